Source: an optimization exercise on an open RTL-to-GDS flow (aim: small area, a short achievable clock period and few clock cycles). Production flows keep margins and buffers that such runs may drop. RTL that was checked went through simulation tests only; none was proved equivalent to the original. Runs are listed by start time; runs that overlapped did not see each other's results, and the first one shown may already differ from the original design. Some runs may be left out. An edit can pass the tests and still lose a function that they never use. Only the layout flow was run in run 2; the RTL was not checked for function there. No activity file was given, so power comes from the tool's default toggle rates.

[flow/design.v]
module Decoder(
input [31:0] instrc,
output add_instrc,
output addu_instrc,
output sub_instrc,
output subu_instrc,
output and_instrc,
output or_instrc,
output xor_instrc,
output nor_instrc,
output slt_instrc,
output sltu_instrc,
output sll_instrc,
output srl_instrc,
output sra_instrc,
output sllv_instrc,
output srlv_instrc,
output srav_instrc,
output jr_instrc,
output addi_instrc,
output addiu_instrc,
output andi_instrc,
output ori_instrc,
output xori_instrc,
output lui_instrc,
output lw_instrc,
output sw_instrc,
output beq_instrc,
output bne_instrc,
output slti_instrc,
output sltiu_instrc,
output j_instrc,
output jal_instrc,
output mult_instrc,
output multu_instrc,
output div_instrc,
output divu_instrc,
output mflo_instrc,
output mfhi_instrc,
output mthi_instrc,
output mtlo_instrc,
output lb_instrc,
output lbu_instrc,
output lh_instrc,
output lhu_instrc,
output sb_instrc,
output sh_instrc,
output bgez_instrc,
output jalr_instrc,
output break_instrc,                                     
output syscall_instrc,
output teq_instrc,
output eret_instrc,
output mfc0_instrc,
output mtc0_instrc,
output clz_instrc,
output [15:0] imm,
output [4:0] shamt,
output [4:0] Rsc,
output [4:0] Rtc,
output [4:0] Rdc,
output [25:0] addr,
output [4:0] Rdc_CP0
);
assign imm = instrc[15:0];
assign shamt = instrc[10:6];
assign addr = instrc[25:0];
assign Rsc = instrc[25:21];
assign Rtc = (bgez_instrc)?5'b00000:instrc[20:16];
assign Rdc = (add_instrc|| addu_instrc ||sub_instrc||subu_instrc||and_instrc||or_instrc||xor_instrc
            ||nor_instrc||slt_instrc||sltu_instrc||sll_instrc|| srl_instrc ||sra_instrc||sllv_instrc||srlv_instrc
            ||srav_instrc||jr_instrc|| mflo_instrc||mfhi_instrc||clz_instrc || jalr_instrc )?instrc[15:11]:(jal_instrc)?5'b11111:instrc[20:16];
assign Rdc_CP0 = instrc[15:11];
assign add_instrc = (instrc[31:26]==6'b0 && instrc[10:6]==5'b00000 && instrc[5:0]==6'b100000)?1:0;
assign addu_instrc = (instrc[31:26]==6'b0 && instrc[10:6]==5'b00000 && instrc[5:0]==6'b100001)?1:0;
assign sub_instrc = (instrc[31:26]==6'b0 && instrc[10:6]==5'b00000 && instrc[5:0]==6'b100010)?1:0;
assign subu_instrc = (instrc[31:26]==6'b0 && instrc[10:6]==5'b00000 && instrc[5:0]==6'b100011)?1:0;
assign and_instrc = (instrc[31:26]==6'b0 && instrc[10:6]==5'b00000 && instrc[5:0]==6'b100100)?1:0;
assign or_instrc = (instrc[31:26]==6'b0 && instrc[10:6]==5'b00000 && instrc[5:0]==6'b100101)?1:0;
assign xor_instrc = (instrc[31:26]==6'b0 && instrc[10:6]==5'b00000 && instrc[5:0]==6'b100110)?1:0;
assign nor_instrc = (instrc[31:26]==6'b0 && instrc[10:6]==5'b00000 && instrc[5:0]==6'b100111)?1:0;
assign slt_instrc = (instrc[31:26]==6'b0 && instrc[10:6]==5'b00000 && instrc[5:0]==6'b101010)?1:0;
assign sltu_instrc = (instrc[31:26]==6'b0 && instrc[10:6]==5'b00000 && instrc[5:0]==6'b101011)?1:0;
assign sll_instrc = (instrc[31:26]==6'b0 && instrc[25:21]==5'b00000 && instrc[5:0]==6'b000000)?1:0;
assign srl_instrc = (instrc[31:26]==6'b0 && instrc[25:21]==5'b00000 && instrc[5:0]==6'b000010)?1:0;
assign sra_instrc = (instrc[31:26]==6'b0 && instrc[25:21]==5'b00000 && instrc[5:0]==6'b000011)?1:0;
assign sllv_instrc = (instrc[31:26]==6'b0 && instrc[10:6]==5'b00000 && instrc[5:0]==6'b000100)?1:0;
assign srlv_instrc = (instrc[31:26]==6'b0 && instrc[10:6]==5'b00000 && instrc[5:0]==6'b000110)?1:0;
assign srav_instrc = (instrc[31:26]==6'b0 && instrc[10:6]==5'b00000 && instrc[5:0]==6'b000111)?1:0;
assign jr_instrc = (instrc[31:26]==6'b0 && instrc[20:16]==5'b00000 && instrc[15:11]==5'b00000 && instrc[10:6]==5'b00000 && instrc[5:0]==6'b001000)?1:0;
assign addi_instrc = (instrc[31:26]==6'b001000)?1:0;
assign addiu_instrc = (instrc[31:26]==6'b001001)?1:0;
assign andi_instrc = (instrc[31:26]==6'b001100)?1:0;
assign ori_instrc = (instrc[31:26]==6'b001101)?1:0;
assign xori_instrc = (instrc[31:26]==6'b001110)?1:0;
assign lui_instrc = (instrc[31:26]==6'b001111 && instrc[25:21]==5'b00000)?1:0;
assign lw_instrc = (instrc[31:26]==6'b100011)?1:0;
assign sw_instrc = (instrc[31:26]==6'b101011)?1:0;
assign beq_instrc = (instrc[31:26]==6'b000100)?1:0;
assign bne_instrc = (instrc[31:26]==6'b000101)?1:0;
assign slti_instrc = (instrc[31:26]==6'b001010)?1:0;
assign sltiu_instrc = (instrc[31:26]==6'b001011)?1:0;
assign j_instrc = (instrc[31:26]==6'b000010)?1:0;
assign jal_instrc = (instrc[31:26]==6'b000011)?1:0;
assign mult_instrc = (instrc[31:26]==6'b000000 && instrc[15:11]==5'b00000 && instrc[5:0]==6'b011000)?1:0;
assign multu_instrc = (instrc[31:26]==6'b000000 && instrc[15:11]==5'b00000 && instrc[5:0]==6'b011001)?1:0;
assign div_instrc = (instrc[31:26]==6'b000000 && instrc[15:11]==5'b00000 && instrc[10:6]==5'b00000 && instrc[5:0]==6'b011010)?1:0;
assign divu_instrc = (instrc[31:26]==6'b000000 && instrc[15:11]==5'b00000 && instrc[5:0]==6'b011011)?1:0;
assign mflo_instrc = (instrc[31:26]==6'b000000 && instrc[25:21]==5'b00000 && instrc[20:16]==5'b00000 && instrc[10:6]==5'b00000 && instrc[5:0]==6'b010010)?1:0;
assign mfhi_instrc = (instrc[31:26]==6'b000000 && instrc[25:21]==5'b00000 && instrc[20:16]==5'b00000 && instrc[10:6]==5'b00000 && instrc[5:0]==6'b010000)?1:0;
assign mtlo_instrc = (instrc[31:26]==6'b000000 && instrc[20:16]==5'b00000 && instrc[15:11]==5'b00000 && instrc[10:6]==5'b00000 && instrc[5:0]==6'b010011)?1:0;
assign mthi_instrc = (instrc[31:26]==6'b000000 && instrc[20:16]==5'b00000 && instrc[15:11]==5'b00000 && instrc[10:6]==5'b00000 && instrc[5:0]==6'b010001)?1:0;
assign lb_instrc = (instrc[31:26]==6'b100000)?1:0;
assign lbu_instrc = (instrc[31:26]==6'b100100)?1:0;
assign lh_instrc = (instrc[31:26]==6'b100001)?1:0;
assign lhu_instrc = (instrc[31:26]==6'b100101)?1:0;
assign sb_instrc = (instrc[31:26]==6'b101000)?1:0;
assign sh_instrc = (instrc[31:26]==6'b101001)?1:0;
assign bgez_instrc = (instrc[31:26]==6'b000001 && instrc[20:16]==5'b00001)?1:0;
assign jalr_instrc = (instrc[31:26]==6'b000000 && instrc[20:16]==5'b00000 && instrc[5:0]==6'b001001)?1:0;
assign break_instrc = (instrc[31:26]==6'b000000 && instrc[5:0]==6'b001101)?1:0;
assign syscall_instrc = (instrc[31:26]==6'b000000 && instrc[5:0]==6'b001100)?1:0;
assign teq_instrc = (instrc[31:26]==6'b000000 && instrc[5:0]==6'b110100)?1:0;
assign eret_instrc = (instrc[31:26]==6'b010000 && instrc[25:21]==5'b10000 && instrc[20:16]==5'b00000 && instrc[15:11]==5'b00000 && instrc[10:6]==5'b00000 && instrc[5:0]==6'b011000)?1:0;
assign mfc0_instrc = (instrc[31:26]==6'b010000 && instrc[25:21]==5'b00000 && instrc[10:6]==5'b00000 && instrc[5:0]==6'b000000)?1:0;
assign mtc0_instrc = (instrc[31:26]==6'b010000 && instrc[25:21]==5'b00100 && instrc[10:6]==5'b00000 && instrc[5:0]==6'b000000)?1:0;
assign clz_instrc = (instrc[31:26]==6'b011100 && instrc[10:6]==5'b00000 && instrc[5:0]==6'b100000)?1:0;
endmodule
module Controller(
input add_instrc,
input addu_instrc,
input sub_instrc,
input subu_instrc,
input and_instrc,
input or_instrc,
input xor_instrc,
input nor_instrc,
input slt_instrc,
input sltu_instrc,
input sll_instrc,
input srl_instrc,
input sra_instrc,
input sllv_instrc,
input srlv_instrc,
input srav_instrc,
input jr_instrc,
input addi_instrc,
input addiu_instrc,
input andi_instrc,
input ori_instrc,
input xori_instrc,
input lui_instrc,
input lw_instrc,
input sw_instrc,
input beq_instrc,
input bne_instrc,
input slti_instrc,
input sltiu_instrc,
input j_instrc,
input jal_instrc,
input mult_instrc,
input multu_instrc,
input div_instrc,
input divu_instrc,
input mflo_instrc,
input mfhi_instrc,
input mthi_instrc,
input mtlo_instrc,
input lb_instrc,
input lbu_instrc,
input lh_instrc,
input lhu_instrc,
input sb_instrc,
input sh_instrc,
input bgez_instrc,
input jalr_instrc,
input break_instrc,                                  
input syscall_instrc,
input teq_instrc,
input eret_instrc,
input mfc0_instrc,
input mtc0_instrc,
input clz_instrc,
output M1,
output M2,
output M3,
output M4,
output M5,
output M6,
output M7,
output M8,
output M9,
output [1:0] M10,
output M11,
output M12,
output M13,
output M14,
output M15,
output M16,
output M17,
output M18,
output M19,
output M20,
output [1:0] cs,
output ready,
output [1:0] w,
output IM_R,
output wena1,
output wena2,
output [3:0] aluc,
output ena,
output WR
);
assign M1 = (sll_instrc || srl_instrc || sra_instrc)?0:1;
assign M2 = (addi_instrc || addiu_instrc || andi_instrc || ori_instrc || xori_instrc || lw_instrc || sw_instrc || slti_instrc || sltiu_instrc
             || lb_instrc || lbu_instrc || lh_instrc || lhu_instrc || sb_instrc || sh_instrc)?0:1;
assign M3 = (addi_instrc || lw_instrc || sw_instrc || slti_instrc || sltiu_instrc || addiu_instrc
             || lb_instrc || lbu_instrc || lh_instrc || lhu_instrc || sb_instrc || sh_instrc)?1:0;
assign M4 = (lui_instrc || jal_instrc || jalr_instrc || mfc0_instrc)?1:0;
assign M5 = (lw_instrc || lb_instrc || lbu_instrc || lh_instrc || lhu_instrc)?0:1;
assign M6 = (beq_instrc || bne_instrc || bgez_instrc)?0:1;
assign M7 = (j_instrc || jal_instrc || eret_instrc)?1:0;
assign M8 = (jal_instrc || jalr_instrc)?0:1;
assign M9 = (jr_instrc || jalr_instrc)?0:1;
assign M10 = (mult_instrc)?2'b00:(
              multu_instrc?2'b01:(
              div_instrc?2'b10:2'b11));
assign M11 =  (mflo_instrc || mfhi_instrc)?1:0;
assign M12 = mthi_instrc?1:0;
assign M13 = mtlo_instrc?1:0;
assign M14 = lb_instrc?1:0;
assign M15 = lh_instrc?1:0;
assign M16 = (lh_instrc || lhu_instrc)?1:0;
assign M17 = lw_instrc?0:1;
assign M18 = eret_instrc?1:0;
assign M19 = mfc0_instrc?1:0;
assign M20 = clz_instrc?1:0;
assign cs = (mfhi_instrc || mthi_instrc)? 2'b11:(
            (mtlo_instrc || mflo_instrc)? 2'b00:2'b01);
assign ready = (mthi_instrc || mtlo_instrc)?1:0;
assign w = sw_instrc?2'b00:(
           sb_instrc?2'b10:2'b01);
assign wena2 = (mult_instrc || multu_instrc || div_instrc || divu_instrc || mthi_instrc || mtlo_instrc)?1:0;                   
assign IM_R = 1;
assign wena1 = (jr_instrc || sw_instrc || beq_instrc || bne_instrc || j_instrc || mult_instrc || multu_instrc || div_instrc || divu_instrc || mthi_instrc || mtlo_instrc
                || sb_instrc || sh_instrc || bgez_instrc || break_instrc || syscall_instrc || teq_instrc || eret_instrc || mtc0_instrc )?0:1;
assign ena = (lw_instrc || sw_instrc || lb_instrc || lbu_instrc || lh_instrc || lhu_instrc || sb_instrc || sh_instrc )?1:0;
assign WR = (sw_instrc || sb_instrc || sh_instrc)?1:0;
assign aluc[0] = (sub_instrc || subu_instrc || or_instrc || nor_instrc || slt_instrc || srl_instrc || srlv_instrc || ori_instrc || beq_instrc || bne_instrc || slti_instrc || bgez_instrc || teq_instrc )?1:0;
assign aluc[1] = (addu_instrc || subu_instrc || and_instrc || or_instrc || srl_instrc || sra_instrc || srlv_instrc || srav_instrc || addiu_instrc || andi_instrc || ori_instrc)?0:1;
assign aluc[2] = (and_instrc || or_instrc || xor_instrc || nor_instrc || sll_instrc || srl_instrc || sra_instrc || sllv_instrc || srlv_instrc || srav_instrc || andi_instrc || ori_instrc || xori_instrc )?1:0;
assign aluc[3] = (slt_instrc || sltu_instrc || sll_instrc || srl_instrc || sra_instrc || sllv_instrc || srlv_instrc || srav_instrc || slti_instrc || sltiu_instrc)?1:0;
endmodule
module ALU(
    input [31:0] a,      
    input [31:0] b,      
    input [3:0] aluc,    
    output reg [31:0] r, 
    output reg zero,     
    output reg carry,   
    output reg negative,
    output reg overflow 
    );
    integer a0,b0;
    always@(*)
    begin
        carry = 0;
        overflow = 0;
        zero = 0;
        negative = 0;
        a0 = 0;
        b0 = 0;
        casex(aluc)
            4'b0000:  
            begin
                {carry, r} = a + b;
            end
            4'b0001: 
            begin
                {carry,r} = a - b;
            end
            4'b0010:  
            begin
                r = a + b;
                overflow = ((a[31] == b[31]) & (r[31]^a[31])) ? 1 : 0;
            end
            4'b0011: 
            begin
                r = a - b;
                overflow=(a[31]^b[31])&(r[31]^a[31]) ? 1 : 0;
            end
            4'b0100: r = a & b; 
            4'b0101: r = a | b; 
            4'b0110: r = a ^ b; 
            4'b0111: r = ~(a | b); 
            4'b100x: r = {b[15:0],16'b0}; 
            4'b1010: 
            begin
                r = (a < b) ? 1 : 0;
                carry = r;
                zero = (a == b) ? 1 : 0;
                negative = (r[31] == 1) ? 1 : 0;
            end
            4'b1011: 
            begin
                a0 = a;
                b0 = b;
                r = (a0 < b0) ? 1 : 0;
                zero = (a0 == b0) ? 1 : 0;
                negative = (a0 < b0) ? 1 : 0;
            end
            4'b1100: 
            begin
                b0 = b;
                r = b0 >>> a;
                carry = (a == 0) ? 0 : b0[a-1];
            end
            4'b1101: begin 
                r = b >> a;
                carry = (a == 0) ? 0 : b[a-1];
            end
            4'b111x: {carry,r} = b << a; 
            default: r = 32'b0;
        endcase
        if(aluc != 4'b1011 && aluc != 4'b1010)
        begin
            zero = (r == 32'b0);
            negative=(r[31]==1)?1:0;
        end
    end
endmodule
module CLZ(
input [31:0] datain,
output [31:0] dataout
);
assign dataout = datain[31] ? 0:(
                 datain[30] ? 1:(
                 datain[29] ? 2:(
                 datain[28] ? 3:(
                 datain[27] ? 4:(
                 datain[26] ? 5:(
                 datain[25] ? 6:(
                 datain[24] ? 7:(
                 datain[23] ? 8:(
                 datain[22] ? 9:(
                 datain[21] ? 10:(
                 datain[20] ? 11:(
                 datain[19] ? 12:(
                 datain[18] ? 13:(
                 datain[17] ? 14:(
                 datain[16] ? 15:(
                 datain[15] ? 16:(
                 datain[14] ? 17:(
                 datain[13] ? 18:(
                 datain[12] ? 19:(
                 datain[11] ? 20:(
                 datain[10] ? 21:(
                 datain[9] ? 22:(
                 datain[8] ? 23:(
                 datain[7] ? 24:(
                 datain[6] ? 25:(
                 datain[5] ? 26:(
                 datain[4] ? 27:(
                 datain[3] ? 28:(
                 datain[2] ? 29:(
                 datain[1] ? 30:(
                 datain[0] ? 31:32
                 )))))))))))))))))))))))))))))));
endmodule
module MULT(
input clk,
input reset,
input mult_instrc,
input [31:0] a,
input [31:0] b,
output ready,
output busy,
output [63:0] z
);
wire signed [63:0] signed_A;         
wire signed [63:0] signed_B;         
wire signed [63:0] signed_result;   
assign signed_A = { {32{a[31]}} , a };
assign signed_B = { {32{b[31]}} , b };
assign signed_result = signed_A * signed_B;
assign z = signed_result;
assign busy = 0;
assign ready = 1;
endmodule
module MULTU(
input clk,
input reset,
input multu_instrc,
input [31:0] a,
input [31:0] b,
output ready,
output busy,
output [63:0] z
);
wire [63:0] unsigned_A;              
wire [63:0] unsigned_B;              
wire [63:0] unsigned_result;        
assign unsigned_A = { 32'd0, a };
assign unsigned_B = { 32'd0, b };
assign unsigned_result = unsigned_A * unsigned_B;
assign z = unsigned_result;
assign busy = 0;
assign ready = 1;
endmodule
module DIV(
input [31:0] dividend,
input [31:0] divisor,
input start,
input clock,
input reset,
output [63:0] z,
output reg busy,
output reg ready
);
wire [31:0] q;
wire [31:0] r;
reg judge;
reg [4:0] count;
reg [31:0] reg_q;
reg [31:0] reg_r;
reg [31:0] reg_b;
reg r_sign;
wire [32:0] sub_add = r_sign?{reg_r,reg_q[31]}+{1'b0,reg_b}:{reg_r,reg_q[31]}-{1'b0,reg_b};
assign r = dividend[31]?~reg_r+1:reg_r;
assign q = (dividend[31] == divisor[31])?reg_q:(~reg_q+1);
assign z = {r,q};
always @(posedge clock,posedge reset)
begin
    if (reset==1)
    begin
        ready<=0;
        count<=5'b0;
        judge<=1;
        busy<=0;
    end
    else if (~start)
    begin
        ready<=0;
        count<=5'b0;
        judge<=1;
        busy<=0;
    end
    else
    begin
        if (start)
        begin
            if (count==5'b00000 && ~busy)
            begin
            reg_r<=32'b0;
            r_sign<=0;
            reg_q<=((dividend[31]==1)?(~dividend+1):dividend);
            reg_b<=((divisor[31]==1)?(~divisor+1):divisor);
            judge<=1;
            ready<=0;
            busy<=1'b1;
            end
            else if(busy && judge)
            begin
                reg_r<=sub_add[31:0];
                r_sign<=sub_add[32];
                reg_q<={reg_q[30:0],~sub_add[32]};
                count<=count+1;
                    if (count==5'b11111)
                    begin
                        judge<=0;
                    end
            end
            else if (busy && !judge)
            begin
                if (~ready)
                begin
                    reg_r <= r_sign ? reg_r + reg_b:reg_r;
                    ready<=1;
                end
                else
                begin
                    busy<=0;
                    ready<=0;
                end      
            end
        end
    end
end
endmodule
module DIVU(
input [31:0] dividend,
input [31:0] divisor,
input start,
input clock,
input reset,
output [63:0] z,
output reg busy,
output reg ready
);
wire [31:0] q;
wire [31:0] r;
reg [4:0] count;
reg [31:0] reg_q;
reg [31:0] reg_r;
reg [31:0] reg_b;
reg r_sign;
wire [32:0] sub_add = r_sign?{reg_r,q[31]}+{1'b0,reg_b}:{reg_r,q[31]}-{1'b0,reg_b};
assign r = r_sign ? reg_r+reg_b :reg_r;
assign q = reg_q;
assign z = {r,q};
always @(posedge clock,posedge reset)
begin
    if (reset==1)
    begin
        count<=5'b0;
        busy<=0;
        ready<=0;
    end
    else if (~start)
    begin
        count<=5'b0;
        busy<=0;
        ready<=0;
    end
    else
    begin
        if (start)
        begin
            if (count==5'b00000 && ~busy)
            begin
                reg_r<=32'b0;
                r_sign<=0;
                reg_q<=dividend;
                reg_b<=divisor;
                count<=5'b0;
                busy<=1'b1;
            end
            else if(busy && ~ready)
            begin
                reg_r<=sub_add[31:0];
                r_sign<=sub_add[32];
                reg_q<={reg_q[30:0],~sub_add[32]};
                count<=count+1;
                if (count==5'b11111)
                    ready<=1;
            end
            else if (busy && ready)
            begin
                busy<=0;
                ready<=0;
            end
        end
    end
end
endmodule
module HILO(
input clk,
input ena,
input rst,
input [31:0] hi_datain,
input [31:0] lo_datain,
input [1:0] cs,
input wena,
input ready,
output [31:0] dataout
);
reg [31:0] HI_reg;
reg [31:0] LO_reg;
assign dataout = (cs==2'b00) ? LO_reg:HI_reg;
always@(posedge clk,posedge rst)
begin
    if (rst)
    begin
        HI_reg <= 32'h0;
        LO_reg <= 32'h0;
    end
    else if (ena && wena && ready)
    begin
        if (cs==2'b00)
            LO_reg <= lo_datain;
        else if (cs==2'b11)
            HI_reg <= hi_datain;
        else if (cs==2'b01)
        begin
            LO_reg <= lo_datain;
            HI_reg <= hi_datain;
        end
    end
end
endmodule
module PC(
input clk,
input rst,
input ena,
input busy,
input [31:0] addr_in,
output [31:0] addr_out
);
reg [31:0] pc_reg;
assign addr_out = pc_reg;
always@(posedge clk,posedge rst)
begin
if (rst)
    pc_reg<=32'h00400000;
else if (ena && !busy)
    pc_reg<=addr_in;
end
endmodule
module regfile(
input clk,
input ena,
input rst,
input [31:0] datain,
input [4:0] Rsc,
input [4:0] Rtc,
input [4:0] Rdc,
input wena,
output [31:0] Rs,
output [31:0] Rt
);
reg [31:0] array_reg[31:0];
assign Rs = array_reg[Rsc];
assign Rt = array_reg[Rtc];
always @(posedge clk,posedge rst)
begin
if (rst)
begin
       array_reg[0] <= 32'h0;
       array_reg[1] <= 32'h0;
       array_reg[2] <= 32'h0;
       array_reg[3] <= 32'h0;
       array_reg[4] <= 32'h0;
       array_reg[5] <= 32'h0;
       array_reg[6] <= 32'h0;
       array_reg[7] <= 32'h0;
       array_reg[8] <= 32'h0;
       array_reg[9] <= 32'h0;
       array_reg[10] <= 32'h0;
       array_reg[11] <= 32'h0;
       array_reg[12] <= 32'h0;
       array_reg[13] <= 32'h0;
       array_reg[14] <= 32'h0;
       array_reg[15] <= 32'h0;
       array_reg[16] <= 32'h0;
       array_reg[17] <= 32'h0;
       array_reg[18] <= 32'h0;
       array_reg[19] <= 32'h0;
       array_reg[20] <= 32'h0;
       array_reg[21] <= 32'h0;
       array_reg[22] <= 32'h0;
       array_reg[23] <= 32'h0;
       array_reg[24] <= 32'h0;
       array_reg[25] <= 32'h0;
       array_reg[26] <= 32'h0;
       array_reg[27] <= 32'h0;
       array_reg[28] <= 32'h0;
       array_reg[29] <= 32'h0;
       array_reg[30] <= 32'h0;
       array_reg[31] <= 32'h0;
end
else if (ena && wena)
begin
    if (Rdc!=0)
    array_reg[Rdc] <= datain;
end
end
endmodule
module CP0( 
input clk, 
input rst, 
input mfc0,    
input mtc0,    
input [31:0]pc, 
input [4:0] Rd,   
input [31:0] wdata,    
input exception, 
input eret,      
input [4:0]cause, 
input intr,    
output [31:0] rdata,  
output [31:0] status, 
output reg timer_int,  
output [31:0]exc_addr   
);
parameter STATUS = 12,
            CAUSE = 13,
            EPC= 14;
reg [31:0] CP0_reg [31:0];
assign status = CP0_reg[STATUS];
assign rdata = (mfc0)? CP0_reg[Rd] : 32'b0;
assign exc_addr = (eret)? CP0_reg[EPC] : 32'b0;
always@(posedge clk,posedge rst)
begin
    if (rst)
    begin
        CP0_reg[0] <= 32'b0;
        CP0_reg[1] <= 32'b0;
        CP0_reg[2] <= 32'b0;
        CP0_reg[3] <= 32'b0;
        CP0_reg[4] <= 32'b0;
        CP0_reg[5] <= 32'b0;
        CP0_reg[6] <= 32'b0;
        CP0_reg[7] <= 32'b0;
        CP0_reg[8] <= 32'b0;
        CP0_reg[9] <= 32'b0;
        CP0_reg[10] <= 32'b0;
        CP0_reg[11] <= 32'b0;
        CP0_reg[12] <= 32'b0;
        CP0_reg[13] <= 32'b0;
        CP0_reg[14] <= 32'b0;
        CP0_reg[15] <= 32'b0;
        CP0_reg[16] <= 32'b0;
        CP0_reg[17] <= 32'b0;
        CP0_reg[18] <= 32'b0;
        CP0_reg[19] <= 32'b0;
        CP0_reg[20] <= 32'b0;
        CP0_reg[21] <= 32'b0;
        CP0_reg[22] <= 32'b0;
        CP0_reg[23] <= 32'b0;
        CP0_reg[24] <= 32'b0;
        CP0_reg[25] <= 32'b0;
        CP0_reg[26] <= 32'b0;
        CP0_reg[27] <= 32'b0;
        CP0_reg[28] <= 32'b0;
        CP0_reg[29] <= 32'b0;
        CP0_reg[30] <= 32'b0;
        CP0_reg[31] <= 32'b0;    
    end
    else
    begin
        if (mtc0)
        begin
            CP0_reg[Rd]<= wdata;
        end
        else if (exception)
        begin
            CP0_reg[STATUS] <= (CP0_reg[STATUS] << 5);
            CP0_reg[CAUSE] <= {24'b0,cause,2'b0};
            CP0_reg[EPC] <= pc;      
        end
        else if (eret)
        begin
            CP0_reg[STATUS] <= (CP0_reg[STATUS] >> 5);
        end
    end
end
endmodule
module cpu(
input [31:0] inst,
input clk,
input [31:0] datain_32,
input [15:0] datain_16,
input [7:0] datain_8,
input pc_ena,
input pc_rst,
input reg_ena,
input reg_rst,
input mult_div_rst,
input hilo_ena,
input hilo_rst,
output [31:0] dataout_32,
output [15:0] dataout_16,
output [7:0] dataout_8,
output [31:0] addr_out,
output [31:0] ALUdataout,
output ena,
output WR,
output [1:0] w,
output IM_R,
input [31:0] exc_addr,
input [31:0] CP0_datain,
output eret_instrc,
output mfc0_instrc,
output mtc0_instrc,
output [31:0] NPC_out,
output [31:0] Rt,
output [4:0] Rdc_CP0,
output [5:0] cause,
output exception
);
wire add_instrc;
wire addu_instrc;
wire sub_instrc;
wire subu_instrc;
wire and_instrc;
wire or_instrc;
wire xor_instrc;
wire nor_instrc;
wire slt_instrc;
wire sltu_instrc;
wire sll_instrc;
wire srl_instrc;
wire sra_instrc;
wire sllv_instrc;
wire srlv_instrc;
wire srav_instrc;
wire jr_instrc;
wire addi_instrc;
wire addiu_instrc;
wire andi_instrc;
wire ori_instrc;
wire xori_instrc;
wire lui_instrc;
wire lw_instrc;
wire sw_instrc;
wire beq_instrc;
wire bne_instrc;
wire slti_instrc;
wire sltiu_instrc;
wire j_instrc;
wire jal_instrc;
wire mult_instrc;
wire multu_instrc;
wire div_instrc;
wire divu_instrc;
wire mflo_instrc;
wire mfhi_instrc;
wire mthi_instrc;
wire mtlo_instrc;
wire lb_instrc;
wire lbu_instrc;
wire lh_instrc;
wire lhu_instrc;
wire sb_instrc;
wire sh_instrc;
wire bgez_instrc;
wire jalr_instrc;
wire break_instrc;
wire syscall_instrc;
wire teq_instrc;
wire clz_instrc;
wire [15:0] imm;
wire [4:0] shamt;
wire [4:0] Rsc;
wire [4:0] Rtc;
wire [4:0] Rdc;
wire [25:0] addr;
Decoder decoder(
.instrc(inst),
.add_instrc(add_instrc),
.addu_instrc(addu_instrc),
.sub_instrc(sub_instrc),
.subu_instrc(subu_instrc),
.and_instrc(and_instrc),
.or_instrc(or_instrc),
.xor_instrc(xor_instrc),
.nor_instrc(nor_instrc),
.slt_instrc(slt_instrc),
.sltu_instrc(sltu_instrc),
.sll_instrc(sll_instrc),
.srl_instrc(srl_instrc),
.sra_instrc(sra_instrc),
.sllv_instrc(sllv_instrc),
.srlv_instrc(srlv_instrc),
.srav_instrc(srav_instrc),
.jr_instrc(jr_instrc),
.addi_instrc(addi_instrc),
.addiu_instrc(addiu_instrc),
.andi_instrc( andi_instrc),
.ori_instrc(ori_instrc),
.xori_instrc(xori_instrc),
.lui_instrc(lui_instrc),
.lw_instrc(lw_instrc),
.sw_instrc(sw_instrc),
.beq_instrc(beq_instrc),
.bne_instrc(bne_instrc),
.slti_instrc(slti_instrc),
.sltiu_instrc(sltiu_instrc),
.j_instrc(j_instrc),
.jal_instrc(jal_instrc),
.mult_instrc(mult_instrc),
.multu_instrc(multu_instrc),
.div_instrc(div_instrc),
.divu_instrc(divu_instrc),
.mflo_instrc(mflo_instrc),
.mfhi_instrc(mfhi_instrc),
.mthi_instrc(mthi_instrc),
.mtlo_instrc(mtlo_instrc),
.lb_instrc(lb_instrc),
.lbu_instrc(lbu_instrc),
.lh_instrc(lh_instrc),
.lhu_instrc(lhu_instrc),
.sb_instrc(sb_instrc),
.sh_instrc(sh_instrc),
.bgez_instrc(bgez_instrc),
.jalr_instrc(jalr_instrc),
.break_instrc(break_instrc),
.syscall_instrc(syscall_instrc),
.teq_instrc(teq_instrc),
.eret_instrc(eret_instrc),
.mfc0_instrc(mfc0_instrc),
.mtc0_instrc(mtc0_instrc),
.clz_instrc(clz_instrc),
.imm(imm),
.shamt(shamt),
.Rsc(Rsc),
.Rtc(Rtc),
.Rdc(Rdc),
.addr(addr),
.Rdc_CP0(Rdc_CP0)
);
wire M1;
wire M2;
wire M3;
wire M4;
wire M5;
wire M6;
wire M7;
wire M8;
wire M9;
wire [1:0] M10;
wire M11;
wire M12;
wire M13;
wire M14;
wire M15;
wire M16;
wire M17;
wire M18;
wire M19;
wire M20;
wire [1:0] cs;
wire ready;
wire ready1;
wire ready2;
wire ready2_1;
wire ready2_2;
wire ready2_3;
wire ready2_4;
wire wena2;
wire wena1;
wire [3:0] aluc;
Controller controller(
.add_instrc(add_instrc),
.addu_instrc(addu_instrc),
.sub_instrc(sub_instrc),
.subu_instrc(subu_instrc),
.and_instrc(and_instrc),
.or_instrc(or_instrc),
.xor_instrc(xor_instrc),
.nor_instrc(nor_instrc),
.slt_instrc(slt_instrc),
.sltu_instrc(sltu_instrc),
.sll_instrc(sll_instrc),
.srl_instrc(srl_instrc),
.sra_instrc(sra_instrc),
.sllv_instrc(sllv_instrc),
.srlv_instrc(srlv_instrc),
.srav_instrc(srav_instrc),
.jr_instrc(jr_instrc),
.addi_instrc(addi_instrc),
.addiu_instrc(addiu_instrc),
.andi_instrc( andi_instrc),
.ori_instrc(ori_instrc),
.xori_instrc(xori_instrc),
.lui_instrc(lui_instrc),
.lw_instrc(lw_instrc),
.sw_instrc(sw_instrc),
.beq_instrc(beq_instrc),
.bne_instrc(bne_instrc),
.slti_instrc(slti_instrc),
.sltiu_instrc(sltiu_instrc),
.j_instrc(j_instrc),
.jal_instrc(jal_instrc),
.mult_instrc(mult_instrc),
.multu_instrc(multu_instrc),
.div_instrc(div_instrc),
.divu_instrc(divu_instrc),
.mflo_instrc(mflo_instrc),
.mfhi_instrc(mfhi_instrc),
.mthi_instrc(mthi_instrc),
.mtlo_instrc(mtlo_instrc),
.lb_instrc(lb_instrc),
.lbu_instrc(lbu_instrc),
.lh_instrc(lh_instrc),
.lhu_instrc(lhu_instrc),
.sb_instrc(sb_instrc),
.sh_instrc(sh_instrc),
.bgez_instrc(bgez_instrc),
.jalr_instrc(jalr_instrc),
.break_instrc(break_instrc),
.syscall_instrc(syscall_instrc),
.teq_instrc(teq_instrc),
.eret_instrc(eret_instrc),
.mfc0_instrc(mfc0_instrc),
.mtc0_instrc(mtc0_instrc),
.clz_instrc(clz_instrc),
.M1(M1),
.M2(M2),
.M3(M3),
.M4(M4),
.M5(M5),
.M6(M6),
.M7(M7),
.M8(M8),
.M9(M9),
.M10(M10),
.M11(M11),
.M12(M12),
.M13(M13),
.M14(M14),
.M15(M15),
.M16(M16),
.M17(M17),
.M18(M18),
.M19(M19),
.M20(M20),
.cs(cs),
.ready(ready1),
.w(w),
.wena2(wena2),
.IM_R(IM_R),
.wena1(wena1),
.aluc(aluc),
.ena(ena),
.WR(WR)
);
wire [31:0] M1_out;
wire [31:0] M2_out;
wire [31:0] M3_out;
wire [31:0] M4_out;
wire [31:0] M5_out;
wire [31:0] M6_out;
wire [31:0] M7_out;
wire [31:0] M8_out;
wire [31:0] M9_out;
wire [31:0] M10_hi_out;
wire [31:0] M10_lo_out;
wire [31:0] M11_out;
wire [31:0] M12_out;
wire [31:0] M13_out;
wire [31:0] M14_out;
wire [31:0] M15_out;
wire [31:0] M16_out;
wire [31:0] M17_out;
wire [31:0] M18_out;
wire [31:0] M19_out;
wire [31:0] M20_out;
wire [31:0] M21_out;
wire [31:0] add_out;
wire [31:0] cat_out;
wire [31:0] shift16_out;
wire [31:0] unExt5_out;
wire [31:0] unExt16_1_out;
wire [31:0] Ext16_1_out;
wire [31:0] Ext18_out;
wire [31:0] clz_out;
wire [15:0] least_significant_16_out;
wire [7:0] least_significant_8_out;
wire [31:0] Ext8_out;
wire [31:0] unExt8_out;
wire [31:0] Ext16_2_out;
wire [31:0] unExt16_2_out;
wire [63:0] mult_out;
wire [63:0] multu_out;
wire [63:0] div_out;
wire [63:0] divu_out;
wire zero;
wire carry;
wire negative;
wire overflow;
wire busy;
wire busy_1;
wire busy_2;
wire busy_3;
wire busy_4;
wire [31:0] Rs;
wire [31:0] hilo_dataout;
wire [31:0] exception_addr;
assign exception_addr = 32'h00400004;
assign M1_out = M1 ? Rs:unExt5_out;
assign M2_out = M2 ? Rt:M3_out;
assign M3_out = M3 ? Ext16_1_out:unExt16_1_out;
assign M4_out = M4 ? M19_out:M20_out;
assign M5_out = M5 ? ALUdataout:M17_out;
assign M6_out = M6 ? NPC_out :((beq_instrc && zero || bne_instrc && !zero || bgez_instrc && !negative) ? add_out:NPC_out);
assign M7_out = M7 ? M18_out:M6_out;
assign M8_out = M8 ? shift16_out:NPC_out;
assign M9_out = M9 ? M7_out:Rs;
assign M10_hi_out = (M10==2'b00)?mult_out[63:32]:(
                    (M10==2'b01)?multu_out[63:32]:(
                    (M10==2'b10)?div_out[63:32]:divu_out[63:32]));
assign M10_lo_out = (M10==2'b00)?mult_out[31:0]:(
                    (M10==2'b01)?multu_out[31:0]:(
                    (M10==2'b10)?div_out[31:0]:divu_out[31:0]));
assign M11_out = M11 ? hilo_dataout:M5_out;
assign M12_out = M12 ? Rs:M10_hi_out;
assign M13_out = M13 ? Rs:M10_lo_out;
assign M14_out = M14 ? Ext8_out:unExt8_out;
assign M15_out = M15 ? Ext16_2_out:unExt16_2_out;
assign M16_out = M16 ? M15_out:M14_out;
assign M17_out = M17 ? M16_out:datain_32;
assign M18_out = M18 ? exc_addr:cat_out;
assign M19_out = M19 ? CP0_datain:M8_out;
assign M20_out = M20 ? clz_out:M11_out;
assign M21_out = exception ? exception_addr : M9_out;
assign NPC_out = addr_out+4;
assign add_out = Ext18_out + NPC_out;
assign cat_out = {{NPC_out[31:28]},addr,2'b00};
assign shift16_out = {imm,16'b0};
assign unExt5_out = {27'b0,shamt};
assign unExt16_1_out = {16'b0,imm};
assign Ext16_1_out = {{16{imm[15]}},imm};
assign Ext18_out = {{14{imm[15]}},imm,2'b0};
assign Ext8_out = {{24{datain_8[7]}},datain_8};
assign unExt8_out = {24'b0,datain_8};
assign Ext16_2_out = {{16{datain_16[15]}},datain_16};
assign unExt16_2_out = {16'b0,datain_16};
assign dataout_32 = Rt;
assign dataout_16 = Rt[15:0];
assign dataout_8 = Rt[7:0];
assign exception = (break_instrc || syscall_instrc || (teq_instrc && zero))?1:0;
assign cause = break_instrc?5'b01001:(
               syscall_instrc?5'b01000:(
               (teq_instrc && zero) ?5'b01101:5'b00000));
assign busy = (div_instrc && !ready2_3) || (divu_instrc && !ready2_4);
assign ready2 = div_instrc ? ready2_3 : (divu_instrc ? ready2_4 : (ready2_1 || ready2_2));
assign ready = (mult_instrc || multu_instrc || div_instrc || divu_instrc) ? ready2:ready1;
ALU alu(
.a(M1_out),
.b(M2_out),
.aluc(aluc),
.r(ALUdataout),
.zero(zero),
.carry(carry),
.negative(negative),
.overflow(overflow)
);
PC pc(
.clk(clk),
.rst(pc_rst),
.ena(pc_ena),
.busy(busy),
.addr_in(M21_out),
.addr_out(addr_out)
);
regfile cpu_ref(
.clk(clk),
.ena(reg_ena),
.rst(reg_rst),
.wena(wena1),
.datain(M4_out),
.Rsc(Rsc),
.Rtc(Rtc),
.Rdc(Rdc),
.Rs(Rs),
.Rt(Rt)
);
CLZ clz(
.datain(Rs),
.dataout(clz_out)
);
MULT mult(
.clk(clk),
.reset(mult_div_rst),
.mult_instrc(mult_instrc),
.a(Rs),
.b(Rt),
.ready(ready2_1),
.busy(busy_1),
.z(mult_out)
);
MULTU multu(
.clk(clk),
.reset(mult_div_rst),
.multu_instrc(multu_instrc),
.a(Rs),
.b(Rt),
.ready(ready2_2),
.busy(busy_2),
.z(multu_out)
);
DIV div(
.dividend(Rs),
.divisor(Rt),
.start(div_instrc),
.clock(clk),
.reset(mult_div_rst),
.busy(busy_3),
.z(div_out),
.ready(ready2_3)
);
DIVU divu(
.dividend(Rs),
.divisor(Rt),
.start(divu_instrc),
.clock(clk),
.reset(mult_div_rst),
.z(divu_out),
.busy(busy_4),
.ready(ready2_4)
);
HILO hilo(
.clk(clk),
.ena(hilo_ena),
.rst(hilo_rst),
.hi_datain(M12_out),
.lo_datain(M13_out),
.cs(cs),
.wena(wena2),
.ready(ready),
.dataout(hilo_dataout)
);
endmodule
module mips54(
input clk,
input rst,
output [31:0] pc,
input [31:0] inst,
output [31:0] dmem_addr,
output dmem_we,
output [3:0] dmem_wstrb,
output [31:0] dmem_wdata,
input [31:0] dmem_rdata
);
wire WR;
wire mem_ena;
wire [1:0] w;
wire [31:0] cpu_dataout_32;
wire [15:0] cpu_dataout_16;
wire [7:0] cpu_dataout_8;
wire [31:0] cpu_datain_32;
wire [15:0] cpu_datain_16;
wire [7:0] cpu_datain_8;
wire IM_R;
wire [31:0] exc_addr;
wire [31:0] rdata;
wire eret_instrc;
wire mfc0_instrc;
wire mtc0_instrc;
wire [31:0] CP0_pc;
wire [31:0] wdata;
wire [4:0] Rdc_CP0;
wire [5:0] cause;
wire exception;
cpu sccpu(
.clk(clk),
.pc_ena(1'b1),
.pc_rst(rst),
.reg_ena(1'b1),
.reg_rst(rst),
.mult_div_rst(rst),
.hilo_ena(1'b1),
.hilo_rst(rst),
.inst(inst),
.dataout_32(cpu_dataout_32),
.dataout_16(cpu_dataout_16),
.dataout_8(cpu_dataout_8),
.datain_32(cpu_datain_32),
.datain_8(cpu_datain_8),
.datain_16(cpu_datain_16),
.addr_out(pc),
.ena(mem_ena),
.WR(WR),
.w(w),
.ALUdataout(dmem_addr),
.IM_R(IM_R),
.exc_addr(exc_addr),
.CP0_datain(rdata),
.eret_instrc(eret_instrc),
.mfc0_instrc(mfc0_instrc),
.mtc0_instrc(mtc0_instrc),
.NPC_out(CP0_pc),
.Rt(wdata),
.Rdc_CP0(Rdc_CP0),
.cause(cause),
.exception(exception)
);
assign cpu_datain_32 = dmem_rdata;
assign cpu_datain_16 = dmem_addr[1] ? dmem_rdata[31:16] : dmem_rdata[15:0];
assign cpu_datain_8 = (dmem_addr[1:0] == 2'b00) ? dmem_rdata[7:0] :
                      (dmem_addr[1:0] == 2'b01) ? dmem_rdata[15:8] :
                      (dmem_addr[1:0] == 2'b10) ? dmem_rdata[23:16] : dmem_rdata[31:24];
assign dmem_we = mem_ena && WR;
assign dmem_wstrb = (w == 2'b00) ? 4'b1111 :
                    (w == 2'b01) ? (dmem_addr[1] ? 4'b1100 : 4'b0011) :
                    (w == 2'b10) ? (4'b0001 << dmem_addr[1:0]) : 4'b0000;
assign dmem_wdata = (w == 2'b00) ? cpu_dataout_32 :
                    (w == 2'b01) ? {cpu_dataout_16, cpu_dataout_16} :
                    {cpu_dataout_8, cpu_dataout_8, cpu_dataout_8, cpu_dataout_8};
CP0 cp0(
.clk(clk),
.rst(rst),
.mfc0(mfc0_instrc),
.mtc0(mtc0_instrc),
.eret(eret_instrc),
.pc(CP0_pc),
.Rd(Rdc_CP0),
.wdata(wdata),
.exception(exception),
.cause(cause[4:0]),
.intr(1'b0),
.rdata(rdata),
.status(),
.timer_int(),
.exc_addr(exc_addr)
);
endmodule
[flow/run.sh]
#!/bin/bash
# synth_recipe.tcl (not shown) runs the flow's synth.tcl, then flattens the netlist and writes it again
# the make line also repeats each setting of config.mk as NAME=value (left out here)
make -C /OpenROAD-flow-scripts/flow DESIGN_CONFIG=/design/flow/config.mk WORK_HOME=/design/flow/orfs CLKGATE_MAP_FILE= SYNTH_SCRIPT=/design/flow/synth_recipe.tcl finish
[flow/config.mk]
export PLATFORM = sky130hd
export DESIGN_NAME = mips54
export DESIGN_NICKNAME = mips54
export VERILOG_FILES = /design/flow/design.v
export SDC_FILE = /design/flow/constraint.sdc
export NUM_CORES = 8
export LEC_CHECK = 0
export CAP_MARGIN = 20
export CORE_MARGIN = 2
export CORE_UTILIZATION = 40
export SLEW_MARGIN = 20
[flow/constraint.sdc]
create_clock -name core_clock -period 20.0 [get_ports {clk}]
set_input_delay 4.0000 -clock core_clock [delete_from_list [all_inputs] [get_ports {clk}]]
set_output_delay 4.0000 -clock core_clock [all_outputs]
set_load 0.01 [all_outputs]
==> flow_summary.toml, run 1 <==
[grt]
overflow = 0
grt_pass1_vias = 169000
gr-usage-all-layers_pct = 42.1
grt_first_pass_wirelength_mm = 1370
grt_max_degree = 180
antenna_found_initial = 142

[cts]
numCtsBuffers = 275
cts_setup_buffers = 0
cts_tree = "done"
path_clk_slew_ns = 0.06
cts_max_level = 5
cts_resized = 0
cts_root_buffer = "clkbuf_16"
clock_latency_ns = 1.01
clock_sinks = 2321
clock_path_buffers = 4
holdBufCountCts = 0

[routing]
avgRoutedWirePerCell_um = 37.1
dr_wl_met3_mm = 134
wl_met1_mm = 363
viasPerCell = 6.62
drt_iter0_markers = 27900
first_pass_iters = 10
dr_wl_met2_mm = 397
top_layer_used = "met5"
ant_nets = 0
drt-total-wl_mm = 996
num_vias = 178000
drc = 0

[sta]
timing_worst_slew_pin_value_ns = 1.42
drv_slew = 0
post-route-period-util_pct = 92.2
max_slew_margin_pct = 5.57
rsz0062_at_grt = "false"
finalSetupViolCount = 0
fin_skew_ns = 0.0953
finalHoldViolations = 0
fin_tns_setup_ns = 0
period_minus_slack_ns = 18.44
max_freq_ghz = 0.0542

[placed_design]
place_congestion = 1.05
io_buffers = 166
hpwlAfterDp_mm = 705

[layout]
area_delta_synth_final_pct = 10.7
final_cell_mix = "2,393 x nand2_1, 2,125 x dfrtp_1, 1,976 x nor2_1"
drive_gt1_share_pct = 8.22
final_common_cell = "nand2_1"
largest_reg_flops = 1024
fin_util_pct = 44.5
nNetsFinal = 22700

[logic_synthesis]
synth.distinct_cells = 123
async_reset_ff_share_pct = 91.6
synthTopCellsByArea = "dfrtp_1 29%, fa_1 16%, nand2_1 5.0%, o21ai_0 4.8%, ha_1 4.5%"
netlist_area_um2 = 183000
synth.avg_cell_area_um2 = 8.72
synth_largest_area_cell = "dfrtp_1"
ys_warn_count = 9
synth_nets = 23200
syn_inst = 21000
ys_seq_area_share_pct = 32.2
ys_seq_elements = 2321
yosys_most_used_dff = "dfrtp_1"
synth_edf_count = 194
synth_top_area_share_pct = 29.0

[worst_setup_path]
r2r.worst_path.cells = 40
required_ns = 16.00
setup.worst_path.end = "dmem_wstrb[2]"
cpMostUsedCell = "buf_4"
rrSetupSlack_ns = 7.04
cp.arrival_ns = 14.44
worst_setup_path_end_kind = "primary output"
criticalPathCategory = "input pin to primary output"
cpMaxStageDelayCell = "or3b_1"
slowest_delay_ns = 0.85
r2r-end = "sccpu.hilo.HI_reg[31]"
crit_fanout = 33
critPathLaunchType = "input pin"
crit_start = "inst[17]"
r2r-start = "sccpu.cpu_ref.array_reg[12][1]"

[floorplanning]
core_um2 = 456000
io_pins = 167
die_w_um = 681
die_area_um2 = 464000
die_h_um = 681
std_cell_rows = 248
initial_core_util_pct = 40.2

[hold_path]
min_path_type = "flop to flop"

[status]
status = "no timing/DRC/antenna violations"

[run]
drv_cap = 0
critical path: cells and delay by family:
kind | cells | cell delay [ns]
simple gates | 9 | 3.73
compound gates | 9 | 3.16
buf+inv | 7 | 2.94
fa+ha+maj | 1 | 0.37
cell usage after synthesis (all sizes together), types with 205 or more instances:
library cell / instances
a22o: 220
a22oi: 564
o21ai: 1911
nand2: 2432
clkbuf: 1274
nand4: 205
inv: 1840
nor2: 2098
xnor2: 291
dfrtp: 2125
and3: 542
fa: 1479
buf: 346
nand3: 491
nor3: 288
ha: 656
a221oi: 277
a21oi: 1302
metal layers:
layer  track usage, %  up-vias
met1             52.8    88100
met4             33.5       68
met2             58.6    13900
met3             14.5     4080
met5            0.729        -
li1                 -    71400
through the flow:
step	instance area, um^2	std cells	setup WS, ns	hold WS, ns
5_1_grt	203000	26800	1.80	0.487
2_1_floorplan	183000	21000	-13.54	0.441
3_3_place_gp	193000	26200	2.09	0.454
4_1_cts	202000	26700	2.25	0.477
3_5_place_dp	193000	26300	2.10	0.464
6_report	203000	26800	1.56	0.477
area by class of cell:
class	instances	area, um^2
flip-flops and latches	2321	59100
diodes	91	228
well taps	6000	7510
clock inverters	91	1210
repair buffers	875	7320
inverters	1861	6990
multi-input cells	15200	112000
fillers	45300	253000
clock buffers	393	7970
worst min-delay path by stage:
stage,endpoint,cells after the start,from
2_1_floorplan,cp0.CP0_reg[16][10],2,cp0.CP0_reg[16][10]
3_3_place_gp,cp0.CP0_reg[16][11],2,cp0.CP0_reg[16][11]
3_5_place_dp,cp0.CP0_reg[16][11],2,cp0.CP0_reg[16][11]
4_1_cts,cp0.CP0_reg[0][23],2,cp0.CP0_reg[0][23]
5_1_grt,sccpu.hilo.HI_reg[3],1,sccpu.hilo.HI_reg[3]
6_report,cp0.CP0_reg[17][15],2,cp0.CP0_reg[17][15]
kinds of logic (layout without fill, tap and decap cells):
kind of cell / Yosys count / in the layout / synth area share, %
xor gates and xnor gates: 473 / 473 / 2.26
buffers and inverters: 3481 / 3220 / 7.37
and+or+nand+nor: 6760 / 6760 / 16.8
DFF: 2321 / 2321 / 32.2
adders and majority gates: 2135 / 2135 / 20.6
muxes: 254 / 254 / 1.47
other: 0 / 91 / 0
AOI/OAI and AO/OA: 5581 / 5581 / 19.2
Testbench counts, summed over its fixed seeds: cycles 124,256.
Power of run 1 is not shown: default switching activity piles up to over one toggle a cycle in this logic, so the estimate is an artifact.
==> run 2: changes to the inputs <==
==> flow/design.v (replaced) <==
module mips54(
input clk,
input rst,
output [31:0] pc,
input [31:0] inst,
output [31:0] dmem_addr,
output dmem_we,
output [3:0] dmem_wstrb,
output [31:0] dmem_wdata,
input [31:0] dmem_rdata
);
reg [31:0] pc_f;     
reg [31:0] ir;       
reg        m_we;
reg [31:0] m_addr;
reg [3:0]  m_strb;
reg [31:0] m_wdata;
reg        m_rwe;    
reg [4:0]  m_rd;
reg [31:0] m_res;
reg        m_ld;
reg [1:0]  m_lsz;    
reg        m_lsg;    
assign pc = pc_f;
assign dmem_addr = m_addr;
assign dmem_we = m_we;
assign dmem_wstrb = m_strb;
assign dmem_wdata = m_wdata;
wire [15:0] ld_h = m_addr[1] ? dmem_rdata[31:16] : dmem_rdata[15:0];
wire [7:0]  ld_b = m_addr[0] ? ld_h[15:8] : ld_h[7:0];
wire [31:0] ld_val = m_lsz[1] ? {{24{m_lsg & ld_b[7]}}, ld_b} :
                     m_lsz[0] ? {{16{m_lsg & ld_h[15]}}, ld_h} : dmem_rdata;
wire [31:0] wb_data = m_ld ? ld_val : m_res;
reg  [31:1]   gv;
wire [1023:0] gq;
assign gq[31:0] = 32'b0;
genvar gi;
generate for (gi = 1; gi < 32; gi = gi + 1) begin : GPR
  reg [31:0] r;
  always @(posedge clk)
    if (m_rwe && m_rd == gi) r <= wb_data;
  assign gq[gi*32 +: 32] = r;
end endgenerate
integer k;
always @(posedge clk or posedge rst)
  if (rst) gv <= 31'b0;
  else for (k = 1; k < 32; k = k + 1)
    if (m_rwe && m_rd == k) gv[k] <= 1'b1;
function [31:0] onehot32(input [4:0] i);
  onehot32 = 32'b1 << i;
endfunction
function [31:0] rdport(input [1023:0] q, input [31:0] sel);
  integer j;
  begin
    rdport = 32'b0;
    for (j = 0; j < 32; j = j + 1)
      rdport = rdport | (q[j*32 +: 32] & {32{sel[j]}});
  end
endfunction
wire [5:0]  op  = ir[31:26];
wire [4:0]  rs  = ir[25:21];
wire [4:0]  rt  = ir[20:16];
wire [4:0]  rd  = ir[15:11];
wire [4:0]  sa  = ir[10:6];
wire [5:0]  fn  = ir[5:0];
wire [15:0] imm = ir[15:0];
wire rtype  = (op == 6'h00);
wire d_sll  = rtype & (fn == 6'h00);
wire d_srl  = rtype & (fn == 6'h02);
wire d_sra  = rtype & (fn == 6'h03);
wire d_sllv = rtype & (fn == 6'h04);
wire d_srlv = rtype & (fn == 6'h06);
wire d_srav = rtype & (fn == 6'h07);
wire d_jr   = rtype & (fn == 6'h08);
wire d_jalr = rtype & (fn == 6'h09);
wire d_sysc = rtype & (fn == 6'h0c);
wire d_brk  = rtype & (fn == 6'h0d);
wire d_mfhi = rtype & (fn == 6'h10);
wire d_mthi = rtype & (fn == 6'h11);
wire d_mflo = rtype & (fn == 6'h12);
wire d_mtlo = rtype & (fn == 6'h13);
wire d_mult = rtype & (fn == 6'h18);
wire d_multu= rtype & (fn == 6'h19);
wire d_div  = rtype & (fn == 6'h1a);
wire d_divu = rtype & (fn == 6'h1b);
wire d_add  = rtype & (fn == 6'h20);
wire d_addu = rtype & (fn == 6'h21);
wire d_sub  = rtype & (fn == 6'h22);
wire d_subu = rtype & (fn == 6'h23);
wire d_and  = rtype & (fn == 6'h24);
wire d_or   = rtype & (fn == 6'h25);
wire d_xor  = rtype & (fn == 6'h26);
wire d_nor  = rtype & (fn == 6'h27);
wire d_slt  = rtype & (fn == 6'h2a);
wire d_sltu = rtype & (fn == 6'h2b);
wire d_teq  = rtype & (fn == 6'h34);
wire d_bgez = (op == 6'h01);
wire d_j    = (op == 6'h02);
wire d_jal  = (op == 6'h03);
wire d_beq  = (op == 6'h04);
wire d_bne  = (op == 6'h05);
wire d_addi = (op == 6'h08);
wire d_addiu= (op == 6'h09);
wire d_slti = (op == 6'h0a);
wire d_sltiu= (op == 6'h0b);
wire d_andi = (op == 6'h0c);
wire d_ori  = (op == 6'h0d);
wire d_xori = (op == 6'h0e);
wire d_lui  = (op == 6'h0f);
wire cop0   = (op == 6'h10);
wire d_mfc0 = cop0 & (rs == 5'b00000);
wire d_mtc0 = cop0 & (rs == 5'b00100);
wire d_eret = cop0 & (rs == 5'b10000);
wire d_clz  = (op == 6'h1c);
wire d_lb   = (op == 6'h20);
wire d_lh   = (op == 6'h21);
wire d_lw   = (op == 6'h23);
wire d_lbu  = (op == 6'h24);
wire d_lhu  = (op == 6'h25);
wire d_sb   = (op == 6'h28);
wire d_sh   = (op == 6'h29);
wire d_sw   = (op == 6'h2b);
wire is_load  = d_lb | d_lh | d_lw | d_lbu | d_lhu;
wire is_store = d_sb | d_sh | d_sw;
wire touch_hl = d_mfhi | d_mflo | d_mthi | d_mtlo | d_mult | d_multu | d_div | d_divu;
wire uses_rs = ~(d_j | d_jal | cop0);
wire uses_rt = rtype | d_beq | d_bne | is_store | d_mtc0;
reg md_busy;
wire lu_stall = m_ld & m_rwe & ((uses_rs & (m_rd == rs)) | (uses_rt & (m_rd == rt)));
wire md_stall = md_busy & touch_hl;
wire stall = lu_stall | md_stall;
wire [31:0] rf_s = rdport(gq, onehot32(rs) & {gv, 1'b0});
wire [31:0] rf_t = rdport(gq, onehot32(rt) & {gv, 1'b0});
wire fw_s = m_rwe & (m_rd == rs);
wire fw_t = m_rwe & (m_rd == rt);
wire [31:0] va = fw_s ? m_res : rf_s;
wire [31:0] vb = fw_t ? m_res : rf_t;
wire use_imm = d_addi | d_addiu | d_slti | d_sltiu | d_andi | d_ori | d_xori | is_load | is_store;
wire zimm    = d_andi | d_ori | d_xori;
wire [31:0] immx = {{16{imm[15] & ~zimm}}, imm};
wire [31:0] opb = use_imm ? immx : vb;
wire do_sub = d_sub | d_subu | d_slt | d_sltu | d_slti | d_sltiu;
wire [32:0] sum = {1'b0, va} + {1'b0, opb ^ {32{do_sub}}} + {32'b0, do_sub};
wire lt_u = ~sum[32];
wire lt_s = (va[31] ^ opb[31]) ? va[31] : sum[31];
function [31:0] rev32(input [31:0] x);
  integer j;
  for (j = 0; j < 32; j = j + 1) rev32[j] = x[31-j];
endfunction
wire sh_var = d_sllv | d_srlv | d_srav;
wire sh_l   = d_sll | d_sllv;
wire sh_a   = d_sra | d_srav;
wire [4:0]  sh_n = sh_var ? va[4:0] : sa;
wire sh_big = sh_var & (|va[31:5]);
wire sh_fill = sh_a & vb[31];
wire [31:0] sh_in = sh_l ? rev32(vb) : vb;
wire [63:0] sh_x = {{32{sh_fill}}, sh_in} >> sh_n;
wire [31:0] sh_r = sh_big ? {32{sh_fill}} : sh_x[31:0];
wire [31:0] sh_out = sh_l ? rev32(sh_r) : sh_r;
function [5:0] clz32(input [31:0] x);
  integer j;
  reg found;
  begin
    clz32 = 6'd32;
    found = 1'b0;
    for (j = 31; j >= 0; j = j - 1)
      if (!found && x[j]) begin clz32 = 31 - j; found = 1'b1; end
  end
endfunction
reg [31:0] c0_status, c0_cause, c0_epc;
reg [31:0] cv;               
wire [1023:0] cq;
generate for (gi = 0; gi < 32; gi = gi + 1) begin : CP0R
  if (gi == 12) begin : ST
    assign cq[gi*32 +: 32] = c0_status;
  end else if (gi == 13) begin : CA
    assign cq[gi*32 +: 32] = c0_cause;
  end else if (gi == 14) begin : EP
    assign cq[gi*32 +: 32] = c0_epc;
  end else begin : R
    reg [31:0] r;
    always @(posedge clk)
      if (!stall && d_mtc0 && rd == gi) r <= vb;
    assign cq[gi*32 +: 32] = r;
  end
end endgenerate
always @(posedge clk or posedge rst)
  if (rst) cv <= 32'b0;
  else for (k = 0; k < 32; k = k + 1)
    if (!stall && d_mtc0 && rd == k) cv[k] <= 1'b1;
wire [31:0] c0_rd = rdport(cq, onehot32(rd) & (cv | 32'h00007000));
reg [31:0] hi, lo;
wire eq = (va == vb);
wire br_taken = (d_beq & eq) | (d_bne & ~eq) | (d_bgez & ~va[31]);
wire exc = d_sysc | d_brk | (d_teq & eq);
wire [4:0] exc_code = d_sysc ? 5'd8 : d_brk ? 5'd9 : 5'd13;
wire jmp = d_j | d_jal;
wire jreg = d_jr | d_jalr;
wire redirect = ~stall & (br_taken | jmp | jreg | d_eret | exc);
wire [31:0] br_target = pc_f + {{14{imm[15]}}, imm, 2'b00};
wire [31:0] target = exc ? 32'h00400004 :
                     d_eret ? c0_epc :
                     jreg ? va :
                     jmp ? {pc_f[31:28], ir[25:0], 2'b00} : br_target;
wire r_add = d_add | d_addu | d_sub | d_subu | d_addi | d_addiu;
wire r_slt = d_slt | d_slti;
wire r_sltu = d_sltu | d_sltiu;
wire r_and = d_and | d_andi;
wire r_or  = d_or | d_ori;
wire r_xor = d_xor | d_xori;
wire r_sh  = d_sll | d_srl | d_sra | d_sllv | d_srlv | d_srav;
wire r_link = d_jal | d_jalr;
wire [31:0] res =
    ({32{r_add}}  & sum[31:0]) |
    ({32{r_slt}}  & {31'b0, lt_s}) |
    ({32{r_sltu}} & {31'b0, lt_u}) |
    ({32{r_and}}  & (va & opb)) |
    ({32{r_or}}   & (va | opb)) |
    ({32{r_xor}}  & (va ^ opb)) |
    ({32{d_nor}}  & ~(va | opb)) |
    ({32{d_lui}}  & {imm, 16'b0}) |
    ({32{r_sh}}   & sh_out) |
    ({32{d_clz}}  & {26'b0, clz32(va)}) |
    ({32{r_link}} & pc_f) |
    ({32{d_mfhi}} & hi) |
    ({32{d_mflo}} & lo) |
    ({32{d_mfc0}} & c0_rd);
wire wr_rd = d_add | d_addu | d_sub | d_subu | d_and | d_or | d_xor | d_nor |
             d_slt | d_sltu | r_sh | d_jalr | d_mfhi | d_mflo | d_clz;
wire wr_rt = d_addi | d_addiu | d_slti | d_sltiu | d_andi | d_ori | d_xori |
             d_lui | is_load | d_mfc0;
wire [4:0] dest = d_jal ? 5'd31 : wr_rd ? rd : rt;
wire rwe_x = (wr_rd | wr_rt | d_jal) & (dest != 5'd0);
always @(posedge clk or posedge rst)
  if (rst) begin
    pc_f <= 32'h00400000;
    ir <= 32'b0;
  end else if (redirect) begin
    pc_f <= target;
    ir <= 32'b0;
  end else if (!stall) begin
    pc_f <= pc_f + 32'd4;
    ir <= inst;
  end
always @(posedge clk or posedge rst)
  if (rst) begin
    m_we <= 1'b0;
    m_rwe <= 1'b0;
  end else begin
    m_we <= ~stall & is_store;
    m_rwe <= ~stall & rwe_x;
  end
always @(posedge clk) begin
  m_addr <= sum[31:0];
  m_strb <= d_sw ? 4'b1111 : d_sh ? (sum[1] ? 4'b1100 : 4'b0011) : (4'b0001 << sum[1:0]);
  m_wdata <= d_sw ? vb : d_sh ? {2{vb[15:0]}} : {4{vb[7:0]}};
  m_rd <= dest;
  m_res <= res;
  m_ld <= is_load;
  m_lsz <= {d_lb | d_lbu, d_lh | d_lhu};
  m_lsg <= d_lb | d_lh;
end
always @(posedge clk or posedge rst)
  if (rst) begin
    c0_status <= 32'b0;
    c0_cause <= 32'b0;
    c0_epc <= 32'b0;
  end else if (!stall) begin
    if (d_mtc0) begin
      if (rd == 5'd12) c0_status <= vb;
      if (rd == 5'd13) c0_cause <= vb;
      if (rd == 5'd14) c0_epc <= vb;
    end else if (exc) begin
      c0_status <= c0_status << 5;
      c0_cause <= {25'b0, exc_code, 2'b00};
      c0_epc <= pc_f;
    end else if (d_eret) begin
      c0_status <= c0_status >> 5;
    end
  end
reg        md_div;
reg [4:0]  md_cnt;
reg [32:0] md_a;
reg        md_sg, md_nq, md_nr;
wire [8:0]  mul_c = {md_sg & (md_cnt[1:0] == 2'd3) & lo[7], lo[7:0]};
wire [41:0] mul_t = $signed({md_sg & hi[31], hi}) + $signed(md_a) * $signed(mul_c);
wire [32:0] dv_r1 = {hi, lo[31]};
wire [33:0] dv_d1 = {1'b0, dv_r1} - {2'b0, md_a[31:0]};
wire        dv_q1 = ~dv_d1[33];
wire [31:0] dv_s1 = dv_q1 ? dv_d1[31:0] : dv_r1[31:0];
wire [32:0] dv_r2 = {dv_s1, lo[30]};
wire [33:0] dv_d2 = {1'b0, dv_r2} - {2'b0, md_a[31:0]};
wire        dv_q2 = ~dv_d2[33];
wire [31:0] dv_s2 = dv_q2 ? dv_d2[31:0] : dv_r2[31:0];
wire [31:0] abs_a = (d_div & va[31]) ? -va : va;
wire [31:0] abs_b = (d_div & vb[31]) ? -vb : vb;
always @(posedge clk or posedge rst)
  if (rst) begin
    hi <= 32'b0;
    lo <= 32'b0;
    md_busy <= 1'b0;
  end else if (md_busy) begin
    if (!md_div) begin
      hi <= mul_t[39:8];
      lo <= {mul_t[7:0], lo[31:8]};
      if (md_cnt[1:0] == 2'd3) md_busy <= 1'b0;
    end else if (md_cnt[4]) begin
      if (md_nr) hi <= -hi;
      if (md_nq) lo <= -lo;
      md_busy <= 1'b0;
    end else begin
      hi <= dv_s2;
      lo <= {lo[29:0], dv_q1, dv_q2};
    end
  end else if (!stall) begin
    if (d_mthi) hi <= va;
    if (d_mtlo) lo <= va;
    if (d_mult | d_multu) begin
      hi <= 32'b0;
      lo <= vb;
      md_busy <= 1'b1;
    end
    if (d_div | d_divu) begin
      hi <= 32'b0;
      lo <= abs_a;
      md_busy <= 1'b1;
    end
  end
always @(posedge clk)
  if (md_busy) md_cnt <= md_cnt + 5'd1;
  else if (!stall) begin
    md_cnt <= 5'd0;
    md_div <= d_div | d_divu;
    md_sg <= d_mult;
    md_a <= (d_div | d_divu) ? {1'b0, abs_b} : {d_mult & va[31], va};
    md_nq <= d_div & (va[31] ^ vb[31]);
    md_nr <= d_div & va[31];
  end
endmodule
==> run 2 against run 1 <==
Still clean; wire length shrank 22%; synthesized area shrank 30%; clock skew fell by 0.032 ns; critical endpoint is now hi[22].
==> flow_summary.toml, run 2 <==
[status]
status = "no timing/DRC/antenna violations"

[routing]
first_pass_iters = 13
drt-total-wl_mm = 773
avgRoutedWirePerCell_um = 47.3
viasPerCell = 7.53
ant_nets = 0
drc = 0
num_vias = 123000
drt_iter0_markers = 25500

[layout]
largest_reg_flops = 992
final_cell_mix = "1,962 x edfxtp_1, 1,089 x nand2_1, 714 x nand3_1"
final_common_cell = "edfxtp_1"
area_delta_synth_final_pct = 14.1
nNetsFinal = 12300
drive_gt1_share_pct = 12.6
fin_area_um2 = 147000
final_cell_count_no_fill = 16300

[sta]
holdWs_ns = 0.457
finalSetupViolCount = 0
drv_slew = 0
fin_tns_setup_ns = 0
post-route-period-util_pct = 50.8
max_freq_ghz = 0.0983
period_minus_slack_ns = 10.17
timing_worst_slew_pin_value_ns = 1.32
max_slew_margin_pct = 11.5
finalHoldViolations = 0
rsz0062_at_grt = "false"
fin_skew_ns = 0.0630

[logic_synthesis]
synth_nets = 12300
synth_largest_area_cell = "edfxtp_1"
synth_edf_count = 1962
synth.distinct_cells = 122
synthTopCellsByArea = "edfxtp_1 46%, dfrtp_1 5.6%, fa_1 4.2%, nand2_1 3.2%, nand4_1 3.2%"
synth_top_area_share_pct = 45.7
async_reset_ff_share_pct = 12.2
netlist_area_um2 = 129000
yosys_most_used_dff = "edfxtp_1"
synth.avg_cell_area_um2 = 11.1
synth_common_cells = "1,962 x edfxtp_1, 1,099 x nand2_1, 716 x nand3_1"
syn_inst = 11600
ys_seq_elements = 2358
ys_warn_count = 1
synth.most_common_cell = "edfxtp_1"
ys_seq_area_share_pct = 53.0

[power_and_ir_drop]
ir_drop_uv = 130
p_clk_share_pct = 25.0
power_density_nw_per_um2 = 141
p_seq_share_pct = 30.9
p_leak_uw = 0.0514
p_int_uw = 11500
power.switching_uw = 9140
sw_frac_of_total_pct = 44.2
p_comb_share_pct = 44.1

[cts]
numCtsBuffers = 271
clock_sinks = 2358
cts_max_level = 5
holdBufCountCts = 0
cts_resized = 0
cts_setup_buffers = 0
cts_root_buffer = "clkbuf_16"
path_clk_slew_ns = 0.07
cts_tree = "done"
clock_path_buffers = 4
clock_latency_ns = 0.97

[grt]
overflow = 0
grt_max_degree = 102
grt_first_pass_wirelength_mm = 1020
antenna_found_initial = 112
grt_pass1_vias = 112000
gr-usage-all-layers_pct = 46.1

[worst_setup_path]
slowest_delay_ns = 0.98
crit_fanout = 38
required_ns = 20.80
critPathLaunchType = "flop"
cpMostUsedCell = "o21ai_0"
cpMaxStageDelayCell = "a2111oi_0"
rrSetupSlack_ns = 9.83
cp.arrival_ns = 10.97
criticalPathCategory = "flop to flop"
worst_setup_path_end_kind = "flop"

[placed_design]
place_congestion = 1.07
dp.cells = 15700
dpl_cell_area_um2 = 138000
hpwlAfterDp_mm = 491
io_buffers = 166

[hold_path]
min_path_type = "flop to flop"

[floorplanning]
die_area_um2 = 327000
core_um2 = 321000
io_pins = 167
std_cell_rows = 208
die_w_um = 572
die_h_um = 572
initial_core_util_pct = 40.2

[run]
drv_cap = 0
==> run 2: cell types whose count changed in the layout (fill, tap and decap cells not counted), sizes merged, moves of 446 or more <==
cell,change
inv,-1427
nor2,-1507
nand2,-1329
fa,-1209
edfxtp,+1768
a21oi,-901
o21ai,-1479
nand4,+446
dfrtp,-1839
==> run 2: power by group through the flow <==
stage	Clock, uW	Sequential (uW)	Combinational [uW]
after floorplan	0	6140	5060
after global placement	0	6430	8590
after detailed placement	0	6450	8610
after CTS	5140	6350	8660
after global routing	5320	6380	9410
final	5180	6390	9110
==> run 2: cell families (layout without fill, tap and decap cells) <==
family | count (synthesis) | after routing | share of synthesized area (%)
AOI/OAI and AO/OA | 2606 | 2606 | 14.9
xor gates and xnor gates | 284 | 284 | 1.93
adders and majority gates | 555 | 555 | 6.96
buffers and inverters | 1382 | 1643 | 4.42
DFF | 2358 | 2358 | 53.0
muxes | 266 | 266 | 2.30
other | 0 | 129 | 0
and+or+nand+nor | 4190 | 4190 | 16.5
==> run 2: path summary, 6_finish.rpt <==
kind	start	endpoint	cells past startpoint
max	md_a[1]	hi[22]	32
min	cv[26]	cv[26]	1
max reg2reg	md_a[1]	hi[22]	32
min reg2reg	cv[26]	cv[26]	1
max in group asynchronous	rst	gv[16]	4
min in group asynchronous	rst	ir[2]	2
==> run 2: layout make-up <==
class | instances | area, um^2
antenna | 129 | 323
clock buffer | 340 | 7280
clock inverter | 152 | 1660
fill | 29500 | 174000
inverter | 420 | 1580
multi-input combinational | 7901 | 56300
sequential | 2358 | 68300
tap | 4305 | 5390
timing repair buffer | 731 | 6130
==> run 2: per-stage QoR <==
step	setup slack [ns]	power (uW)	utilization, %
floorplan	8.08	11200	-
global placement	9.58	15000	42.9
detailed placement	9.89	15100	42.9
CTS	9.81	20100	45.7
global route	9.20	21100	45.7
finish	9.83	20700	45.8
==> run 2: worst max-delay path: cells and delay by family, from the launching register on <==
kind / cells / cell delay [ns]
AO/OA/AOI/OAI: 17 / 5.59
adder cells (fa/ha/maj): 2 / 0.61
buffers and inverters: 5 / 1.25
flip-flops: 1 / 0.52
multiplexers: 1 / 0.40
AND/OR/NAND/NOR: 7 / 1.55
==> run 2: layer usage <==
layer / global-route usage (%) / share of wire [%]
met5: 0.250 / 0.074
met4: 32.8 / 9.5
met3: 21.2 / 16
met2: 62.9 / 39
met1: 57.1 / 35
==> run 3: changes to the inputs <==
==> flow/design.v (replaced) <==
module mips54(
input clk,
input rst,
output [31:0] pc,
input [31:0] inst,
output [31:0] dmem_addr,
output dmem_we,
output [3:0] dmem_wstrb,
output [31:0] dmem_wdata,
input [31:0] dmem_rdata
);
localparam C_ADD = 0, C_SUB = 1, C_SLT = 2, C_SLTU = 3, C_AND = 4, C_OR = 5,
           C_XOR = 6, C_NOR = 7, C_LUI = 8, C_SLL = 9, C_SRL = 10, C_SRA = 11,
           C_VAR = 12, C_CLZ = 13, C_LINK = 14, C_MFHI = 15, C_MFLO = 16,
           C_MFC0 = 17, C_MTHI = 18, C_MTLO = 19, C_MULT = 20, C_MULTU = 21,
           C_DIV = 22, C_DIVU = 23, C_BEQ = 24, C_BNE = 25, C_BGEZ = 26,
           C_J = 27, C_JR = 28, C_SYSC = 29, C_BRK = 30, C_TEQ = 31,
           C_ERET = 32, C_MTC0 = 33, C_LD = 34, C_ST = 35, C_IMM = 36,
           C_ZIMM = 37, C_RWE = 38, C_SZH = 39, C_SZB = 40, C_LSG = 41,
           C_HL = 42, C_BR = 43, C_AR = 44, C_C0R = 45, NC = 46;
function [NC+4:0] decode(input [31:0] i);    
  reg [5:0] op, fn;
  reg [4:0] rs, rt, rd, dest;
  reg [NC-1:0] c;
  reg rtype, wr_rd, wr_rt;
  begin
    op = i[31:26]; fn = i[5:0]; rs = i[25:21]; rt = i[20:16]; rd = i[15:11];
    rtype = (op == 6'h00);
    c = {NC{1'b0}};
    c[C_ADD]  = (rtype & (fn == 6'h20 | fn == 6'h21)) | op == 6'h08 | op == 6'h09;
    c[C_SUB]  = rtype & (fn == 6'h22 | fn == 6'h23);
    c[C_SLT]  = (rtype & fn == 6'h2a) | op == 6'h0a;
    c[C_SLTU] = (rtype & fn == 6'h2b) | op == 6'h0b;
    c[C_AND]  = (rtype & fn == 6'h24) | op == 6'h0c;
    c[C_OR]   = (rtype & fn == 6'h25) | op == 6'h0d;
    c[C_XOR]  = (rtype & fn == 6'h26) | op == 6'h0e;
    c[C_NOR]  = rtype & fn == 6'h27;
    c[C_LUI]  = op == 6'h0f;
    c[C_SLL]  = rtype & (fn == 6'h00 | fn == 6'h04);
    c[C_SRL]  = rtype & (fn == 6'h02 | fn == 6'h06);
    c[C_SRA]  = rtype & (fn == 6'h03 | fn == 6'h07);
    c[C_VAR]  = rtype & (fn == 6'h04 | fn == 6'h06 | fn == 6'h07);
    c[C_CLZ]  = op == 6'h1c;
    c[C_LINK] = op == 6'h03 | (rtype & fn == 6'h09);
    c[C_MFHI] = rtype & fn == 6'h10;
    c[C_MFLO] = rtype & fn == 6'h12;
    c[C_MFC0] = op == 6'h10 & rs == 5'b00000;
    c[C_MTHI] = rtype & fn == 6'h11;
    c[C_MTLO] = rtype & fn == 6'h13;
    c[C_MULT] = rtype & fn == 6'h18;
    c[C_MULTU]= rtype & fn == 6'h19;
    c[C_DIV]  = rtype & fn == 6'h1a;
    c[C_DIVU] = rtype & fn == 6'h1b;
    c[C_BEQ]  = op == 6'h04;
    c[C_BNE]  = op == 6'h05;
    c[C_BGEZ] = op == 6'h01;
    c[C_J]    = op == 6'h02 | op == 6'h03;
    c[C_JR]   = rtype & (fn == 6'h08 | fn == 6'h09);
    c[C_SYSC] = rtype & fn == 6'h0c;
    c[C_BRK]  = rtype & fn == 6'h0d;
    c[C_TEQ]  = rtype & fn == 6'h34;
    c[C_ERET] = op == 6'h10 & rs == 5'b10000;
    c[C_MTC0] = op == 6'h10 & rs == 5'b00100;
    c[C_LD]   = op == 6'h20 | op == 6'h21 | op == 6'h23 | op == 6'h24 | op == 6'h25;
    c[C_ST]   = op == 6'h28 | op == 6'h29 | op == 6'h2b;
    c[C_IMM]  = op == 6'h08 | op == 6'h09 | op == 6'h0a | op == 6'h0b |
                op == 6'h0c | op == 6'h0d | op == 6'h0e | c[C_LD] | c[C_ST];
    c[C_ZIMM] = op == 6'h0c | op == 6'h0d | op == 6'h0e;
    c[C_SZH]  = op == 6'h21 | op == 6'h25 | op == 6'h29;
    c[C_SZB]  = op == 6'h20 | op == 6'h24 | op == 6'h28;
    c[C_LSG]  = op == 6'h20 | op == 6'h21;
    c[C_BR]   = op == 6'h04 | op == 6'h05 | op == 6'h01;
    c[C_AR]   = c[C_ADD] | c[C_SUB] | c[C_SLT] | c[C_SLTU];
    c[C_C0R]  = c[C_MFC0] | c[C_ERET] | c[C_SYSC] | c[C_BRK] | c[C_TEQ];
    c[C_HL]   = c[C_MFHI] | c[C_MFLO] | c[C_MTHI] | c[C_MTLO];
    wr_rd = rtype & (fn == 6'h20 | fn == 6'h21 | fn == 6'h22 | fn == 6'h23 |
                     fn == 6'h24 | fn == 6'h25 | fn == 6'h26 | fn == 6'h27 |
                     fn == 6'h2a | fn == 6'h2b | fn == 6'h00 | fn == 6'h02 |
                     fn == 6'h03 | fn == 6'h04 | fn == 6'h06 | fn == 6'h07 |
                     fn == 6'h09 | fn == 6'h10 | fn == 6'h12) | c[C_CLZ];
    wr_rt = op == 6'h08 | op == 6'h09 | op == 6'h0a | op == 6'h0b | op == 6'h0c |
            op == 6'h0d | op == 6'h0e | op == 6'h0f | c[C_LD] | c[C_MFC0];
    dest = (rtype | op == 6'h1c | c[C_MTC0]) ? rd : (op == 6'h03) ? 5'd31 : rt;
    c[C_RWE]  = (wr_rd & (rd != 5'd0)) | (wr_rt & (rt != 5'd0)) | op == 6'h03;
    decode = {dest, c};
  end
endfunction
function [31:0] onehot32(input [4:0] i);
  onehot32 = 32'b1 << i;
endfunction
function [31:0] rdport(input [1023:0] q, input [31:0] sel);
  integer j;
  begin
    rdport = 32'b0;
    for (j = 0; j < 32; j = j + 1)
      rdport = rdport | (q[j*32 +: 32] & {32{sel[j]}});
  end
endfunction
reg [31:0] pc_r;         
wire [31:0] pc_f = pc_r ^ 32'h00400000;    
reg [31:0] npc_x;        
reg        x_erx;        
reg [31:0] ir;           
reg [NC-1:0] xc;         
reg [4:0]  x_dest;
reg [31:0] xs, xt;       
reg        xfsa, xfta;   
reg        xfsr, xftr;   
reg        x_c0st;       
reg        x_lu;         
reg        m_we;
reg [31:0] m_addr;
reg [3:0]  m_strb;
reg [31:0] m_wdata;
reg        m_rwe;        
reg [4:0]  m_rd;
reg [31:0] m_res;        
reg [31:0] m_ar;         
reg        m_sar;        
reg        m_c0w;        
reg        m_ld;
reg        m_szh, m_szb, m_lsg;
reg [31:1] gv;           
reg [31:0] cv;           
reg        hv, lv;       
reg [31:0] hi, lo;
reg        md_busy;
assign pc = pc_f;
assign dmem_addr = m_addr;
assign dmem_we = m_we;
assign dmem_wstrb = m_strb;
assign dmem_wdata = m_wdata;
wire [15:0] ld_h = m_addr[1] ? dmem_rdata[31:16] : dmem_rdata[15:0];
wire [7:0]  ld_b = m_addr[0] ? ld_h[15:8] : ld_h[7:0];
wire [31:0] ld_val = m_szb ? {{24{m_lsg & ld_b[7]}}, ld_b} :
                     m_szh ? {{16{m_lsg & ld_h[15]}}, ld_h} : dmem_rdata;
wire [31:0] wb_data = m_ld ? ld_val : m_sar ? m_ar : m_res;
wire [31:0] wb_sel = m_rwe ? onehot32(m_rd) : 32'b0;
wire [1023:0] gq;
assign gq[31:0] = 32'b0;
genvar gi;
generate for (gi = 1; gi < 32; gi = gi + 1) begin : GPR
  reg [31:0] r;
  always @(posedge clk)
    if (wb_sel[gi]) r <= wb_data;
  assign gq[gi*32 +: 32] = r;
end endgenerate
wire [31:0] gv_next = {gv, 1'b0} | {wb_sel[31:1], 1'b0};
always @(posedge clk or posedge rst)
  if (rst) gv <= 31'b0;
  else gv <= gv_next[31:1];
wire x_add = xc[C_ADD], x_sub = xc[C_SUB], x_slt = xc[C_SLT], x_sltu = xc[C_SLTU];
wire x_and = xc[C_AND], x_or = xc[C_OR], x_xor = xc[C_XOR], x_nor = xc[C_NOR];
wire x_lui = xc[C_LUI], x_sll = xc[C_SLL], x_srl = xc[C_SRL], x_sra = xc[C_SRA];
wire x_var = xc[C_VAR], x_clz = xc[C_CLZ], x_link = xc[C_LINK];
wire x_mfhi = xc[C_MFHI], x_mflo = xc[C_MFLO], x_mfc0 = xc[C_MFC0];
wire x_mthi = xc[C_MTHI], x_mtlo = xc[C_MTLO];
wire x_mult = xc[C_MULT], x_multu = xc[C_MULTU], x_div = xc[C_DIV], x_divu = xc[C_DIVU];
wire x_beq = xc[C_BEQ], x_bne = xc[C_BNE], x_bgez = xc[C_BGEZ];
wire x_j = xc[C_J], x_jr = xc[C_JR];
wire x_sysc = xc[C_SYSC], x_brk = xc[C_BRK], x_teq = xc[C_TEQ];
wire x_eret = xc[C_ERET], x_mtc0 = xc[C_MTC0];
wire x_ld = xc[C_LD], x_st = xc[C_ST], x_imm = xc[C_IMM], x_zimm = xc[C_ZIMM];
wire x_rwe = xc[C_RWE], x_szh = xc[C_SZH], x_szb = xc[C_SZB], x_lsg = xc[C_LSG];
wire x_hl = xc[C_HL], x_br = xc[C_BR], x_ar = xc[C_AR], x_c0r = xc[C_C0R];
wire md_stall = md_busy & x_hl & ~(md_lok & x_mflo);
wire stall = x_lu | md_stall | x_c0st;
wire [31:0] va = rdport(gq, xs) | ({32{xfsa}} & m_ar) | ({32{xfsr}} & m_res);
wire [31:0] vb = rdport(gq, xt) | ({32{xfta}} & m_ar) | ({32{xftr}} & m_res);
wire [15:0] imm = ir[15:0];
wire [31:0] immx = {{16{imm[15] & ~x_zimm}}, imm};
wire [31:0] opb = x_imm ? immx : vb;
function [32:0] ksadd(input [31:0] a, input [31:0] b, input ci);
  reg [31:0] g, p, gn, pn;
  integer lv, j;
  begin
    g = a & b;
    p = a ^ b;
    g[0] = g[0] | (p[0] & ci);
    for (lv = 1; lv < 32; lv = lv * 2) begin
      gn = g; pn = p;
      for (j = lv; j < 32; j = j + 1) begin
        gn[j] = g[j] | (p[j] & g[j-lv]);
        pn[j] = p[j] & p[j-lv];
      end
      g = gn; p = pn;
    end
    ksadd = {g[31], (a ^ b) ^ {g[30:0], ci}};
  end
endfunction
wire [32:0] sum_c = ksadd(va, opb, 1'b0);
wire [31:0] sum = sum_c[31:0];
wire [32:0] dif_c = ksadd(va, ~opb, 1'b1);
wire [32:0] dif = {~dif_c[32], dif_c[31:0]};
wire lt_u = dif[32];
wire lt_s = (va[31] ^ opb[31]) ? va[31] : dif[31];
wire [4:0]  sh_n = x_var ? va[4:0] : ir[10:6];
wire sh_big = x_var & (|va[31:5]);
wire [31:0] shl = sh_big ? 32'b0 : (vb << sh_n);
wire [63:0] shr_x = {{32{x_sra & vb[31]}}, vb} >> sh_n;
wire [31:0] shr = sh_big ? {32{x_sra & vb[31]}} : shr_x[31:0];
function [5:0] clz32(input [31:0] x);
  integer j;
  reg found;
  begin
    clz32 = 6'd32;
    found = 1'b0;
    for (j = 31; j >= 0; j = j - 1)
      if (!found && x[j]) begin clz32 = 31 - j; found = 1'b1; end
  end
endfunction
wire [31:0] c0_wsel;
wire        c0_exc, c0_eret;
wire [4:0]  exc_code;
wire [31:0] status, epc;
wire [1023:0] cq;
generate for (gi = 0; gi < 32; gi = gi + 1) begin : CP0R
  reg [31:0] r;
  assign cq[gi*32 +: 32] = r;
  if (gi == 12) begin : ST
    always @(posedge clk)
      if (c0_exc) r <= status << 5;
      else if (c0_eret) r <= status >> 5;
      else if (c0_wsel[gi]) r <= m_wdata;
  end else if (gi == 13) begin : CA
    always @(posedge clk)
      if (c0_exc) r <= {25'b0, exc_code, 2'b00};
      else if (c0_wsel[gi]) r <= m_wdata;
  end else if (gi == 14) begin : EP
    always @(posedge clk)
      if (c0_exc) r <= npc_x;
      else if (c0_wsel[gi]) r <= m_wdata;
  end else begin : R
    always @(posedge clk)
      if (c0_wsel[gi]) r <= m_wdata;
  end
end endgenerate
wire [31:0] c0_rd = rdport(cq, onehot32(ir[15:11]) & cv);
assign status = cv[12] ? cq[12*32 +: 32] : 32'b0;
assign epc    = cv[14] ? cq[14*32 +: 32] : 32'b0;
always @(posedge clk or posedge rst)
  if (rst) cv <= 32'b0;
  else cv <= cv | c0_wsel | {17'b0, {3{c0_exc}}, 12'b0} | {19'b0, c0_eret, 12'b0};
wire eq = (va == vb);
wire br_taken = (x_beq & eq) | (x_bne & ~eq) | (x_bgez & ~va[31]);
wire exc = x_sysc | x_brk | (x_teq & eq);
assign exc_code = x_sysc ? 5'd8 : x_brk ? 5'd9 : 5'd13;
wire teq_exc = x_teq & eq;
wire redirect = ~stall & ((x_br & ~br_taken) | x_jr | teq_exc | x_erx);
wire [31:0] target = teq_exc ? 32'h00400004 :
                     x_erx ? epc :
                     x_jr ? va : npc_x;
wire [31:0] hi_v = hv ? hi : 32'b0;
wire [31:0] lo_v = lv ? lo : 32'b0;
wire [31:0] ar = x_sub ? dif[31:0] : x_add ? sum : {31'b0, (x_slt & lt_s) | (x_sltu & lt_u)};
wire [31:0] res =
    ({32{x_and}}  & (va & opb)) |
    ({32{x_or}}   & (va | opb)) |
    ({32{x_xor}}  & (va ^ opb)) |
    ({32{x_nor}}  & ~(va | opb)) |
    ({32{x_lui}}  & {imm, 16'b0}) |
    ({32{x_sll}}  & shl) |
    ({32{x_srl | x_sra}} & shr) |
    ({32{x_clz}}  & {26'b0, clz32(va)}) |
    ({32{x_link}} & npc_x) |
    ({32{x_mfhi}} & hi_v) |
    ({32{x_mflo}} & lo_v) |
    ({32{x_mfc0}} & c0_rd);
wire [NC+4:0] f_dec = decode(inst);
wire [NC-1:0] f_c = f_dec[NC-1:0];
wire [4:0] f_rs = stall ? ir[25:21] : inst[25:21];
wire [4:0] f_rt = stall ? ir[20:16] : inst[20:16];
wire nfs = ~stall & x_rwe & (x_dest == inst[25:21]);
wire nft = ~stall & x_rwe & (x_dest == inst[20:16]);
wire nc0 = ~stall & x_mtc0 & f_c[C_C0R];
wire nlu = ~stall & x_ld & x_rwe & ((x_dest == inst[25:21]) | (x_dest == inst[20:16]));
wire [31:0] pc4 = pc_f + 32'd4;
wire f_br = f_c[C_BR];
wire f_j  = f_c[C_J];
wire f_sc = f_c[C_SYSC] | f_c[C_BRK];
wire f_er = f_c[C_ERET] & ~(x_mtc0 | x_sysc | x_brk | x_teq | m_c0w);
wire fr = f_br | f_j | f_sc | f_er;
wire [31:0] f_bt = pc4 + {{14{inst[15]}}, inst[15:0], 2'b00};
wire [31:0] f_target = f_br ? f_bt :
                       f_j ? {pc4[31:28], inst[25:0], 2'b00} :
                       f_sc ? 32'h00400004 : epc;
always @(posedge clk or posedge rst)
  if (rst) begin
    pc_r <= 32'b0;
    xc <= {NC{1'b0}};
    x_lu <= 1'b0;
    x_c0st <= 1'b0;
    x_erx <= 1'b0;
  end else if (redirect) begin
    pc_r <= target ^ 32'h00400000;
    xc <= {NC{1'b0}};
    x_lu <= 1'b0;
    x_c0st <= 1'b0;
    x_erx <= 1'b0;
  end else if (!stall) begin
    pc_r <= (fr ? f_target : pc4) ^ 32'h00400000;
    xc <= f_c;
    x_lu <= nlu;
    x_c0st <= nc0;
    x_erx <= f_c[C_ERET] & ~f_er;
  end else begin
    x_lu <= 1'b0;
    x_c0st <= 1'b0;
  end
always @(posedge clk) begin
  if (!stall) begin
    ir <= inst;
    npc_x <= pc4;
    x_dest <= f_dec[NC+4:NC];
  end
  xs <= onehot32(f_rs) & gv_next & {32{~nfs}};
  xt <= onehot32(f_rt) & gv_next & {32{~nft}};
  xfsa <= nfs & x_ar;
  xfta <= nft & x_ar;
  xfsr <= nfs & ~x_ar;
  xftr <= nft & ~x_ar;
end
always @(posedge clk or posedge rst)
  if (rst) begin
    m_we <= 1'b0;
    m_rwe <= 1'b0;
    m_c0w <= 1'b0;
  end else begin
    m_we <= ~stall & x_st;
    m_rwe <= ~stall & x_rwe;
    m_c0w <= ~stall & x_mtc0;
  end
always @(posedge clk) begin
  m_addr <= sum;
  m_strb <= x_szb ? (4'b0001 << sum[1:0]) : x_szh ? (sum[1] ? 4'b1100 : 4'b0011) : 4'b1111;
  m_wdata <= x_szb ? {4{vb[7:0]}} : x_szh ? {2{vb[15:0]}} : vb;
  m_rd <= x_dest;
  m_res <= res;
  m_ar <= ar;
  m_sar <= x_ar;
  m_ld <= x_ld;
  m_szh <= x_szh;
  m_szb <= x_szb;
  m_lsg <= x_lsg;
end
assign c0_wsel = m_c0w ? onehot32(m_rd) : 32'b0;
assign c0_exc  = ~stall & exc;
assign c0_eret = ~stall & x_eret;
reg        md_div;
reg [4:0]  md_cnt;
reg [32:0] md_a;         
reg [33:0] md_a3;        
reg        md_sg, md_nq, md_nr, md_lok;
reg [34:0] md_s, md_c;
reg        md_ci;
reg [11:0] md_be;        
function [2:0] benc(input [2:0] b);
  benc = {b[2], (b[2] & ~b[1] & ~b[0]) | (~b[2] & b[1] & b[0]), b[1] ^ b[0]};
endfunction
function [11:0] benc4(input [7:0] b, input bp);
  benc4 = {benc(b[7:5]), benc(b[5:3]), benc(b[3:1]), benc({b[1:0], bp})};
endfunction
function [34:0] brow(input [32:0] a, input [2:0] e);
  reg [34:0] t;
  begin
    t = e[0] ? {{2{a[32]}}, a} : e[1] ? {a[32], a, 1'b0} : 35'b0;
    t = t ^ {35{e[2]}};
    brow = {~t[34], t[33:0]};
  end
endfunction
function [87:0] csa(input [43:0] x, input [43:0] y, input [43:0] z);
  csa = {(x & y) | (x & z) | (y & z), x ^ y ^ z};
endfunction
wire mlast = (md_cnt[1:0] == 2'd3);
wire [43:0] mr0 = {9'b0, md_s};
wire [43:0] mr1 = {9'b0, md_c};
wire [43:0] mr2 = {9'b0, brow(md_a, md_be[2:0])};
wire [43:0] mr3 = {7'b0, brow(md_a, md_be[5:3]), 2'b0};
wire [43:0] mr4 = {5'b0, brow(md_a, md_be[8:6]), 4'b0};
wire [43:0] mr5 = {3'b0, brow(md_a, md_be[11:9]), 6'b0};
wire [43:0] mr6 = {3'b0, (~md_sg & mlast & lo[7]) ? md_a : 33'b0, 7'b0, md_ci};
wire [43:0] mr7 = {37'b0, md_be[11], 1'b0, md_be[8], 1'b0, md_be[5], 1'b0, md_be[2]};
wire [87:0] ml1a = csa(mr0, mr1, mr2);
wire [87:0] ml1b = csa(mr3, mr4, mr5);
wire [87:0] ml2a = csa(ml1a[43:0], {ml1a[86:44], 1'b0}, ml1b[43:0]);
wire [87:0] ml2b = csa({ml1b[86:44], 1'b0}, mr6, mr7);
wire [87:0] ml3  = csa(ml2a[43:0], {ml2a[86:44], 1'b0}, ml2b[43:0]);
wire [87:0] ml4  = csa(ml3[43:0], {ml3[86:44], 1'b0}, {ml2b[86:44], 1'b0});
wire [43:0] ms = ml4[43:0];
wire [43:0] mc = {ml4[86:44], 1'b0};
wire [8:0]  mlow = {1'b0, ms[7:0]} + {1'b0, mc[7:0]};
wire [31:0] mhi = md_s[31:0] + md_c[31:0] + {31'b0, md_ci} + 32'haaaaaaac;
wire        dv_first = (md_cnt == 5'd0);
wire [33:0] dv_x  = {hi, lo[31:30]};
wire [35:0] dv_t1 = {2'b00, dv_x} - {3'b000, md_a[31:0]};
wire [35:0] dv_t2 = {2'b00, dv_x} - {2'b00, md_a[31:0], 1'b0};
wire [35:0] dv_t3 = {2'b00, dv_x} - {2'b00, md_a3};
wire        dv_d0 = (md_a[31:0] == 32'd0);
wire        dv_d1 = (md_a[31:0] == 32'd1);
wire        dv_g3 = dv_first ? (dv_d0 | (dv_d1 & dv_x[1:0] == 2'd3)) : ~dv_t3[35];
wire [31:0] dv_r3 = dv_first ? (dv_d0 ? dv_x[31:0] : 32'b0) : dv_t3[31:0];
wire [1:0]  dv_q  = dv_g3 ? 2'd3 : ~dv_t2[35] ? 2'd2 : ~dv_t1[35] ? 2'd1 : 2'd0;
wire [31:0] dv_r  = dv_g3 ? dv_r3 : ~dv_t2[35] ? dv_t2[31:0] :
                    ~dv_t1[35] ? dv_t1[31:0] : dv_x[31:0];
wire [31:0] abs_a = (x_div & va[31]) ? -va : va;
wire [31:0] abs_b = (x_div & vb[31]) ? -vb : vb;
wire md_go = ~stall & (x_mult | x_multu | x_div | x_divu);
wire md_end = md_busy & (md_div ? md_cnt[4] : md_cnt[2]);
always @(posedge clk or posedge rst)
  if (rst) begin
    md_busy <= 1'b0;
    md_lok <= 1'b0;
    hv <= 1'b0;
    lv <= 1'b0;
  end else begin
    if (md_go) md_busy <= 1'b1;
    else if (md_end) md_busy <= 1'b0;
    md_lok <= ~md_go & md_busy & ~md_div & mlast;
    if (md_go | (~stall & x_mthi)) hv <= 1'b1;
    if (md_go | (~stall & x_mtlo)) lv <= 1'b1;
  end
always @(posedge clk)
  if (md_go) begin
    if (x_mult | x_multu) begin
      lo <= vb;
      md_s <= 35'b0;
      md_c <= 35'b0;
      md_ci <= 1'b0;
      md_be <= benc4(vb[7:0], 1'b0);
    end else begin
      hi <= 32'b0;
      lo <= abs_a;
    end
  end else if (md_busy) begin
    if (!md_div) begin
      if (md_cnt[2]) hi <= mhi;
      else begin
        md_s <= ms[42:8];
        md_c <= mc[42:8];
        md_ci <= mlow[8];
        lo <= {mlow[7:0], lo[31:8]};
        md_be <= benc4(lo[15:8], lo[7]);
      end
    end else if (md_cnt[4]) begin
      if (md_nr) hi <= -hi;
      if (md_nq) lo <= -lo;
    end else begin
      hi <= dv_r;
      lo <= {lo[29:0], dv_q};
      if (dv_first) md_a3 <= {1'b0, md_a[31:0], 1'b0} + {2'b0, md_a[31:0]};
    end
  end else if (!stall) begin
    if (x_mthi) hi <= va;
    if (x_mtlo) lo <= va;
  end
always @(posedge clk)
  if (md_go) begin
    md_cnt <= 5'd0;
    md_div <= x_div | x_divu;
    md_sg <= x_mult;
    md_a <= (x_div | x_divu) ? {1'b0, abs_b} : {x_mult & va[31], va};
    md_nq <= x_div & (va[31] ^ vb[31]);
    md_nr <= x_div & va[31];
  end else if (md_busy) md_cnt <= md_cnt + 5'd1;
endmodule
==> flow/flow/run.sh (new file) <==
#!/bin/bash
# Standard ORFS layout (standard.sh), with repair_timing aiming at a
# setup slack margin (shorter achieved period) and faster port buffers.
set -euo pipefail
bash standard.sh SETUP_SLACK_MARGIN=14.5 "BUFFER_PORTS_ARGS=-buffer_cell sky130_fd_sc_hd__buf_4" finish > flow_make.log 2>&1
==> flow/standard.sh (new file) <==
#!/bin/bash
# synth_recipe.tcl (not shown) runs the flow's synth.tcl, then flattens the netlist and writes it again
# the make line also repeats each setting of config.mk as NAME=value (left out here)
make -C /OpenROAD-flow-scripts/flow DESIGN_CONFIG=/design/flow/config.mk WORK_HOME=/design/flow/orfs CLKGATE_MAP_FILE= SYNTH_SCRIPT=/design/flow/synth_recipe.tcl "${@:-finish}"
removed: flow/run.sh
==> run 3 against run 2 <==
Clock power grew 8.5%; sequential share of layout area grew 0.75 points; synthesized cell count up 0.41%; sequential power is 3% higher; via count decreased by 0.36%; clock-buffer cell count grew 40; worst hold slack got worse by 0.016 ns; critical path type is now input pin to flop; critical path depth shrank 18; synthesized area grew 6.3%; largest power group is now registers; clock skew increased by 0.075 ns; final area grew 11%.
==> flow_summary.toml, run 3 <==
[logic_synthesis]
ys_seq_area_share_pct = 55.9
ys_seq_elements = 2657
synth_top_area_share_pct = 49.6
synth_nets = 12300
synth.distinct_cells = 96
syn_inst = 11700
netlist_area_um2 = 137000
synth_edf_count = 2263
synth_largest_area_cell = "edfxtp_1"
async_reset_ff_share_pct = 5.61
ys_warn_count = 1
yosys_most_used_dff = "edfxtp_1"
synth.avg_cell_area_um2 = 11.7
synth.most_common_cell = "edfxtp_1"
synth_common_cells = "2,263 x edfxtp_1, 1,310 x a22oi_1, 714 x nand2_1"
synthTopCellsByArea = "edfxtp_1 50%, a22oi_1 7.2%, ha_1 3.7%, dfxtp_1 3.6%, dfrtp_1 2.7%"

[placed_design]
hpwlAfterDp_mm = 454
io_buffers = 166
place_congestion = 1.04

[routing]
viasPerCell = 7.21
num_vias = 123000
ant_nets = 0
drt-total-wl_mm = 748
drt_iter0_markers = 24200
avgRoutedWirePerCell_um = 44.0
drc = 0
first_pass_iters = 14

[worst_setup_path]
critPathLaunchType = "input pin"
cp.arrival_ns = 6.79
criticalPathCategory = "input pin to flop"
r2r.worst_path.cells = 11
worst_setup_path_end_kind = "flop"
slowest_delay_ns = 0.40
required_ns = 20.88
crit_fanout = 3
cpMostUsedCell = "a21o_1"
cpMaxStageDelayCell = "o41a_1"
cp_cell_sequence = "buf_12 -> ha_4 -> fa_2 -> a21o_1 -> a21oi_2 -> o21ai_2 -> a21oi_4 -> a311oi_4 -> o41a_1 -> a21o_1 -> nor4b_2 -> o21ai_1 -> a211o_1 -> o311ai_2"

[floorplanning]
initial_core_util_pct = 40.2
die_h_um = 589
std_cell_rows = 214
die_w_um = 589
io_pins = 167
core_um2 = 340000
die_area_um2 = 347000

[layout]
final_common_cell = "edfxtp_1"
fillers = 30100
regArea_um2 = 77000
multi_input_area_um2 = 57500
final_cell_mix = "2,263 x edfxtp_1, 1,282 x a22oi_1, 703 x nand2_1"
drive_gt1_share_pct = 17.5
nNetsFinal = 12800
area_delta_synth_final_pct = 19.0
largest_reg_flops = 1024

[sta]
finalSetupViolCount = 0
timing_worst_slew_pin_value_ns = 1.34
fin_tns_setup_ns = 0
post-route-period-util_pct = 29.5
rsz0062_at_grt = "true"
max_freq_ghz = 0.169
drv_slew = 0
fin_skew_ns = 0.138
period_minus_slack_ns = 5.91
max_slew_margin_pct = 9.78
finalHoldViolations = 0

[grt]
grt.busiest_layer = "met2"
met2_usage_pct = 57.2
use_met3_pct = 17.7
globalRouteMet1Util_pct = 50.8
antenna_found_initial = 82
overflow = 0
grt_max_degree = 137
gr-usage-all-layers_pct = 41.3
grt_pass1_vias = 112000
grt_first_pass_wirelength_mm = 982

[cts]
clock_sinks = 2657
cts_tree = "done"
path_clk_slew_ns = 0.06
cts_max_level = 5
holdBufCountCts = 0
numCtsBuffers = 298
clock_path_buffers = 4
clock_latency_ns = 1.01
cts_root_buffer = "clkbuf_16"

[hold_path]
min_path_type = "flop to flop"
hold_path_depth = 0

[run]
drv_cap = 0

[status]
status = "no timing/DRC/antenna violations"

[power_and_ir_drop]
p_leak_uw = 0.0589
p_total_uw = 15400
ir_drop_uv = 113
power_density_nw_per_um2 = 94.4
## run 3: cell count changes in the layout (fill, tap and decap cells not counted), sizes merged, moves of 166 or more
| cell | before | now |
|---|---|---|
| edfxtp | 1962 | 2263 |
| a22oi | 232 | 1310 |
| nand2 | 1103 | 714 |
| o2111ai | 224 | 18 |
| nand3 | 718 | 289 |
| nand4 | 651 | 269 |
| clkdlybuf4s50 | 166 | 0 |
| buf | 565 | 935 |
## run 3: per-layer routing
metal	part of all wire (%)	vias up
li1	-	46400
met1	35	60400
met2	39	12300
met3	16	3475
met4	9.8	72
met5	0.097	-
## run 3: worst paths after layout
kind                            startpoint  slack, ns         to
worst max-delay path               inst[0]      14.09   pc_r[30]
worst min register to register      xc[34]       0.44       m_ld
max in group asynchronous              rst      15.27    md_busy
worst max register to register      ir[12]      14.12  m_res[20]
min in group asynchronous              rst       3.19     gv[23]
worst min-delay path                xc[34]       0.44       m_ld
## run 3: worst max-delay path, delay by kind of cell
family	cells	cell delay (ns)
AOI/OAI and AO/OA	10	1.93
adders and majority gates	2	0.53
and+or+nand+nor	1	0.22
buffers and inverters	1	0.10
## run 3: what timing repair did
item                       4_1_cts  5_1_grt
hold endpoints to repair         0        0
cloned                          49       12
setup endpoints to repair      349      418
resized for setup              625      201
buffers inserted               225      137
pin swaps                       74      110
## run 3: cell type report
class | instances | share of cell area (%)
Sequential cell | 2657 | 47.2
Multi-Input combinational cell | 7665 | 35.3
Timing Repair Buffer | 994 | 6.69
Clock buffer | 380 | 5.00
Tap cell | 4536 | 3.48
Inverter | 532 | 1.24
Clock inverter | 165 | 0.977
Antenna cell | 67 | 0.103
## run 3: cells by family after synthesis
group / Yosys count / share of synthesized area (%)
AOI/OAI and AO/OA: 3515 / 18.4
xor gates and xnor gates: 509 / 3.26
adders and majority gates: 581 / 6.27
buffers and inverters: 1370 / 3.97
DFF: 2657 / 55.9
muxes: 290 / 2.27
and+or+nand+nor: 2767 / 9.88
## run 3: metrics by stage
| stage | instances | util, % | area [um^2] | hold WS (ns) | setup WS, ns |
|---|---|---|---|---|---|
| 2_1_floorplan | 11700 | - | 138000 | 0.348 | 13.51 |
| 3_3_place_gp | 15900 | 42.5 | 145000 | 0.406 | 12.66 |
| 3_5_place_dp | 16000 | 42.6 | 145000 | 0.422 | 12.83 |
| 4_1_cts | 16800 | 47.1 | 160000 | 0.434 | 14.14 |
| 5_1_grt | 16900 | 47.8 | 163000 | 0.445 | 14.03 |
| 6_report | 17000 | 47.9 | 163000 | 0.441 | 14.09 |
## run 3: report_power, final
part	switching [uW]	internal, uW
logic	2040	1170
clock network	2470	3150
registers	276	6290
Testbench counts for the RTL of run 3, summed over its fixed seeds: cycles 115,418.
==> run 4: changes to the inputs <==
--- a/flow/design.v
+++ b/flow/design.v
@@ -101,4 +101,5 @@
 reg [31:0] npc_x;        
 reg        x_erx;        
+reg [31:0] x_c0s;        
 reg [31:0] ir;           
 reg [NC-1:0] xc;         
@@ -118,4 +119,5 @@
 reg [31:0] m_ar;         
 reg        m_sar;        
+reg        m_slt, m_sltu, m_cy, m_sx, m_sa;   
 reg        m_c0w;        
 reg        m_ld;
@@ -126,4 +128,6 @@
 reg [31:0] hi, lo;
 reg        md_busy;
+reg        md_hcs;       
+wire [31:0] mhi;
 assign pc = pc_f;
 assign dmem_addr = m_addr;
@@ -135,5 +139,7 @@
 wire [31:0] ld_val = m_szb ? {{24{m_lsg & ld_b[7]}}, ld_b} :
                      m_szh ? {{16{m_lsg & ld_h[15]}}, ld_h} : dmem_rdata;
-wire [31:0] wb_data = m_ld ? ld_val : m_sar ? m_ar : m_res;
+wire        m_lt  = m_sltu ? m_cy : m_sx ? m_sa : m_ar[31];
+wire [31:0] m_arv = (m_slt | m_sltu) ? {31'b0, m_lt} : m_ar;
+wire [31:0] wb_data = m_ld ? ld_val : m_sar ? m_arv : m_res;
 wire [31:0] wb_sel = m_rwe ? onehot32(m_rd) : 32'b0;
 wire [1023:0] gq;
@@ -164,8 +170,8 @@
 wire x_rwe = xc[C_RWE], x_szh = xc[C_SZH], x_szb = xc[C_SZB], x_lsg = xc[C_LSG];
 wire x_hl = xc[C_HL], x_br = xc[C_BR], x_ar = xc[C_AR], x_c0r = xc[C_C0R];
-wire md_stall = md_busy & x_hl & ~(md_lok & x_mflo);
+wire md_stall = md_busy & x_hl;
 wire stall = x_lu | md_stall | x_c0st;
-wire [31:0] va = rdport(gq, xs) | ({32{xfsa}} & m_ar) | ({32{xfsr}} & m_res);
-wire [31:0] vb = rdport(gq, xt) | ({32{xfta}} & m_ar) | ({32{xftr}} & m_res);
+wire [31:0] va = rdport(gq, xs) | ({32{xfsa}} & m_arv) | ({32{xfsr}} & m_res);
+wire [31:0] vb = rdport(gq, xt) | ({32{xfta}} & m_arv) | ({32{xftr}} & m_res);
 wire [15:0] imm = ir[15:0];
 wire [31:0] immx = {{16{imm[15] & ~x_zimm}}, imm};
@@ -193,6 +199,4 @@
 wire [32:0] dif_c = ksadd(va, ~opb, 1'b1);
 wire [32:0] dif = {~dif_c[32], dif_c[31:0]};
-wire lt_u = dif[32];
-wire lt_s = (va[31] ^ opb[31]) ? va[31] : dif[31];
 wire [4:0]  sh_n = x_var ? va[4:0] : ir[10:6];
 wire sh_big = x_var & (|va[31:5]);
@@ -236,5 +240,5 @@
   end
 end endgenerate
-wire [31:0] c0_rd = rdport(cq, onehot32(ir[15:11]) & cv);
+wire [31:0] c0_rd = rdport(cq, x_c0s & cv);
 assign status = cv[12] ? cq[12*32 +: 32] : 32'b0;
 assign epc    = cv[14] ? cq[14*32 +: 32] : 32'b0;
@@ -247,11 +251,12 @@
 assign exc_code = x_sysc ? 5'd8 : x_brk ? 5'd9 : 5'd13;
 wire teq_exc = x_teq & eq;
-wire redirect = ~stall & ((x_br & ~br_taken) | x_jr | teq_exc | x_erx);
+wire [31:0] br_target = npc_x + {{14{imm[15]}}, imm, 2'b00};
+wire redirect = ~stall & (br_taken | x_jr | teq_exc | x_erx);
 wire [31:0] target = teq_exc ? 32'h00400004 :
                      x_erx ? epc :
-                     x_jr ? va : npc_x;
-wire [31:0] hi_v = hv ? hi : 32'b0;
+                     x_jr ? va : br_target;
+wire [31:0] hi_v = ~hv ? 32'b0 : md_hcs ? mhi : hi;
 wire [31:0] lo_v = lv ? lo : 32'b0;
-wire [31:0] ar = x_sub ? dif[31:0] : x_add ? sum : {31'b0, (x_slt & lt_s) | (x_sltu & lt_u)};
+wire [31:0] ar = x_add ? sum : dif[31:0];
 wire [31:0] res =
     ({32{x_and}}  & (va & opb)) |
@@ -276,16 +281,18 @@
 wire nlu = ~stall & x_ld & x_rwe & ((x_dest == inst[25:21]) | (x_dest == inst[20:16]));
 wire [31:0] pc4 = pc_f + 32'd4;
-wire f_br = f_c[C_BR];
 wire f_j  = f_c[C_J];
 wire f_sc = f_c[C_SYSC] | f_c[C_BRK];
 wire f_er = f_c[C_ERET] & ~(x_mtc0 | x_sysc | x_brk | x_teq | m_c0w);
-wire fr = f_br | f_j | f_sc | f_er;
-wire [31:0] f_bt = pc4 + {{14{inst[15]}}, inst[15:0], 2'b00};
-wire [31:0] f_target = f_br ? f_bt :
-                       f_j ? {pc4[31:28], inst[25:0], 2'b00} :
-                       f_sc ? 32'h00400004 : epc;
+wire fr = f_j | f_sc | f_er;
+wire [31:0] f_other = f_j ? {pc4[31:28], inst[25:0], 2'b00} :
+                      f_sc ? 32'h00400004 : epc;
+wire [31:0] pc_base = redirect ? target : stall ? pc_f :
+                      (f_j | f_sc | f_er) ? f_other : pc4;
+wire [31:0] pc_next = pc_base;
+always @(posedge clk or posedge rst)
+  if (rst) pc_r <= 32'b0;
+  else pc_r <= pc_next ^ 32'h00400000;
 always @(posedge clk or posedge rst)
   if (rst) begin
-    pc_r <= 32'b0;
     xc <= {NC{1'b0}};
     x_lu <= 1'b0;
@@ -293,5 +300,4 @@
     x_erx <= 1'b0;
   end else if (redirect) begin
-    pc_r <= target ^ 32'h00400000;
     xc <= {NC{1'b0}};
     x_lu <= 1'b0;
@@ -299,5 +305,4 @@
     x_erx <= 1'b0;
   end else if (!stall) begin
-    pc_r <= (fr ? f_target : pc4) ^ 32'h00400000;
     xc <= f_c;
     x_lu <= nlu;
@@ -311,4 +316,5 @@
   if (!stall) begin
     ir <= inst;
+    x_c0s <= onehot32(inst[15:11]);
     npc_x <= pc4;
     x_dest <= f_dec[NC+4:NC];
@@ -339,4 +345,9 @@
   m_ar <= ar;
   m_sar <= x_ar;
+  m_slt <= x_slt;
+  m_sltu <= x_sltu;
+  m_cy <= dif[32];
+  m_sx <= va[31] ^ opb[31];
+  m_sa <= va[31];
   m_ld <= x_ld;
   m_szh <= x_szh;
@@ -350,6 +361,6 @@
 reg [4:0]  md_cnt;
 reg [32:0] md_a;         
-reg [33:0] md_a3;        
-reg        md_sg, md_nq, md_nr, md_lok;
+reg        md_nrm;       
+reg        md_sg, md_nq, md_nr, md_nb;    
 reg [34:0] md_s, md_c;
 reg        md_ci;
@@ -390,25 +401,24 @@
 wire [43:0] mc = {ml4[86:44], 1'b0};
 wire [8:0]  mlow = {1'b0, ms[7:0]} + {1'b0, mc[7:0]};
-wire [31:0] mhi = md_s[31:0] + md_c[31:0] + {31'b0, md_ci} + 32'haaaaaaac;
-wire        dv_first = (md_cnt == 5'd0);
+assign mhi = md_s[31:0] + md_c[31:0] + {31'b0, md_ci} + 32'haaaaaaac;
+wire [33:0] md_a3 = md_s[33:0];    
+wire [5:0]  dv_lz0 = clz32(lo ^ {32{md_nr}});
+wire [5:0]  dv_lz = (md_a[31:0] == 32'd0) ? 6'd0 : dv_lz0 - {5'b0, md_nr};
+wire [31:0] dv_na = md_nr ? -lo : lo;
+wire [31:0] dv_nb = md_nb ? -md_a[31:0] : md_a[31:0];
 wire [33:0] dv_x  = {hi, lo[31:30]};
 wire [35:0] dv_t1 = {2'b00, dv_x} - {3'b000, md_a[31:0]};
 wire [35:0] dv_t2 = {2'b00, dv_x} - {2'b00, md_a[31:0], 1'b0};
 wire [35:0] dv_t3 = {2'b00, dv_x} - {2'b00, md_a3};
-wire        dv_d0 = (md_a[31:0] == 32'd0);
-wire        dv_d1 = (md_a[31:0] == 32'd1);
-wire        dv_g3 = dv_first ? (dv_d0 | (dv_d1 & dv_x[1:0] == 2'd3)) : ~dv_t3[35];
-wire [31:0] dv_r3 = dv_first ? (dv_d0 ? dv_x[31:0] : 32'b0) : dv_t3[31:0];
+wire        dv_g3 = ~dv_t3[35];
 wire [1:0]  dv_q  = dv_g3 ? 2'd3 : ~dv_t2[35] ? 2'd2 : ~dv_t1[35] ? 2'd1 : 2'd0;
-wire [31:0] dv_r  = dv_g3 ? dv_r3 : ~dv_t2[35] ? dv_t2[31:0] :
+wire [31:0] dv_r  = dv_g3 ? dv_t3[31:0] : ~dv_t2[35] ? dv_t2[31:0] :
                     ~dv_t1[35] ? dv_t1[31:0] : dv_x[31:0];
-wire [31:0] abs_a = (x_div & va[31]) ? -va : va;
-wire [31:0] abs_b = (x_div & vb[31]) ? -vb : vb;
 wire md_go = ~stall & (x_mult | x_multu | x_div | x_divu);
-wire md_end = md_busy & (md_div ? md_cnt[4] : md_cnt[2]);
+wire md_end = md_busy & (md_div ? md_cnt[4] : mlast);
 always @(posedge clk or posedge rst)
   if (rst) begin
     md_busy <= 1'b0;
-    md_lok <= 1'b0;
+    md_hcs <= 1'b0;
     hv <= 1'b0;
     lv <= 1'b0;
@@ -416,5 +426,6 @@
     if (md_go) md_busy <= 1'b1;
     else if (md_end) md_busy <= 1'b0;
-    md_lok <= ~md_go & md_busy & ~md_div & mlast;
+    if (md_go | (~stall & x_mthi)) md_hcs <= 1'b0;
+    else if (md_end & ~md_div) md_hcs <= 1'b1;
     if (md_go | (~stall & x_mthi)) hv <= 1'b1;
     if (md_go | (~stall & x_mtlo)) lv <= 1'b1;
@@ -430,23 +441,22 @@
     end else begin
       hi <= 32'b0;
-      lo <= abs_a;
+      lo <= va;
     end
   end else if (md_busy) begin
     if (!md_div) begin
-      if (md_cnt[2]) hi <= mhi;
-      else begin
-        md_s <= ms[42:8];
-        md_c <= mc[42:8];
-        md_ci <= mlow[8];
-        lo <= {mlow[7:0], lo[31:8]};
-        md_be <= benc4(lo[15:8], lo[7]);
-      end
+      md_s <= ms[42:8];
+      md_c <= mc[42:8];
+      md_ci <= mlow[8];
+      lo <= {mlow[7:0], lo[31:8]};
+      md_be <= benc4(lo[15:8], lo[7]);
     end else if (md_cnt[4]) begin
       if (md_nr) hi <= -hi;
       if (md_nq) lo <= -lo;
+    end else if (md_nrm) begin
+      lo <= dv_na << {dv_lz[5:1], 1'b0};
+      md_s <= {1'b0, dv_nb, 1'b0} + {2'b0, dv_nb};
     end else begin
       hi <= dv_r;
       lo <= {lo[29:0], dv_q};
-      if (dv_first) md_a3 <= {1'b0, md_a[31:0], 1'b0} + {2'b0, md_a[31:0]};
     end
   end else if (!stall) begin
@@ -457,9 +467,15 @@
   if (md_go) begin
     md_cnt <= 5'd0;
+    md_nrm <= x_div | x_divu;
     md_div <= x_div | x_divu;
     md_sg <= x_mult;
-    md_a <= (x_div | x_divu) ? {1'b0, abs_b} : {x_mult & va[31], va};
+    md_a <= (x_div | x_divu) ? {1'b0, vb} : {x_mult & va[31], va};
+    md_nb <= x_div & vb[31];
     md_nq <= x_div & (va[31] ^ vb[31]);
     md_nr <= x_div & va[31];
-  end else if (md_busy) md_cnt <= md_cnt + 5'd1;
+  end else if (md_busy) begin
+    md_nrm <= 1'b0;
+    if (md_nrm) md_a <= {1'b0, dv_nb};
+    md_cnt <= md_nrm ? dv_lz[5:1] : md_cnt + 5'd1;
+  end
 endmodule
==> flow/flow/run.sh (replaced) <==
#!/bin/bash
# Standard ORFS layout (standard.sh) with: repair_timing aiming at a
# setup slack margin (shorter achieved period), faster port buffers, denser
# placement and somewhat larger clock-tree sink clusters.
set -euo pipefail
bash standard.sh SETUP_SLACK_MARGIN=14.5 "BUFFER_PORTS_ARGS=-buffer_cell sky130_fd_sc_hd__buf_4" \
  CORE_UTILIZATION=60 PLACE_DENSITY=0.75 CTS_CLUSTER_SIZE=25 CTS_CLUSTER_DIAMETER=60 \
  finish > flow_make.log 2>&1
==> run 4 against run 3 <==
The flow now stops in 5_1_grt; synthesized cell count is 3.7% higher; synthesized area increased by 1.9%.
==> flow_summary.toml, run 4 <==
[cts]
cts_max_level = 4
cts_root_buffer = "clkbuf_16"
clock_sinks = 2659
clock_path_buffers = 3
numCtsBuffers = 179

[logic_synthesis]
ys_seq_area_share_pct = 54.9
yosys_most_used_dff = "edfxtp_1"
synth.most_common_cell = "edfxtp_1"
ys_seq_elements = 2659
synth.distinct_cells = 110
netlist_area_um2 = 140000
synth_edf_count = 2263
synth_top_area_share_pct = 48.7
synth_common_cells = "2,263 x edfxtp_1, 1,365 x a22oi_1, 766 x nand2_1"
synth.avg_cell_area_um2 = 11.5
ys_warn_count = 1
synthTopCellsByArea = "edfxtp_1 49%, a22oi_1 7.3%, dfxtp_1 3.6%, ha_1 3.4%, dfrtp_1 2.6%"
synth_largest_area_cell = "edfxtp_1"
synth_nets = 12700
async_reset_ff_share_pct = 5.53
syn_inst = 12100

[floorplanning]
std_cell_rows = 177
die_w_um = 486
io_pins = 167
initial_core_util_pct = 60.2
die_h_um = 486

[grt]
overflow = 112
gr-usage-all-layers_pct = 72.0
grt_max_degree = 125
antenna_found_initial = 107

[placed_design]
hpwlAfterDp_mm = 459
io_buffers = 166
place_congestion = 1.13

[status]
lastStage = "5_1_grt"
firstError = "[ERROR GRT-0232] Routing congestion too high. Check the congestion heatmap in the GUI."
status = "stopped before the end"

[sta]
timing.grt.repair.worst_endpoint = "pc[22]"
worstEndpointType = "top-level output"
## run 4: cell families after synthesis
family / Yosys count / synth area share (%)
flip-flops: 2659 / 54.9
adder cells (fa/ha/maj): 558 / 5.94
buffers and inverters: 1394 / 4.20
AO/OA/AOI/OAI: 3736 / 19.1
AND/OR/NAND/NOR: 3011 / 10.6
XOR/XNOR: 509 / 3.20
multiplexers: 258 / 1.97
## run 4: how the worst min path moves through the flow
stage            from  endpoint  cells after the start
3_5_place_dp    xc[2]     m_slt                      0
2_1_floorplan  xc[40]     m_szb                      0
3_3_place_gp    xc[2]     m_slt                      0
4_1_cts         xc[3]    m_sltu                      0
## run 4: timing repair
action	in CTS
setup endpoints to repair	446
pin swaps	24
setup buffers	149
hold buffers	0
gates resized for setup	492
cloned	34
endpoints found under the hold margin	0
## run 4: stage by stage
step           worst slack, ns  hold slack [ns]  area, um^2  util (%)  instances
2_1_floorplan            14.15            0.345      140000         -      12100
3_3_place_gp             12.92            0.355      145000      62.6      14900
3_5_place_dp             12.65            0.370      145000      62.6      14900
4_1_cts                  14.40            0.392      156000      67.1      15400
## run 4: metal layers
metal | GRT overflow | track usage, %
met1 | 14 | 77.4
met2 | 26 | 84.8
met3 | 12 | 57.8
met4 | 60 | 63.4
met5 | 0 | 31.8
Testbench counts for the RTL of run 4, summed over its fixed seeds: cycles 118,561.
==> run 5: changes to the inputs <==
--- a/flow/design.v
+++ b/flow/design.v
@@ -129,4 +129,6 @@
 reg        md_busy;
 reg        md_hcs;       
+reg        md_dvh, md_dvl;   
+reg        md_nr, md_nq;
 wire [31:0] mhi;
 assign pc = pc_f;
@@ -251,11 +253,10 @@
 assign exc_code = x_sysc ? 5'd8 : x_brk ? 5'd9 : 5'd13;
 wire teq_exc = x_teq & eq;
-wire [31:0] br_target = npc_x + {{14{imm[15]}}, imm, 2'b00};
-wire redirect = ~stall & (br_taken | x_jr | teq_exc | x_erx);
+wire redirect = ~stall & ((x_br & ~br_taken) | x_jr | teq_exc | x_erx);
 wire [31:0] target = teq_exc ? 32'h00400004 :
                      x_erx ? epc :
-                     x_jr ? va : br_target;
-wire [31:0] hi_v = ~hv ? 32'b0 : md_hcs ? mhi : hi;
-wire [31:0] lo_v = lv ? lo : 32'b0;
+                     x_jr ? va : npc_x;
+wire [31:0] hi_v = ~hv ? 32'b0 : md_hcs ? mhi : (md_dvh & md_nr) ? -hi : hi;
+wire [31:0] lo_v = ~lv ? 32'b0 : (md_dvl & md_nq) ? -lo : lo;
 wire [31:0] ar = x_add ? sum : dif[31:0];
 wire [31:0] res =
@@ -284,4 +285,5 @@
 wire f_sc = f_c[C_SYSC] | f_c[C_BRK];
 wire f_er = f_c[C_ERET] & ~(x_mtc0 | x_sysc | x_brk | x_teq | m_c0w);
+wire f_br = f_c[C_BR];
 wire fr = f_j | f_sc | f_er;
 wire [31:0] f_other = f_j ? {pc4[31:28], inst[25:0], 2'b00} :
@@ -289,5 +291,26 @@
 wire [31:0] pc_base = redirect ? target : stall ? pc_f :
                       (f_j | f_sc | f_er) ? f_other : pc4;
-wire [31:0] pc_next = pc_base;
+wire sel_bt = ~redirect & ~stall & f_br;
+wire [16:0] f_bl;
+add16c u_badd(.a(pc4[17:2]), .b(inst[15:0]), .s(f_bl));
+wire [13:0] f_ph = pc4[31:18];
+function [13:0] incdec14(input [13:0] x, input dn);    
+  integer j;
+  reg t;
+  begin
+    t = 1'b1;
+    for (j = 0; j < 14; j = j + 1) begin
+      incdec14[j] = x[j] ^ t;
+      t = t & (x[j] ^ dn);
+    end
+  end
+endfunction
+wire [13:0] f_pi = incdec14(f_ph, 1'b0);
+wire [13:0] f_pd = incdec14(f_ph, 1'b1);
+wire [13:0] f_x1 = sel_bt ? (inst[15] ? f_ph : f_pi) : pc_base[31:18];
+wire [13:0] f_x0 = sel_bt ? (inst[15] ? f_pd : f_ph) : pc_base[31:18];
+wire [31:0] pc_next;
+pcpick u_pick(.sb(sel_bt), .c(f_bl[16]), .bl(f_bl[15:0]), .x1(f_x1), .x0(f_x0),
+              .base(pc_base[17:0]), .pn(pc_next));
 always @(posedge clk or posedge rst)
   if (rst) pc_r <= 32'b0;
@@ -362,5 +385,5 @@
 reg [32:0] md_a;         
 reg        md_nrm;       
-reg        md_sg, md_nq, md_nr, md_nb;    
+reg        md_sg, md_nb;    
 reg [34:0] md_s, md_c;
 reg        md_ci;
@@ -416,9 +439,11 @@
                     ~dv_t1[35] ? dv_t1[31:0] : dv_x[31:0];
 wire md_go = ~stall & (x_mult | x_multu | x_div | x_divu);
-wire md_end = md_busy & (md_div ? md_cnt[4] : mlast);
+wire md_end = md_busy & (~md_div ? mlast : md_nrm ? dv_lz[5] : (md_cnt == 5'd15));
 always @(posedge clk or posedge rst)
   if (rst) begin
     md_busy <= 1'b0;
     md_hcs <= 1'b0;
+    md_dvh <= 1'b0;
+    md_dvl <= 1'b0;
     hv <= 1'b0;
     lv <= 1'b0;
@@ -428,4 +453,8 @@
     if (md_go | (~stall & x_mthi)) md_hcs <= 1'b0;
     else if (md_end & ~md_div) md_hcs <= 1'b1;
+    if (md_go | (~stall & x_mthi)) md_dvh <= 1'b0;
+    else if (md_end & md_div) md_dvh <= 1'b1;
+    if (md_go | (~stall & x_mtlo)) md_dvl <= 1'b0;
+    else if (md_end & md_div) md_dvl <= 1'b1;
     if (md_go | (~stall & x_mthi)) hv <= 1'b1;
     if (md_go | (~stall & x_mtlo)) lv <= 1'b1;
@@ -450,7 +479,4 @@
       lo <= {mlow[7:0], lo[31:8]};
       md_be <= benc4(lo[15:8], lo[7]);
-    end else if (md_cnt[4]) begin
-      if (md_nr) hi <= -hi;
-      if (md_nq) lo <= -lo;
     end else if (md_nrm) begin
       lo <= dv_na << {dv_lz[5:1], 1'b0};
@@ -480,2 +506,22 @@
   end
 endmodule
+module add16c(
+input [15:0] a,
+input [15:0] b,
+output [16:0] s
+);
+assign s = {1'b0, a} + {1'b0, b};
+endmodule
+module pcpick(
+input sb,
+input c,
+input [15:0] bl,
+input [13:0] x1,
+input [13:0] x0,
+input [17:0] base,
+output [31:0] pn
+);
+assign pn[1:0] = base[1:0];
+assign pn[17:2] = sb ? bl : base[17:2];
+assign pn[31:18] = c ? x1 : x0;
+endmodule
==> flow/flow/run.sh (replaced) <==
#!/bin/bash
set -euo pipefail
bash standard.sh SETUP_SLACK_MARGIN=14.5 "BUFFER_PORTS_ARGS=-buffer_cell sky130_fd_sc_hd__buf_4" \
  CORE_UTILIZATION=45 PLACE_DENSITY=0.62 CTS_CLUSTER_SIZE=25 CTS_CLUSTER_DIAMETER=60 \
  finish > flow_make.log 2>&1
--- a/flow/config.mk
+++ b/flow/config.mk
@@ -10,2 +10,3 @@
 export CORE_UTILIZATION = 40
 export SLEW_MARGIN = 20
+export SYNTH_HIERARCHICAL = 1
==> run 5 against run 4 <==
Synthesized cell count about the same; now clean on timing, DRC and antenna; synthesized area up 0.23%.
==> flow_summary.toml, run 5 <==
[worst_setup_path]
crit_buf_inv = 3
cpMaxStageDelayCell = "dfxtp_4"
critPathLaunchType = "flop"
cp_cell_sequence = "buf_4 -> a22oi_1 -> nand4_1 -> nor4_4 -> nand2_2 -> buf_4 -> clkinvlp_4 -> fa_1 -> o21bai_1 -> a21oi_2 -> o21ai_1 -> a21o_1 -> a211o_1 -> a221oi_4 -> a31oi_2 -> a21oi_2 -> o41ai_2 -> o21ai_0 -> xor2_1"
required_ns = 20.84
criticalPathCategory = "flop to flop"
cpLargestDelayFamily = "compound AO/OA/AOI/OAI gates"
slowest_delay_ns = 0.65
crit_fanout = 19
worst_setup_path_end_kind = "flop"
cp.arrival_ns = 6.49

[logic_synthesis]
netlist_area_um2 = 140000
synth_common_cells = "2,263 x edfxtp_1, 1,452 x a22oi_1, 837 x nand2_1"
ys_warn_count = 7
syn_inst = 12100
ys_seq_elements = 2662
yosys_most_used_dff = "edfxtp_1"
yosys.area_share.simple_pct = 10.4
synth-adder-area-share_pct = 6.04
synth_nets = 12800
synth_edf_count = 2263
synth.distinct_cells = 117
synth_top_area_share_pct = 48.6
synth.most_common_cell = "edfxtp_1"
synth_top_family_by_area = "compound AO/OA/AOI/OAI gates"
ys_seq_area_share_pct = 54.8
synth_compound_area_share_pct = 18.8
async_reset_ff_share_pct = 5.63
synth_largest_area_cell = "edfxtp_1"
synth_xor_area_share_pct = 3.20
synthTopCellsByArea = "edfxtp_1 49%, a22oi_1 7.8%, dfxtp_1 3.6%, ha_1 3.6%, dfrtp_1 2.7%"
muxShareOfSynthArea_pct = 2.71
synth.avg_cell_area_um2 = 11.5

[placed_design]
hpwlAfterDp_mm = 471
io_buffers = 166
preCtsSetupSlack_ns = 13.17
place_congestion = 1.02
dp.cells = 16000
dpl_cell_area_um2 = 147000

[grt]
grt_max_degree = 115
overflow = 0
antenna_found_initial = 50
grt_pass1_vias = 114000
grt_first_pass_wirelength_mm = 990
gr-usage-all-layers_pct = 45.7

[sta]
fin_tns_setup_ns = 0
worst_slack_ns = 14.34
finalSetupViolCount = 0
finalHoldViolations = 0
timing_worst_slew_pin_value_ns = 1.30
max_freq_ghz = 0.177
holdWs_ns = 0.389
fin_skew_ns = 0.0737
max_slew_margin_pct = 12.4
period_minus_slack_ns = 5.66
rsz0062_at_grt = "true"
drv_slew = 0
post-route-period-util_pct = 28.3

[hold_path]
min_path_type = "flop to flop"

[floorplanning]
initial_core_util_pct = 45.2
die_h_um = 561
die_w_um = 561
die_area_um2 = 315000
std_cell_rows = 204
io_pins = 167
core_um2 = 309000

[routing]
drc = 0
drt_iter0_markers = 22900
ant_nets = 0
drt-total-wl_mm = 745
first_pass_iters = 10
num_vias = 123000
avgRoutedWirePerCell_um = 44.6
viasPerCell = 7.36

[layout]
multi_input_area_um2 = 59900
fillers = 26700
final_common_cell = "edfxtp_1"
final_cell_count_no_fill = 16700
largest_reg_flops = 1024
nNetsFinal = 13000
area_delta_synth_final_pct = 15.3
fin_area_um2 = 161000
drive_gt1_share_pct = 15.7
final_cell_mix = "2,263 x edfxtp_1, 1,441 x a22oi_1, 826 x nand2_1"
regArea_um2 = 77100

[power_and_ir_drop]
power_density_nw_per_um2 = 92.5
ir_drop_uv = 105
p_leak_uw = 0.0576

[cts]
path_clk_slew_ns = 0.09
cts_tree = "done"
clock_sinks = 2662
numCtsBuffers = 223
holdBufCountCts = 0
clock_path_buffers = 4
cts_max_level = 4
cts_root_buffer = "clkbuf_16"
clock_latency_ns = 0.99

[run]
drv_cap = 0

[status]
status = "no timing/DRC/antenna violations"
==> run 5: worst reg2reg max path: stages (launching register included) <==
cell and delay (ns):
dfxtp_4 0.65, buf_4 0.62, a22oi_1 0.26, nand4_1 0.22
nor4_4 0.10, nand2_2 0.08, buf_4 0.36, clkinvlp_4 0.45
fa_1 0.51, o21bai_1 0.21, a21oi_2 0.12, o21ai_1 0.30
a21o_1 0.24, a211o_1 0.22, a221oi_4 0.10, a31oi_2 0.29
a21oi_2 0.14, o41ai_2 0.31, o21ai_0 0.16, xor2_1 0.18
==> run 5: final cells by class <==
class | instances | area share [%]
Clock inverter | 176 | 1.54
Multi-Input combinational cell | 8082 | 37.2
Tap cell | 4120 | 3.20
Inverter | 517 | 1.22
Timing Repair Buffer | 852 | 5.41
Antenna cell | 45 | 0.0698
Sequential cell | 2662 | 47.8
Clock buffer | 243 | 3.59
==> run 5: Yosys stat by module, one instance, submodules excluded <==
| module | flip-flops and latches | times used | area (um^2) | cells inside |
|---|---|---|---|---|
| add16c | 0 | 1 | 856 | 110 |
| mips54 | 2662 | 1 | 139000 | 12000 |
| pcpick | 0 | 1 | 433 | 35 |
==> run 5: metrics by stage <==
stage | utilization [%] | power [uW]
after global routing | 52.1 | 15100
after CTS | 51.6 | 14600
after global placement | 47.6 | 9400
after floorplan | - | 8060
after detailed placement | 47.6 | 9410
final | 52.2 | 14900
==> run 5: what timing repair did <==
action	CTS	global route
pin swaps	25	47
buffers inserted	145	88
endpoints found under the setup margin	559	375
cloned	35	6
resized for setup	519	178
==> run 5: cell families after synthesis <==
family	Yosys count
adder cells (fa/ha/maj)	571
flip-flops	2662
buffers and inverters	1392
AO/OA/AOI/OAI	3712
XOR/XNOR	511
multiplexers	347
AND/OR/NAND/NOR	2934
==> run 5: final timing paths <==
check	start	slack, ns	to	cells after the start
max	xs[27]	14.34	m_ar[30]	19
min	xc[3]	0.39	m_sltu	0
max reg2reg	xs[27]	14.34	m_ar[30]	19
min reg2reg	xc[3]	0.39	m_sltu	0
max in group asynchronous	rst	15.18	md_busy	4
min in group asynchronous	rst	3.29	gv[14]	3
==> run 5: metal layers <==
metal,vias up,wire length (um),track usage [%]
met5,-,184,0
met4,22,66300,31.7
met3,2681,114000,16.4
met2,11600,296000,63.1
met1,61200,269000,59.5
li1,47400,-,-
==> run 5: where the power goes <==
group,leakage [uW],switching [uW],internal (uW)
clock,0.00398,2580,2380
sequential,0.0250,354,6350
combinational,0.0286,2100,1150
total,0.0576,5030,9880
Testbench counts for the RTL of run 5, summed over its fixed seeds: cycles 113,788.
==> run 6: changes to the inputs <==
==> flow/flow/run.sh (replaced) <==
#!/bin/bash
set -euo pipefail
bash standard.sh SETUP_SLACK_MARGIN=14.8 "BUFFER_PORTS_ARGS=-buffer_cell sky130_fd_sc_hd__buf_4" \
  CORE_UTILIZATION=45 PLACE_DENSITY=0.62 CTS_CLUSTER_SIZE=25 CTS_CLUSTER_DIAMETER=60 \
  finish > flow_make.log 2>&1
==> run 6 against run 5 <==
The layout now fails its checks (max-slew violations); first-iteration DRC count grew 15%; global-route usage is 0.31 points higher; clock power is 2% lower; clock skew increased by 0.044 ns; combinational power up 6%; die area is the same.
==> flow_summary.toml, run 6 <==
[logic_synthesis]
ys_warn_count = 7
synth.avg_cell_area_um2 = 11.5
yosys_most_used_dff = "edfxtp_1"
synth.most_common_cell = "edfxtp_1"
synth_largest_area_cell = "edfxtp_1"
synth_top_area_share_pct = 48.6
synthTopCellsByArea = "edfxtp_1 49%, a22oi_1 7.8%, dfxtp_1 3.6%, ha_1 3.6%, dfrtp_1 2.7%"
synth_edf_count = 2263
syn_inst = 12100
netlist_area_um2 = 140000
ys_seq_area_share_pct = 54.8
ys_seq_elements = 2662
synth_nets = 12800
async_reset_ff_share_pct = 5.63
synth_common_cells = "2,263 x edfxtp_1, 1,452 x a22oi_1, 837 x nand2_1"
synth.distinct_cells = 117

[cts]
clock_path_buffers = 4
holdBufCountCts = 0
cts_tree = "done"
cts_max_level = 4
path_clk_slew_ns = 0.10
clock_sinks = 2662
numCtsBuffers = 220
clock_latency_ns = 1.03
cts_root_buffer = "clkbuf_16"

[grt]
grt_pass1_vias = 117000
overflow = 0
gr-usage-all-layers_pct = 46.0
grt_first_pass_wirelength_mm = 998
antenna_found_initial = 51
grt_max_degree = 138

[layout]
area_delta_synth_final_pct = 17.9
largest_reg_flops = 1024
final_common_cell = "edfxtp_1"
nNetsFinal = 13100
fillers = 26200
drive_gt1_share_pct = 18.5
fin_util_pct = 53.3
final_cell_mix = "2,263 x edfxtp_1, 1,422 x a22oi_1, 807 x nand2_1"

[routing]
first_pass_iters = 13
avgRoutedWirePerCell_um = 44.9
drt_iter0_markers = 26400
drc = 0
viasPerCell = 7.50
ant_nets = 0
drt-total-wl_mm = 756
num_vias = 126000

[placed_design]
place_congestion = 1.07
io_buffers = 166
hpwlAfterDp_mm = 471
preCtsSetupSlack_ns = 12.62

[floorplanning]
initial_core_util_pct = 45.2
die_h_um = 561
die_area_um2 = 315000
io_pins = 167
std_cell_rows = 204
die_w_um = 561
core_um2 = 309000

[sta]
max_slew_margin_pct = -1.92
fin_tns_setup_ns = 0
finalHoldViolations = 0
finalSetupViolCount = 0
period_minus_slack_ns = 5.64
max_freq_ghz = 0.177
rsz0062_at_grt = "true"
drv_slew = 2
post-route-period-util_pct = 28.2
fin_skew_ns = 0.118
worst_slack_ns = 14.36
timing_worst_slew_pin_value_ns = 1.53

[status]
status = "finished with violations"
so.violations = "max-slew violations"

[worst_setup_path]
cp.arrival_ns = 1.64
required_ns = 16.00
critPathLaunchType = "flop"
criticalPathCategory = "flop to primary output"
crit_fanout = 2
worst_setup_path_end_kind = "primary output"

[power_and_ir_drop]
p_leak_uw = 0.0590
p_clk_share_pct = 32.5
p_int_uw = 9940
ir_drop_uv = 82.1
power_density_nw_per_um2 = 91.1
p_comb_share_pct = 22.8
power.switching_uw = 5080
p_seq_share_pct = 44.7
sw_frac_of_total_pct = 33.8
p_total_uw = 15000

[hold_path]
min_path_type = "flop to flop"

[run]
drv_cap = 0
==> run 6: cell counts after synthesis <==
Identical to the previous run, type by type.
==> run 6: final timing paths <==
path | start | to | slack (ns) | cells after the start
min | xc[41] | m_lsg | 0.41 | 0
min reg2reg | xc[41] | m_lsg | 0.41 | 0
max reg2reg | xs[24] | m_res[30] | 14.54 | 16
max | m_wdata[29] | dmem_wdata[29] | 14.36 | 2
min in group asynchronous | rst | gv[21] | 2.97 | 2
max in group asynchronous | rst | md_busy | 15.65 | 3
==> run 6: logic make-up (layout without fill, tap and decap cells) <==
logic type | after synthesis | count (layout) | share of synthesized area (%)
other | 0 | 43 | 0
buffers and inverters | 1392 | 1926 | 4.01
adders and majority gates | 571 | 571 | 6.04
DFF | 2662 | 2662 | 54.8
and+or+nand+nor | 2934 | 2939 | 10.4
xor gates and xnor gates | 511 | 511 | 3.20
muxes | 347 | 347 | 2.71
AOI/OAI and AO/OA | 3712 | 3720 | 18.8
==> run 6: layout make-up <==
| type | count | area [um^2] | area share, % |
|---|---|---|---|
| repair buffers | 998 | 10700 | 6.52 |
| diodes | 43 | 108 | 0.0653 |
| clock inverters | 170 | 2360 | 1.43 |
| multi-input cells | 8088 | 61600 | 37.4 |
| flip-flops and latches | 2662 | 77100 | 46.8 |
| inverters | 517 | 1980 | 1.20 |
| clock buffers | 241 | 5690 | 3.45 |
| well taps | 4120 | 5150 | 3.13 |
==> run 6: Yosys stat by module (local to each module, per instance) <==
module,flops+latches,cells,times used
mips54,2662,12000,1
add16c,0,110,1
pcpick,0,35,1
==> run 6: worst max-delay path, cell delays in order, from the launching register on <==
cell,delay (ns)
dfxtp_4,0.36
buf_12,0.14
buf_8,0.14
==> run 6: through the flow <==
stage	hold WS [ns]	instances	instance area, um^2
2_1_floorplan	0.345	12100	140000
3_3_place_gp	0.368	16000	147000
3_5_place_dp	0.370	16000	147000
4_1_cts	0.408	16600	162000
5_1_grt	0.413	16800	165000
6_report	0.406	16800	165000
==> run 6: power by group through the flow <==
stage,Combinational (uW),Sequential (uW),Clock (uW)
CTS,3080,6680,4860
floorplan,1430,6630,0
detailed placement,2590,6790,0
global route,3470,6690,5060
global placement,2580,6790,0
finish,3420,6710,4880
==> run 6: repair_timing <==
item / CTS / global route
hold endpoints to repair: 0 / 0
gates cloned: 42 / 17
pin swaps: 88 / 144
buffers inserted: 242 / 127
setup endpoints to repair: 1232 / 821
resized for setup: 806 / 372
==> run 6: layer usage <==
metal,global-route usage [%],up-vias,routed length [um]
met5,1.07,-,877
met4,31.4,46,70100
met3,20.0,3363,127000
met2,62.3,12700,294000
met1,58.8,62300,263000
li1,-,47800,-
==> run 7: changes to the inputs <==
--- a/flow/design.v
+++ b/flow/design.v
@@ -197,7 +197,8 @@
   end
 endfunction
-wire [32:0] sum_c = ksadd(va, opb, 1'b0);
+wire [32:0] sum_c, dif_c;
+add32 u_add(.a(va), .b(opb), .ci(1'b0), .s(sum_c));
+add32 u_sub(.a(va), .b(~opb), .ci(1'b1), .s(dif_c));
 wire [31:0] sum = sum_c[31:0];
-wire [32:0] dif_c = ksadd(va, ~opb, 1'b1);
 wire [32:0] dif = {~dif_c[32], dif_c[31:0]};
 wire [4:0]  sh_n = x_var ? va[4:0] : ir[10:6];
@@ -526,2 +527,10 @@
 assign pn[31:18] = c ? x1 : x0;
 endmodule
+module add32(
+input [31:0] a,
+input [31:0] b,
+input ci,
+output [32:0] s
+);
+assign s = {1'b0, a} + {1'b0, b} + {32'b0, ci};
+endmodule
==> run 7 against run 6 <==
The run now finishes clean; fmax fell by 3.3%; clock-buffer cell count increased by 10; first-iteration DRC count decreased by 9.4%; register-to-register slack got worse by 0.05 ns.
==> flow_summary.toml, run 7 <==
[routing]
viasPerCell = 7.40
drt_iter0_markers = 23900
num_vias = 125000
drc = 0
avgRoutedWirePerCell_um = 45.6
drt-total-wl_mm = 772
ant_nets = 0
first_pass_iters = 14

[cts]
numCtsBuffers = 228
cts_root_buffer = "clkbuf_16"
holdBufCountCts = 0
clock_latency_ns = 1.02
clock_sinks = 2663
clock_path_buffers = 4
path_clk_slew_ns = 0.09
cts_max_level = 4
cts_tree = "done"

[logic_synthesis]
synth.avg_cell_area_um2 = 11.5
synth_nets = 12900
ys_warn_count = 7
netlist_area_um2 = 141000
syn_inst = 12200

[power_and_ir_drop]
p_clk_share_pct = 32.9
p_int_uw = 10100
p_total_uw = 15300
p_seq_share_pct = 43.6
power.switching_uw = 5200
p_leak_uw = 0.0593
p_comb_share_pct = 23.5
power_density_nw_per_um2 = 93.1
ir_drop_uv = 79.2
sw_frac_of_total_pct = 34.0

[floorplanning]
die_h_um = 564
std_cell_rows = 205
core_um2 = 312000
initial_core_util_pct = 45.3
die_area_um2 = 318000
die_w_um = 564
io_pins = 167

[sta]
post-route-period-util_pct = 29.2
finalSetupViolCount = 0
finalHoldViolations = 0
period_minus_slack_ns = 5.84
rsz0062_at_grt = "true"
fin_tns_setup_ns = 0
max_freq_ghz = 0.171
timing_worst_slew_pin_value_ns = 1.28
max_slew_margin_pct = 13.8
fin_skew_ns = 0.127
drv_slew = 0

[worst_setup_path]
required_ns = 20.89
criticalPathCategory = "input pin to flop"
cp.arrival_ns = 6.73
r2r.worst_path.cells = 14
r2r-end = "m_res[9]"
critPathLaunchType = "input pin"
r2r-start = "xs[15]"
worst_setup_path_end_kind = "flop"
rrSetupSlack_ns = 14.49
crit_fanout = 6

[layout]
final_cell_count_no_fill = 16900
largest_reg_flops = 1024
fillers = 26800
area_delta_synth_final_pct = 16.3
final_cell_mix = "2,263 x edfxtp_1, 1,351 x a22oi_1, 743 x nand2_1"
final_common_cell = "edfxtp_1"
regArea_um2 = 77100
drive_gt1_share_pct = 17.7
nNetsFinal = 13200
multi_input_area_um2 = 61800

[run]
drv_cap = 0

[placed_design]
dp.cells = 16200
place_congestion = 1.03
hpwlAfterDp_mm = 495
io_buffers = 166

[hold_path]
min_path_type = "flop to flop"
hold_path_end = "m_sar"
hold_path_depth = 0
hold_start = "xc[44]"

[grt]
grt_pass1_vias = 116000
overflow = 0
antenna_found_initial = 93
grt_max_degree = 68
gr-usage-all-layers_pct = 47.0
grt_first_pass_wirelength_mm = 1020

[status]
status = "no timing/DRC/antenna violations"
## run 7: worst max-delay path by stage
stage                          end  startpoint
after floorplan           pc_r[23]    inst[31]
after detailed placement  pc_r[23]    inst[31]
final                     pc_r[17]    inst[31]
after global routing      pc_r[21]    inst[30]
after CTS                 pc_r[19]    inst[30]
after global placement    pc_r[20]    inst[31]
## run 7: power groups by stage
stage / Combinational (uW) / Sequential (uW) / Clock [uW]
2_1_floorplan: 1590 / 6620 / 0
3_3_place_gp: 2950 / 6760 / 0
3_5_place_dp: 2950 / 6760 / 0
4_1_cts: 3340 / 6650 / 5010
5_1_grt: 3680 / 6650 / 5200
6_report: 3590 / 6670 / 5030
## run 7: cell type report
| class | instances | area share (%) |
|---|---|---|
| sequential | 2663 | 46.9 |
| clock buffer | 251 | 3.62 |
| inverter | 528 | 1.27 |
| clock inverter | 178 | 1.46 |
| timing repair buffer | 946 | 5.86 |
| timing repair inverter | 2 | 0.0198 |
| tap | 4140 | 3.15 |
| multi-input combinational | 8178 | 37.6 |
| antenna | 45 | 0.0685 |
## run 7: what timing repair did
action,in CTS,in global routing
resized for setup,656,227
cloned,37,9
pin swaps,70,79
setup endpoints to repair,631,613
buffers inserted,164,90
## run 7: worst max-delay path: stages
cell,delay (ns)
buf_12,0.11
or2_4,0.24
nor3_4,0.18
nand4_1,0.24
nor4_4,0.31
nor2_2,0.08
and2_4,0.18
buf_4,0.13
buf_6,0.10
buf_6,0.13
buf_16,0.15
a221oi_4,0.24
o21ai_1,0.09
a32o_1,0.26
mux2_2,0.26
## run 7: metrics by stage
| stage | util [%] | worst slack (ns) | hold slack, ns | cell area [um^2] |
|---|---|---|---|---|
| final | 52.6 | 14.16 | 0.425 | 164000 |
| after global routing | 52.6 | 14.10 | 0.441 | 164000 |
| after CTS | 52.0 | 14.17 | 0.413 | 162000 |
| after detailed placement | 47.7 | 12.30 | 0.391 | 149000 |
| after global placement | 47.7 | 12.31 | 0.395 | 149000 |
| after floorplan | - | 13.54 | 0.345 | 142000 |
## run 7: routing by layer
layer / part of all wire (%) / vias to the layer above / GRT usage, %
met3: 15 / 3121 / 17.3
met4: 8.5 / 60 / 31.2
met1: 36 / 62300 / 59.9
met2: 41 / 11500 / 66.6
met5: 0.058 / - / 0.0893
li1: - / 48200 / -
Testbench counts for the RTL of run 7, summed over its fixed seeds: cycles 113,788.
==> run 8: changes to the inputs <==
--- a/flow/design.v
+++ b/flow/design.v
@@ -197,8 +197,7 @@
   end
 endfunction
-wire [32:0] sum_c, dif_c;
-add32 u_add(.a(va), .b(opb), .ci(1'b0), .s(sum_c));
-add32 u_sub(.a(va), .b(~opb), .ci(1'b1), .s(dif_c));
+wire [32:0] sum_c = ksadd(va, opb, 1'b0);
 wire [31:0] sum = sum_c[31:0];
+wire [32:0] dif_c = ksadd(va, ~opb, 1'b1);
 wire [32:0] dif = {~dif_c[32], dif_c[31:0]};
 wire [4:0]  sh_n = x_var ? va[4:0] : ir[10:6];
@@ -290,6 +289,9 @@
 wire [31:0] f_other = f_j ? {pc4[31:28], inst[25:0], 2'b00} :
                       f_sc ? 32'h00400004 : epc;
-wire [31:0] pc_base = redirect ? target : stall ? pc_f :
-                      (f_j | f_sc | f_er) ? f_other : pc4;
+wire f_o = f_j | f_sc | f_er;
+wire [31:0] pc_base;
+pcsel u_psel(.t(target), .h(pc_f), .o(f_other), .q(pc4),
+             .st(redirect), .sh(~redirect & stall), .so(~redirect & ~stall & f_o),
+             .sq(~redirect & ~stall & ~f_o), .y(pc_base));
 wire sel_bt = ~redirect & ~stall & f_br;
 wire [16:0] f_bl;
@@ -527,10 +529,15 @@
 assign pn[31:18] = c ? x1 : x0;
 endmodule
-module add32(
-input [31:0] a,
-input [31:0] b,
-input ci,
-output [32:0] s
+module pcsel(
+input [31:0] t,
+input [31:0] h,
+input [31:0] o,
+input [31:0] q,
+input st,
+input sh,
+input so,
+input sq,
+output [31:0] y
 );
-assign s = {1'b0, a} + {1'b0, b} + {32'b0, ci};
+assign y = ({32{st}} & t) | ({32{sh}} & h) | ({32{so}} & o) | ({32{sq}} & q);
 endmodule
==> flow/flow/run.sh (replaced) <==
#!/bin/bash
set -euo pipefail
bash standard.sh SETUP_SLACK_MARGIN=14.5 "BUFFER_PORTS_ARGS=-buffer_cell sky130_fd_sc_hd__buf_4" \
  CORE_UTILIZATION=45 PLACE_DENSITY=0.62 CTS_CLUSTER_SIZE=25 CTS_CLUSTER_DIAMETER=60 \
  finish > flow_make.log 2>&1
==> run 8 against run 7 <==
Now fails the layout checks on antenna violations; synthesized area is 1.2% lower; flip-flop and latch count down 1; clock skew is 0.033 ns higher; clock power grew 2%; sequential power about the same; first-iteration DRC count decreased by 3.8%; wire length grew 1.1%; combinational power decreased by 13%; critical path type is now flop to primary output; largest cell class unchanged.
==> flow_summary.toml, run 8 <==
[grt]
grt_max_degree = 99
gr-usage-all-layers_pct = 48.1
grt_first_pass_wirelength_mm = 1030
overflow = 0
grt_pass1_vias = 115000
antenna_found_initial = 96

[sta]
period_minus_slack_ns = 5.71
finalHoldViolations = 0
rsz0062_at_grt = "true"
drv_slew = 0
worst_slack_ns = 14.29
fin_skew_ns = 0.159
post-route-period-util_pct = 28.5
finalSetupViolCount = 0
fin_tns_setup_ns = 0
timing_worst_slew_pin_value_ns = 1.34
max_freq_ghz = 0.175
max_slew_margin_pct = 10.3

[layout]
drive_gt1_share_pct = 16.5
final_cell_mix = "2,263 x edfxtp_1, 1,362 x a22oi_1, 885 x nand2_1"
largest_reg_flops = 1024
area_delta_synth_final_pct = 16.1
final_common_cell = "edfxtp_1"
fillers = 26600
nNetsFinal = 13100

[logic_synthesis]
synth.avg_cell_area_um2 = 11.4
synth_nets = 12900
synth.most_common_cell = "edfxtp_1"
synthTopCellsByArea = "edfxtp_1 49%, a22oi_1 7.4%, dfxtp_1 3.6%, ha_1 3.6%, dfrtp_1 2.7%"
netlist_area_um2 = 140000
syn_inst = 12200
synth_edf_count = 2263
ys_seq_elements = 2662
synth_top_area_share_pct = 48.7
synth.distinct_cells = 110
async_reset_ff_share_pct = 5.63
ys_seq_area_share_pct = 54.9
ys_warn_count = 7
synth_largest_area_cell = "edfxtp_1"
yosys_most_used_dff = "edfxtp_1"
synth_common_cells = "2,263 x edfxtp_1, 1,376 x a22oi_1, 901 x nand2_1"

[hold_path]
min_path_type = "flop to flop"
hold_path_depth = 0
hold_path_end = "m_slt"
hold_start = "xc[2]"

[worst_setup_path]
critPathLaunchType = "flop"
r2r-start = "xs[4]"
r2r.worst_path.cells = 16
rrSetupSlack_ns = 14.32
slowest_delay_ns = 0.42
required_ns = 16.00
crit_fanout = 2
cpMaxStageDelayCell = "dfrtp_2"
criticalPathCategory = "flop to primary output"
cp.arrival_ns = 1.71
r2r-end = "m_res[15]"
worst_setup_path_end_kind = "primary output"
cp_cell_sequence = "buf_12 -> buf_6"

[floorplanning]
die_w_um = 561
std_cell_rows = 204
core_um2 = 309000
initial_core_util_pct = 45.2
io_pins = 167
die_area_um2 = 315000
die_h_um = 561

[cts]
clock_latency_ns = 1.04
cts_tree = "done"
cts_root_buffer = "clkbuf_16"
holdBufCountCts = 0
clock_sinks = 2662
numCtsBuffers = 229
cts_max_level = 4
path_clk_slew_ns = 0.08
clock_path_buffers = 4

[power_and_ir_drop]
p_comb_share_pct = 21.0
p_seq_share_pct = 44.8
sw_frac_of_total_pct = 33.8
ir_drop_uv = 94.1
p_leak_uw = 0.0586
power.switching_uw = 5060
p_int_uw = 9900
p_clk_share_pct = 34.2
power_density_nw_per_um2 = 92.3

[routing]
drt_iter0_markers = 23000
wl_met1_mm = 283
drt-total-wl_mm = 781
dr_wl_met3_mm = 121
num_vias = 124000
drc = 0
ant_nets = 1
dr_wl_met2_mm = 311
top_layer_used = "met5"
viasPerCell = 7.38
avgRoutedWirePerCell_um = 46.3
first_pass_iters = 19

[placed_design]
preCtsSetupSlack_ns = 12.44
io_buffers = 166
hpwlAfterDp_mm = 510
place_congestion = 1.07

[status]
so.violations = "antenna violations"
status = "finished with violations"

[run]
drv_cap = 0
## run 8: how the worst max path moves through the flow
stage | from | end | slack [ns]
2_1_floorplan | inst[28] | pc_r[25] | 13.46
3_3_place_gp | xt[23] | m_ar[30] | 12.31
3_5_place_dp | xt[23] | m_ar[30] | 12.44
5_1_grt | pc_r[3] | pc[3] | 14.28
6_report | pc_r[3] | pc[3] | 14.29
4_1_cts | pc_r[3] | pc[3] | 14.28
## run 8: Yosys stat by module (local to each module, per instance)
module / flip-flops and latches / copies in the design
mips54: 2662 / 1
add16c: 0 / 1
pcsel: 0 / 1
pcpick: 0 / 1
## run 8: power groups by stage
stage | combinational (uW) | sequential, uW | clock [uW]
after floorplan | 1320 | 6610 | 0
after global placement | 2480 | 6780 | 0
after detailed placement | 2490 | 6780 | 0
after CTS | 2910 | 6660 | 5100
after global routing | 3200 | 6680 | 5290
final | 3140 | 6700 | 5110
## run 8: cells by family after synthesis
family / count (synthesis) / share of synthesized area [%]
adder cells (fa/ha/maj): 571 / 6.05
AO/OA/AOI/OAI: 3721 / 18.9
multiplexers: 302 / 2.35
XOR/XNOR: 514 / 3.22
AND/OR/NAND/NOR: 3054 / 10.5
flip-flops: 2662 / 54.9
buffers and inverters: 1396 / 4.02
## run 8: timing repair
item                       4_1_cts  5_1_grt
buffers inserted               187       78
resized for setup              578      207
cloned                          34        4
setup endpoints to repair      699      337
pin swaps                       36       80
## run 8: cell type report
type	count	area (um^2)	share of cell area [%]
Timing Repair Buffer	926	9350	5.77
Clock buffer	251	5960	3.68
Clock inverter	180	2640	1.63
Tap cell	4120	5150	3.18
Antenna cell	57	143	0.0880
Multi-Input combinational cell	8168	59900	36.9
Sequential cell	2662	77100	47.6
Inverter	509	1930	1.19
## run 8: per-stage QoR
step / utilization (%) / area (um^2) / hold slack (ns) / std cells / total power (uW)
2_1_floorplan: - / 140000 / 0.345 / 12200 / 7930
3_3_place_gp: 47.6 / 147000 / 0.361 / 16100 / 9270
3_5_place_dp: 47.6 / 147000 / 0.360 / 16100 / 9270
4_1_cts: 51.9 / 160000 / 0.378 / 16700 / 14700
5_1_grt: 52.5 / 162000 / 0.381 / 16800 / 15200
6_report: 52.5 / 162000 / 0.375 / 16900 / 15000
## run 8: critical path, delay by kind of cell (launching register included)
kind     cells  cell delay (ns)
buf+inv      2             0.27
flops        1             0.42
## run 8: metal layers
metal / track usage (%) / vias to the layer above
li1: - / 47800
met1: 62.3 / 62400
met2: 66.5 / 11400
met3: 18.6 / 2732
met4: 31.4 / 92
met5: 0.211 / -
Testbench counts for the RTL of run 8, summed over its fixed seeds: cycles 113,788.
==> run 9: changes to the inputs <==
--- a/flow/design.v
+++ b/flow/design.v
@@ -120,4 +120,5 @@
 reg        m_sar;        
 reg        m_slt, m_sltu, m_cy, m_sx, m_sa;   
+reg        m_tx;         
 reg        m_c0w;        
 reg        m_ld;
@@ -250,6 +251,6 @@
 wire eq = (va == vb);
 wire br_taken = (x_beq & eq) | (x_bne & ~eq) | (x_bgez & ~va[31]);
-wire exc = x_sysc | x_brk | (x_teq & eq);
-assign exc_code = x_sysc ? 5'd8 : x_brk ? 5'd9 : 5'd13;
+wire exc = x_sysc | x_brk;
+assign exc_code = m_tx ? 5'd13 : x_sysc ? 5'd8 : 5'd9;
 wire teq_exc = x_teq & eq;
 wire redirect = ~stall & ((x_br & ~br_taken) | x_jr | teq_exc | x_erx);
@@ -284,5 +285,5 @@
 wire f_j  = f_c[C_J];
 wire f_sc = f_c[C_SYSC] | f_c[C_BRK];
-wire f_er = f_c[C_ERET] & ~(x_mtc0 | x_sysc | x_brk | x_teq | m_c0w);
+wire f_er = f_c[C_ERET] & ~(x_mtc0 | x_sysc | x_brk | x_teq | m_c0w | m_tx);
 wire f_br = f_c[C_BR];
 wire fr = f_j | f_sc | f_er;
@@ -339,9 +340,10 @@
     x_c0st <= 1'b0;
   end
+always @(posedge clk)
+  if (!stall && !teq_exc) npc_x <= pc4;
 always @(posedge clk) begin
   if (!stall) begin
     ir <= inst;
     x_c0s <= onehot32(inst[15:11]);
-    npc_x <= pc4;
     x_dest <= f_dec[NC+4:NC];
   end
@@ -358,5 +360,7 @@
     m_rwe <= 1'b0;
     m_c0w <= 1'b0;
+    m_tx <= 1'b0;
   end else begin
+    m_tx <= ~stall & teq_exc;
     m_we <= ~stall & x_st;
     m_rwe <= ~stall & x_rwe;
@@ -382,5 +386,5 @@
 end
 assign c0_wsel = m_c0w ? onehot32(m_rd) : 32'b0;
-assign c0_exc  = ~stall & exc;
+assign c0_exc  = (~stall & exc) | m_tx;
 assign c0_eret = ~stall & x_eret;
 reg        md_div;
==> flow/flow/run.sh (replaced) <==
#!/bin/bash
set -euo pipefail
bash standard.sh SETUP_SLACK_MARGIN=14.5 "BUFFER_PORTS_ARGS=-buffer_cell sky130_fd_sc_hd__buf_4" \
  CORE_UTILIZATION=45 PLACE_DENSITY=0.62 CTS_CLUSTER_SIZE=25 CTS_CLUSTER_DIAMETER=60 SKIP_GATE_CLONING=1 \
  finish > flow_make.log 2>&1
==> run 9 against run 8 <==
Now clean on timing, DRC and antenna; total power grew 0.72%; critical endpoint is now m_ar[31]; final area fell by 0.59%; highest routed layer unchanged; flip-flop and latch count up 1; sequential power about the same; synthesized area grew 0.42%; non-clock buffer count fell by 67; critical path type is now flop to flop; core utilization fell by 0.40 points; clock skew is 0.056 ns lower; cell count is 0.49% lower.
==> flow_summary.toml, run 9 <==
[logic_synthesis]
synth_edf_count = 2263
synthTopCellsByArea = "edfxtp_1 48%, a22oi_1 8.0%, dfxtp_1 3.6%, ha_1 3.5%, dfrtp_1 2.7%"
synth_common_cells = "2,263 x edfxtp_1, 1,490 x a22oi_1, 878 x nand2_1"
synth_top_area_share_pct = 48.5
synth_top_family_by_area = "compound AO/OA/AOI/OAI gates"
synth_nets = 12900
muxShareOfSynthArea_pct = 2.71
synth.distinct_cells = 103
netlist_area_um2 = 140000
synth.most_common_cell = "edfxtp_1"
ys_seq_area_share_pct = 54.7
syn_inst = 12200
yosys.area_share.simple_pct = 10.4
yosys_most_used_dff = "edfxtp_1"
ys_warn_count = 7
synth_compound_area_share_pct = 19.0
synth_largest_area_cell = "edfxtp_1"
synth_xor_area_share_pct = 3.09
async_reset_ff_share_pct = 5.67
synth-adder-area-share_pct = 6.03
synth.avg_cell_area_um2 = 11.5
ys_seq_elements = 2663

[routing]
first_pass_iters = 14
drt-total-wl_mm = 759
avgRoutedWirePerCell_um = 45.2
drt_iter0_markers = 24600
viasPerCell = 7.43
ant_nets = 0
num_vias = 125000
drc = 0

[worst_setup_path]
rrSetupSlack_ns = 14.20
r2r.worst_path.cells = 14
cp.arrival_ns = 6.59
r2r-end = "m_ar[31]"
r2r-start = "xs[6]"
critPathLaunchType = "flop"
criticalPathCategory = "flop to flop"
setup.worst_path.end = "m_ar[31]"
required_ns = 20.79
worst_setup_path_end_kind = "flop"
crit_fanout = 21
crit_start = "xs[6]"

[floorplanning]
die_h_um = 562
io_pins = 167
die_area_um2 = 316000
std_cell_rows = 204
core_um2 = 309000
initial_core_util_pct = 45.3
die_w_um = 562

[sta]
rsz0062_at_grt = "true"
post-route-period-util_pct = 29.0
finalHoldViolations = 0
max_freq_ghz = 0.172
timing_worst_slew_pin_value_ns = 1.35
fin_tns_setup_ns = 0
drv_slew = 0
fin_skew_ns = 0.103
period_minus_slack_ns = 5.80
max_slew_margin_pct = 9.12
finalSetupViolCount = 0

[layout]
drive_gt1_share_pct = 16.1
final_cell_count_no_fill = 16800
nNetsFinal = 13100
largest_reg_flops = 1024
area_delta_synth_final_pct = 14.9
final_cell_mix = "2,263 x edfxtp_1, 1,455 x a22oi_1, 858 x nand2_1"
multi_input_area_um2 = 60600
regArea_um2 = 77000
final_common_cell = "edfxtp_1"
fillers = 26800

[grt]
antenna_found_initial = 61
grt_pass1_vias = 115000
overflow = 0
grt_first_pass_wirelength_mm = 1000
grt_max_degree = 132
gr-usage-all-layers_pct = 46.3

[hold_path]
min_path_type = "flop to flop"

[cts]
holdBufCountCts = 0
cts_root_buffer = "clkbuf_16"
path_clk_slew_ns = 0.09
numCtsBuffers = 219
clock_latency_ns = 0.98
cts_max_level = 4
cts_tree = "done"
clock_path_buffers = 4
clock_sinks = 2663

[power_and_ir_drop]
ir_drop_uv = 86.8
power_density_nw_per_um2 = 93.5
p_leak_uw = 0.0578

[placed_design]
io_buffers = 166
place_congestion = 1.05
hpwlAfterDp_mm = 482
dp.cells = 16100

[status]
status = "no timing/DRC/antenna violations"

[run]
drv_cap = 0
[run 9: worst min path at each step]
stage / slack (ns) / end / cells after the start / from
after floorplan: 0.35 / m_szb / 0 / xc[40]
after global placement: 0.37 / m_sltu / 0 / xc[3]
after detailed placement: 0.36 / m_sltu / 0 / xc[3]
after CTS: 0.38 / m_sltu / 0 / xc[3]
after global routing: 0.39 / m_sltu / 0 / xc[3]
final: 0.38 / m_sltu / 0 / xc[3]
[run 9: power breakdown]
part,internal (uW),total (uW),switching (uW)
registers,6370,6720,350
logic,1190,3470,2280
clock network,2350,4880,2520
total,9910,15100,5160
[run 9: kinds of logic after synthesis]
kind of cell,after synthesis
mux,348
xor+xnor,494
simple gates,3017
buf+inv,1415
fa+ha+maj,571
flops,2663
compound gates,3735
[run 9: repair_timing]
item | CTS | global route
pin swaps | 38 | 68
endpoints found under the setup margin | 343 | 306
setup buffers | 185 | 61
gates resized for setup | 553 | 190
[run 9: per-layer routing]
layer | track usage [%] | vias to the layer above | routed length [um]
met4 | 30.9 | 34 | 66100
met1 | 59.9 | 62100 | 272000
met3 | 17.0 | 2983 | 115000
met2 | 64.7 | 11900 | 304000
met5 | 0.437 | - | 450
li1 | - | 47700 | -
[run 9: final cells by class]
type                            instances  area share (%)
Tap cell                             4120            3.20
Clock inverter                        168            1.43
Antenna cell                           37          0.0575
Inverter                              538            1.27
Timing Repair Buffer                  859            5.15
Sequential cell                      2663            47.8
Clock buffer                          241            3.52
Multi-Input combinational cell       8165            37.6
[run 9: critical path: stages (launching register included)]
cell and delay [ns]:
dfxtp_2 0.52, buf_6 0.35, a22oi_1 0.51, nand4_1 0.17
nor3_1 0.38, nand2_2 0.47, ha_1 0.60, or4_1 0.48
or4b_4 0.54, a211o_1 0.33, a31oi_4 0.21, a41o_1 0.28
o41ai_4 0.10, o211a_1 0.25, a2111oi_2 0.34
[run 9: metrics by stage]
step	cell area [um^2]	hold WS, ns	utilization (%)	setup slack, ns	power (uW)
finish	161000	0.380	52.1	14.20	15100
global route	161000	0.386	52.1	14.24	15300
CTS	160000	0.380	51.6	14.26	14800
detailed placement	148000	0.362	47.8	12.56	9630
global placement	148000	0.372	47.7	12.52	9620
floorplan	141000	0.345	-	13.53	8190
[run 9: modules after synthesis (local to each module, per instance)]
module | area, um^2 | cells | flops+latches | copies in the design
mips54 | 138000 | 12000 | 2663 | 1
add16c | 856 | 110 | 0 | 1
pcsel | 679 | 108 | 0 | 1
pcpick | 433 | 35 | 0 | 1
Testbench counts for the RTL of run 9, summed over its fixed seeds: cycles 113,788.
==> run 10: changes to the inputs <==
--- a/flow/design.v
+++ b/flow/design.v
@@ -175,6 +175,19 @@
 wire md_stall = md_busy & x_hl;
 wire stall = x_lu | md_stall | x_c0st;
-wire [31:0] va = rdport(gq, xs) | ({32{xfsa}} & m_arv) | ({32{xfsr}} & m_res);
-wire [31:0] vb = rdport(gq, xt) | ({32{xfta}} & m_arv) | ({32{xftr}} & m_res);
+function [15:0] rdport16(input [1023:0] q, input [31:0] sel, input h);
+  integer j;
+  begin
+    rdport16 = 16'b0;
+    for (j = 0; j < 32; j = j + 1)
+      rdport16 = rdport16 | (q[j*32 + h*16 +: 16] & {16{sel[j]}});
+  end
+endfunction
+wire [31:0] xsh, xth;
+wire        xfsah, xfsrh, xftah, xftrh;
+wire [31:0] va, vb;
+assign va[15:0]  = rdport16(gq, xs, 1'b0) | ({16{xfsa}} & m_arv[15:0]) | ({16{xfsr}} & m_res[15:0]);
+assign va[31:16] = rdport16(gq, xsh, 1'b1) | ({16{xfsah}} & m_arv[31:16]) | ({16{xfsrh}} & m_res[31:16]);
+assign vb[15:0]  = rdport16(gq, xt, 1'b0) | ({16{xfta}} & m_arv[15:0]) | ({16{xftr}} & m_res[15:0]);
+assign vb[31:16] = rdport16(gq, xth, 1'b1) | ({16{xftah}} & m_arv[31:16]) | ({16{xftrh}} & m_res[31:16]);
 wire [15:0] imm = ir[15:0];
 wire [31:0] immx = {{16{imm[15] & ~x_zimm}}, imm};
@@ -340,4 +353,8 @@
     x_c0st <= 1'b0;
   end
+wire [31:0] xs_d = onehot32(f_rs) & gv_next & {32{~nfs}};
+wire [31:0] xt_d = onehot32(f_rt) & gv_next & {32{~nft}};
+dreg34 u_xsh(.clk(clk), .d({nfs & ~x_ar, nfs & x_ar, xs_d}), .q({xfsrh, xfsah, xsh}));
+dreg34 u_xth(.clk(clk), .d({nft & ~x_ar, nft & x_ar, xt_d}), .q({xftrh, xftah, xth}));
 always @(posedge clk)
   if (!stall && !teq_exc) npc_x <= pc4;
@@ -348,6 +365,6 @@
     x_dest <= f_dec[NC+4:NC];
   end
-  xs <= onehot32(f_rs) & gv_next & {32{~nfs}};
-  xt <= onehot32(f_rt) & gv_next & {32{~nft}};
+  xs <= xs_d;
+  xt <= xt_d;
   xfsa <= nfs & x_ar;
   xfta <= nft & x_ar;
@@ -546,2 +563,9 @@
 assign y = ({32{st}} & t) | ({32{sh}} & h) | ({32{so}} & o) | ({32{sq}} & q);
 endmodule
+module dreg34(
+input clk,
+input [33:0] d,
+output reg [33:0] q
+);
+always @(posedge clk) q <= d;
+endmodule
==> flow/flow/run.sh (replaced) <==
#!/bin/bash
set -euo pipefail
ARGS=(SETUP_SLACK_MARGIN=14.5 "BUFFER_PORTS_ARGS=-buffer_cell sky130_fd_sc_hd__buf_4"
      CORE_UTILIZATION=45 PLACE_DENSITY=0.62 CTS_CLUSTER_SIZE=25 CTS_CLUSTER_DIAMETER=60
      SKIP_GATE_CLONING=1)
bash standard.sh "${ARGS[@]}" finish > flow_make.log 2>&1
RPT=orfs/reports/sky130hd/mips54/base/6_finish.rpt
ANT=$(grep -hoE "ANT-0002\] Found [0-9]+ net violations" orfs/logs/sky130hd/mips54/base/5_2_route.log | tail -1 | grep -oE "[0-9]+ net" | grep -oE "[0-9]+" || echo 0)
if grep -qE "max (slew|cap) violation count [1-9]" "$RPT" || [ "${ANT:-0}" != "0" ]; then
  cp "$RPT" 6_finish_first.rpt
  rm -f orfs/results/sky130hd/mips54/base/5_* orfs/results/sky130hd/mips54/base/6_* out/final.def
  ARGS[0]=SETUP_SLACK_MARGIN=14.2
  bash standard.sh "${ARGS[@]}" finish > flow_make_retry.log 2>&1
fi
==> run 10 against run 9 <==
Sequential share of layout area increased by 0.31 points; still clean on timing, DRC and antenna; cell count rose by 0.69%; synthesized area increased by 0.95%; via count decreased by 0.66%; clock skew up 0.014 ns; first-iteration DRC count fell by 7.0%; synthesized cell count is 0.50% higher; total power up 1.7%; fmax grew 0.30%; die area rose by 0.95%; worst hold slack better by 0.0014 ns; register-to-register slack better by 0.12 ns.
==> flow_summary.toml, run 10 <==
[cts]
holdBufCountCts = 0
path_clk_slew_ns = 0.08
numCtsBuffers = 237
clock_latency_ns = 1.01
cts_root_buffer = "clkbuf_16"
clock_path_buffers = 4
clock_sinks = 2729
cts_tree = "done"
cts_max_level = 4

[layout]
final_common_cell = "edfxtp_1"
fillers = 27000
regArea_um2 = 78300
drive_gt1_share_pct = 16.4
largest_reg_flops = 1024
multi_input_area_um2 = 60100
area_delta_synth_final_pct = 15.1
final_cell_mix = "2,263 x edfxtp_1, 1,370 x a22oi_1, 845 x nand2_1"
nNetsFinal = 13100

[worst_setup_path]
crit_fanout = 8
criticalPathCategory = "input pin to flop"
r2r.worst_path.cells = 21
r2r-end = "pc_r[2]"
worst_setup_path_end_kind = "flop"
rrSetupSlack_ns = 14.32
required_ns = 20.79
cp.arrival_ns = 6.57
r2r-start = "u_xth.q[23]"
critPathLaunchType = "input pin"

[grt]
gr-usage-all-layers_pct = 46.8
grt_first_pass_wirelength_mm = 1010
grt_max_degree = 72
antenna_found_initial = 101
grt_pass1_vias = 114000
overflow = 0

[routing]
num_vias = 124000
first_pass_iters = 8
drc = 0
ant_nets = 0
drt-total-wl_mm = 769
viasPerCell = 7.33
drt_iter0_markers = 22800
avgRoutedWirePerCell_um = 45.5

[sta]
period_minus_slack_ns = 5.78
timing_worst_slew_pin_value_ns = 1.29
holdWs_ns = 0.382
max_slew_margin_pct = 12.9
rsz0062_at_grt = "true"
post-route-period-util_pct = 28.9
finalSetupViolCount = 0
fin_skew_ns = 0.117
drv_slew = 0
fin_tns_setup_ns = 0
finalHoldViolations = 0
max_freq_ghz = 0.173

[floorplanning]
core_um2 = 312000
die_h_um = 565
die_w_um = 565
io_pins = 167
die_area_um2 = 319000
std_cell_rows = 205
initial_core_util_pct = 45.3

[logic_synthesis]
syn_inst = 12300
ys_warn_count = 8
netlist_area_um2 = 142000
synth.avg_cell_area_um2 = 11.5
synth_nets = 12900

[hold_path]
hold_path_end = "m_slt"
hold_path_depth = 0
hold_start = "xc[2]"
min_path_type = "flop to flop"

[power_and_ir_drop]
p_leak_uw = 0.0589
p_seq_share_pct = 44.6
p_clk_share_pct = 34.0
p_comb_share_pct = 21.4
power_density_nw_per_um2 = 94.1
ir_drop_uv = 123
power.switching_uw = 5160
p_int_uw = 10200
sw_frac_of_total_pct = 33.7

[placed_design]
hpwlAfterDp_mm = 493
place_congestion = 1.07
io_buffers = 166

[run]
drv_cap = 0

[status]
status = "no timing/DRC/antenna violations"
==> run 10: cell type report <==
class	instances	area share, %
clock inverter	188	1.60
clock buffer	259	3.78
timing repair buffer	907	5.18
sequential	2729	48.1
multi-input combinational	8113	36.9
tap	4140	3.18
antenna	53	0.0814
inverter	518	1.21
==> run 10: power groups by stage <==
| stage | sequential [uW] | clock [uW] | combinational, uW |
|---|---|---|---|
| after global routing | 6820 | 5390 | 3350 |
| after detailed placement | 6930 | 0 | 2710 |
| after CTS | 6810 | 5200 | 3080 |
| after global placement | 6940 | 0 | 2710 |
| after floorplan | 6770 | 0 | 1470 |
| final | 6830 | 5210 | 3280 |
==> run 10: layer usage <==
| layer | wire, um | part of all wire, % | up-vias | track usage, % |
|---|---|---|---|---|
| li1 | - | - | 47800 | - |
| met1 | 273000 | 36 | 61800 | 59.5 |
| met2 | 317000 | 41 | 11500 | 67.1 |
| met3 | 115000 | 15 | 2819 | 17.2 |
| met4 | 63100 | 8.2 | 64 | 29.9 |
| met5 | 527 | 0.069 | - | 0.208 |
==> run 10: timing repair <==
item                                    CTS  global route
pin swaps                                59            54
setup buffers                           150            86
endpoints found under the setup margin  331           542
resized for setup                       456           151
endpoints found under the hold margin     0             0
==> run 10: critical path, cell delays in order <==
cell,delay (ns)
buf_12,0.11
nor4_4,0.39
nand2_4,0.17
nor3_4,0.17
nand4_1,0.20
buf_4,0.20
buf_6,0.12
and4b_4,0.22
buf_12,0.16
buf_16,0.15
buf_4,0.18
a22oi_2,0.13
nand2_1,0.07
mux2_2,0.26
==> run 10: metrics by stage <==
step	std cells	total power (uW)	worst slack, ns	instance area (um^2)	utilization (%)
detailed placement	16200	9650	12.60	149000	47.8
global placement	16200	9650	12.59	149000	47.8
finish	16900	15300	14.22	163000	52.1
global route	16900	15600	14.25	163000	52.1
CTS	16800	15100	14.28	161000	51.6
floorplan	12300	8240	13.69	142000	-
==> run 10: worst max-delay path by stage <==
stage                         from  endpoint  slack, ns  cells past startpoint
after floorplan           inst[27]  pc_r[19]      13.69                     12
after global routing      inst[30]  pc_r[26]      14.25                     13
after detailed placement  inst[29]  pc_r[22]      12.60                     11
final                     inst[30]   pc_r[2]      14.22                     14
after global placement    inst[29]  pc_r[26]      12.59                     10
after CTS                 pc_r[24]    pc[24]      14.28                      1
Testbench counts for the RTL of run 10, summed over its fixed seeds: cycles 113,788.
==> run 11: changes to the inputs <==
==> flow/design.v: back to that of run 5 <==
--- a/flow/flow/run.sh
+++ b/flow/flow/run.sh
@@ -2,5 +2,5 @@
 set -euo pipefail
 ARGS=(SETUP_SLACK_MARGIN=14.5 "BUFFER_PORTS_ARGS=-buffer_cell sky130_fd_sc_hd__buf_4"
-      CORE_UTILIZATION=45 PLACE_DENSITY=0.62 CTS_CLUSTER_SIZE=25 CTS_CLUSTER_DIAMETER=60
+      CORE_UTILIZATION=50 PLACE_DENSITY=0.68 CTS_CLUSTER_SIZE=25 CTS_CLUSTER_DIAMETER=60
       SKIP_GATE_CLONING=1)
 bash standard.sh "${ARGS[@]}" finish > flow_make.log 2>&1
==> run 11 against run 10 <==
Cell count shrank 4.2%; largest cell class unchanged; clock power shrank 11%; still clean; fmax grew 0.34%; first-iteration DRC count grew 16%; worst hold slack gained 0.0029 ns; non-clock buffer count shrank 94.
==> flow_summary.toml, run 11 <==
[status]
status = "no timing/DRC/antenna violations"

[floorplanning]
die_h_um = 533
io_pins = 167
core_um2 = 279000
die_area_um2 = 284000
die_w_um = 533
std_cell_rows = 194
initial_core_util_pct = 50.1

[logic_synthesis]
synth.most_common_cell = "edfxtp_1"
synthTopCellsByArea = "edfxtp_1 49%, a22oi_1 7.8%, dfxtp_1 3.6%, ha_1 3.6%, dfrtp_1 2.7%"
synth_largest_area_cell = "edfxtp_1"
ys_seq_area_share_pct = 54.8
ys_warn_count = 7
async_reset_ff_share_pct = 5.63
synth_common_cells = "2,263 x edfxtp_1, 1,452 x a22oi_1, 837 x nand2_1"
synth_top_area_share_pct = 48.6
ys_seq_elements = 2662
synth.distinct_cells = 117
netlist_area_um2 = 140000
yosys_most_used_dff = "edfxtp_1"
syn_inst = 12100
synth.avg_cell_area_um2 = 11.5
synth_edf_count = 2263
synth_nets = 12800

[sta]
fin_tns_setup_ns = 0
drv_slew = 0
max_freq_ghz = 0.174
timing_worst_slew_pin_value_ns = 1.35
post-route-period-util_pct = 28.8
worst_slack_ns = 14.24
period_minus_slack_ns = 5.76
max_slew_margin_pct = 10.3
rsz0062_at_grt = "true"
finalHoldViolations = 0
fin_skew_ns = 0.0810
finalSetupViolCount = 0

[worst_setup_path]
slowest_delay_ns = 0.89
cp.arrival_ns = 6.62
critPathLaunchType = "flop"
r2r-start = "xs[8]"
r2r-end = "pc_r[2]"
r2r.worst_path.cells = 17
required_ns = 20.86
cpLargestDelayFamily = "simple AND/OR/NAND/NOR gates"
cp_cell_sequence = "buf_4 -> a22oi_1 -> nand4_1 -> nor4_4 -> nand2_1 -> buf_4 -> clkinv_2 -> xnor2_1 -> nor4_1 -> nand4_2 -> buf_4 -> o21ai_4 -> and3b_4 -> nand2_1 -> nor3_4 -> buf_6 -> mux2_2"
crit_buf_inv = 5
cpMostUsedCell = "buf_4"
rrSetupSlack_ns = 14.24
criticalPathCategory = "flop to flop"
cpMaxStageDelayCell = "dfxtp_2"
worst_setup_path_end_kind = "flop"
crit_fanout = 19

[power_and_ir_drop]
p_clk_share_pct = 32.1
p_seq_share_pct = 46.2
p_total_uw = 14500
ir_drop_uv = 86.6
sw_frac_of_total_pct = 33.7
p_comb_share_pct = 21.7
power.switching_uw = 4870
p_leak_uw = 0.0567
p_int_uw = 9600
power_density_nw_per_um2 = 91.2

[layout]
nNetsFinal = 12900
drive_gt1_share_pct = 15.2
largest_reg_flops = 1024
fin_area_um2 = 159000
final_common_cell = "edfxtp_1"
fillers = 22800
final_cell_mix = "2,263 x edfxtp_1, 1,447 x a22oi_1, 824 x nand2_1"
area_delta_synth_final_pct = 13.6

[grt]
grt_first_pass_wirelength_mm = 966
grt_max_degree = 67
use_met3_pct = 23.7
gr-usage-all-layers_pct = 49.2
grt_pass1_vias = 116000
met2_usage_pct = 64.9
overflow = 0
globalRouteMet1Util_pct = 62.0
antenna_found_initial = 52
grt.busiest_layer = "met2"

[cts]
clock_sinks = 2662
clock_path_buffers = 4
holdBufCountCts = 0
clock_latency_ns = 0.98
cts_max_level = 4
numCtsBuffers = 204
cts_tree = "done"
cts_root_buffer = "clkbuf_16"
path_clk_slew_ns = 0.09

[routing]
avgRoutedWirePerCell_um = 44.7
drt-total-wl_mm = 724
drt_iter0_markers = 26600
drc = 0
viasPerCell = 7.70
first_pass_iters = 22
num_vias = 125000
ant_nets = 0

[placed_design]
dpl_cell_area_um2 = 147000
preCtsSetupSlack_ns = 12.96
place_congestion = 1.09
hpwlAfterDp_mm = 458
io_buffers = 166

[hold_path]
hold_path_depth = 0
hold_path_end = "m_slt"
hold_start = "xc[2]"
min_path_type = "flop to flop"

[run]
drv_cap = 0
==> run 11: power groups by stage <==
stage               clock network, uW  registers [uW]  logic (uW)
floorplan                           0            6630        1430
global placement                    0            6780        2530
detailed placement                  0            6780        2550
CTS                              4610            6650        2880
global route                     4820            6670        3190
finish                           4650            6690        3140
==> run 11: modules after synthesis (local to each module, per instance) <==
module  flops+latches  area (um^2)  cells
add16c              0          856    110
pcpick              0          433     35
mips54           2662       139000  12000
==> run 11: worst register-to-register path: cells and delay by family, from the launching register on <==
family	cells	cell delay (ns)
xor gates and xnor gates	1	0.23
AOI/OAI and AO/OA	2	0.52
and+or+nand+nor	8	1.88
muxes	1	0.37
buffers and inverters	5	1.78
DFF	1	0.89
==> run 11: logic make-up after synthesis <==
logic type,after synthesis,synth area share [%]
adders and majority gates,571,6.04
and+or+nand+nor,2934,10.4
AOI/OAI and AO/OA,3712,18.8
DFF,2662,54.8
xor gates and xnor gates,511,3.20
buffers and inverters,1392,4.01
muxes,347,2.71
==> run 11: worst max-delay path by stage <==
| stage | from | endpoint | slack, ns | cells after the start |
|---|---|---|---|---|
| 2_1_floorplan | inst[27] | pc_r[3] | 13.86 | 13 |
| 3_3_place_gp | xs[22] | pc_r[17] | 13.01 | 15 |
| 3_5_place_dp | xt[1] | m_ar[26] | 12.96 | 19 |
| 4_1_cts | pc_r[13] | pc[13] | 14.38 | 1 |
| 5_1_grt | pc_r[13] | pc[13] | 14.38 | 1 |
| 6_report | xs[8] | pc_r[2] | 14.24 | 17 |
==> run 11: per-layer routing <==
metal / routed length (um) / part of all wire (%)
met1: 244000 / 34
met2: 275000 / 38
met3: 131000 / 18
met4: 72500 / 10
met5: 981 / 0.14
==> run 11: timing repair <==
item	4_1_cts	5_1_grt
pin swaps	21	47
gates resized for setup	454	172
endpoints found under the setup margin	1083	355
setup buffers	150	77
==> run 11: per-stage QoR <==
stage          hold slack, ns  instances  utilization [%]
3_3_place_gp            0.361      15600             52.5
5_1_grt                 0.402      16200             56.9
4_1_cts                 0.400      16100             56.4
3_5_place_dp            0.367      15600             52.6
6_report                0.385      16200             56.9
2_1_floorplan           0.345      12100                -
==> run 11: area by class of cell <==
class / count / area, um^2 / share of cell area (%)
multi-input combinational: 8075 / 59900 / 37.7
timing repair buffer: 813 / 7660 / 4.83
antenna: 27 / 67.6 / 0.0425
tap: 3724 / 4660 / 2.93
clock inverter: 147 / 2130 / 1.34
inverter: 517 / 1960 / 1.24
sequential: 2662 / 77000 / 48.5
clock buffer: 234 / 5400 / 3.40
Testbench counts for the RTL of run 11, summed over its fixed seeds: cycles 113,788.
==> run 12: changes to the inputs <==
--- a/flow/design.v
+++ b/flow/design.v
@@ -18,5 +18,5 @@
            C_ERET = 32, C_MTC0 = 33, C_LD = 34, C_ST = 35, C_IMM = 36,
            C_ZIMM = 37, C_RWE = 38, C_SZH = 39, C_SZB = 40, C_LSG = 41,
-           C_HL = 42, C_BR = 43, C_AR = 44, C_C0R = 45, NC = 46;
+           C_HL = 42, C_BR = 43, C_AR = 44, C_C0R = 45, C_IMS = 46, NC = 47;
 function [NC+4:0] decode(input [31:0] i);    
   reg [5:0] op, fn;
@@ -66,4 +66,5 @@
     c[C_IMM]  = op == 6'h08 | op == 6'h09 | op == 6'h0a | op == 6'h0b |
                 op == 6'h0c | op == 6'h0d | op == 6'h0e | c[C_LD] | c[C_ST];
+    c[C_IMS]  = c[C_IMM] & ~c[C_ST];    
     c[C_ZIMM] = op == 6'h0c | op == 6'h0d | op == 6'h0e;
     c[C_SZH]  = op == 6'h21 | op == 6'h25 | op == 6'h29;
@@ -120,4 +121,5 @@
 reg        m_sar;        
 reg        m_slt, m_sltu, m_cy, m_sx, m_sa;   
+reg        m_tx;         
 reg        m_c0w;        
 reg        m_ld;
@@ -169,5 +171,5 @@
 wire x_sysc = xc[C_SYSC], x_brk = xc[C_BRK], x_teq = xc[C_TEQ];
 wire x_eret = xc[C_ERET], x_mtc0 = xc[C_MTC0];
-wire x_ld = xc[C_LD], x_st = xc[C_ST], x_imm = xc[C_IMM], x_zimm = xc[C_ZIMM];
+wire x_ld = xc[C_LD], x_st = xc[C_ST], x_ims = xc[C_IMS], x_zimm = xc[C_ZIMM];
 wire x_rwe = xc[C_RWE], x_szh = xc[C_SZH], x_szb = xc[C_SZB], x_lsg = xc[C_LSG];
 wire x_hl = xc[C_HL], x_br = xc[C_BR], x_ar = xc[C_AR], x_c0r = xc[C_C0R];
@@ -175,8 +177,10 @@
 wire stall = x_lu | md_stall | x_c0st;
 wire [31:0] va = rdport(gq, xs) | ({32{xfsa}} & m_arv) | ({32{xfsr}} & m_res);
-wire [31:0] vb = rdport(gq, xt) | ({32{xfta}} & m_arv) | ({32{xftr}} & m_res);
+wire [31:0] vb = rdport(gq, xt) | ({32{xfta}} & m_arv) | ({32{xftr}} & m_res) | ({32{x_ims}} & immx);
 wire [15:0] imm = ir[15:0];
 wire [31:0] immx = {{16{imm[15] & ~x_zimm}}, imm};
-wire [31:0] opb = x_imm ? immx : vb;
+wire [31:0] opb = vb;
+wire [32:0] sadd_c = ksadd(va, immx, 1'b0);
+wire [31:0] saddr = sadd_c[31:0];
 function [32:0] ksadd(input [31:0] a, input [31:0] b, input ci);
   reg [31:0] g, p, gn, pn;
@@ -250,6 +254,6 @@
 wire eq = (va == vb);
 wire br_taken = (x_beq & eq) | (x_bne & ~eq) | (x_bgez & ~va[31]);
-wire exc = x_sysc | x_brk | (x_teq & eq);
-assign exc_code = x_sysc ? 5'd8 : x_brk ? 5'd9 : 5'd13;
+wire exc = x_sysc | x_brk;
+assign exc_code = m_tx ? 5'd13 : x_sysc ? 5'd8 : 5'd9;
 wire teq_exc = x_teq & eq;
 wire redirect = ~stall & ((x_br & ~br_taken) | x_jr | teq_exc | x_erx);
@@ -278,5 +282,5 @@
 wire [4:0] f_rt = stall ? ir[20:16] : inst[20:16];
 wire nfs = ~stall & x_rwe & (x_dest == inst[25:21]);
-wire nft = ~stall & x_rwe & (x_dest == inst[20:16]);
+wire nft = ~stall & x_rwe & (x_dest == inst[20:16]) & ~f_c[C_IMS];
 wire nc0 = ~stall & x_mtc0 & f_c[C_C0R];
 wire nlu = ~stall & x_ld & x_rwe & ((x_dest == inst[25:21]) | (x_dest == inst[20:16]));
@@ -284,11 +288,14 @@
 wire f_j  = f_c[C_J];
 wire f_sc = f_c[C_SYSC] | f_c[C_BRK];
-wire f_er = f_c[C_ERET] & ~(x_mtc0 | x_sysc | x_brk | x_teq | m_c0w);
+wire f_er = f_c[C_ERET] & ~(x_mtc0 | x_sysc | x_brk | x_teq | m_c0w | m_tx);
 wire f_br = f_c[C_BR];
 wire fr = f_j | f_sc | f_er;
 wire [31:0] f_other = f_j ? {pc4[31:28], inst[25:0], 2'b00} :
                       f_sc ? 32'h00400004 : epc;
-wire [31:0] pc_base = redirect ? target : stall ? pc_f :
-                      (f_j | f_sc | f_er) ? f_other : pc4;
+wire f_o = f_j | f_sc | f_er;
+wire [31:0] pc_base;
+pcsel u_psel(.t(target), .h(pc_f), .o(f_other), .q(pc4),
+             .st(redirect), .sh(~redirect & stall), .so(~redirect & ~stall & f_o),
+             .sq(~redirect & ~stall & ~f_o), .y(pc_base));
 wire sel_bt = ~redirect & ~stall & f_br;
 wire [16:0] f_bl;
@@ -336,13 +343,14 @@
     x_c0st <= 1'b0;
   end
+always @(posedge clk)
+  if (!stall && !teq_exc) npc_x <= pc4;
 always @(posedge clk) begin
   if (!stall) begin
     ir <= inst;
     x_c0s <= onehot32(inst[15:11]);
-    npc_x <= pc4;
     x_dest <= f_dec[NC+4:NC];
   end
   xs <= onehot32(f_rs) & gv_next & {32{~nfs}};
-  xt <= onehot32(f_rt) & gv_next & {32{~nft}};
+  xt <= onehot32(f_rt) & gv_next & {32{~nft}} & {32{~(stall ? x_ims : f_c[C_IMS])}};
   xfsa <= nfs & x_ar;
   xfta <= nft & x_ar;
@@ -355,5 +363,7 @@
     m_rwe <= 1'b0;
     m_c0w <= 1'b0;
+    m_tx <= 1'b0;
   end else begin
+    m_tx <= ~stall & teq_exc;
     m_we <= ~stall & x_st;
     m_rwe <= ~stall & x_rwe;
@@ -361,6 +371,6 @@
   end
 always @(posedge clk) begin
-  m_addr <= sum;
-  m_strb <= x_szb ? (4'b0001 << sum[1:0]) : x_szh ? (sum[1] ? 4'b1100 : 4'b0011) : 4'b1111;
+  m_addr <= x_st ? saddr : sum;
+  m_strb <= x_szb ? (4'b0001 << saddr[1:0]) : x_szh ? (saddr[1] ? 4'b1100 : 4'b0011) : 4'b1111;
   m_wdata <= x_szb ? {4{vb[7:0]}} : x_szh ? {2{vb[15:0]}} : vb;
   m_rd <= x_dest;
@@ -379,5 +389,5 @@
 end
 assign c0_wsel = m_c0w ? onehot32(m_rd) : 32'b0;
-assign c0_exc  = ~stall & exc;
+assign c0_exc  = (~stall & exc) | m_tx;
 assign c0_eret = ~stall & x_eret;
 reg        md_div;
@@ -526,2 +536,15 @@
 assign pn[31:18] = c ? x1 : x0;
 endmodule
+module pcsel(
+input [31:0] t,
+input [31:0] h,
+input [31:0] o,
+input [31:0] q,
+input st,
+input sh,
+input so,
+input sq,
+output [31:0] y
+);
+assign y = ({32{st}} & t) | ({32{sh}} & h) | ({32{so}} & o) | ({32{sq}} & q);
+endmodule
--- a/flow/flow/run.sh
+++ b/flow/flow/run.sh
@@ -2,5 +2,5 @@
 set -euo pipefail
 ARGS=(SETUP_SLACK_MARGIN=14.5 "BUFFER_PORTS_ARGS=-buffer_cell sky130_fd_sc_hd__buf_4"
-      CORE_UTILIZATION=50 PLACE_DENSITY=0.68 CTS_CLUSTER_SIZE=25 CTS_CLUSTER_DIAMETER=60
+      CORE_UTILIZATION=45 PLACE_DENSITY=0.62 CTS_CLUSTER_SIZE=25 CTS_CLUSTER_DIAMETER=60
       SKIP_GATE_CLONING=1)
 bash standard.sh "${ARGS[@]}" finish > flow_make.log 2>&1
==> run 12 against run 11 <==
Still clean on timing, DRC and antenna; setup slack lost 0.046 ns; sequential share of layout area shrank 1.6 points; non-clock buffer count grew 232; cell count grew 6.0%; wire length grew 12%; clock skew grew 0.048 ns; final area grew 3.5%; synthesized area grew 0.11%; die area grew 11%; flip-flop and latch count grew 2; first-iteration DRC count shrank 5.1%; largest power group unchanged.
==> flow_summary.toml, run 12 <==
[power_and_ir_drop]
sw_frac_of_total_pct = 34.8
ir_drop_uv = 99.2
p_total_uw = 15100
p_clk_share_pct = 32.8
p_leak_uw = 0.0594
power.switching_uw = 5240
power_density_nw_per_um2 = 91.7
p_int_uw = 9830
p_comb_share_pct = 22.6
p_seq_share_pct = 44.6

[routing]
dr_wl_met2_mm = 326
drt_iter0_markers = 25200
dr_wl_met3_mm = 125
drt-total-wl_mm = 814
wl_met1_mm = 280
drc = 0
ant_nets = 0
top_layer_used = "met5"
num_vias = 128000
avgRoutedWirePerCell_um = 47.4
first_pass_iters = 14
viasPerCell = 7.47

[placed_design]
io_buffers = 166
place_congestion = 1.11
hpwlAfterDp_mm = 534
preCtsSetupSlack_ns = 11.72
dpl_cell_area_um2 = 148000

[layout]
final_cell_mix = "2,263 x edfxtp_1, 1,343 x a22oi_1, 934 x nand2_1"
drive_gt1_share_pct = 18.0
area_delta_synth_final_pct = 17.4
nNetsFinal = 13400
final_common_cell = "edfxtp_1"
fin_area_um2 = 164000
largest_reg_flops = 1024
fillers = 26700

[cts]
numCtsBuffers = 224
cts_tree = "done"
path_clk_slew_ns = 0.09
holdBufCountCts = 0
clock_path_buffers = 4
cts_max_level = 4
cts_root_buffer = "clkbuf_16"
clock_latency_ns = 1.04
clock_sinks = 2664

[run]
drv_cap = 0

[sta]
worst_slack_ns = 14.19
finalHoldViolations = 0
fin_skew_ns = 0.129
period_minus_slack_ns = 5.81
rsz0062_at_grt = "true"
drv_slew = 0
post-route-period-util_pct = 29.0
holdWs_ns = 0.462
max_freq_ghz = 0.172
fin_tns_setup_ns = 0
max_slew_margin_pct = 7.98
timing_worst_slew_pin_value_ns = 1.37
finalSetupViolCount = 0

[grt]
grt_pass1_vias = 117000
grt_first_pass_wirelength_mm = 1070
gr-usage-all-layers_pct = 50.0
overflow = 0
grt_max_degree = 108
antenna_found_initial = 116

[logic_synthesis]
yosys_most_used_dff = "edfxtp_1"
netlist_area_um2 = 140000
async_reset_ff_share_pct = 5.67
synth.distinct_cells = 100
synth_top_area_share_pct = 48.5
ys_seq_elements = 2664
synth_common_cells = "2,263 x edfxtp_1, 1,373 x a22oi_1, 965 x nand2_1"
synth.avg_cell_area_um2 = 11.4
synth_edf_count = 2263
ys_seq_area_share_pct = 54.8
synthTopCellsByArea = "edfxtp_1 49%, a22oi_1 7.4%, ha_1 3.8%, dfxtp_1 3.6%, dfrtp_1 2.7%"
ys_warn_count = 7
synth.most_common_cell = "edfxtp_1"
syn_inst = 12300
synth_largest_area_cell = "edfxtp_1"
synth_nets = 13000

[floorplanning]
io_pins = 167
die_h_um = 562
die_w_um = 562
core_um2 = 309000
initial_core_util_pct = 45.3
die_area_um2 = 316000
std_cell_rows = 204

[worst_setup_path]
worst_setup_path_end_kind = "flop"
criticalPathCategory = "input pin to flop"
crit_fanout = 32
required_ns = 20.88
critPathLaunchType = "input pin"
cp.arrival_ns = 6.69

[hold_path]
min_path_type = "flop to flop"

[status]
status = "no timing/DRC/antenna violations"
run 12: logic make-up (layout without fill, tap and decap cells):
group,after synthesis,count (layout),synth area share [%]
buffers and inverters,1379,1967,3.97
adders and majority gates,603,603,6.33
AOI/OAI and AO/OA,3820,3820,19.2
muxes,246,246,1.91
other,0,145,0
DFF,2664,2664,54.8
xor gates and xnor gates,512,512,3.20
and+or+nand+nor,3092,3092,10.5
run 12: power groups by stage:
stage / Sequential [uW] / Clock (uW) / Combinational [uW]
floorplan: 6610 / 0 / 1390
global placement: 6790 / 0 / 2660
detailed placement: 6790 / 0 / 2680
CTS: 6660 / 4920 / 3100
global route: 6680 / 5120 / 3460
finish: 6720 / 4940 / 3410
run 12: worst paths after layout:
kind / start / end / slack (ns) / cells after the start
min: CP0R[13].r[12] / CP0R[13].r[12] / 0.46 / 2
min reg2reg: CP0R[13].r[12] / CP0R[13].r[12] / 0.46 / 2
max in group asynchronous: rst / pc_r[15] / 14.72 / 5
min in group asynchronous: rst / gv[6] / 3.35 / 3
max: inst[31] / pc_r[22] / 14.19 / 17
max reg2reg: xs[4] / pc_r[22] / 14.22 / 22
run 12: critical path, cell delays in order:
cell and delay (ns):
buf_12 0.11, nor2_4 0.11, buf_6 0.10, buf_6 0.10
nand2_4 0.05, nor3_4 0.29, nand2b_4 0.09, or3_4 0.37
o211ai_1 0.20, nor2_2 0.13, buf_8 0.21, a22oi_2 0.19
nand2_1 0.13, nor2_2 0.17, a21oi_1 0.07, mux2_2 0.27
inv_1 0.06
run 12: per-module statistics from Yosys, one instance, submodules excluded:
module | cells inside | times used | cell area (um^2)
add16c | 110 | 1 | 856
pcpick | 35 | 1 | 433
mips54 | 12100 | 1 | 138000
pcsel | 108 | 1 | 679
run 12: per-layer routing:
metal / vias up / track usage (%)
met5: - / 1.67
met4: 76 / 38.5
met3: 3623 / 20.8
met2: 12700 / 69.4
met1: 63600 / 61.3
li1: 48300 / -
run 12: what timing repair did:
action / CTS / global route
pin swaps: 66 / 94
hold endpoints to repair: 0 / 0
cloned: 0 / 0
setup endpoints to repair: 880 / 226
gates resized for setup: 762 / 329
setup buffers: 250 / 113
run 12: area by class of cell:
class,count,area (um^2),area share [%]
Tap cell,4120,5150,3.14
Inverter,507,1980,1.20
Timing Repair Buffer,1045,10300,6.28
Clock inverter,179,2380,1.45
Clock buffer,236,5730,3.49
Multi-Input combinational cell,8273,61400,37.4
Sequential cell,2664,77000,46.9
Antenna cell,145,363,0.221
run 12: through the flow:
stage | std cells | util (%)
floorplan | 12300 | -
global placement | 16200 | 47.8
detailed placement | 16200 | 47.9
CTS | 16900 | 52.2
global route | 17100 | 53.1
finish | 17200 | 53.2
Testbench counts for the RTL of run 12, summed over its fixed seeds: cycles 113,788.
==> run 13: changes to the inputs <==
--- a/flow/flow/run.sh
+++ b/flow/flow/run.sh
@@ -2,5 +2,5 @@
 set -euo pipefail
 ARGS=(SETUP_SLACK_MARGIN=14.5 "BUFFER_PORTS_ARGS=-buffer_cell sky130_fd_sc_hd__buf_4"
-      CORE_UTILIZATION=45 PLACE_DENSITY=0.62 CTS_CLUSTER_SIZE=25 CTS_CLUSTER_DIAMETER=60
+      CORE_UTILIZATION=50 PLACE_DENSITY=0.68 CTS_CLUSTER_SIZE=25 CTS_CLUSTER_DIAMETER=60
       SKIP_GATE_CLONING=1)
 bash standard.sh "${ARGS[@]}" finish > flow_make.log 2>&1
==> run 13 against run 12 <==
Still clean; critical path depth grew 9; clock power down 6.7%; sequential share of layout area increased by 0.97 points; via count down 1.0%; non-clock buffer count fell by 89; die area shrank 9.9%; combinational power decreased by 5%; synthesized cell count stayed put; clock-buffer cell count rose by 8; largest power group unchanged.
==> flow_summary.toml, run 13 <==
[cts]
numCtsBuffers = 209
holdBufCountCts = 0
cts_tree = "done"
cts_max_level = 4
clock_latency_ns = 1.03
clock_sinks = 2664
cts_root_buffer = "clkbuf_16"
clock_path_buffers = 4
path_clk_slew_ns = 0.10

[logic_synthesis]
synthTopCellsByArea = "edfxtp_1 49%, a22oi_1 7.4%, ha_1 3.8%, dfxtp_1 3.6%, dfrtp_1 2.7%"
synth_top_area_share_pct = 48.5
synth.most_common_cell = "edfxtp_1"
syn_inst = 12300
synth_common_cells = "2,263 x edfxtp_1, 1,373 x a22oi_1, 965 x nand2_1"
async_reset_ff_share_pct = 5.67
synth.avg_cell_area_um2 = 11.4
synth_largest_area_cell = "edfxtp_1"
ys_seq_elements = 2664
synth_nets = 13000
synth.distinct_cells = 100
netlist_area_um2 = 140000
yosys_most_used_dff = "edfxtp_1"
ys_warn_count = 7
synth_edf_count = 2263
ys_seq_area_share_pct = 54.8

[layout]
nNetsFinal = 13300
drive_gt1_share_pct = 16.2
final_common_cell = "edfxtp_1"
fillers = 22700
final_cell_count_no_fill = 16600
final_cell_mix = "2,263 x edfxtp_1, 1,344 x a22oi_1, 944 x nand2_1"
fin_util_pct = 57.8
largest_reg_flops = 1024
area_delta_synth_final_pct = 15.1

[grt]
overflow = 0
grt_max_degree = 75
gr-usage-all-layers_pct = 51.7
grt_first_pass_wirelength_mm = 1010
grt_pass1_vias = 116000
antenna_found_initial = 78

[sta]
max_slew_margin_pct = 5.84
period_minus_slack_ns = 5.73
rsz0062_at_grt = "true"
timing_worst_slew_pin_value_ns = 1.40
fin_tns_setup_ns = 0
finalHoldViolations = 0
drv_slew = 0
max_freq_ghz = 0.174
fin_skew_ns = 0.124
finalSetupViolCount = 0
worst_slack_ns = 14.27
post-route-period-util_pct = 28.7

[placed_design]
dp.cells = 15800
place_congestion = 1.08
io_buffers = 166
hpwlAfterDp_mm = 487
preCtsSetupSlack_ns = 12.37

[worst_setup_path]
required_ns = 20.82
worst_setup_path_end_kind = "flop"
slowest_delay_ns = 0.47
crit_fanout = 21
critPathLaunchType = "flop"
cpLargestDelayFamily = "buffers and inverters"
cpMaxStageDelayCell = "buf_4"
criticalPathCategory = "flop to flop"
cp.arrival_ns = 6.56
crit_buf_inv = 8

[routing]
ant_nets = 0
first_pass_iters = 22
num_vias = 127000
avgRoutedWirePerCell_um = 46.0
drc = 0
drt_iter0_markers = 26200
drt-total-wl_mm = 762
viasPerCell = 7.66

[floorplanning]
die_area_um2 = 284000
core_um2 = 279000
die_w_um = 533
io_pins = 167
std_cell_rows = 194
die_h_um = 533
initial_core_util_pct = 50.2

[power_and_ir_drop]
power_density_nw_per_um2 = 90.4
p_leak_uw = 0.0584
ir_drop_uv = 133

[status]
status = "no timing/DRC/antenna violations"

[hold_path]
min_path_type = "flop to flop"

[run]
drv_cap = 0
[run 13: cell counts after synthesis]
Identical to the previous run, type by type.
[run 13: where the power goes]
group	leakage, uW	internal [uW]	total, uW	switching (uW)
combinational	0.0298	1080	3240	2160
clock	0.00356	2210	4610	2400
sequential	0.0250	6330	6720	391
[run 13: path summary, 6_finish.rpt]
| path | startpoint | to | slack, ns | cells past startpoint |
|---|---|---|---|---|
| min in group asynchronous | rst | m_we | 3.29 | 3 |
| max | xt[29] | pc_r[18] | 14.27 | 26 |
| max in group asynchronous | rst | pc_r[16] | 15.02 | 4 |
| max reg2reg | xt[29] | pc_r[18] | 14.27 | 26 |
| min reg2reg | CP0R[13].r[10] | CP0R[13].r[10] | 0.46 | 2 |
| min | CP0R[13].r[10] | CP0R[13].r[10] | 0.46 | 2 |
[run 13: kinds of logic (layout without fill, tap and decap cells)]
family          after synthesis  count (layout)  share of synthesized area (%)
compound gates             3820            3820                           19.2
mux                         246             246                           1.91
simple gates               3092            3092                           10.5
xor+xnor                    512             512                           3.20
buf+inv                    1379            1851                           3.97
flops                      2664            2664                           54.8
fa+ha+maj                   603             603                           6.33
other cells                   0              58                              0
[run 13: area by class of cell]
cell class / instances / area, um^2 / share of cell area (%)
clock inverters: 144 / 1880 / 1.17
repair buffers: 956 / 9330 / 5.79
inverters: 507 / 1980 / 1.23
clock buffers: 244 / 5480 / 3.40
multi-input cells: 8273 / 60600 / 37.6
flip-flops and latches: 2664 / 77100 / 47.8
well taps: 3724 / 4660 / 2.89
diodes: 58 / 145 / 0.0901
[run 13: timing repair]
action / CTS / global route
cloned: 0 / 0
buffers inserted: 193 / 144
pin swaps: 26 / 94
setup endpoints to repair: 1008 / 211
resized for setup: 591 / 300
[run 13: Yosys stat by module (local to each module, per instance)]
module,cell area [um^2],flops+latches,cells inside
mips54,138000,2664,12100
add16c,856,0,110
pcsel,679,0,108
pcpick,433,0,35
[run 13: worst reg2reg max path, delay by kind of cell (launching register included)]
kind | cells | cell delay [ns]
compound gates | 2 | 0.29
fa+ha+maj | 1 | 0.46
buf+inv | 8 | 2.16
flops | 1 | 0.40
mux | 1 | 0.27
simple gates | 14 | 2.00
[run 13: stage by stage]
step / power, uW / hold slack [ns] / cell area [um^2]
3_5_place_dp: 9400 / 0.445 / 147000
5_1_grt: 14700 / 0.474 / 161000
6_report: 14600 / 0.460 / 161000
3_3_place_gp: 9380 / 0.437 / 147000
4_1_cts: 14200 / 0.459 / 158000
2_1_floorplan: 8000 / 0.345 / 140000
[run 13: metal layers]
layer  share of wire [%]  wire, um  track usage [%]
met1                  33    254000             63.8
met5                0.10       780             1.10
met2                  39    301000             71.0
met3                  17    132000             23.8
met4                 9.7     74100             37.2

-- re-timing with driven ports --
The results above use ideal ports. As a check the final layouts listed here were re-extracted and re-timed, cells and wires unchanged.
Step 1, drivers: a clkbuf_16 drives clk and a buf_2 each remaining input, both assumed.
Step 2 adds t to the input delays and takes it off the output delays; t is the mean of the earliest and latest rising clock arrival at the registers after step 1. Input paths then give back, and output paths get back, about the clock's delay inside the block.
a / b / c = ideal / step 1 / step 2; a / b = the first two.
| run | t (ns) | setup slack, ns | clock arrival spread, ns | worst register clock-pin slew, ns | worst slew at a driven data input, ns |
|---|---|---|---|---|---|
| run 1 | 1.099 | 1.557 / 1.522 / 1.438 | 0.102 / 0.102 | 0.08 / 0.08 | 0.30 |
| run 2 | 1.044 | 9.832 / 9.832 / 9.832 | 0.065 / 0.066 | 0.07 / 0.07 | 0.13 |
| run 3 | 1.058 | 14.092 / 14.119 / 13.071 | 0.138 / 0.138 | 0.08 / 0.08 | 0.24 |
| run 5 | 1.059 | 14.341 / 14.271 / 13.548 | 0.082 / 0.081 | 0.10 / 0.10 | 0.06 |
| run 6 | 1.073 | 14.356 / 14.250 / 13.564 | 0.120 / 0.121 | 0.10 / 0.10 | 0.12 |
| run 7 | 1.065 | 14.164 / 14.119 / 13.054 | 0.130 / 0.130 | 0.10 / 0.10 | 0.26 |
| run 8 | 1.070 | 14.291 / 14.179 / 13.391 | 0.161 / 0.160 | 0.11 / 0.11 | 0.30 |
| run 9 | 1.051 | 14.200 / 14.180 / 13.224 | 0.119 / 0.119 | 0.10 / 0.10 | 0.26 |
| run 10 | 1.068 | 14.218 / 14.166 / 13.145 | 0.124 / 0.123 | 0.10 / 0.10 | 0.24 |
| run 11 | 1.054 | 14.237 / 14.237 / 13.565 | 0.088 / 0.089 | 0.10 / 0.10 | 0.07 |
| run 12 | 1.096 | 14.191 / 14.160 / 13.082 | 0.130 / 0.130 | 0.10 / 0.10 | 0.21 |
| run 13 | 1.084 | 14.269 / 14.193 / 13.182 | 0.129 / 0.130 | 0.10 / 0.10 | 0.32 |
The setup slack of run 7, which loses most, moves by -0.045 ns with the drivers and by -1.110 ns with both steps.
